This design comes from an exercise in tuning for small area on the open sky130 flow, not from production work. Where RTL was checked, it was by simulation tests only, not by an equivalence proof against the original. Order is by start time. A run may have started before the one above it ended, and the first run may already hold edits. Some runs may be left out. An edit can pass the tests and still lose a function that they never use. The RTL of runs 1, 2, 8, 12 and 13 was laid out without a check of its function. No activity file was given, so power comes from the tool's default toggle rates.

`design/flow/design.v`:
```
module fifo_32x32 (
    input  logic        clk_i,
    input  logic        rst_n_i,
    input  logic        flush_i,
    output logic        full_o,
    output logic        empty_o,
    output logic [ 5:0] cnt_o,
    input  logic [31:0] dat_i,
    input  logic        push_i,
    output logic [31:0] dat_o,
    input  logic        pop_i
);
  fifo #(
      .DATA_WIDTH  (32),
      .BUFFER_DEPTH(32)
  ) u_fifo (
      .clk_i  (clk_i),
      .rst_n_i(rst_n_i),
      .flush_i(flush_i),
      .full_o (full_o),
      .empty_o(empty_o),
      .cnt_o  (cnt_o),
      .dat_i  (dat_i),
      .push_i (push_i),
      .dat_o  (dat_o),
      .pop_i  (pop_i)
  );
endmodule

module dff #(
    parameter int DATA_WIDTH = 1
) (
    input  logic                  clk_i,
    input  logic [DATA_WIDTH-1:0] dat_i,
    output logic [DATA_WIDTH-1:0] dat_o
);
  always_ff @(posedge clk_i) begin
    dat_o <= #0.0 dat_i;
  end
endmodule
module dffr #(
    parameter int DATA_WIDTH = 1
) (
    input  logic                  clk_i,
    input  logic                  rst_n_i,
    input  logic [DATA_WIDTH-1:0] dat_i,
    output logic [DATA_WIDTH-1:0] dat_o
);
  always_ff @(posedge clk_i, negedge rst_n_i) begin
    if (~rst_n_i) begin
      dat_o <= '0;
    end else begin
      dat_o <= #0.0 dat_i;
    end
  end
endmodule
module ndffr #(
    parameter int DATA_WIDTH = 1
) (
    input  logic                  clk_i,
    input  logic                  rst_n_i,
    input  logic [DATA_WIDTH-1:0] dat_i,
    output logic [DATA_WIDTH-1:0] dat_o
);
  always_ff @(negedge clk_i, negedge rst_n_i) begin
    if (~rst_n_i) begin
      dat_o <= '0;
    end else begin
      dat_o <= #0.0 dat_i;
    end
  end
endmodule
module dffrh #(
    parameter int DATA_WIDTH = 1
) (
    input  logic                  clk_i,
    input  logic                  rst_n_i,
    input  logic [DATA_WIDTH-1:0] dat_i,
    output logic [DATA_WIDTH-1:0] dat_o
);
  always_ff @(posedge clk_i, negedge rst_n_i) begin
    if (~rst_n_i) begin
      dat_o <= '1;
    end else begin
      dat_o <= #0.0 dat_i;
    end
  end
endmodule
module dffrc #(
    parameter int                    DATA_WIDTH = 1,
    parameter logic [DATA_WIDTH-1:0] RESET_VAL  = '0
) (
    input  logic                  clk_i,
    input  logic                  rst_n_i,
    input  logic [DATA_WIDTH-1:0] dat_i,
    output logic [DATA_WIDTH-1:0] dat_o
);
  always_ff @(posedge clk_i, negedge rst_n_i) begin
    if (~rst_n_i) begin
      dat_o <= RESET_VAL;
    end else begin
      dat_o <= #0.0 dat_i;
    end
  end
endmodule
module dffsr #(
    parameter int DATA_WIDTH = 1
) (
    input  logic                  clk_i,
    input  logic                  rst_n_i,
    input  logic [DATA_WIDTH-1:0] dat_i,
    output logic [DATA_WIDTH-1:0] dat_o
);
  always_ff @(posedge clk_i) begin
    if (~rst_n_i) begin
      dat_o <= '0;
    end else begin
      dat_o <= #0.0 dat_i;
    end
  end
endmodule
module dffl #(
    parameter int DATA_WIDTH = 1
) (
    input  logic                  clk_i,
    input  logic                  en_i,
    input  logic [DATA_WIDTH-1:0] dat_i,
    output logic [DATA_WIDTH-1:0] dat_o
);
  always_ff @(posedge clk_i) begin
    if (en_i) begin
      dat_o <= #0.0 dat_i;
    end
  end
endmodule
module dffer #(
    parameter int DATA_WIDTH = 1
) (
    input  logic                  clk_i,
    input  logic                  rst_n_i,
    input  logic                  en_i,
    input  logic [DATA_WIDTH-1:0] dat_i,
    output logic [DATA_WIDTH-1:0] dat_o
);
  always_ff @(posedge clk_i, negedge rst_n_i) begin
    if (~rst_n_i) begin
      dat_o <= '0;
    end else if (en_i) begin
      dat_o <= #0.0 dat_i;
    end
  end
endmodule
module dfferh #(
    parameter int DATA_WIDTH = 1
) (
    input  logic                  clk_i,
    input  logic                  rst_n_i,
    input  logic                  en_i,
    input  logic [DATA_WIDTH-1:0] dat_i,
    output logic [DATA_WIDTH-1:0] dat_o
);
  always_ff @(posedge clk_i, negedge rst_n_i) begin
    if (~rst_n_i) begin
      dat_o <= '1;
    end else if (en_i) begin
      dat_o <= #0.0 dat_i;
    end
  end
endmodule
module dfferc #(
    parameter int                    DATA_WIDTH = 1,
    parameter logic [DATA_WIDTH-1:0] RESET_VAL  = '0
) (
    input  logic                  clk_i,
    input  logic                  rst_n_i,
    input  logic                  en_i,
    input  logic [DATA_WIDTH-1:0] dat_i,
    output logic [DATA_WIDTH-1:0] dat_o
);
  always_ff @(posedge clk_i, negedge rst_n_i) begin
    if (~rst_n_i) begin
      dat_o <= RESET_VAL;
    end else if (en_i) begin
      dat_o <= #0.0 dat_i;
    end
  end
endmodule
module dffesr #(
    parameter int DATA_WIDTH = 1
) (
    input  logic                  clk_i,
    input  logic                  rst_n_i,
    input  logic                  en_i,
    input  logic [DATA_WIDTH-1:0] dat_i,
    output logic [DATA_WIDTH-1:0] dat_o
);
  always_ff @(posedge clk_i) begin
    if (~rst_n_i) begin
      dat_o <= '0;
    end else if (en_i) begin
      dat_o <= #0.0 dat_i;
    end
  end
endmodule
module fifo #(
    parameter int DATA_WIDTH       = 32,
    parameter int BUFFER_DEPTH     = 8,
    parameter int LOG_BUFFER_DEPTH = (BUFFER_DEPTH > 1) ? $clog2(BUFFER_DEPTH) : 1
) (
    input  logic                      clk_i,
    input  logic                      rst_n_i,
    input  logic                      flush_i,
    output logic                      full_o,
    output logic                      empty_o,
    output logic [LOG_BUFFER_DEPTH:0] cnt_o,
    input  logic [    DATA_WIDTH-1:0] dat_i,
    input  logic                      push_i,
    output logic [    DATA_WIDTH-1:0] dat_o,
    input  logic                      pop_i
);
  logic [LOG_BUFFER_DEPTH - 1:0] s_rd_ptr_d, s_rd_ptr_q, s_wr_ptr_d, s_wr_ptr_q;
  logic [LOG_BUFFER_DEPTH:0] s_cnt_d, s_cnt_q;
  logic [BUFFER_DEPTH - 1:0][DATA_WIDTH-1:0] s_mem_d, s_mem_q;
  logic push_hdshk, pop_hdshk;
  assign push_hdshk = push_i & ~full_o;
  assign pop_hdshk  = pop_i & ~empty_o;
  assign cnt_o      = s_cnt_q;
  assign empty_o    = s_cnt_q == 0;
  assign full_o     = s_cnt_q == BUFFER_DEPTH;
  assign dat_o      = s_mem_q[s_rd_ptr_q];
  always_comb begin
    s_rd_ptr_d = s_rd_ptr_q;
    if (flush_i) begin
      s_rd_ptr_d = '0;
    end else if (pop_hdshk) begin
      s_rd_ptr_d = s_rd_ptr_q + 1'b1;
    end
  end
  dffr #(LOG_BUFFER_DEPTH) u_rd_ptr_dffr (
      clk_i,
      rst_n_i,
      s_rd_ptr_d,
      s_rd_ptr_q
  );
  always_comb begin
    s_wr_ptr_d = s_wr_ptr_q;
    if (flush_i) begin
      s_wr_ptr_d = '0;
    end else if (push_hdshk) begin
      s_wr_ptr_d = s_wr_ptr_q + 1'b1;
    end
  end
  dffr #(LOG_BUFFER_DEPTH) u_wr_ptr_dffr (
      clk_i,
      rst_n_i,
      s_wr_ptr_d,
      s_wr_ptr_q
  );
  always_comb begin
    s_cnt_d = s_cnt_q;
    if (flush_i) begin
      s_cnt_d = '0;
    end else if (push_hdshk && ~pop_hdshk) begin
      s_cnt_d = s_cnt_q + 1'b1;
    end else if (~push_hdshk && pop_hdshk) begin
      s_cnt_d = s_cnt_q - 1'b1;
    end
  end
  dffr #(LOG_BUFFER_DEPTH + 1) u_cnt_dffr (
      clk_i,
      rst_n_i,
      s_cnt_d,
      s_cnt_q
  );
  always_comb begin
    s_mem_d = s_mem_q;
    if (push_hdshk) begin
      s_mem_d[s_wr_ptr_q] = dat_i;
    end
  end
  dffr #(BUFFER_DEPTH * DATA_WIDTH) u_mem_dffr (
      clk_i,
      rst_n_i,
      s_mem_d,
      s_mem_q
  );
endmodule
```
`design/flow/run.sh`:
```
#!/bin/bash
# synth_recipe.tcl (not shown) runs the flow's synth.tcl, then flattens the netlist and writes it again
# the make line also repeats each setting of config.mk as NAME=value (left out here)
make -C /OpenROAD-flow-scripts/flow DESIGN_CONFIG=/design/flow/config.mk WORK_HOME=/design/flow/orfs CLKGATE_MAP_FILE= SYNTH_SCRIPT=/design/flow/synth_recipe.tcl finish
```
`design/flow/config.mk`:
```
export PLATFORM = sky130hd
export DESIGN_NAME = fifo_32x32
export DESIGN_NICKNAME = fifo_32x32
export VERILOG_FILES = /design/flow/design.v
export SDC_FILE = /design/flow/constraint.sdc
export NUM_CORES = 8
export LEC_CHECK = 0
export CAP_MARGIN = 20
export CORE_MARGIN = 2
export CORE_UTILIZATION = 50
export PLACE_DENSITY = 0.6
export SLEW_MARGIN = 20
```
`design/flow/constraint.sdc`:
```
create_clock -name core_clock -period 5.0 [get_ports {clk_i}]
set_input_delay 1.0000 -clock core_clock [delete_from_list [all_inputs] [get_ports {clk_i}]]
set_output_delay 1.0000 -clock core_clock [all_outputs]
set_load 0.01 [all_outputs]
```
==> flow_summary.toml, run 1 <==
[timing]
setup_tns_ns = 0
whs_ns = 0.260
drv_slew = 0
finalCritPeriodShare_pct = 93.2
setup_violations = 0
rsz0062_at_grt = "false"
hold_viol = 0
worst_pin_slew_ns = 1.10
period_minus_slack_ns = 4.66
relSlewSlack_pct = 26.2
max_freq_mhz = 215
fin_worst_skew_ns = 0.0345

[clock_network]
clkTransAtPathRegs_ns = 0.06
cts-hold-fix-buffers = 0
cts_resized = 0
insertion_delay_ns = 0.70
htree_levels = 3
post_cts_buffers = 0
cts_made_buffers = 111
cts_sinks = 1040
clock_path_buffers = 3
cts_tree = "built"
cts-root-buf = "clkbuf_16"

[synthesis]
ys.flop_type = "dfrtp_1"
ys_types = 53
yosysSeqAreaShare_pct = 54.1
synth_area_leaders = "dfrtp_1 54%, mux2_2 19%, mux2i_1 6.7%"
synth_top_area_share_pct = 54.1
yosys_warnings = 4
synth_area_um2 = 48100
synth_edf_count = 0
ys_seq_elements = 1040
synth_area_leader_cell = "dfrtp_1"
synth_area_per_cell_um2 = 14.9
synthArstFlopShare_pct = 100
syn_inst = 3238

[critical_path]
cp.required_ns = 4.00
crit_path_end_kind = "output pin"
worst-path-max-fanout = 49
r2r_cells = 8
crit_arrival_ns = 3.66
r2r-start = "u_fifo.u_wr_ptr_dffr.dat_o[0]"
worstSetupPathType = "reg -> out"
worstSetupStartpointType = "flop"
rr_endpoint = "u_fifo.u_mem_dffr.dat_o[789]"
r2r_slack_ns = 1.13

[floorplanning]
start_util_pct = 50.6
io_pins = 77
die_h_um = 314
die_x_um = 314
fp-row-count = 113
core_um2 = 95200
die_area_um2 = 98700

[worst_hold_path]
hold_class = "in -> async"

[finish]
stdcell_count = 4573
fillerInstances = 7464
layout.nets = 3262
layout-area-overhead-vs-synth_pct = 11.9
drive_above_1_share_pct = 40.6

[run]
drv_cap = 0

[pwr]
p_leak_nw = 25.4
peakVddDrop_mv = 0.312
pwr_density_cell_nw_per_um2 = 424

[global_routing]
overflow = 0
grt_use_total_pct = 25.7
antenna_found_initial = 1
grt_max_degree = 120
grt_pass1_wl_um = 191000
grt_pass1_vias = 30200

[place]
port-buffer-count = 76
gp_congestion = 0.792
dp.cells = 4366
dpl.hpwl_um = 71300

[drt]
dr.pass1.iters = 5
first_iter_violations = 1762
final_antenna_net_count = 0
drt-total-wl_um = 125000
wl_per_cell_um = 27.3
drc = 0
via_per_inst = 6.11
num_vias = 27900

[outcome]
status = "no timing/DRC/antenna violations"
-- metal layers --
metal	up-vias	global-route usage [%]	routed length, um
met5	-	0	0
met4	0	7.30	2790
met3	184	4.62	6450
met2	621	40.4	58300
met1	15200	36.9	57500
li1	11900	-	-
-- state kept, by name, indices dropped and copies added (netlist names) --
name	count
u_fifo.u_mem_dffr.dat_o	1024
u_fifo.u_cnt_dffr.dat_o	6
u_fifo.u_wr_ptr_dffr.dat_o	5
u_fifo.u_rd_ptr_dffr.dat_o	5
-- kinds of logic after synthesis --
group / Yosys count / synth area share, %
multiplexers: 1478 / 37.0
XOR/XNOR: 14 / 0.255
buffers and inverters: 323 / 3.26
flip-flops: 1040 / 54.1
adder cells (fa/ha/maj): 9 / 0.250
AO/OA/AOI/OAI: 208 / 3.29
AND/OR/NAND/NOR: 166 / 1.85
-- Yosys cell counts, types with 8 or more instances --
library cell	count
dfrtp_1	1040
a31oi_1	32
nand3_1	9
nor3_1	35
and3_1	9
mux4_2	128
a22o_1	87
mux2_4	30
buf_2	67
buf_4	32
nor2_1	20
buf_1	24
a21oi_1	38
mux2i_1	324
clkbuf_1	176
nand2_1	51
buf_6	14
ha_1	8
nor2b_1	8
a22oi_1	9
xnor2_1	8
mux2_2	830
o221ai_1	32
mux2_1	166
-- layout make-up --
| type | instances | area [um2] | area share [%] |
|---|---|---|---|
| clock buffers | 160 | 3260 | 6.06 |
| diodes | 1 | 2.50 | 0.00465 |
| clock inverters | 44 | 465 | 0.865 |
| well taps | 1265 | 1580 | 2.94 |
| multi-input cells | 1875 | 20700 | 38.4 |
| inverters | 7 | 26.3 | 0.0488 |
| flip-flops and latches | 1040 | 26000 | 48.4 |
| repair buffers | 181 | 1790 | 3.33 |
-- cells in the final DEF, fill, tap and decap left out, types with 32 or more instances in the layout --
cell / instances
mux4_2: 128
a31oi_1: 32
mux2_1: 166
nor3_1: 34
buf_4: 80
clkdlybuf4s50_1: 60
clkbuf_16: 112
mux2_2: 830
a22o_1: 87
mux2i_1: 324
nand2_1: 40
o221ai_1: 32
dfrtp_1: 1037
a21oi_1: 38
-- through the flow --
stage / util (%) / cell area [um2] / worst slack, ns / power (mW)
2_1_floorplan: - / 48100 / 1.73 / 12.8
3_5_place_dp: 52.7 / 50100 / 1.11 / 14.7
4_1_cts: 56.6 / 53900 / 0.330 / 23.1
5_1_grt: 56.6 / 53800 / 0.230 / 23.8
3_3_place_gp: 52.7 / 50100 / 1.12 / 14.6
6_report: 56.6 / 53800 / 0.342 / 22.8
-- critical path, stage by stage (launching register included) --
cell,delay (ns)
dfrtp_4,0.84
buf_12,0.38
mux2i_1,0.33
a22oi_1,0.12
and3_1,0.21
a31oi_1,0.24
o221ai_1,0.23
clkdlybuf4s50_1,0.54
-- how the worst max path moves through the flow --
stage,startpoint,endpoint,slack (ns),depth (start not counted)
floorplan,u_fifo.u_cnt_dffr.dat_o[1],u_fifo.u_cnt_dffr.dat_o[5],1.73,12
global placement,u_fifo.u_rd_ptr_dffr.dat_o[1],dat_o[12],1.12,7
detailed placement,u_fifo.u_rd_ptr_dffr.dat_o[1],dat_o[26],1.11,8
CTS,u_fifo.u_rd_ptr_dffr.dat_o[1],dat_o[26],0.33,8
global route,u_fifo.u_rd_ptr_dffr.dat_o[1],dat_o[26],0.23,8
finish,u_fifo.u_rd_ptr_dffr.dat_o[1],dat_o[4],0.34,7
-- power breakdown --
part / leakage, nW / switching (mW) / internal, mW
clock network: 1.85 / 3.44 / 4.89
logic: 9.11 / 2.59 / 2.41
registers: 14.4 / 0.417 / 9.09
total: 25.4 / 6.45 / 16.4
==> inputs of run 2 (changes only) <==
--- a/design/flow/design.v
+++ b/design/flow/design.v
@@ -218,44 +218,17 @@
     output logic [    DATA_WIDTH-1:0] dat_o,
     input  logic                      pop_i
 );
-  logic [LOG_BUFFER_DEPTH - 1:0] s_rd_ptr_d, s_rd_ptr_q, s_wr_ptr_d, s_wr_ptr_q;
+  localparam int NGRP = (BUFFER_DEPTH + 2) / 3;   
+  localparam int NSEL = 3 * NGRP;
   logic [LOG_BUFFER_DEPTH:0] s_cnt_d, s_cnt_q;
-  logic [BUFFER_DEPTH - 1:0][DATA_WIDTH-1:0] s_mem_d, s_mem_q;
+  logic [BUFFER_DEPTH-1:0][DATA_WIDTH-1:0] s_mem_q;
+  logic [NSEL-1:0] s_sel;
   logic push_hdshk, pop_hdshk;
   assign push_hdshk = push_i & ~full_o;
   assign pop_hdshk  = pop_i & ~empty_o;
   assign cnt_o      = s_cnt_q;
   assign empty_o    = s_cnt_q == 0;
   assign full_o     = s_cnt_q == BUFFER_DEPTH;
-  assign dat_o      = s_mem_q[s_rd_ptr_q];
-  always_comb begin
-    s_rd_ptr_d = s_rd_ptr_q;
-    if (flush_i) begin
-      s_rd_ptr_d = '0;
-    end else if (pop_hdshk) begin
-      s_rd_ptr_d = s_rd_ptr_q + 1'b1;
-    end
-  end
-  dffr #(LOG_BUFFER_DEPTH) u_rd_ptr_dffr (
-      clk_i,
-      rst_n_i,
-      s_rd_ptr_d,
-      s_rd_ptr_q
-  );
-  always_comb begin
-    s_wr_ptr_d = s_wr_ptr_q;
-    if (flush_i) begin
-      s_wr_ptr_d = '0;
-    end else if (push_hdshk) begin
-      s_wr_ptr_d = s_wr_ptr_q + 1'b1;
-    end
-  end
-  dffr #(LOG_BUFFER_DEPTH) u_wr_ptr_dffr (
-      clk_i,
-      rst_n_i,
-      s_wr_ptr_d,
-      s_wr_ptr_q
-  );
   always_comb begin
     s_cnt_d = s_cnt_q;
     if (flush_i) begin
@@ -272,16 +245,51 @@
       s_cnt_d,
       s_cnt_q
   );
-  always_comb begin
-    s_mem_d = s_mem_q;
+  always_ff @(posedge clk_i) begin
     if (push_hdshk) begin
-      s_mem_d[s_wr_ptr_q] = dat_i;
-    end
-  end
-  dffr #(BUFFER_DEPTH * DATA_WIDTH) u_mem_dffr (
-      clk_i,
-      rst_n_i,
-      s_mem_d,
-      s_mem_q
-  );
-endmodule
+      s_mem_q[0] <= dat_i;
+      for (int i = 1; i < BUFFER_DEPTH; i++) s_mem_q[i] <= s_mem_q[i-1];
+    end
+  end
+  for (genvar i = 0; i < NSEL; i++) begin : g_sel
+    if (i < BUFFER_DEPTH) begin : g_used
+      assign s_sel[i] = s_cnt_q[LOG_BUFFER_DEPTH-1:0] == LOG_BUFFER_DEPTH'(i + 1);
+    end else begin : g_pad
+      assign s_sel[i] = 1'b0;
+    end
+  end
+  for (genvar b = 0; b < DATA_WIDTH; b++) begin : g_bit
+    logic [NSEL-1:0] s_col;
+    logic [NGRP-1:0] s_grp_n;
+    for (genvar i = 0; i < NSEL; i++) begin : g_col
+      if (i < BUFFER_DEPTH) begin : g_used
+        assign s_col[i] = s_mem_q[i][b];
+      end else begin : g_pad
+        assign s_col[i] = 1'b0;
+      end
+    end
+    for (genvar g = 0; g < NGRP; g++) begin : g_grp
+      fifo_aoi222 u_aoi (
+          .a1(s_sel[3*g]),
+          .a2(s_col[3*g]),
+          .b1(s_sel[3*g+1]),
+          .b2(s_col[3*g+1]),
+          .c1(s_sel[3*g+2]),
+          .c2(s_col[3*g+2]),
+          .y (s_grp_n[g])
+      );
+    end
+    assign dat_o[b] = ~&s_grp_n;
+  end
+endmodule
+module fifo_aoi222 (
+    input  logic a1,
+    input  logic a2,
+    input  logic b1,
+    input  logic b2,
+    input  logic c1,
+    input  logic c2,
+    output logic y
+);
+  assign y = ~((a1 & a2) | (b1 & b2) | (c1 & c2));
+endmodule
--- a/design/flow/config.mk
+++ b/design/flow/config.mk
@@ -10,3 +10,4 @@
 export CORE_UTILIZATION = 50
 export PLACE_DENSITY = 0.6
 export SLEW_MARGIN = 20
+export SYNTH_HIERARCHICAL = 1
==> flow_summary.toml, run 2 <==
[outcome]
status = "no timing/DRC/antenna violations"

[timing]
finalWorstSetupSlack_ns = 0.169
drv_slew = 0
finalCritPeriodShare_pct = 96.6
setup_tns_ns = 0
whs_ns = 0.441
hold_viol = 0
setup_violations = 0
max_freq_mhz = 207
period_minus_slack_ns = 4.83
fin_worst_skew_ns = 0.0245
rsz0062_at_grt = "false"
relSlewSlack_pct = 22.4
worst_pin_slew_ns = 1.16

[drt]
via_per_inst = 6.85
first_iter_violations = 4852
wl_per_cell_um = 30.6
num_vias = 20200
dr.pass1.iters = 8
final_antenna_net_count = 0
drt-total-wl_um = 90300
drc = 0

[floorplanning]
core_um2 = 71200
fp-row-count = 98
io_pins = 77
die_area_um2 = 73900
start_util_pct = 50.3
die_x_um = 272
die_h_um = 272

[global_routing]
grt_pass1_vias = 19200
overflow = 0
grt_use_total_pct = 23.9
antenna_found_initial = 1
grt_max_degree = 138
grt_pass1_wl_um = 130000

[pwr]
pwr-share-comb_pct = 15.7
p_total_mw = 23.3
pwr_density_cell_nw_per_um2 = 551
p_leak_nw = 13.8
p_clk_share_pct = 32.9
intPower_mw = 17.2
power_switching_mw = 6.16
seq_power_share_pct = 51.4
peakVddDrop_mv = 0.522
swShare_pct = 26.4

[clock_network]
htree_levels = 3
clock_path_buffers = 3
cts_tree = "built"
cts-root-buf = "clkbuf_16"
insertion_delay_ns = 0.66
clkTransAtPathRegs_ns = 0.07
post_cts_buffers = 0
cts-hold-fix-buffers = 0
cts_made_buffers = 101
cts_sinks = 1030

[critical_path]
r2r_cells = 7
crit_arrival_ns = 3.83
cp_cell_sequence = "inv_1 > nand2_1 > nor2_4 > buf_4 > a222oi_1 > nand4_1 > nor2_1 > nand4_1 > clkdlybuf4s50_1"
crit_cells = 9
slowest_stage = "a222oi_1"
crit_path_end_kind = "output pin"
crit_family = "buffers and inverters"
cp.required_ns = 4.00
worstSetupStartpointType = "flop"
crit_buf_inv = 3
worst-path-max-fanout = 32
worstSetupPathType = "reg -> out"
slowest_delay_ns = 0.61
path_common_cell = "nand4_1"

[synthesis]
synth_area_um2 = 35900
ys_types = 42
synth_edf_count = 1024
synth_top_area_share_pct = 85.7
synth_area_leader_cell = "edfxtp_1"
yosys_warnings = 8
ys_seq_elements = 1030
synthTopCellsByCount = "1024 x edfxtp_1, 352 x a222oi_1, 96 x nand4_1"
synth_area_leaders = "edfxtp_1 86%, a222oi_1 9.8%, nand4_1 1.7%"
syn_inst = 1621
yosysSeqAreaShare_pct = 86.2
synthArstFlopShare_pct = 0.583
synth.most_common_cell = "edfxtp_1"
ys.flop_type = "edfxtp_1"
synth_area_per_cell_um2 = 22.1

[finish]
drive_above_1_share_pct = 12.6
top_regs = "u_fifo.s_mem_q x1024, u_fifo.u_cnt_dffr.dat_o x6"
fillerInstances = 5090
top_register = "u_fifo.s_mem_q"
seq_area_um2 = 30900
largest_reg_flops = 1024
layout_commonest_cell = "edfxtp_1"
stdcell_count = 2949
diodes = 0
final_cell_mix = "1024 x edfxtp_1, 352 x a222oi_1, 104 x clkbuf_16"
multi_input_area_um2 = 5320
finish.utilization_pct = 59.4
layout.nets = 1963
stdcell_area_um2 = 42300
layout-area-overhead-vs-synth_pct = 18.0

[place]
gp_congestion = 0.781
dp.cells = 2766
dpl.hpwl_um = 47600
dpl_cell_area_um2 = 39000
port-buffer-count = 76
place_ws_ns = 0.682

[worst_hold_path]
worstHoldPathCells = 0
hold_class = "reg -> reg"

[run]
drv_cap = 0
[run 2: cell types whose count changed in the layout (fill, tap and decap cells not counted), sizes merged, moves of 56 or more]
cell / delta
a222oi: +352
buf: -56
mux4: -128
nand4: +91
mux2i: -320
dfrtp: -1034
conb: +64
edfxtp: +1024
mux2: -1022
a22o: -87
[run 2: final cells by class]
| class | instances | share of cell area, % |
|---|---|---|
| sequential | 1030 | 73.0 |
| multi-input combinational | 637 | 12.6 |
| clock buffer | 126 | 6.34 |
| tap | 950 | 2.81 |
| timing repair buffer | 141 | 3.63 |
| clock inverter | 57 | 1.50 |
| inverter | 8 | 0.133 |
[run 2: worst paths after layout]
path                                            startpoint                         end  slack, ns
max in group asynchronous                          rst_n_i  u_fifo.u_cnt_dffr.dat_o[0]       4.11
min in group asynchronous                          rst_n_i  u_fifo.u_cnt_dffr.dat_o[1]       0.62
worst max register to register  u_fifo.u_cnt_dffr.dat_o[1]         u_fifo.s_mem_q[139]       1.91
worst min-delay path                   u_fifo.s_mem_q[238]         u_fifo.s_mem_q[270]       0.44
worst min register to register         u_fifo.s_mem_q[238]         u_fifo.s_mem_q[270]       0.44
worst max-delay path            u_fifo.u_cnt_dffr.dat_o[4]                    dat_o[6]       0.17
[run 2: metal layers]
layer	global-route usage [%]	up-vias	share of wire, %
li1	-	8199	-
met1	38.2	10500	42
met2	33.5	1395	43
met3	5.48	114	14
met4	5.86	2	1.8
met5	0	-	0.0078
[run 2: power by group through the flow]
stage | Sequential, mW | Clock (mW) | Combinational (mW)
floorplan | 12.5 | 0 | 1.90
global placement | 12.0 | 0 | 3.63
detailed placement | 12.1 | 0 | 3.65
CTS | 12.0 | 7.81 | 3.67
global route | 12.1 | 8.13 | 3.90
finish | 12.0 | 7.67 | 3.67
[run 2: cell families (layout without fill, tap and decap cells)]
kind of cell               Yosys count  count (layout)  share of synthesized area (%)
and+or+nand+nor                    193             193                           2.85
adders and majority gates            7               7                          0.244
muxes                                8               8                          0.304
other                                1              64                         0.0105
buffers and inverters               17             332                          0.241
DFF                               1030            1030                           86.2
AOI/OAI and AO/OA                  365             365                           10.2
[run 2: what timing repair did]
| action | in CTS | in global routing |
|---|---|---|
| gates resized for setup | 1 | 1 |
| hold endpoints to repair | 0 | 0 |
| endpoints found under the setup margin | 1 | 19 |
==> inputs of run 3 (changes only) <==
--- a/design/flow/design.v
+++ b/design/flow/design.v
@@ -218,11 +218,12 @@
     output logic [    DATA_WIDTH-1:0] dat_o,
     input  logic                      pop_i
 );
-  localparam int NGRP = (BUFFER_DEPTH + 2) / 3;   
-  localparam int NSEL = 3 * NGRP;
+  localparam int NG3 = BUFFER_DEPTH / 3;   
+  localparam int NREM = BUFFER_DEPTH % 3;   
+  localparam int NGRP = NG3 + NREM;   
   logic [LOG_BUFFER_DEPTH:0] s_cnt_d, s_cnt_q;
   logic [BUFFER_DEPTH-1:0][DATA_WIDTH-1:0] s_mem_q;
-  logic [NSEL-1:0] s_sel;
+  logic [BUFFER_DEPTH-1:0] s_sel;
   logic push_hdshk, pop_hdshk;
   assign push_hdshk = push_i & ~full_o;
   assign pop_hdshk  = pop_i & ~empty_o;
@@ -251,35 +252,32 @@
       for (int i = 1; i < BUFFER_DEPTH; i++) s_mem_q[i] <= s_mem_q[i-1];
     end
   end
-  for (genvar i = 0; i < NSEL; i++) begin : g_sel
-    if (i < BUFFER_DEPTH) begin : g_used
-      assign s_sel[i] = s_cnt_q[LOG_BUFFER_DEPTH-1:0] == LOG_BUFFER_DEPTH'(i + 1);
-    end else begin : g_pad
-      assign s_sel[i] = 1'b0;
-    end
+  for (genvar i = 0; i < BUFFER_DEPTH; i++) begin : g_sel
+    assign s_sel[i] = s_cnt_q[LOG_BUFFER_DEPTH-1:0] == LOG_BUFFER_DEPTH'(i + 1);
   end
   for (genvar b = 0; b < DATA_WIDTH; b++) begin : g_bit
-    logic [NSEL-1:0] s_col;
     logic [NGRP-1:0] s_grp_n;
-    for (genvar i = 0; i < NSEL; i++) begin : g_col
-      if (i < BUFFER_DEPTH) begin : g_used
-        assign s_col[i] = s_mem_q[i][b];
-      end else begin : g_pad
-        assign s_col[i] = 1'b0;
-      end
-    end
-    for (genvar g = 0; g < NGRP; g++) begin : g_grp
+    for (genvar g = 0; g < NG3; g++) begin : g_grp
       fifo_aoi222 u_aoi (
           .a1(s_sel[3*g]),
-          .a2(s_col[3*g]),
+          .a2(s_mem_q[3*g][b]),
           .b1(s_sel[3*g+1]),
-          .b2(s_col[3*g+1]),
+          .b2(s_mem_q[3*g+1][b]),
           .c1(s_sel[3*g+2]),
-          .c2(s_col[3*g+2]),
+          .c2(s_mem_q[3*g+2][b]),
           .y (s_grp_n[g])
       );
     end
-    assign dat_o[b] = ~&s_grp_n;
+    for (genvar r = 0; r < NREM; r++) begin : g_rem
+      fifo_nand_n #(2) u_nand (
+          .a({s_sel[3*NG3+r], s_mem_q[3*NG3+r][b]}),
+          .y(s_grp_n[NG3+r])
+      );
+    end
+    fifo_or_n #(NGRP) u_or (
+        .a_n(s_grp_n),
+        .y  (dat_o[b])
+    );
   end
 endmodule
 module fifo_aoi222 (
@@ -293,3 +291,38 @@
 );
   assign y = ~((a1 & a2) | (b1 & b2) | (c1 & c2));
 endmodule
+module fifo_aoi22 (
+    input  logic a1,
+    input  logic a2,
+    input  logic b1,
+    input  logic b2,
+    output logic y
+);
+  assign y = ~((a1 & a2) | (b1 & b2));
+endmodule
+module fifo_or_n #(
+    parameter int N = 11
+) (
+    input  logic [N-1:0] a_n,
+    output logic         y
+);
+  localparam int NQ = (N + 3) / 4;
+  logic [NQ-1:0] s_part;
+  for (genvar q = 0; q < NQ; q++) begin : g_q
+    localparam int LO = 4 * q;
+    localparam int HI = (4 * q + 3 < N) ? 4 * q + 3 : N - 1;
+    fifo_nand_n #(HI - LO + 1) u_nand (
+        .a(a_n[HI:LO]),
+        .y(s_part[q])
+    );
+  end
+  assign y = |s_part;
+endmodule
+module fifo_nand_n #(
+    parameter int N = 4
+) (
+    input  logic [N-1:0] a,
+    output logic         y
+);
+  assign y = ~&a;
+endmodule
--- a/design/flow/config.mk
+++ b/design/flow/config.mk
@@ -8,6 +8,7 @@
 export CAP_MARGIN = 20
 export CORE_MARGIN = 2
 export CORE_UTILIZATION = 50
+export CTS_BUF_LIST = sky130_fd_sc_hd__clkbuf_4
 export PLACE_DENSITY = 0.6
 export SLEW_MARGIN = 20
 export SYNTH_HIERARCHICAL = 1
==> flow_summary.toml, run 3 <==
[outcome]
status = "no timing/DRC/antenna violations"

[global_routing]
grt_pass1_vias = 20100
grt_max_degree = 110
grt_pass1_wl_um = 123000
overflow = 0
grt.busiest_layer = "met2"
antenna_found_initial = 3
grt_use_total_pct = 22.1
grt.met2_usage_pct = 32.2
use_met3_pct = 7.03
grtUsageMet1_pct = 31.8

[clock_network]
cts_made_buffers = 274
cts_tree = "built"
clock_path_buffers = 4
clkTransAtPathRegs_ns = 0.07
htree_levels = 5
cts-hold-fix-buffers = 0
insertion_delay_ns = 1.07
cts_sinks = 1030
cts-root-buf = "clkbuf_4"

[floorplanning]
fp-row-count = 98
io_pins = 77
start_util_pct = 50.3
die_area_um2 = 73800
core_um2 = 71200
die_h_um = 272
die_x_um = 272

[critical_path]
worst-path-max-fanout = 16
crit_path_end_kind = "output pin"
rr_endpoint = "u_fifo.s_mem_q[433]"
crit_buf_inv = 3
crit_arrival_ns = 3.91
cp.required_ns = 4.00
r2r-start = "u_fifo.u_cnt_dffr.dat_o[0]"
slowest_delay_ns = 0.72
crit_family = "simple AND/OR/NAND/NOR gates"
r2r_slack_ns = 1.98
worstSetupStartpointType = "flop"
r2r_cells = 8
cp_cell_sequence = "inv_2 > ha_2 > nand2_4 > nor2_4 > clkbuf_16 > a222oi_1 > nand4_1 > or3_4 > clkdlybuf4s15_1"
slowest_stage = "a222oi_1"
worstSetupPathType = "reg -> out"

[place]
gp_congestion = 0.788
dpl.hpwl_um = 44700
port-buffer-count = 76

[finish]
final_cell_mix = "1024 x edfxtp_1, 385 x clkbuf_4, 320 x a222oi_1"
finish.utilization_pct = 58.7
fillerInstances = 5265
layout_commonest_cell = "edfxtp_1"
drive_above_1_share_pct = 24.0
layout.nets = 2104
top_register = "u_fifo.s_mem_q"
layout-area-overhead-vs-synth_pct = 16.9
largest_reg_flops = 1024
top_regs = "u_fifo.s_mem_q x1024, u_fifo.u_cnt_dffr.dat_o x6"

[drt]
wl_per_cell_um = 26.2
num_vias = 20400
dr.pass1.iters = 10
final_antenna_net_count = 0
drt-total-wl_um = 83000
drc = 0
first_iter_violations = 4170
via_per_inst = 6.45

[timing]
setup_violations = 0
max_freq_mhz = 204
finalCritPeriodShare_pct = 98.2
rsz0062_at_grt = "true"
fin_worst_skew_ns = 0.0583
worst_pin_slew_ns = 0.783
setup_tns_ns = 0
hold_viol = 0
relSlewSlack_pct = 47.8
drv_slew = 0
period_minus_slack_ns = 4.91

[synthesis]
synth_edf_count = 1024
ys.flop_type = "edfxtp_1"
synthArstFlopShare_pct = 0.583
synth_area_um2 = 35800
synth_area_leader_cell = "edfxtp_1"
synth_area_leaders = "edfxtp_1 86%, a222oi_1 8.9%, nand4_1 1.7%"
yosysSeqAreaShare_pct = 86.3
ys_seq_elements = 1030
ys_types = 36
synth_top_area_share_pct = 85.9
yosys_warnings = 8
synthTopCellsByCount = "1024 x edfxtp_1, 320 x a222oi_1, 96 x nand4_1"
synth_area_per_cell_um2 = 21.6
syn_inst = 1659
synth.most_common_cell = "edfxtp_1"

[pwr]
peakVddDrop_mv = 0.335
p_leak_nw = 14.1
pwr_density_cell_nw_per_um2 = 531
p_total_mw = 22.2

[worst_hold_path]
hold_class = "in -> async"

[run]
drv_cap = 0
-- run 3: worst max-delay path by stage --
stage | from | end | slack (ns) | depth (start not counted)
after global placement | u_fifo.u_cnt_dffr.dat_o[2] | dat_o[20] | 0.56 | 8
final | u_fifo.u_cnt_dffr.dat_o[1] | dat_o[25] | 0.09 | 9
after CTS | u_fifo.u_cnt_dffr.dat_o[0] | dat_o[20] | -0.01 | 9
after floorplan | u_fifo.u_cnt_dffr.dat_o[1] | u_fifo.s_mem_q[0] | -3.65 | 7
after global routing | u_fifo.u_cnt_dffr.dat_o[0] | dat_o[30] | -0.02 | 9
after detailed placement | u_fifo.u_cnt_dffr.dat_o[2] | dat_o[20] | 0.54 | 8
-- run 3: logic make-up (layout without fill, tap and decap cells) --
logic type,count (synthesis),count (layout),synth area share (%)
muxes,4,4,0.122
and+or+nand+nor,267,267,3.88
buffers and inverters,17,570,0.210
other,0,1,0
AOI/OAI and AO/OA,335,335,9.28
DFF,1030,1030,86.3
adders and majority gates,6,6,0.210
-- run 3: metrics by stage --
stage               hold slack (ns)  instance area [um2]  instances  setup WS (ns)
floorplan                     0.425                35900       1659          -3.65
global placement              0.429                38300       2725          0.561
detailed placement            0.431                38300       2725          0.540
CTS                           0.101                41700       3158        -0.0111
global route                  0.175                41900       3163        -0.0236
finish                        0.219                41900       3163         0.0900
-- run 3: power breakdown --
group | total, mW | switching (mW) | internal [mW]
sequential | 11.4 | 0.546 | 10.8
combinational | 4.07 | 2.43 | 1.63
clock | 6.77 | 3.22 | 3.55
-- run 3: area by class of cell --
class | instances | area [um2] | share of cell area (%)
Sequential cell | 1030 | 30900 | 73.8
Clock buffer | 385 | 2890 | 6.91
Antenna cell | 1 | 2.50 | 0.00598
Inverter | 8 | 60.1 | 0.144
Clock inverter | 42 | 185 | 0.442
Multi-Input combinational cell | 612 | 5100 | 12.2
Tap cell | 950 | 1190 | 2.84
Timing Repair Buffer | 135 | 1520 | 3.63
-- run 3: repair_timing --
| action | in CTS | in global routing |
|---|---|---|
| endpoints found under the setup margin | 32 | 24 |
| pin swaps | 72 | 39 |
| resized for setup | 73 | 25 |
| setup buffers | 6 | 3 |
| cloned | 0 | 1 |
-- run 3: per-layer routing --
metal / vias up / wire length, um / share of wire (%)
li1: 8617 / - / -
met1: 10400 / 34700 / 42
met2: 1243 / 37800 / 46
met3: 116 / 8950 / 11
met4: 0 / 1520 / 1.8
met5: - / 0 / 0
-- run 3: worst reg2reg max path: cells and delay by family (launching register included) --
kind	cells	cell delay, ns
buffers and inverters	4	1.06
and+or+nand+nor	3	0.95
DFF	1	0.45
adders and majority gates	1	0.20
==> inputs of run 4 (changes only) <==
--- a/design/flow/config.mk
+++ b/design/flow/config.mk
@@ -8,7 +8,9 @@
 export CAP_MARGIN = 20
 export CORE_MARGIN = 2
 export CORE_UTILIZATION = 50
-export CTS_BUF_LIST = sky130_fd_sc_hd__clkbuf_4
+export CTS_BUF_LIST = sky130_fd_sc_hd__clkbuf_2 sky130_fd_sc_hd__clkbuf_4 sky130_fd_sc_hd__clkbuf_8
+export CTS_CLUSTER_DIAMETER = 40
+export CTS_CLUSTER_SIZE = 16
 export PLACE_DENSITY = 0.6
 export SLEW_MARGIN = 20
 export SYNTH_HIERARCHICAL = 1
==> flow_summary.toml, run 4 <==
[global_routing]
grt_pass1_wl_um = 119000
grt_max_degree = 110
antenna_found_initial = 9
grt_pass1_vias = 18800
overflow = 0
grt_use_total_pct = 21.4

[critical_path]
slowest_stage = "a222oi_1"
r2r-start = "u_fifo.u_cnt_dffr.dat_o[1]"
slowest_delay_ns = 0.73
crit_arrival_ns = 3.95
cp.required_ns = 4.00
crit_path_end_kind = "output pin"
worstSetupStartpointType = "flop"
crit_family = "simple AND/OR/NAND/NOR gates"
cp_cell_sequence = "ha_1 > nand2_2 > nor2_2 > buf_6 > a222oi_1 > nand4_1 > or3_4 > clkdlybuf4s50_1"
worstSetupPathType = "reg -> out"
crit_buf_inv = 2
worst-path-max-fanout = 32
crit_start = "u_fifo.u_cnt_dffr.dat_o[1]"

[synthesis]
synth_area_leader_cell = "edfxtp_1"
synthArstFlopShare_pct = 0.583
synth_top_area_share_pct = 85.9
synth_area_um2 = 35800
syn_inst = 1659
ys_seq_elements = 1030
synth_edf_count = 1024
synth_area_leaders = "edfxtp_1 86%, a222oi_1 8.9%, nand4_1 1.7%"
synthTopCellsByCount = "1024 x edfxtp_1, 320 x a222oi_1, 96 x nand4_1"
yosys_warnings = 8
ys.flop_type = "edfxtp_1"
synth_area_per_cell_um2 = 21.6
synth.most_common_cell = "edfxtp_1"
ys_types = 36
yosysSeqAreaShare_pct = 86.3

[floorplanning]
die_area_um2 = 73800
start_util_pct = 50.3
fp-row-count = 98
die_h_um = 272
io_pins = 77
core_um2 = 71200
die_x_um = 272

[worst_hold_path]
hold_class = "reg -> reg"
min-delay-start = "u_fifo.s_mem_q[661]"

[run]
drv_cap = 0

[timing]
setup_tns_ns = 0
max_freq_mhz = 202
hold_viol = 0
finalCritPeriodShare_pct = 99.0
period_minus_slack_ns = 4.95
worst_pin_slew_ns = 0.778
drv_slew = 0
setup_violations = 0
relSlewSlack_pct = 48.2
fin_worst_skew_ns = 0.0367

[drt]
highest_layer = "met4"
met3_length_um = 8110
first_iter_violations = 4393
drt-total-wl_um = 80900
num_vias = 19400
wl_per_cell_um = 27.4
drc = 0
final_antenna_net_count = 0
via_per_inst = 6.56
wl_met1_um = 34100
dr.pass1.iters = 8
routed-wl-met2_um = 37100

[finish]
final_cell_mix = "1024 x edfxtp_1, 320 x a222oi_1, 123 x clkbuf_8"
fillerInstances = 5156
largest_reg_flops = 1024
drive_above_1_share_pct = 15.8
stdcell_count = 2955
layout-area-overhead-vs-synth_pct = 15.5
top_regs = "u_fifo.s_mem_q x1024, u_fifo.u_cnt_dffr.dat_o x6"
top_register = "u_fifo.s_mem_q"
finish.utilization_pct = 58.0
multi_input_area_um2 = 4960
seq_area_um2 = 30900
layout.nets = 1941
layout_commonest_cell = "edfxtp_1"

[clock_network]
cts_tree = "built"
clock_path_buffers = 3
cts_sinks = 1030
cts-root-buf = "clkbuf_8"
cts_made_buffers = 120
htree_levels = 3
clkTransAtPathRegs_ns = 0.08
insertion_delay_ns = 0.75

[place]
port-buffer-count = 76
dp.cells = 2725
gp_congestion = 0.788
dpl.hpwl_um = 44700

[outcome]
status = "no timing/DRC/antenna violations"

[pwr]
peakVddDrop_mv = 0.264
p_leak_nw = 13.5
pwr_density_cell_nw_per_um2 = 533
[run 4: worst register-to-register path, delay by kind of cell, from the launching register on]
family                   cells  cell delay (ns)
buffers and inverters        4             1.02
adder cells (fa/ha/maj)      1             0.19
AND/OR/NAND/NOR              3             1.11
flip-flops                   1             0.45
[run 4: stage by stage]
step / hold WS [ns] / area, um2 / total power, mW / setup WS [ns]
3_5_place_dp: 0.431 / 38300 / 15.3 / 0.540
4_1_cts: 0.410 / 41300 / 22.2 / 0.00811
6_report: 0.421 / 41400 / 22.0 / 0.0490
5_1_grt: 0.423 / 41300 / 22.9 / -0.00736
2_1_floorplan: 0.425 / 35900 / 13.3 / -3.65
3_3_place_gp: 0.429 / 38300 / 15.2 / 0.561
[run 4: area by class of cell]
cell class,count,area share (%)
sequential,1030,74.7
multi-input combinational,612,12.0
clock buffer,129,4.20
timing repair buffer,126,3.18
clock inverter,97,2.89
tap,950,2.87
inverter,8,0.0908
antenna,3,0.0182
[run 4: routing by layer]
| layer | global-route usage [%] | vias up |
|---|---|---|
| met2 | 31.8 | 1019 |
| met1 | 31.9 | 10100 |
| met5 | 0 | - |
| met4 | 6.45 | 0 |
| li1 | - | 8175 |
| met3 | 4.92 | 105 |
[run 4: repair_timing]
action	in CTS	in global routing
pin swaps	6	5
gates cloned	0	0
setup endpoints to repair	26	16
hold buffers	0	0
resized for setup	6	13
buffers inserted	0	1
[run 4: cells by family (layout without fill, tap and decap cells)]
logic type                 count (synthesis)  count (layout)  synth area share (%)
AOI/OAI and AO/OA                        335             335                  9.28
adders and majority gates                  6               6                 0.210
buffers and inverters                     17             360                 0.210
DFF                                     1030            1030                  86.3
muxes                                      4               4                 0.122
other                                      0               3                     0
and+or+nand+nor                          267             267                  3.88
[run 4: power breakdown]
| part | internal [mW] | switching, mW |
|---|---|---|
| logic | 1.44 | 2.37 |
| registers | 10.8 | 0.551 |
| clock network | 3.50 | 3.35 |
| total | 15.8 | 6.27 |
[run 4: path summary, 6_finish.rpt]
check	to	slack, ns	cells after the start
min in group asynchronous	u_fifo.u_cnt_dffr.dat_o[5]	0.53	1
hold / removal	u_fifo.s_mem_q[693]	0.42	0
max in group asynchronous	u_fifo.u_cnt_dffr.dat_o[4]	4.20	1
hold reg to reg	u_fifo.s_mem_q[693]	0.42	0
setup reg to reg	u_fifo.s_mem_q[421]	1.85	8
setup / recovery	dat_o[25]	0.05	8
==> inputs of run 5 (changes only) <==
==> design/flow/flow/run.sh (new file) <==
#!/bin/bash
# Standard ORFS layout with a lighter clock tree (no dummy loads, one
# mid-size clock buffer) and the smallest buffer on the ports.
set -euo pipefail
bash standard.sh \
  "CTS_ARGS=-sink_clustering_enable -repair_clock_nets -dont_use_dummy_load -buf_list sky130_fd_sc_hd__clkbuf_8 -sink_clustering_size 16 -sink_clustering_max_diameter 50" \
  "BUFFER_PORTS_ARGS=-buffer_cell sky130_fd_sc_hd__buf_1" \
  finish > standard.log 2>&1
==> design/flow/standard.sh (new file) <==
#!/bin/bash
# synth_recipe.tcl (not shown) runs the flow's synth.tcl, then flattens the netlist and writes it again
# the make line also repeats each setting of config.mk as NAME=value (left out here)
make -C /OpenROAD-flow-scripts/flow DESIGN_CONFIG=/design/flow/config.mk WORK_HOME=/design/flow/orfs CLKGATE_MAP_FILE= SYNTH_SCRIPT=/design/flow/synth_recipe.tcl "${@:-finish}"
==> design/flow/config.mk (replaced) <==
export PLATFORM = sky130hd
export DESIGN_NAME = fifo_32x32
export DESIGN_NICKNAME = fifo_32x32
export VERILOG_FILES = /design/flow/design.v
export SDC_FILE = /design/flow/constraint.sdc
export NUM_CORES = 8
export LEC_CHECK = 0
export CAP_MARGIN = 20
export CORE_MARGIN = 2
export CORE_UTILIZATION = 80
export PLACE_DENSITY = 0.9
export SLEW_MARGIN = 20
export SYNTH_HIERARCHICAL = 1
removed: design/flow/run.sh
==> flow_summary.toml, run 5 <==
[clock_network]
cts-hold-fix-buffers = 0
clkTransAtPathRegs_ns = 0.10
cts_tree = "built"
cts_sinks = 1030
cts-root-buf = "clkbuf_8"
cts_made_buffers = 75
htree_levels = 3
post_cts_buffers = 0
insertion_delay_ns = 0.71
cts_resized = 0
clock_path_buffers = 3

[floorplanning]
die_area_um2 = 46500
start_util_pct = 81.0
fp-row-count = 77
core_um2 = 44200
die_h_um = 216
die_x_um = 216
io_pins = 77

[global_routing]
grt_pass1_wl_um = 126000
overflow = 0
grt_max_degree = 123
grt_use_total_pct = 37.1
antenna_found_initial = 12
grt_pass1_vias = 20100

[synthesis]
synthArstFlopShare_pct = 0.583
synth_area_leaders = "edfxtp_1 86%, a222oi_1 8.9%, nand4_1 1.7%"
ys.flop_type = "edfxtp_1"
synth_area_um2 = 35800
yosysSeqAreaShare_pct = 86.3
synth_top_area_share_pct = 85.9
synth_area_leader_cell = "edfxtp_1"
ys_types = 36
synth_area_per_cell_um2 = 21.6
synth_edf_count = 1024
synth.most_common_cell = "edfxtp_1"
syn_inst = 1659
yosys_warnings = 8
synthTopCellsByCount = "1024 x edfxtp_1, 320 x a222oi_1, 96 x nand4_1"
ys_seq_elements = 1030

[finish]
top_register = "u_fifo.s_mem_q"
stdcell_area_um2 = 38400
layout.nets = 1896
drive_above_1_share_pct = 8.97
layout_commonest_cell = "edfxtp_1"
finish.utilization_pct = 86.8
final_cell_mix = "1024 x edfxtp_1, 320 x a222oi_1, 96 x nand4_1"
largest_reg_flops = 1024
top_regs = "u_fifo.s_mem_q x1024, u_fifo.u_cnt_dffr.dat_o x6"
layout-area-overhead-vs-synth_pct = 7.26

[timing]
finalCritPeriodShare_pct = 102
finalWorstSetupSlack_ns = -0.0826
whs_ns = 0.170
hold_viol = 0
period_minus_slack_ns = 5.08
worst_pin_slew_ns = 1.14
relSlewSlack_pct = 24.1
setup_tns_ns = -0.0826
fin_worst_skew_ns = 0.0684
drv_slew = 0
setup_violations = 1
rsz0062_at_grt = "false"
max_freq_mhz = 197

[critical_path]
cp_cell_sequence = "inv_1 > nand2_1 > nor2_4 > a222oi_1 > nand4_1 > or3_1 > buf_1"
slowest_delay_ns = 0.73
worstSetupStartpointType = "flop"
slowest_stage = "a222oi_1"
worst-path-max-fanout = 32
crit_buf_inv = 2
crit_arrival_ns = 4.08
crit_path_end_kind = "output pin"
crit_family = "simple AND/OR/NAND/NOR gates"
worstSetupPathType = "reg -> out"
cp.required_ns = 4.00

[place]
port-buffer-count = 76
dpl_cell_area_um2 = 37400
place_ws_ns = 1.16
gp_congestion = 0.868
dpl.hpwl_um = 46600

[drt]
dr.pass1.iters = 13
via_per_inst = 8.55
first_iter_violations = 5460
wl_per_cell_um = 35.1
drc = 0
final_antenna_net_count = 0
num_vias = 20900
drt-total-wl_um = 86000

[run]
drv_cap = 0

[pwr]
p_leak_nw = 12.4
peakVddDrop_mv = 0.421
pwr_density_cell_nw_per_um2 = 487

[outcome]
status = "finished with violations"
violatedChecks = "setup timing"

[worst_hold_path]
hold_class = "in -> async"
[run 5: cell types whose count changed in the layout (fill, tap and decap cells not counted), moves of 16 or more]
cell	delta
buf_1	+76
bufinv_16	-19
clkbuf_8	-48
clkdlybuf4s50_1	-75
clkinv_4	-18
inv_6	-16
[run 5: where the power goes]
| group | switching (mW) | internal [mW] |
|---|---|---|
| logic | 2.43 | 0.927 |
| clock network | 2.48 | 1.35 |
| registers | 0.683 | 10.8 |
[run 5: per-layer routing]
layer / GRT usage (%) / vias up / share of wire [%]
met5: 0 / - / 0.066
met1: 51.0 / 10100 / 32
met3: 9.50 / 410 / 16
li1: - / 7967 / -
met2: 57.5 / 2430 / 47
met4: 17.5 / 8 / 5.0
[run 5: area by class of cell]
| type | instances | area, um2 |
|---|---|---|
| tap | 592 | 741 |
| antenna | 5 | 12.5 |
| clock buffer | 75 | 1030 |
| sequential | 1030 | 30900 |
| inverter | 8 | 37.5 |
| multi-input combinational | 612 | 4930 |
| fill | 1546 | 5820 |
| timing repair buffer | 126 | 748 |
[run 5: through the flow]
stage / std cells / total power, mW
global placement: 2368 / 14.4
finish: 2448 / 18.7
floorplan: 1659 / 13.3
global route: 2443 / 19.1
CTS: 2443 / 18.5
detailed placement: 2368 / 14.7
[run 5: final timing paths]
check	startpoint	end	slack (ns)	cells after the start
worst max register to register	u_fifo.u_cnt_dffr.dat_o[1]	u_fifo.s_mem_q[126]	1.58	7
worst max-delay path	u_fifo.u_cnt_dffr.dat_o[2]	dat_o[7]	-0.08	7
max in group asynchronous	rst_n_i	u_fifo.u_cnt_dffr.dat_o[0]	4.47	1
worst min register to register	u_fifo.s_mem_q[427]	u_fifo.s_mem_q[459]	0.42	0
min in group core_clock	u_fifo.s_mem_q[427]	u_fifo.s_mem_q[459]	0.42	0
worst min-delay path	rst_n_i	u_fifo.u_cnt_dffr.dat_o[3]	0.17	1
[run 5: worst register-to-register path, stage by stage, from the launching register on]
cell and delay, ns:
dfrtp_2 0.45, inv_2 0.09, ha_4 0.20, or4b_1 0.41, inv_8 0.22, nand2_4 0.16, and2_4 0.82, buf_4 0.72
[run 5: logic make-up after synthesis]
| group | Yosys count | synth area share (%) |
|---|---|---|
| AND/OR/NAND/NOR | 267 | 3.88 |
| flip-flops | 1030 | 86.3 |
| multiplexers | 4 | 0.122 |
| AO/OA/AOI/OAI | 335 | 9.28 |
| adder cells (fa/ha/maj) | 6 | 0.210 |
| buffers and inverters | 17 | 0.210 |
==> inputs of run 6 (changes only) <==
--- a/design/flow/config.mk
+++ b/design/flow/config.mk
@@ -7,7 +7,7 @@
 export LEC_CHECK = 0
 export CAP_MARGIN = 20
 export CORE_MARGIN = 2
-export CORE_UTILIZATION = 80
-export PLACE_DENSITY = 0.9
+export CORE_UTILIZATION = 70
+export PLACE_DENSITY = 0.8
 export SLEW_MARGIN = 20
 export SYNTH_HIERARCHICAL = 1
==> flow_summary.toml, run 6 <==
[synthesis]
synthSimpleGateAreaFrac_pct = 3.88
ys.flop_type = "edfxtp_1"
synth_area_leaders = "edfxtp_1 86%, a222oi_1 8.9%, nand4_1 1.7%"
synth_mux_area_share_pct = 0.122
synth_edf_count = 1024
yosysSeqAreaShare_pct = 86.3
yosys.area_share.xor_xnor_pct = 0
synth_area_um2 = 35800
synth_top_family_by_area = "compound AO/OA/AOI/OAI gates"
ys_types = 36
yosys_warnings = 8
ys_seq_elements = 1030
synth_top_area_share_pct = 85.9
syn_inst = 1659
synth_area_leader_cell = "edfxtp_1"
synthTopCellsByCount = "1024 x edfxtp_1, 320 x a222oi_1, 96 x nand4_1"
synth_fa_ha_area_share_pct = 0.210
synthArstFlopShare_pct = 0.583
synth.most_common_cell = "edfxtp_1"
synth_area_per_cell_um2 = 21.6
synth_compound_area_share_pct = 9.28

[critical_path]
crit_arrival_ns = 3.66
r2r_cells = 8
worstSetupPathType = "reg -> out"
rr_endpoint = "u_fifo.s_mem_q[851]"
r2r_slack_ns = 1.69
worstSetupStartpointType = "flop"
crit_path_end_kind = "output pin"
r2r-start = "u_fifo.u_cnt_dffr.dat_o[1]"
worst-path-max-fanout = 32
cp.required_ns = 4.00

[floorplanning]
die_x_um = 230
die_area_um2 = 53000
die_h_um = 230
start_util_pct = 71.2
io_pins = 77
core_um2 = 50300
fp-row-count = 82

[global_routing]
antenna_found_initial = 6
grt_max_degree = 131
overflow = 0
grt_use_total_pct = 27.8
grt_pass1_vias = 18600
grt_pass1_wl_um = 111000

[finish]
top_register = "u_fifo.s_mem_q"
layout.nets = 1897
fillerInstances = 2660
diodes = 0
seq_area_um2 = 30900
largest_reg_flops = 1024
drive_above_1_share_pct = 8.96
layout-area-overhead-vs-synth_pct = 7.73
stdcell_area_um2 = 38600
layout_commonest_cell = "edfxtp_1"
multi_input_area_um2 = 4920
final_cell_mix = "1024 x edfxtp_1, 320 x a222oi_1, 96 x nand4_1"
stdcell_count = 2524
top_regs = "u_fifo.s_mem_q x1024, u_fifo.u_cnt_dffr.dat_o x6"

[timing]
period_minus_slack_ns = 4.66
finalCritPeriodShare_pct = 93.1
finalWorstSetupSlack_ns = 0.343
fin_worst_skew_ns = 0.0585
max_freq_mhz = 215
worst_pin_slew_ns = 0.861
hold_viol = 0
rsz0062_at_grt = "false"
setup_tns_ns = 0
setup_violations = 0
relSlewSlack_pct = 42.6
drv_slew = 0

[drt]
wl_per_cell_um = 29.3
final_antenna_net_count = 0
drc = 0
dr.pass1.iters = 10
drt-total-wl_um = 74000
via_per_inst = 7.65
num_vias = 19300
first_iter_violations = 4414

[clock_network]
cts-hold-fix-buffers = 0
insertion_delay_ns = 0.67
cts_tree = "built"
cts_made_buffers = 80
post_cts_buffers = 0
cts_resized = 0
clkTransAtPathRegs_ns = 0.10
cts_sinks = 1030
cts-root-buf = "clkbuf_8"
clock_path_buffers = 3
htree_levels = 3

[place]
dpl.hpwl_um = 42000
place_ws_ns = 1.14
gp_congestion = 0.841
dp.cells = 2444
dpl_cell_area_um2 = 37500
port-buffer-count = 76

[pwr]
p_leak_nw = 12.4
pwr_density_cell_nw_per_um2 = 479
peakVddDrop_mv = 0.325
p_total_mw = 18.5

[outcome]
status = "no timing/DRC/antenna violations"

[worst_hold_path]
hold_class = "in -> async"

[run]
drv_cap = 0
run 6: changes by cell type in the layout (fill, tap and decap cells not counted):
cell | before | now
nor2_2 | 28 | 29
buf_12 | 7 | 11
buf_4 | 43 | 35
diode_2 | 5 | 0
ha_1 | 4 | 5
nor2_4 | 1 | 0
ha_2 | 1 | 0
clkbuf_8 | 75 | 80
run 6: per-layer routing:
layer  track usage, %  share of wire (%)
met1             42.9                 39
met4             9.78                2.3
met5                0              0.045
met2             40.7                 46
met3             5.70                 13
run 6: metrics by stage:
step | utilization [%] | hold slack [ns]
finish | 76.7 | 0.209
global route | 76.7 | 0.189
CTS | 76.7 | 0.161
detailed placement | 74.5 | 0.432
global placement | 74.5 | 0.428
floorplan | - | 0.425
run 6: worst max-delay path, stage by stage (launching register included):
cell      delay (ns)
dfrtp_2         0.46
inv_2           0.08
ha_1            0.21
nand2_1         0.20
nor2_2          0.07
buf_4           0.28
a222oi_1        0.60
nand4_1         0.41
or3_1           0.51
buf_1           0.16
run 6: layout make-up:
class / count / area share [%]
Clock buffer: 80 / 2.85
Inverter: 8 / 0.0973
Multi-Input combinational cell: 612 / 12.8
Sequential cell: 1030 / 80.1
Tap cell: 672 / 2.18
Timing Repair Buffer: 122 / 1.99
run 6: cells by family after synthesis:
kind of cell | after synthesis
muxes | 4
and+or+nand+nor | 267
adders and majority gates | 6
AOI/OAI and AO/OA | 335
buffers and inverters | 17
DFF | 1030
run 6: how the worst max path moves through the flow:
stage	start	endpoint	slack, ns	cells past startpoint
detailed placement	u_fifo.u_cnt_dffr.dat_o[4]	dat_o[5]	1.14	8
CTS	u_fifo.u_cnt_dffr.dat_o[1]	dat_o[5]	0.39	9
global placement	u_fifo.u_cnt_dffr.dat_o[4]	dat_o[5]	1.21	8
floorplan	u_fifo.u_cnt_dffr.dat_o[1]	u_fifo.s_mem_q[0]	-3.65	7
global route	u_fifo.u_cnt_dffr.dat_o[1]	dat_o[5]	0.15	9
finish	u_fifo.u_cnt_dffr.dat_o[1]	dat_o[5]	0.34	9
run 6: where the power goes:
group / internal [mW] / switching, mW
Combinational: 0.925 / 2.27
Sequential: 10.8 / 0.570
Clock: 1.44 / 2.43
Total: 13.2 / 5.27
==> inputs of run 7 (changes only) <==
--- a/design/flow/design.v
+++ b/design/flow/design.v
@@ -230,16 +230,17 @@
   assign cnt_o      = s_cnt_q;
   assign empty_o    = s_cnt_q == 0;
   assign full_o     = s_cnt_q == BUFFER_DEPTH;
-  always_comb begin
-    s_cnt_d = s_cnt_q;
-    if (flush_i) begin
-      s_cnt_d = '0;
-    end else if (push_hdshk && ~pop_hdshk) begin
-      s_cnt_d = s_cnt_q + 1'b1;
-    end else if (~push_hdshk && pop_hdshk) begin
-      s_cnt_d = s_cnt_q - 1'b1;
-    end
+  logic s_inc, s_dec;
+  logic [LOG_BUFFER_DEPTH:0] s_all1, s_all0;
+  assign s_inc = push_hdshk & ~pop_hdshk;
+  assign s_dec = pop_hdshk & ~push_hdshk;
+  assign s_all1[0] = s_inc;
+  assign s_all0[0] = s_dec;
+  for (genvar i = 1; i <= LOG_BUFFER_DEPTH; i++) begin : g_cnt
+    assign s_all1[i] = s_all1[i-1] & s_cnt_q[i-1];
+    assign s_all0[i] = s_all0[i-1] & ~s_cnt_q[i-1];
   end
+  assign s_cnt_d = flush_i ? '0 : s_cnt_q ^ (s_all1 | s_all0);
   dffr #(LOG_BUFFER_DEPTH + 1) u_cnt_dffr (
       clk_i,
       rst_n_i,
@@ -252,8 +253,19 @@
       for (int i = 1; i < BUFFER_DEPTH; i++) s_mem_q[i] <= s_mem_q[i-1];
     end
   end
+  localparam int LLO = LOG_BUFFER_DEPTH / 2;
+  localparam int LHI = LOG_BUFFER_DEPTH - LLO;
+  logic [(1<<LLO)-1:0] s_nlo;
+  logic [(1<<LHI)-1:0] s_nhi;
+  for (genvar j = 0; j < (1 << LLO); j++) begin : g_lo
+    assign s_nlo[j] = ~(s_cnt_q[LLO-1:0] == LLO'(j));
+  end
+  for (genvar j = 0; j < (1 << LHI); j++) begin : g_hi
+    assign s_nhi[j] = ~(s_cnt_q[LOG_BUFFER_DEPTH-1:LLO] == LHI'(j));
+  end
   for (genvar i = 0; i < BUFFER_DEPTH; i++) begin : g_sel
-    assign s_sel[i] = s_cnt_q[LOG_BUFFER_DEPTH-1:0] == LOG_BUFFER_DEPTH'(i + 1);
+    localparam int K = (i + 1) % (1 << LOG_BUFFER_DEPTH);
+    assign s_sel[i] = ~(s_nlo[K%(1<<LLO)] | s_nhi[K>>LLO]);
   end
   for (genvar b = 0; b < DATA_WIDTH; b++) begin : g_bit
     logic [NGRP-1:0] s_grp_n;
==> design/flow/flow/run.sh (replaced) <==
#!/bin/bash
# Standard ORFS layout. Synthesis runs unchanged; the later steps use a
# lighter clock tree (no dummy loads, clkbuf_8 only), the smallest buffer on
# the ports, and no buffers above buf_4 for repairs.
set -euo pipefail
bash standard.sh synth > standard_synth.log 2>&1
DU="sky130_fd_sc_hd__probe_p_8 sky130_fd_sc_hd__probec_p_8 sky130_fd_sc_hd__lpflow_bleeder_1 sky130_fd_sc_hd__lpflow_clkbufkapwr_1 sky130_fd_sc_hd__lpflow_clkbufkapwr_16 sky130_fd_sc_hd__lpflow_clkbufkapwr_2 sky130_fd_sc_hd__lpflow_clkbufkapwr_4 sky130_fd_sc_hd__lpflow_clkbufkapwr_8 sky130_fd_sc_hd__lpflow_clkinvkapwr_1 sky130_fd_sc_hd__lpflow_clkinvkapwr_16 sky130_fd_sc_hd__lpflow_clkinvkapwr_2 sky130_fd_sc_hd__lpflow_clkinvkapwr_4 sky130_fd_sc_hd__lpflow_clkinvkapwr_8 sky130_fd_sc_hd__lpflow_decapkapwr_12 sky130_fd_sc_hd__lpflow_decapkapwr_3 sky130_fd_sc_hd__lpflow_decapkapwr_4 sky130_fd_sc_hd__lpflow_decapkapwr_6 sky130_fd_sc_hd__lpflow_decapkapwr_8 sky130_fd_sc_hd__lpflow_inputiso0n_1 sky130_fd_sc_hd__lpflow_inputiso0p_1 sky130_fd_sc_hd__lpflow_inputiso1n_1 sky130_fd_sc_hd__lpflow_inputiso1p_1 sky130_fd_sc_hd__lpflow_inputisolatch_1 sky130_fd_sc_hd__lpflow_isobufsrc_1 sky130_fd_sc_hd__lpflow_isobufsrc_16 sky130_fd_sc_hd__lpflow_isobufsrc_2 sky130_fd_sc_hd__lpflow_isobufsrc_4 sky130_fd_sc_hd__lpflow_isobufsrc_8 sky130_fd_sc_hd__lpflow_isobufsrckapwr_16 sky130_fd_sc_hd__lpflow_lsbuf_lh_hl_isowell_tap_1 sky130_fd_sc_hd__lpflow_lsbuf_lh_hl_isowell_tap_2 sky130_fd_sc_hd__lpflow_lsbuf_lh_hl_isowell_tap_4 sky130_fd_sc_hd__lpflow_lsbuf_lh_isowell_4 sky130_fd_sc_hd__lpflow_lsbuf_lh_isowell_tap_1 sky130_fd_sc_hd__lpflow_lsbuf_lh_isowell_tap_2 sky130_fd_sc_hd__lpflow_lsbuf_lh_isowell_tap_4 sky130_fd_sc_hd__fill_1 sky130_fd_sc_hd__fill_2 sky130_fd_sc_hd__fill_4 sky130_fd_sc_hd__fill_8  sky130_fd_sc_hd__buf_6 sky130_fd_sc_hd__buf_8 sky130_fd_sc_hd__buf_12 sky130_fd_sc_hd__buf_16 sky130_fd_sc_hd__bufbuf_8 sky130_fd_sc_hd__bufbuf_16"
bash standard.sh \
  "DONT_USE_CELLS=$DU" \
  "CTS_ARGS=-sink_clustering_enable -repair_clock_nets -dont_use_dummy_load -buf_list sky130_fd_sc_hd__clkbuf_8 -sink_clustering_size 18 -sink_clustering_max_diameter 60" \
  "BUFFER_PORTS_ARGS=-buffer_cell sky130_fd_sc_hd__buf_1" \
  finish > standard.log 2>&1
==> flow_summary.toml, run 7 <==
[global_routing]
overflow = 0
grt_use_total_pct = 28.5
grt_max_degree = 73
grt_pass1_wl_um = 113000
antenna_found_initial = 9
grt_pass1_vias = 18700

[synthesis]
syn_inst = 1629
synth.most_common_cell = "edfxtp_1"
ys_seq_elements = 1030
ys_types = 34
yosysSeqAreaShare_pct = 86.7
synth_top_area_share_pct = 86.3
ys.flop_type = "edfxtp_1"
synthArstFlopShare_pct = 0.583
synth_area_leader_cell = "edfxtp_1"
synth_area_per_cell_um2 = 21.9
synthTopCellsByCount = "1024 x edfxtp_1, 320 x a222oi_1, 96 x nand4_1"
yosys_warnings = 8
synth_edf_count = 1024
synth_area_um2 = 35600
synth_area_leaders = "edfxtp_1 86%, a222oi_1 9.0%, nand4_1 1.7%"

[critical_path]
worstSetupPathType = "reg -> out"
slowest_delay_ns = 0.54
slowest_stage = "dfrtp_1"
crit_arrival_ns = 3.82
cp_cell_sequence = "nand2b_1 > nor2_2 > buf_2 > a222oi_1 > nand4_1 > or3_1 > buf_1"
worstSetupStartpointType = "flop"
crit_path_end_kind = "output pin"
worst-path-max-fanout = 10
cp.required_ns = 4.00

[pwr]
p_total_mw = 19.0
pwr_density_cell_nw_per_um2 = 498
peakVddDrop_mv = 0.382
power_switching_mw = 5.48
seq_power_share_pct = 64.4
p_clk_share_pct = 19.0
swShare_pct = 28.8
p_leak_nw = 12.3
pwr-share-comb_pct = 16.6
intPower_mw = 13.5

[finish]
layout_commonest_cell = "edfxtp_1"
drive_above_1_share_pct = 9.29
top_register = "u_fifo.s_mem_q"
fillerInstances = 2632
layout.nets = 1882
final_cell_mix = "1024 x edfxtp_1, 320 x a222oi_1, 96 x nand4_1"
largest_reg_flops = 1024
layout-area-overhead-vs-synth_pct = 7.17
top_regs = "u_fifo.s_mem_q x1024, u_fifo.u_cnt_dffr.dat_o x6"

[drt]
dr.pass1.iters = 14
final_antenna_net_count = 0
first_iter_violations = 4420
wl_per_cell_um = 29.9
num_vias = 19200
drt-total-wl_um = 75000
drc = 0
via_per_inst = 7.62

[timing]
hold_viol = 0
finalCritPeriodShare_pct = 96.3
rsz0062_at_grt = "false"
period_minus_slack_ns = 4.82
setup_violations = 0
relSlewSlack_pct = 24.8
setup_tns_ns = 0
fin_worst_skew_ns = 0.0927
drv_slew = 0
worst_pin_slew_ns = 1.12
max_freq_mhz = 208

[clock_network]
cts_made_buffers = 68
htree_levels = 3
clkTransAtPathRegs_ns = 0.10
insertion_delay_ns = 0.67
cts_tree = "built"
clock_path_buffers = 3
cts_sinks = 1030
cts-root-buf = "clkbuf_8"
post_cts_buffers = 0

[floorplanning]
die_x_um = 230
die_h_um = 230
die_area_um2 = 52700
fp-row-count = 82
start_util_pct = 71.0
core_um2 = 50200
io_pins = 77

[run]
drv_cap = 0

[place]
port-buffer-count = 76
dpl.hpwl_um = 48000
gp_congestion = 0.826

[outcome]
status = "no timing/DRC/antenna violations"

[worst_hold_path]
hold_class = "in -> async"
run 7: cell count changes after synthesis, sizes merged, moves of 4 or more:
cell,change
nor2,+4
nand2,-11
ha,-4
inv,-6
run 7: worst max-delay path, delay by kind of cell, from the launching register on:
family	cells	cell delay, ns
flops	1	0.54
simple gates	4	1.66
buf+inv	2	0.43
compound gates	1	0.52
run 7: routing by layer:
metal	GRT usage, %	vias to the layer above	part of all wire (%)
met5	0	-	0.040
met4	8.30	4	2.7
li1	-	7892	-
met1	43.6	9648	38
met2	42.9	1480	46
met3	5.67	143	13
run 7: worst paths after layout:
check | startpoint | to | slack, ns | cells past startpoint
hold / removal | rst_n_i | u_fifo.u_cnt_dffr.dat_o[1] | 0.24 | 1
max in group asynchronous | rst_n_i | u_fifo.u_cnt_dffr.dat_o[4] | 4.46 | 1
min in group core_clock | u_fifo.s_mem_q[950] | u_fifo.s_mem_q[982] | 0.37 | 0
hold reg to reg | u_fifo.s_mem_q[950] | u_fifo.s_mem_q[982] | 0.37 | 0
setup reg to reg | u_fifo.u_cnt_dffr.dat_o[0] | u_fifo.s_mem_q[131] | 1.59 | 5
setup / recovery | u_fifo.u_cnt_dffr.dat_o[0] | dat_o[5] | 0.18 | 7
run 7: what timing repair did:
item,in CTS,in global routing
resized for setup,0,1
endpoints found under the setup margin,0,2
hold buffers,0,0
run 7: metrics by stage:
stage / instances / worst slack [ns] / utilization (%) / instance area (um2) / hold WS (ns)
5_1_grt: 2514 / 0.0108 / 76.1 / 38200 / 0.206
3_3_place_gp: 2445 / 1.01 / 74.3 / 37300 / 0.427
3_5_place_dp: 2445 / 0.815 / 74.3 / 37300 / 0.433
6_report: 2514 / 0.184 / 76.1 / 38200 / 0.244
4_1_cts: 2513 / 0.0599 / 76.1 / 38200 / 0.195
2_1_floorplan: 1629 / -13.07 / - / 35700 / 0.425
run 7: layout make-up:
cell class | instances | area, um2 | area share, %
Sequential cell | 1030 | 30900 | 80.9
Multi-Input combinational cell | 589 | 4790 | 12.5
Clock buffer | 68 | 936 | 2.45
Tap cell | 672 | 841 | 2.20
Timing Repair Buffer | 152 | 727 | 1.90
Inverter | 2 | 7.51 | 0.0197
Antenna cell | 1 | 2.50 | 0.00655
run 7: kinds of logic after synthesis:
group	after synthesis	synth area share (%)
DFF	1030	86.7
AOI/OAI and AO/OA	326	9.10
and+or+nand+nor	254	3.79
buffers and inverters	10	0.137
muxes	5	0.161
xor gates and xnor gates	2	0.0492
adders and majority gates	2	0.0702
run 7: power by group through the flow:
stage	clock, mW	combinational (mW)	sequential (mW)
6_report	3.60	3.16	12.3
5_1_grt	3.94	3.33	12.4
3_3_place_gp	0	3.02	12.3
3_5_place_dp	0	3.11	12.4
4_1_cts	3.66	3.12	12.2
2_1_floorplan	0	1.69	12.6
==> inputs of run 8 (changes only) <==
--- a/design/flow/design.v
+++ b/design/flow/design.v
@@ -224,7 +224,7 @@
   logic [LOG_BUFFER_DEPTH:0] s_cnt_d, s_cnt_q;
   logic [BUFFER_DEPTH-1:0][DATA_WIDTH-1:0] s_mem_q;
   logic [BUFFER_DEPTH-1:0] s_sel;
-  logic push_hdshk, pop_hdshk;
+  logic push_hdshk, pop_hdshk, s_mem_en;
   assign push_hdshk = push_i & ~full_o;
   assign pop_hdshk  = pop_i & ~empty_o;
   assign cnt_o      = s_cnt_q;
@@ -247,8 +247,18 @@
       s_cnt_d,
       s_cnt_q
   );
+  logic s_push_n;
+  fifo_inv u_push_n (
+      .a(push_i),
+      .y(s_push_n)
+  );
+  fifo_nor2 u_mem_en (
+      .a(s_push_n),
+      .b(full_o),
+      .y(s_mem_en)
+  );
   always_ff @(posedge clk_i) begin
-    if (push_hdshk) begin
+    if (s_mem_en) begin
       s_mem_q[0] <= dat_i;
       for (int i = 1; i < BUFFER_DEPTH; i++) s_mem_q[i] <= s_mem_q[i-1];
     end
@@ -265,7 +275,11 @@
   end
   for (genvar i = 0; i < BUFFER_DEPTH; i++) begin : g_sel
     localparam int K = (i + 1) % (1 << LOG_BUFFER_DEPTH);
-    assign s_sel[i] = ~(s_nlo[K%(1<<LLO)] | s_nhi[K>>LLO]);
+    fifo_nor2 u_sel (
+        .a(s_nlo[K%(1<<LLO)]),
+        .b(s_nhi[K>>LLO]),
+        .y(s_sel[i])
+    );
   end
   for (genvar b = 0; b < DATA_WIDTH; b++) begin : g_bit
     logic [NGRP-1:0] s_grp_n;
@@ -338,3 +352,16 @@
 );
   assign y = ~&a;
 endmodule
+module fifo_inv (
+    input  logic a,
+    output logic y
+);
+  assign y = ~a;
+endmodule
+module fifo_nor2 (
+    input  logic a,
+    input  logic b,
+    output logic y
+);
+  assign y = ~(a | b);
+endmodule
==> flow_summary.toml, run 8 <==
[outcome]
status = "no timing/DRC/antenna violations"

[worst_hold_path]
hold_class = "in -> async"

[critical_path]
worstSetupPathType = "reg -> out"
r2r_cells = 6
crit_start = "u_fifo.u_cnt_dffr.dat_o[0]"
worst-path-max-fanout = 14
worstSetupStartpointType = "flop"
crit_arrival_ns = 3.87
r2r-start = "u_fifo.u_cnt_dffr.dat_o[2]"
crit_path_end_kind = "output pin"
cp.required_ns = 4.00

[finish]
largest_reg_flops = 1024
fillerInstances = 2580
top_regs = "u_fifo.s_mem_q x1024, u_fifo.u_cnt_dffr.dat_o x6"
layout.nets = 1910
stdcell_count = 2545
top_register = "u_fifo.s_mem_q"
layout_commonest_cell = "edfxtp_1"
drive_above_1_share_pct = 9.90
final_cell_mix = "1024 x edfxtp_1, 320 x a222oi_1, 98 x buf_1"
finish.utilization_pct = 76.5
layout-area-overhead-vs-synth_pct = 7.62

[floorplanning]
start_util_pct = 71.0
io_pins = 77
die_x_um = 230
core_um2 = 50200
fp-row-count = 82
die_area_um2 = 52700
die_h_um = 230

[global_routing]
grtUsageMet1_pct = 41.4
use_met3_pct = 7.79
grt_use_total_pct = 27.3
overflow = 0
grt_pass1_wl_um = 109000
grt_max_degree = 61
grt_pass1_vias = 18100
grt.busiest_layer = "met1"
antenna_found_initial = 8
grt.met2_usage_pct = 39.9

[clock_network]
cts_resized = 0
cts_tree = "built"
htree_levels = 3
clock_path_buffers = 3
cts-root-buf = "clkbuf_8"
cts_made_buffers = 68
cts-hold-fix-buffers = 0
cts_sinks = 1030
post_cts_buffers = 0
clkTransAtPathRegs_ns = 0.08
insertion_delay_ns = 0.69

[drt]
final_antenna_net_count = 0
num_vias = 19100
first_iter_violations = 4199
dr.pass1.iters = 10
drt-total-wl_um = 72400
via_per_inst = 7.51
wl_per_cell_um = 28.4
drc = 0

[timing]
finalWorstSetupSlack_ns = 0.134
hold_viol = 0
finalCritPeriodShare_pct = 97.3
setup_tns_ns = 0
period_minus_slack_ns = 4.87
rsz0062_at_grt = "false"
relSlewSlack_pct = 22.9
worst_pin_slew_ns = 1.16
drv_slew = 0
max_freq_mhz = 205
fin_worst_skew_ns = 0.0540
setup_violations = 0

[synthesis]
synth_compound_area_share_pct = 9.09
synth_area_um2 = 35600
synth_mux_area_share_pct = 0.151
ys_seq_elements = 1030
synth_area_per_cell_um2 = 21.9
synth_edf_count = 1024
synth_top_area_share_pct = 86.3
synthTopCellsByCount = "1024 x edfxtp_1, 320 x a222oi_1, 96 x nand4_1"
yosys_warnings = 8
synth_area_leader_cell = "edfxtp_1"
synthSimpleGateAreaFrac_pct = 3.79
ys.flop_type = "edfxtp_1"
ys_types = 30
yosysSeqAreaShare_pct = 86.7
yosys.area_share.xor_xnor_pct = 0.0491
synth.most_common_cell = "edfxtp_1"
synth_area_leaders = "edfxtp_1 86%, a222oi_1 9.0%, nand4_1 1.7%"
synth_top_family_by_area = "compound AO/OA/AOI/OAI gates"
synthArstFlopShare_pct = 0.583
syn_inst = 1631
synth_fa_ha_area_share_pct = 0.0702

[pwr]
p_clk_share_pct = 18.9
seq_power_share_pct = 65.0
swShare_pct = 28.3
power_switching_mw = 5.34
peakVddDrop_mv = 0.285
pwr-share-comb_pct = 16.1
p_total_mw = 18.9
intPower_mw = 13.5
pwr_density_cell_nw_per_um2 = 492
p_leak_nw = 12.4

[run]
drv_cap = 0

[place]
gp_congestion = 0.872
place_ws_ns = 0.836
dp.cells = 2472
port-buffer-count = 76
dpl.hpwl_um = 47600
==> run 8: worst paths after layout <==
check                                                  end  slack [ns]
max in group asynchronous       u_fifo.u_cnt_dffr.dat_o[4]        4.55
worst max-delay path                              dat_o[2]        0.13
worst min-delay path            u_fifo.u_cnt_dffr.dat_o[1]        0.20
worst max register to register         u_fifo.s_mem_q[740]        2.01
worst min register to register         u_fifo.s_mem_q[575]        0.41
min in group core_clock                u_fifo.s_mem_q[575]        0.41
==> run 8: per-layer routing <==
layer,wire (um),up-vias,part of all wire [%]
met5,31,-,0.043
met4,1780,6,2.5
met1,28500,9556,39
li1,-,7955,-
met2,32500,1453,45
met3,9530,134,13
==> run 8: worst max-delay path, cell delays in order (launching register included) <==
cell and delay [ns]:
dfrtp_1 0.56, nand2b_1 0.56, nor2_2 0.30, buf_4 0.28, a222oi_1 0.52, nand4_1 0.35
or3_1 0.46, buf_1 0.15
==> run 8: cell type report <==
| class | instances | area (um2) | share of cell area [%] |
|---|---|---|---|
| tap | 672 | 841 | 2.19 |
| clock buffer | 68 | 936 | 2.44 |
| sequential | 1030 | 30900 | 80.6 |
| antenna | 4 | 10.0 | 0.0261 |
| inverter | 4 | 27.5 | 0.0718 |
| multi-input combinational | 591 | 4800 | 12.5 |
| timing repair buffer | 176 | 848 | 2.21 |
==> run 8: Yosys stat by module (local to each module, per instance), excerpt <==
| module | cell area (um2) | flops+latches | cells | copies in the design |
|---|---|---|---|---|
| fifo_aoi222 | 10.0 | 0 | 1 | 320 |
| fifo_inv | 3.75 | 0 | 1 | 1 |
| fifo_nor2 | 3.75 | 0 | 1 | 33 |
==> run 8: kinds of logic (layout without fill, tap and decap cells) <==
| kind of cell | count (synthesis) | count (layout) |
|---|---|---|
| AOI/OAI and AO/OA | 325 | 325 |
| xor gates and xnor gates | 2 | 2 |
| adders and majority gates | 2 | 2 |
| buffers and inverters | 10 | 248 |
| DFF | 1030 | 1030 |
| muxes | 5 | 5 |
| other | 0 | 4 |
| and+or+nand+nor | 257 | 257 |
==> run 8: power by group through the flow <==
stage	clock network [mW]	logic (mW)	registers, mW
floorplan	0	1.63	12.7
global placement	0	2.88	12.3
detailed placement	0	2.97	12.4
CTS	3.65	2.98	12.2
global route	3.90	3.22	12.4
finish	3.58	3.03	12.3
==> run 8: stage by stage <==
| step | hold WS [ns] | instance area, um2 |
|---|---|---|
| final | 0.199 | 38400 |
| after global routing | 0.199 | 38300 |
| after CTS | 0.170 | 38300 |
| after detailed placement | 0.432 | 37400 |
| after global placement | 0.427 | 37400 |
| after floorplan | 0.425 | 35700 |
==> inputs of run 9 (changes only) <==
--- a/design/flow/design.v
+++ b/design/flow/design.v
@@ -223,7 +223,8 @@
   localparam int NGRP = NG3 + NREM;   
   logic [LOG_BUFFER_DEPTH:0] s_cnt_d, s_cnt_q;
   logic [BUFFER_DEPTH-1:0][DATA_WIDTH-1:0] s_mem_q;
-  logic [BUFFER_DEPTH-1:0] s_sel;
+  localparam int NHALF = 2;   
+  logic [NHALF-1:0][BUFFER_DEPTH-1:0] s_sel;
   logic push_hdshk, pop_hdshk, s_mem_en;
   assign push_hdshk = push_i & ~full_o;
   assign pop_hdshk  = pop_i & ~empty_o;
@@ -275,28 +276,31 @@
   end
   for (genvar i = 0; i < BUFFER_DEPTH; i++) begin : g_sel
     localparam int K = (i + 1) % (1 << LOG_BUFFER_DEPTH);
-    fifo_nor2 u_sel (
-        .a(s_nlo[K%(1<<LLO)]),
-        .b(s_nhi[K>>LLO]),
-        .y(s_sel[i])
-    );
+    for (genvar h = 0; h < NHALF; h++) begin : g_half
+      fifo_nor2 u_sel (
+          .a(s_nlo[K%(1<<LLO)]),
+          .b(s_nhi[K>>LLO]),
+          .y(s_sel[h][i])
+      );
+    end
   end
   for (genvar b = 0; b < DATA_WIDTH; b++) begin : g_bit
+    localparam int H = b * NHALF / DATA_WIDTH;
     logic [NGRP-1:0] s_grp_n;
     for (genvar g = 0; g < NG3; g++) begin : g_grp
       fifo_aoi222 u_aoi (
-          .a1(s_sel[3*g]),
+          .a1(s_sel[H][3*g]),
           .a2(s_mem_q[3*g][b]),
-          .b1(s_sel[3*g+1]),
+          .b1(s_sel[H][3*g+1]),
           .b2(s_mem_q[3*g+1][b]),
-          .c1(s_sel[3*g+2]),
+          .c1(s_sel[H][3*g+2]),
           .c2(s_mem_q[3*g+2][b]),
           .y (s_grp_n[g])
       );
     end
     for (genvar r = 0; r < NREM; r++) begin : g_rem
       fifo_nand_n #(2) u_nand (
-          .a({s_sel[3*NG3+r], s_mem_q[3*NG3+r][b]}),
+          .a({s_sel[H][3*NG3+r], s_mem_q[3*NG3+r][b]}),
           .y(s_grp_n[NG3+r])
       );
     end
==> flow_summary.toml, run 9 <==
[finish]
largest_reg_flops = 1024
top_register = "u_fifo.s_mem_q"
fillerInstances = 2685
layout-area-overhead-vs-synth_pct = 6.85
layout_commonest_cell = "edfxtp_1"
multi_input_area_um2 = 4900
layout.nets = 1905
drive_above_1_share_pct = 8.10
seq_area_um2 = 30900
top_regs = "u_fifo.s_mem_q x1024, u_fifo.u_cnt_dffr.dat_o x6"
final_cell_mix = "1024 x edfxtp_1, 320 x a222oi_1, 100 x buf_1"

[synthesis]
synth_area_um2 = 35800
ys_seq_elements = 1030
yosysSeqAreaShare_pct = 86.4
synth_mux_area_share_pct = 0.150
synth.most_common_cell = "edfxtp_1"
synth_edf_count = 1024
ys.flop_type = "edfxtp_1"
synth_area_per_cell_um2 = 21.5
synth_fa_ha_area_share_pct = 0.0700
synth_area_leader_cell = "edfxtp_1"
yosys_warnings = 8
synth_compound_area_share_pct = 9.06
synth_top_family_by_area = "compound AO/OA/AOI/OAI gates"
synthArstFlopShare_pct = 0.583
yosys.area_share.xor_xnor_pct = 0.0490
synthTopCellsByCount = "1024 x edfxtp_1, 320 x a222oi_1, 96 x nand4_1"
synth_area_leaders = "edfxtp_1 86%, a222oi_1 9.0%, nand4_1 1.7%"
synth_top_area_share_pct = 86.0
synthSimpleGateAreaFrac_pct = 4.11
syn_inst = 1663
ys_types = 30

[timing]
period_minus_slack_ns = 4.89
rsz0062_at_grt = "false"
drv_slew = 0
hold_viol = 0
fin_worst_skew_ns = 0.0309
max_freq_mhz = 205
finalWorstSetupSlack_ns = 0.113
finalCritPeriodShare_pct = 97.7
worst_pin_slew_ns = 1.16
setup_violations = 0
relSlewSlack_pct = 22.6
setup_tns_ns = 0

[drt]
num_vias = 19000
via_per_inst = 7.47
final_antenna_net_count = 0
drc = 0
dr.pass1.iters = 12
wl_per_cell_um = 26.8
drt-total-wl_um = 68000
first_iter_violations = 4339

[clock_network]
cts_tree = "built"
insertion_delay_ns = 0.66
clkTransAtPathRegs_ns = 0.10
post_cts_buffers = 0
cts-root-buf = "clkbuf_8"
cts_made_buffers = 67
clock_path_buffers = 3
cts-hold-fix-buffers = 0
cts_sinks = 1030
cts_resized = 0
htree_levels = 3

[critical_path]
worst-path-max-fanout = 16
crit_start = "u_fifo.u_cnt_dffr.dat_o[0]"
cp.required_ns = 4.00
path_common_cell = "nor2_1"
crit_arrival_ns = 3.89
crit_path_end_kind = "output pin"
cp_cell_sequence = "nor2_1 > clkinvlp_4 > nor2_1 > a222oi_1 > nand4_1 > or3_1 > buf_1"
crit_buf_inv = 2
crit_family = "simple AND/OR/NAND/NOR gates"
worstSetupStartpointType = "flop"
worstSetupPathType = "reg -> out"
slowest_delay_ns = 1.05
r2r-start = "u_fifo.u_cnt_dffr.dat_o[0]"
slowest_stage = "nor2_1"

[global_routing]
antenna_found_initial = 4
grt_pass1_vias = 17700
overflow = 0
grt_pass1_wl_um = 103000
grt_use_total_pct = 25.5
grt_max_degree = 65

[place]
gp_congestion = 0.824
port-buffer-count = 76
place_ws_ns = 0.749
dpl.hpwl_um = 45600

[outcome]
status = "no timing/DRC/antenna violations"

[floorplanning]
die_x_um = 230
core_um2 = 50300
io_pins = 77
start_util_pct = 71.1
die_area_um2 = 52900
die_h_um = 230
fp-row-count = 82

[run]
drv_cap = 0

[pwr]
pwr_density_cell_nw_per_um2 = 492
peakVddDrop_mv = 0.296
p_leak_nw = 12.2

[worst_hold_path]
hold_class = "in -> async"
==> run 9: final cells by class <==
type	count	area share, %
clock buffers	67	2.41
multi-input cells	623	12.8
diodes	2	0.0131
flip-flops and latches	1030	80.9
repair buffers	140	1.60
inverters	4	0.0819
well taps	672	2.20
==> run 9: per-layer routing <==
layer | track usage, % | routed length [um] | up-vias
li1 | - | - | 7984
met1 | 41.5 | 28200 | 9551
met2 | 35.8 | 29900 | 1338
met3 | 5.48 | 8530 | 92
met4 | 7.38 | 1360 | 0
met5 | 0 | 0 | -
==> run 9: logic make-up after synthesis <==
| family | after synthesis |
|---|---|
| fa+ha+maj | 2 |
| flops | 1030 |
| simple gates | 289 |
| mux | 5 |
| xor+xnor | 2 |
| buf+inv | 10 |
| compound gates | 325 |
==> run 9: final timing paths <==
| check | end | slack (ns) | cells past startpoint |
|---|---|---|---|
| setup / recovery | dat_o[4] | 0.11 | 7 |
| min in group core_clock | u_fifo.s_mem_q[891] | 0.45 | 0 |
| hold / removal | u_fifo.u_cnt_dffr.dat_o[5] | 0.21 | 1 |
| max in group asynchronous | u_fifo.u_cnt_dffr.dat_o[2] | 4.49 | 1 |
| hold reg to reg | u_fifo.s_mem_q[891] | 0.45 | 0 |
| setup reg to reg | u_fifo.s_mem_q[603] | 1.95 | 6 |
==> run 9: Yosys stat by module, one instance, submodules excluded, a selection <==
module       copies in the design  cell area (um2)  cells inside
fifo_nor2                      65             3.75             1
fifo_aoi222                   320             10.0             1
fifo_inv                        1             3.75             1
==> run 9: where the power goes <==
part | internal [mW] | switching, mW
clock network | 1.21 | 2.29
logic | 0.817 | 2.22
registers | 11.5 | 0.801
==> run 9: per-stage QoR <==
step | area [um2] | util (%) | total power [mW] | hold WS (ns) | std cells
3_5_place_dp | 37200 | 73.9 | 15.4 | 0.433 | 2466
4_1_cts | 38100 | 75.8 | 18.8 | 0.169 | 2533
3_3_place_gp | 37200 | 73.9 | 15.1 | 0.426 | 2466
2_1_floorplan | 35800 | - | 14.3 | 0.425 | 1663
6_report | 38200 | 76.0 | 18.8 | 0.213 | 2538
5_1_grt | 38200 | 76.0 | 19.5 | 0.202 | 2537
==> inputs of run 10 (changes only) <==
--- a/design/flow/flow/run.sh
+++ b/design/flow/flow/run.sh
@@ -7,6 +7,6 @@
 DU="sky130_fd_sc_hd__probe_p_8 sky130_fd_sc_hd__probec_p_8 sky130_fd_sc_hd__lpflow_bleeder_1 sky130_fd_sc_hd__lpflow_clkbufkapwr_1 sky130_fd_sc_hd__lpflow_clkbufkapwr_16 sky130_fd_sc_hd__lpflow_clkbufkapwr_2 sky130_fd_sc_hd__lpflow_clkbufkapwr_4 sky130_fd_sc_hd__lpflow_clkbufkapwr_8 sky130_fd_sc_hd__lpflow_clkinvkapwr_1 sky130_fd_sc_hd__lpflow_clkinvkapwr_16 sky130_fd_sc_hd__lpflow_clkinvkapwr_2 sky130_fd_sc_hd__lpflow_clkinvkapwr_4 sky130_fd_sc_hd__lpflow_clkinvkapwr_8 sky130_fd_sc_hd__lpflow_decapkapwr_12 sky130_fd_sc_hd__lpflow_decapkapwr_3 sky130_fd_sc_hd__lpflow_decapkapwr_4 sky130_fd_sc_hd__lpflow_decapkapwr_6 sky130_fd_sc_hd__lpflow_decapkapwr_8 sky130_fd_sc_hd__lpflow_inputiso0n_1 sky130_fd_sc_hd__lpflow_inputiso0p_1 sky130_fd_sc_hd__lpflow_inputiso1n_1 sky130_fd_sc_hd__lpflow_inputiso1p_1 sky130_fd_sc_hd__lpflow_inputisolatch_1 sky130_fd_sc_hd__lpflow_isobufsrc_1 sky130_fd_sc_hd__lpflow_isobufsrc_16 sky130_fd_sc_hd__lpflow_isobufsrc_2 sky130_fd_sc_hd__lpflow_isobufsrc_4 sky130_fd_sc_hd__lpflow_isobufsrc_8 sky130_fd_sc_hd__lpflow_isobufsrckapwr_16 sky130_fd_sc_hd__lpflow_lsbuf_lh_hl_isowell_tap_1 sky130_fd_sc_hd__lpflow_lsbuf_lh_hl_isowell_tap_2 sky130_fd_sc_hd__lpflow_lsbuf_lh_hl_isowell_tap_4 sky130_fd_sc_hd__lpflow_lsbuf_lh_isowell_4 sky130_fd_sc_hd__lpflow_lsbuf_lh_isowell_tap_1 sky130_fd_sc_hd__lpflow_lsbuf_lh_isowell_tap_2 sky130_fd_sc_hd__lpflow_lsbuf_lh_isowell_tap_4 sky130_fd_sc_hd__fill_1 sky130_fd_sc_hd__fill_2 sky130_fd_sc_hd__fill_4 sky130_fd_sc_hd__fill_8  sky130_fd_sc_hd__buf_6 sky130_fd_sc_hd__buf_8 sky130_fd_sc_hd__buf_12 sky130_fd_sc_hd__buf_16 sky130_fd_sc_hd__bufbuf_8 sky130_fd_sc_hd__bufbuf_16"
 bash standard.sh \
   "DONT_USE_CELLS=$DU" \
-  "CTS_ARGS=-sink_clustering_enable -repair_clock_nets -dont_use_dummy_load -buf_list sky130_fd_sc_hd__clkbuf_8 -sink_clustering_size 18 -sink_clustering_max_diameter 60" \
+  "CTS_ARGS=-sink_clustering_enable -repair_clock_nets -dont_use_dummy_load -buf_list sky130_fd_sc_hd__clkbuf_8 -sink_clustering_size 20 -sink_clustering_max_diameter 60" \
   "BUFFER_PORTS_ARGS=-buffer_cell sky130_fd_sc_hd__buf_1" \
   finish > standard.log 2>&1
==> flow_summary.toml, run 10 <==
[timing]
finalWorstSetupSlack_ns = 0.140
finalCritPeriodShare_pct = 97.2
relSlewSlack_pct = 22.2
worst_pin_slew_ns = 1.16
period_minus_slack_ns = 4.86
fin_worst_skew_ns = 0.0339
setup_violations = 0
hold_viol = 0
max_freq_mhz = 206
rsz0062_at_grt = "true"
drv_slew = 0
setup_tns_ns = 0

[global_routing]
overflow = 0
grt_max_degree = 65
antenna_found_initial = 4
grt_use_total_pct = 25.6
grt_pass1_wl_um = 104000
grt_pass1_vias = 17600

[critical_path]
worstSetupPathType = "reg -> out"
crit_path_end_kind = "output pin"
crit_arrival_ns = 3.86
r2r_cells = 6
worst-path-max-fanout = 16
cp.required_ns = 4.00
worstSetupStartpointType = "flop"

[synthesis]
synth_area_per_cell_um2 = 21.5
yosys.area_share.xor_xnor_pct = 0.0490
ys_seq_elements = 1030
synth_fa_ha_area_share_pct = 0.0700
synthTopCellsByCount = "1024 x edfxtp_1, 320 x a222oi_1, 96 x nand4_1"
syn_inst = 1663
ys.flop_type = "edfxtp_1"
synth_area_leaders = "edfxtp_1 86%, a222oi_1 9.0%, nand4_1 1.7%"
synth_top_family_by_area = "compound AO/OA/AOI/OAI gates"
yosys_warnings = 8
synthArstFlopShare_pct = 0.583
synth_area_leader_cell = "edfxtp_1"
synth_edf_count = 1024
synthSimpleGateAreaFrac_pct = 4.11
synth_mux_area_share_pct = 0.150
ys_types = 30
synth_area_um2 = 35800
synth_compound_area_share_pct = 9.06
synth_top_area_share_pct = 86.0
synth.most_common_cell = "edfxtp_1"
yosysSeqAreaShare_pct = 86.4

[pwr]
peakVddDrop_mv = 0.363
seq_power_share_pct = 65.9
p_leak_nw = 12.1
pwr_density_cell_nw_per_um2 = 489
p_clk_share_pct = 17.8
power_switching_mw = 5.30
intPower_mw = 13.3
swShare_pct = 28.5
pwr-share-comb_pct = 16.3

[finish]
drive_above_1_share_pct = 7.82
stdcell_count = 2528
layout_commonest_cell = "edfxtp_1"
fillerInstances = 2705
finish.utilization_pct = 75.8
top_register = "u_fifo.s_mem_q"
top_regs = "u_fifo.s_mem_q x1024, u_fifo.u_cnt_dffr.dat_o x6"
layout.nets = 1896
multi_input_area_um2 = 4900
seq_area_um2 = 30900
final_cell_mix = "1024 x edfxtp_1, 320 x a222oi_1, 100 x buf_1"
largest_reg_flops = 1024
layout-area-overhead-vs-synth_pct = 6.51

[run]
drv_cap = 0

[outcome]
status = "no timing/DRC/antenna violations"

[place]
dp.cells = 2466
place_ws_ns = 0.749
port-buffer-count = 76
gp_congestion = 0.824
dpl.hpwl_um = 45600

[clock_network]
cts_tree = "built"
htree_levels = 2
clkTransAtPathRegs_ns = 0.09
cts_made_buffers = 58
clock_path_buffers = 3
cts_sinks = 1030
cts-root-buf = "clkbuf_8"
insertion_delay_ns = 0.72

[drt]
final_antenna_net_count = 0
drt-total-wl_um = 68400
wl_per_cell_um = 27.1
via_per_inst = 7.51
num_vias = 19000
dr.pass1.iters = 10
drc = 0
first_iter_violations = 4227

[floorplanning]
die_h_um = 230
core_um2 = 50300
start_util_pct = 71.1
die_x_um = 230
fp-row-count = 82
die_area_um2 = 52900
io_pins = 77

[worst_hold_path]
hold_class = "in -> async"
-- run 10: changes by cell type in the layout (fill, tap and decap cells not counted), sizes merged --
cell and change:
clkbuf -9, diode -1
-- run 10: final cells by class --
class                           count  area share, %
Clock buffer                       58           2.10
Sequential cell                  1030           81.1
Tap cell                          672           2.21
Inverter                            4         0.0821
Timing Repair Buffer              140           1.61
Antenna cell                        1        0.00657
Multi-Input combinational cell    623           12.9
-- run 10: critical path, cell delays in order (launching register included) --
cell      delay (ns)
dfrtp_1         0.57
nand2b_2        0.53
nor2_1          0.38
a222oi_1        0.59
nand4_1         0.42
or3_1           0.50
buf_1           0.15
-- run 10: timing repair --
item / 4_1_cts / 5_1_grt
setup buffers: 0 / 0
hold buffers: 0 / 0
setup endpoints to repair: 5 / 31
gates resized for setup: 3 / 14
gates cloned: 0 / 0
pin swaps: 0 / 1
-- run 10: final timing paths --
kind	startpoint	end	slack, ns
min in group core_clock	dat_i[25]	u_fifo.s_mem_q[25]	0.44
min reg2reg	u_fifo.s_mem_q[240]	u_fifo.s_mem_q[272]	0.44
max	u_fifo.u_cnt_dffr.dat_o[1]	dat_o[16]	0.14
max reg2reg	u_fifo.u_cnt_dffr.dat_o[0]	u_fifo.s_mem_q[974]	1.95
max in group asynchronous	rst_n_i	u_fifo.u_cnt_dffr.dat_o[4]	4.52
min	rst_n_i	u_fifo.u_cnt_dffr.dat_o[1]	0.17
-- run 10: through the flow --
step                      hold slack, ns  instance area, um2  power [mW]
after global placement             0.426               37200        15.1
final                              0.170               38100        18.6
after detailed placement           0.433               37200        15.4
after global routing               0.149               38100        19.3
after CTS                          0.122               38000        18.6
after floorplan                    0.425               35800        14.3
-- run 10: logic make-up (layout without fill, tap and decap cells) --
family	count (synthesis)	after routing
AOI/OAI and AO/OA	325	325
xor gates and xnor gates	2	2
adders and majority gates	2	2
buffers and inverters	10	202
DFF	1030	1030
muxes	5	5
other	0	1
and+or+nand+nor	289	289
-- run 10: power by group through the flow --
stage | registers, mW | clock network, mW | logic, mW
5_1_grt | 12.4 | 3.68 | 3.23
3_3_place_gp | 12.2 | 0 | 2.84
2_1_floorplan | 12.7 | 0 | 1.67
4_1_cts | 12.2 | 3.40 | 2.95
3_5_place_dp | 12.4 | 0 | 2.94
6_report | 12.3 | 3.32 | 3.03
-- run 10: metal layers --
| metal | GRT usage (%) | wire length (um) | vias to the layer above |
|---|---|---|---|
| li1 | - | - | 7953 |
| met1 | 41.6 | 28200 | 9622 |
| met2 | 36.0 | 30200 | 1315 |
| met3 | 5.94 | 8630 | 90 |
| met4 | 6.71 | 1330 | 0 |
| met5 | 0 | 0 | - |
-- run 10: modules after synthesis, one instance, submodules excluded, a selection --
| module | times used | cells |
|---|---|---|
| fifo_inv | 1 | 1 |
| fifo_aoi222 | 320 | 1 |
| fifo_nor2 | 65 | 1 |
==> inputs of run 11 (changes only) <==
--- a/design/flow/config.mk
+++ b/design/flow/config.mk
@@ -8,6 +8,6 @@
 export CAP_MARGIN = 20
 export CORE_MARGIN = 2
 export CORE_UTILIZATION = 70
-export PLACE_DENSITY = 0.8
+export PLACE_DENSITY = 0.75
 export SLEW_MARGIN = 20
 export SYNTH_HIERARCHICAL = 1
==> flow_summary.toml, run 11 <==
[outcome]
status = "no timing/DRC/antenna violations"

[synthesis]
synth_area_per_cell_um2 = 21.5
synth_edf_count = 1024
synth_top_area_share_pct = 86.0
synth_area_leader_cell = "edfxtp_1"
synth_mux_area_share_pct = 0.150
yosysSeqAreaShare_pct = 86.4
synth_area_leaders = "edfxtp_1 86%, a222oi_1 9.0%, nand4_1 1.7%"
yosys.area_share.xor_xnor_pct = 0.0490
ys.flop_type = "edfxtp_1"
synth_compound_area_share_pct = 9.06
synthTopCellsByCount = "1024 x edfxtp_1, 320 x a222oi_1, 96 x nand4_1"
synthSimpleGateAreaFrac_pct = 4.11
ys_seq_elements = 1030
synth_area_um2 = 35800
synth_top_family_by_area = "compound AO/OA/AOI/OAI gates"
ys_types = 30
synthArstFlopShare_pct = 0.583
yosys_warnings = 8
synth_fa_ha_area_share_pct = 0.0700
synth.most_common_cell = "edfxtp_1"
syn_inst = 1663

[drt]
drt-total-wl_um = 68000
dr.pass1.iters = 9
first_iter_violations = 4178
drc = 0
final_antenna_net_count = 0
via_per_inst = 7.41
wl_per_cell_um = 26.7
num_vias = 18800

[critical_path]
worstSetupPathType = "reg -> out"
worst-path-max-fanout = 16
worstSetupStartpointType = "flop"
crit_start = "u_fifo.u_cnt_dffr.dat_o[2]"
rr_endpoint = "u_fifo.s_mem_q[1022]"
r2r_slack_ns = 1.94
r2r_cells = 6
crit_path_end_kind = "output pin"
crit_arrival_ns = 3.88
cp.required_ns = 4.00
r2r-start = "u_fifo.u_cnt_dffr.dat_o[2]"
critical_path.endpoint = "dat_o[31]"

[place]
dpl.hpwl_um = 45700
place_ws_ns = 0.783
gp_congestion = 0.816
dp.cells = 2484
port-buffer-count = 76

[pwr]
p_total_mw = 18.7
pwr-share-comb_pct = 16.9
swShare_pct = 28.7
pwr_density_cell_nw_per_um2 = 489
intPower_mw = 13.3
seq_power_share_pct = 65.3
p_leak_nw = 12.2
power_switching_mw = 5.37
peakVddDrop_mv = 0.320
p_clk_share_pct = 17.8

[clock_network]
clock_path_buffers = 3
htree_levels = 2
insertion_delay_ns = 0.72
post_cts_buffers = 0
cts_made_buffers = 58
cts-root-buf = "clkbuf_8"
cts_tree = "built"
clkTransAtPathRegs_ns = 0.11
cts_sinks = 1030
cts-hold-fix-buffers = 0
cts_resized = 1

[floorplanning]
start_util_pct = 71.1
die_area_um2 = 52900
die_h_um = 230
die_x_um = 230
core_um2 = 50300
io_pins = 77
fp-row-count = 82

[finish]
drive_above_1_share_pct = 8.81
stdcell_count = 2544
diodes = 0
top_register = "u_fifo.s_mem_q"
top_regs = "u_fifo.s_mem_q x1024, u_fifo.u_cnt_dffr.dat_o x6"
layout_commonest_cell = "edfxtp_1"
layout-area-overhead-vs-synth_pct = 7.03
fillerInstances = 2773
final_cell_mix = "1024 x edfxtp_1, 320 x a222oi_1, 106 x buf_1"
largest_reg_flops = 1024
layout.nets = 1913

[timing]
rsz0062_at_grt = "true"
setup_violations = 0
relSlewSlack_pct = 24.8
finalCritPeriodShare_pct = 97.7
period_minus_slack_ns = 4.88
finalWorstSetupSlack_ns = 0.117
max_freq_mhz = 205
fin_worst_skew_ns = 0.0514
hold_viol = 0
whs_ns = 0.149
setup_tns_ns = 0
drv_slew = 0
worst_pin_slew_ns = 1.12

[global_routing]
grt_pass1_vias = 17500
grt_max_degree = 59
overflow = 0
antenna_found_initial = 7
grt_use_total_pct = 25.7
grt_pass1_wl_um = 104000

[run]
drv_cap = 0

[worst_hold_path]
hold_class = "in -> async"
==> run 11: power groups by stage <==
stage / clock network [mW] / registers, mW / logic (mW)
6_report: 3.34 / 12.2 / 3.16
2_1_floorplan: 0 / 12.7 / 1.67
3_3_place_gp: 0 / 12.2 / 2.96
4_1_cts: 3.42 / 12.2 / 3.03
3_5_place_dp: 0 / 12.4 / 3.02
5_1_grt: 3.71 / 12.4 / 3.37
==> run 11: cell type report <==
class | count | area [um2] | share of cell area [%]
Sequential cell | 1030 | 30900 | 80.7
Inverter | 4 | 35.0 | 0.0915
Clock buffer | 58 | 798 | 2.09
Timing Repair Buffer | 157 | 726 | 1.90
Tap cell | 672 | 841 | 2.20
Multi-Input combinational cell | 623 | 4980 | 13.0
==> run 11: cells by family (layout without fill, tap and decap cells) <==
family                     count (synthesis)  in the layout
and+or+nand+nor                          289            289
DFF                                     1030           1030
xor gates and xnor gates                   2              2
adders and majority gates                  2              2
buffers and inverters                     10            219
muxes                                      5              5
AOI/OAI and AO/OA                        325            325
==> run 11: layer usage <==
metal | vias to the layer above | global-route usage [%] | part of all wire, %
met5 | - | 0 | 0.019
met4 | 2 | 5.79 | 1.9
met3 | 98 | 6.05 | 12
met2 | 1235 | 35.2 | 43
met1 | 9509 | 43.0 | 43
li1 | 7999 | - | -
==> run 11: worst min path at each step <==
| stage | startpoint | endpoint |
|---|---|---|
| floorplan | u_fifo.s_mem_q[96] | u_fifo.s_mem_q[128] |
| global placement | u_fifo.s_mem_q[677] | u_fifo.s_mem_q[709] |
| detailed placement | u_fifo.s_mem_q[97] | u_fifo.s_mem_q[129] |
| CTS | rst_n_i | u_fifo.u_cnt_dffr.dat_o[5] |
| global route | rst_n_i | u_fifo.u_cnt_dffr.dat_o[2] |
| finish | rst_n_i | u_fifo.u_cnt_dffr.dat_o[2] |
==> run 11: stage by stage <==
stage,cell area (um2),util [%]
6_report,38300,76.1
5_1_grt,38300,76.1
4_1_cts,38100,75.8
3_5_place_dp,37300,74.2
3_3_place_gp,37300,74.2
2_1_floorplan,35800,-
==> run 11: critical path, stage by stage, from the launching register on <==
cell and delay [ns]:
dfrtp_1 0.66, or3b_2 0.63, nor2_1 0.88, a222oi_1 0.28, nand4_1 0.35, or3_1 0.19
buf_1 0.16
==> run 11: modules after synthesis, one instance, submodules excluded, excerpt <==
module	cells	copies in the design	area [um2]	flops+latches
fifo_nor2	1	65	3.75	0
fifo_inv	1	1	3.75	0
fifo_aoi222	1	320	10.0	0
==> inputs of run 12 (changes only) <==
--- a/design/flow/design.v
+++ b/design/flow/design.v
@@ -230,7 +230,7 @@
   assign pop_hdshk  = pop_i & ~empty_o;
   assign cnt_o      = s_cnt_q;
   assign empty_o    = s_cnt_q == 0;
-  assign full_o     = s_cnt_q == BUFFER_DEPTH;
+  assign full_o     = s_cnt_q[LOG_BUFFER_DEPTH];
   logic s_inc, s_dec;
   logic [LOG_BUFFER_DEPTH:0] s_all1, s_all0;
   assign s_inc = push_hdshk & ~pop_hdshk;
--- a/design/flow/config.mk
+++ b/design/flow/config.mk
@@ -8,6 +8,6 @@
 export CAP_MARGIN = 20
 export CORE_MARGIN = 2
 export CORE_UTILIZATION = 70
-export PLACE_DENSITY = 0.75
+export PLACE_DENSITY = 0.8
 export SLEW_MARGIN = 20
 export SYNTH_HIERARCHICAL = 1
==> flow_summary.toml, run 12 <==
[outcome]
status = "no timing/DRC/antenna violations"

[drt]
drc = 0
final_antenna_net_count = 0
drt-total-wl_um = 69600
first_iter_violations = 3936
via_per_inst = 7.46
wl_per_cell_um = 27.2
num_vias = 19100
dr.pass1.iters = 10

[synthesis]
synth_top_area_share_pct = 86.0
syn_inst = 1660
ys_seq_elements = 1030
synthArstFlopShare_pct = 0.583
synth.most_common_cell = "edfxtp_1"
synth_edf_count = 1024
synth_area_leader_cell = "edfxtp_1"
synth_area_um2 = 35700
ys.flop_type = "edfxtp_1"
synth_area_leaders = "edfxtp_1 86%, a222oi_1 9.0%, nand4_1 1.7%"
yosys_warnings = 8
ys_types = 32
synth_area_per_cell_um2 = 21.5
synthTopCellsByCount = "1024 x edfxtp_1, 320 x a222oi_1, 96 x nand4_1"
yosysSeqAreaShare_pct = 86.4

[global_routing]
overflow = 0
antenna_found_initial = 6
grt_pass1_vias = 17900
grt_max_degree = 54
grt_pass1_wl_um = 105000
grt_use_total_pct = 26.0

[finish]
layout-area-overhead-vs-synth_pct = 6.84
top_register = "u_fifo.s_mem_q"
layout_commonest_cell = "edfxtp_1"
largest_reg_flops = 1024
drive_above_1_share_pct = 7.34
final_cell_mix = "1024 x edfxtp_1, 320 x a222oi_1, 119 x buf_1"
layout.nets = 1921
fillerInstances = 2735
top_regs = "u_fifo.s_mem_q x1024, u_fifo.u_cnt_dffr.dat_o x6"

[timing]
hold_viol = 0
finalCritPeriodShare_pct = 97.6
worst_pin_slew_ns = 1.13
rsz0062_at_grt = "false"
period_minus_slack_ns = 4.88
whs_ns = 0.218
fin_worst_skew_ns = 0.0517
setup_violations = 0
finalWorstSetupSlack_ns = 0.122
relSlewSlack_pct = 24.3
setup_tns_ns = 0
drv_slew = 0
max_freq_mhz = 205

[clock_network]
cts_sinks = 1030
clock_path_buffers = 3
htree_levels = 2
insertion_delay_ns = 0.70
cts_tree = "built"
cts-root-buf = "clkbuf_8"
cts_made_buffers = 59
clkTransAtPathRegs_ns = 0.11

[pwr]
p_total_mw = 19.9
p_leak_nw = 12.2
peakVddDrop_mv = 0.401
pwr_density_cell_nw_per_um2 = 522

[place]
port-buffer-count = 76
place_ws_ns = 0.765
gp_congestion = 0.839
dpl.hpwl_um = 47100

[critical_path]
rr_endpoint = "u_fifo.u_cnt_dffr.dat_o[4]"
cp_cell_sequence = "nand2_1 > nor2_1 > a222oi_1 > nand4_1 > or3_1 > buf_1"
critical_path.endpoint = "dat_o[18]"
worst-path-max-fanout = 16
worstSetupStartpointType = "flop"
crit_arrival_ns = 3.88
crit_path_end_kind = "output pin"
slowest_delay_ns = 0.61
slowest_stage = "nand2_1"
r2r_slack_ns = 1.90
r2r_cells = 7
r2r-start = "u_fifo.u_cnt_dffr.dat_o[0]"
crit_start = "u_fifo.u_cnt_dffr.dat_o[0]"
worstSetupPathType = "reg -> out"
cp.required_ns = 4.00

[floorplanning]
fp-row-count = 82
die_area_um2 = 52900
start_util_pct = 71.1
io_pins = 77
die_x_um = 230
die_h_um = 230
core_um2 = 50300

[run]
drv_cap = 0

[worst_hold_path]
hold_class = "in -> async"
==> run 12: changes by cell type in the layout (fill, tap and decap cells not counted), moves of 3 or more <==
| cell | change |
|---|---|
| nor2_1 | +20 |
| nor2_2 | -14 |
| buf_1 | +13 |
| nor2_4 | -8 |
| buf_2 | +4 |
| buf_4 | -4 |
| diode_2 | +3 |
==> run 12: timing repair <==
item / CTS / global route
setup buffers: 0 / 0
hold buffers: 0 / 0
gates resized for setup: 1 / 1
endpoints found under the hold margin: 0 / 0
setup endpoints to repair: 3 / 1
==> run 12: cell type report <==
cell class,instances,area [um2],area share (%)
multi-input combinational,620,4860,12.7
timing repair buffer,167,744,1.95
sequential,1030,30900,80.9
clock buffer,59,812,2.13
inverter,4,27.5,0.0721
tap,672,841,2.20
antenna,3,7.51,0.0197
==> run 12: worst max-delay path, delay by kind of cell, from the launching register on <==
| family | cells | cell delay (ns) |
|---|---|---|
| buffers and inverters | 1 | 0.16 |
| AO/OA/AOI/OAI | 1 | 0.57 |
| AND/OR/NAND/NOR | 4 | 1.92 |
| flip-flops | 1 | 0.51 |
==> run 12: Yosys stat by module (local to each module, per instance), excerpt <==
module	cells	copies in the design	flip-flops and latches	area [um2]
fifo_aoi222	1	320	0	10.0
fifo_inv	1	1	0	3.75
fifo_nor2	1	65	0	3.75
==> run 12: power by group <==
part / internal, mW / leakage, nW / switching (mW)
clock: 1.06 / 0.424 / 2.30
sequential: 12.0 / 10.1 / 0.978
combinational: 0.936 / 1.68 / 2.63
==> run 12: cell families after synthesis <==
| kind of cell | share of synthesized area, % |
|---|---|
| compound gates | 9.04 |
| xor+xnor | 0.0490 |
| fa+ha+maj | 0.0700 |
| buf+inv | 0.140 |
| flops | 86.4 |
| mux | 0.161 |
| simple gates | 4.10 |
==> run 12: per-stage QoR <==
| step | util [%] | std cells | instance area, um2 |
|---|---|---|---|
| final | 76.0 | 2555 | 38200 |
| after global routing | 76.0 | 2553 | 38200 |
| after CTS | 75.8 | 2550 | 38100 |
| after detailed placement | 74.2 | 2491 | 37300 |
| after global placement | 74.2 | 2491 | 37300 |
| after floorplan | - | 1660 | 35800 |
==> run 12: worst min-delay path by stage <==
stage                        start                          to  slack (ns)
4_1_cts                    rst_n_i  u_fifo.u_cnt_dffr.dat_o[4]        0.15
3_3_place_gp   u_fifo.s_mem_q[602]         u_fifo.s_mem_q[634]        0.43
3_5_place_dp   u_fifo.s_mem_q[439]         u_fifo.s_mem_q[471]        0.43
2_1_floorplan   u_fifo.s_mem_q[96]         u_fifo.s_mem_q[128]        0.43
6_report                   rst_n_i  u_fifo.u_cnt_dffr.dat_o[0]        0.22
5_1_grt                    rst_n_i  u_fifo.u_cnt_dffr.dat_o[0]        0.20
==> run 12: per-layer routing <==
metal  track usage, %  up-vias  part of all wire (%)
li1                 -     8009                     -
met1             40.7     9614                    40
met2             36.8     1330                    44
met3             7.22      116                    13
met4             7.80        0                   2.5
met5                0        -                     0
==> inputs of run 13 (changes only) <==
--- a/design/flow/flow/run.sh
+++ b/design/flow/flow/run.sh
@@ -7,6 +7,6 @@
 DU="sky130_fd_sc_hd__probe_p_8 sky130_fd_sc_hd__probec_p_8 sky130_fd_sc_hd__lpflow_bleeder_1 sky130_fd_sc_hd__lpflow_clkbufkapwr_1 sky130_fd_sc_hd__lpflow_clkbufkapwr_16 sky130_fd_sc_hd__lpflow_clkbufkapwr_2 sky130_fd_sc_hd__lpflow_clkbufkapwr_4 sky130_fd_sc_hd__lpflow_clkbufkapwr_8 sky130_fd_sc_hd__lpflow_clkinvkapwr_1 sky130_fd_sc_hd__lpflow_clkinvkapwr_16 sky130_fd_sc_hd__lpflow_clkinvkapwr_2 sky130_fd_sc_hd__lpflow_clkinvkapwr_4 sky130_fd_sc_hd__lpflow_clkinvkapwr_8 sky130_fd_sc_hd__lpflow_decapkapwr_12 sky130_fd_sc_hd__lpflow_decapkapwr_3 sky130_fd_sc_hd__lpflow_decapkapwr_4 sky130_fd_sc_hd__lpflow_decapkapwr_6 sky130_fd_sc_hd__lpflow_decapkapwr_8 sky130_fd_sc_hd__lpflow_inputiso0n_1 sky130_fd_sc_hd__lpflow_inputiso0p_1 sky130_fd_sc_hd__lpflow_inputiso1n_1 sky130_fd_sc_hd__lpflow_inputiso1p_1 sky130_fd_sc_hd__lpflow_inputisolatch_1 sky130_fd_sc_hd__lpflow_isobufsrc_1 sky130_fd_sc_hd__lpflow_isobufsrc_16 sky130_fd_sc_hd__lpflow_isobufsrc_2 sky130_fd_sc_hd__lpflow_isobufsrc_4 sky130_fd_sc_hd__lpflow_isobufsrc_8 sky130_fd_sc_hd__lpflow_isobufsrckapwr_16 sky130_fd_sc_hd__lpflow_lsbuf_lh_hl_isowell_tap_1 sky130_fd_sc_hd__lpflow_lsbuf_lh_hl_isowell_tap_2 sky130_fd_sc_hd__lpflow_lsbuf_lh_hl_isowell_tap_4 sky130_fd_sc_hd__lpflow_lsbuf_lh_isowell_4 sky130_fd_sc_hd__lpflow_lsbuf_lh_isowell_tap_1 sky130_fd_sc_hd__lpflow_lsbuf_lh_isowell_tap_2 sky130_fd_sc_hd__lpflow_lsbuf_lh_isowell_tap_4 sky130_fd_sc_hd__fill_1 sky130_fd_sc_hd__fill_2 sky130_fd_sc_hd__fill_4 sky130_fd_sc_hd__fill_8  sky130_fd_sc_hd__buf_6 sky130_fd_sc_hd__buf_8 sky130_fd_sc_hd__buf_12 sky130_fd_sc_hd__buf_16 sky130_fd_sc_hd__bufbuf_8 sky130_fd_sc_hd__bufbuf_16"
 bash standard.sh \
   "DONT_USE_CELLS=$DU" \
-  "CTS_ARGS=-sink_clustering_enable -repair_clock_nets -dont_use_dummy_load -buf_list sky130_fd_sc_hd__clkbuf_8 -sink_clustering_size 20 -sink_clustering_max_diameter 60" \
+  "CTS_ARGS=-sink_clustering_enable -repair_clock_nets -dont_use_dummy_load -buf_list sky130_fd_sc_hd__clkbuf_8 -sink_clustering_size 20 -sink_clustering_max_diameter 45" \
   "BUFFER_PORTS_ARGS=-buffer_cell sky130_fd_sc_hd__buf_1" \
   finish > standard.log 2>&1
==> flow_summary.toml, run 13 <==
[timing]
relSlewSlack_pct = 24.5
max_freq_mhz = 206
drv_slew = 0
hold_viol = 0
fin_worst_skew_ns = 0.0611
worst_pin_slew_ns = 1.13
rsz0062_at_grt = "false"
finalCritPeriodShare_pct = 97.0
period_minus_slack_ns = 4.85
setup_tns_ns = 0
setup_violations = 0

[place]
port-buffer-count = 76
dpl_cell_area_um2 = 37300
gp_congestion = 0.839
dpl.hpwl_um = 47100

[global_routing]
grt_pass1_vias = 18100
grt_pass1_wl_um = 106000
grt_max_degree = 54
antenna_found_initial = 7
overflow = 0
grt_use_total_pct = 26.3

[clock_network]
clkTransAtPathRegs_ns = 0.11
cts-hold-fix-buffers = 0
insertion_delay_ns = 0.71
htree_levels = 3
cts_made_buffers = 86
cts_tree = "built"
clock_path_buffers = 3
cts-root-buf = "clkbuf_8"
cts_sinks = 1030

[synthesis]
yosysSeqAreaShare_pct = 86.4
synth_edf_count = 1024
synth_area_leader_cell = "edfxtp_1"
synth_top_area_share_pct = 86.0
synth_fa_ha_area_share_pct = 0.0700
synthArstFlopShare_pct = 0.583
synth_top_family_by_area = "compound AO/OA/AOI/OAI gates"
yosys_warnings = 8
ys.flop_type = "edfxtp_1"
synth.most_common_cell = "edfxtp_1"
ys_types = 32
yosys.area_share.xor_xnor_pct = 0.0490
synth_area_per_cell_um2 = 21.5
ys_seq_elements = 1030
synth_mux_area_share_pct = 0.161
synth_area_um2 = 35700
synthSimpleGateAreaFrac_pct = 4.10
synthTopCellsByCount = "1024 x edfxtp_1, 320 x a222oi_1, 96 x nand4_1"
synth_area_leaders = "edfxtp_1 86%, a222oi_1 9.0%, nand4_1 1.7%"
synth_compound_area_share_pct = 9.04
syn_inst = 1660

[floorplanning]
io_pins = 77
core_um2 = 50300
start_util_pct = 71.1
fp-row-count = 82
die_x_um = 230
die_h_um = 230
die_area_um2 = 52900

[critical_path]
worstSetupStartpointType = "flop"
slowest_delay_ns = 0.60
crit_path_end_kind = "output pin"
cp.required_ns = 4.00
worstSetupPathType = "reg -> out"
crit_arrival_ns = 3.85
slowest_stage = "nand2_1"
worst-path-max-fanout = 16
cp_cell_sequence = "nand2_1 > nor2_1 > a222oi_1 > nand4_1 > or3_1 > buf_1"

[drt]
drc = 0
wl_per_cell_um = 27.2
first_iter_violations = 4033
final_antenna_net_count = 0
dr.pass1.iters = 11
via_per_inst = 7.43
drt-total-wl_um = 70100
num_vias = 19200

[finish]
final_cell_mix = "1024 x edfxtp_1, 320 x a222oi_1, 119 x buf_1"
layout-area-overhead-vs-synth_pct = 7.87
drive_above_1_share_pct = 8.65
layout_commonest_cell = "edfxtp_1"
stdcell_area_um2 = 38600
largest_reg_flops = 1024
top_register = "u_fifo.s_mem_q"
fillerInstances = 2690
top_regs = "u_fifo.s_mem_q x1024, u_fifo.u_cnt_dffr.dat_o x6"
layout.nets = 1948

[pwr]
p_leak_nw = 12.4
intPower_mw = 14.5
swShare_pct = 29.3
power_switching_mw = 6.01
pwr_density_cell_nw_per_um2 = 532
pwr-share-comb_pct = 17.3
peakVddDrop_mv = 0.315
p_clk_share_pct = 19.2
seq_power_share_pct = 63.5

[run]
drv_cap = 0

[outcome]
status = "no timing/DRC/antenna violations"

[worst_hold_path]
hold_class = "in -> async"
run 13: worst paths after layout:
check,start,to,slack [ns],cells past startpoint
max,u_fifo.u_cnt_dffr.dat_o[0],dat_o[18],0.15,6
min,rst_n_i,u_fifo.u_cnt_dffr.dat_o[1],0.23,1
max reg2reg,u_fifo.u_cnt_dffr.dat_o[0],u_fifo.u_cnt_dffr.dat_o[4],1.85,7
min reg2reg,u_fifo.s_mem_q[538],u_fifo.s_mem_q[570],0.39,0
max in group asynchronous,rst_n_i,u_fifo.u_cnt_dffr.dat_o[3],4.39,1
min in group core_clock,u_fifo.s_mem_q[538],u_fifo.s_mem_q[570],0.39,0
run 13: layout make-up:
cell class,count,area (um2),share of cell area (%)
Antenna cell,2,5.00,0.0130
Clock buffer,86,1180,3.07
Inverter,4,27.5,0.0714
Multi-Input combinational cell,620,4860,12.6
Sequential cell,1030,30900,80.1
Tap cell,672,841,2.18
Timing Repair Buffer,167,744,1.93
run 13: modules after synthesis, one instance, submodules excluded, a selection:
module,area (um2),copies in the design,cells inside
fifo_inv,3.75,1,1
fifo_aoi222,10.0,320,1
fifo_nor2,3.75,65,1
run 13: metal layers:
| layer | vias up | global-route usage [%] | share of wire (%) |
|---|---|---|---|
| li1 | 8071 | - | - |
| met1 | 9602 | 41.0 | 40 |
| met2 | 1412 | 37.4 | 44 |
| met3 | 103 | 7.78 | 14 |
| met4 | 0 | 7.34 | 2.1 |
| met5 | - | 0 | 0 |
run 13: per-stage QoR:
| stage | utilization (%) | std cells | hold WS [ns] | setup slack (ns) | power (mW) |
|---|---|---|---|---|---|
| 3_5_place_dp | 74.2 | 2491 | 0.432 | 0.765 | 16.6 |
| 5_1_grt | 76.7 | 2580 | 0.205 | 0.00208 | 21.3 |
| 3_3_place_gp | 74.2 | 2491 | 0.426 | 0.958 | 16.3 |
| 2_1_floorplan | - | 1660 | 0.425 | -11.55 | 15.4 |
| 6_report | 76.7 | 2581 | 0.227 | 0.151 | 20.5 |
| 4_1_cts | 76.6 | 2577 | 0.185 | 0.214 | 20.5 |
run 13: critical path, delay by kind of cell, from the launching register on:
family,cells,cell delay (ns)
and+or+nand+nor,4,1.90
AOI/OAI and AO/OA,1,0.57
DFF,1,0.51
buffers and inverters,1,0.16
run 13: kinds of logic after synthesis:
kind of cell / count (synthesis)
compound gates: 323
xor+xnor: 2
fa+ha+maj: 2
buf+inv: 10
flops: 1030
mux: 5
simple gates: 288
run 13: what timing repair did:
| action | 4_1_cts | 5_1_grt |
|---|---|---|
| resized for setup | 1 | 1 |
| endpoints found under the setup margin | 3 | 1 |
| endpoints found under the hold margin | 0 | 0 |
| buffers inserted | 0 | 0 |
run 13: power groups by stage:
stage               logic, mW  clock network, mW  registers (mW)
finish                   3.55               3.95            13.0
global route             3.75               4.32            13.2
CTS                      3.46               4.03            13.0
detailed placement       3.45                  0            13.2
global placement         3.33                  0            12.9
floorplan                1.89                  0            13.5
==> inputs of run 14 (changes only) <==
--- a/design/flow/design.v
+++ b/design/flow/design.v
@@ -230,7 +230,7 @@
   assign pop_hdshk  = pop_i & ~empty_o;
   assign cnt_o      = s_cnt_q;
   assign empty_o    = s_cnt_q == 0;
-  assign full_o     = s_cnt_q[LOG_BUFFER_DEPTH];
+  assign full_o     = s_cnt_q == BUFFER_DEPTH;
   logic s_inc, s_dec;
   logic [LOG_BUFFER_DEPTH:0] s_all1, s_all0;
   assign s_inc = push_hdshk & ~pop_hdshk;
--- a/design/flow/flow/run.sh
+++ b/design/flow/flow/run.sh
@@ -7,6 +7,6 @@
 DU="sky130_fd_sc_hd__probe_p_8 sky130_fd_sc_hd__probec_p_8 sky130_fd_sc_hd__lpflow_bleeder_1 sky130_fd_sc_hd__lpflow_clkbufkapwr_1 sky130_fd_sc_hd__lpflow_clkbufkapwr_16 sky130_fd_sc_hd__lpflow_clkbufkapwr_2 sky130_fd_sc_hd__lpflow_clkbufkapwr_4 sky130_fd_sc_hd__lpflow_clkbufkapwr_8 sky130_fd_sc_hd__lpflow_clkinvkapwr_1 sky130_fd_sc_hd__lpflow_clkinvkapwr_16 sky130_fd_sc_hd__lpflow_clkinvkapwr_2 sky130_fd_sc_hd__lpflow_clkinvkapwr_4 sky130_fd_sc_hd__lpflow_clkinvkapwr_8 sky130_fd_sc_hd__lpflow_decapkapwr_12 sky130_fd_sc_hd__lpflow_decapkapwr_3 sky130_fd_sc_hd__lpflow_decapkapwr_4 sky130_fd_sc_hd__lpflow_decapkapwr_6 sky130_fd_sc_hd__lpflow_decapkapwr_8 sky130_fd_sc_hd__lpflow_inputiso0n_1 sky130_fd_sc_hd__lpflow_inputiso0p_1 sky130_fd_sc_hd__lpflow_inputiso1n_1 sky130_fd_sc_hd__lpflow_inputiso1p_1 sky130_fd_sc_hd__lpflow_inputisolatch_1 sky130_fd_sc_hd__lpflow_isobufsrc_1 sky130_fd_sc_hd__lpflow_isobufsrc_16 sky130_fd_sc_hd__lpflow_isobufsrc_2 sky130_fd_sc_hd__lpflow_isobufsrc_4 sky130_fd_sc_hd__lpflow_isobufsrc_8 sky130_fd_sc_hd__lpflow_isobufsrckapwr_16 sky130_fd_sc_hd__lpflow_lsbuf_lh_hl_isowell_tap_1 sky130_fd_sc_hd__lpflow_lsbuf_lh_hl_isowell_tap_2 sky130_fd_sc_hd__lpflow_lsbuf_lh_hl_isowell_tap_4 sky130_fd_sc_hd__lpflow_lsbuf_lh_isowell_4 sky130_fd_sc_hd__lpflow_lsbuf_lh_isowell_tap_1 sky130_fd_sc_hd__lpflow_lsbuf_lh_isowell_tap_2 sky130_fd_sc_hd__lpflow_lsbuf_lh_isowell_tap_4 sky130_fd_sc_hd__fill_1 sky130_fd_sc_hd__fill_2 sky130_fd_sc_hd__fill_4 sky130_fd_sc_hd__fill_8  sky130_fd_sc_hd__buf_6 sky130_fd_sc_hd__buf_8 sky130_fd_sc_hd__buf_12 sky130_fd_sc_hd__buf_16 sky130_fd_sc_hd__bufbuf_8 sky130_fd_sc_hd__bufbuf_16"
 bash standard.sh \
   "DONT_USE_CELLS=$DU" \
-  "CTS_ARGS=-sink_clustering_enable -repair_clock_nets -dont_use_dummy_load -buf_list sky130_fd_sc_hd__clkbuf_8 -sink_clustering_size 20 -sink_clustering_max_diameter 45" \
+  "CTS_ARGS=-sink_clustering_enable -repair_clock_nets -dont_use_dummy_load -buf_list sky130_fd_sc_hd__clkbuf_8 -sink_clustering_size 20 -sink_clustering_max_diameter 60" \
   "BUFFER_PORTS_ARGS=-buffer_cell sky130_fd_sc_hd__buf_1" \
   finish > standard.log 2>&1
--- a/design/flow/config.mk
+++ b/design/flow/config.mk
@@ -8,6 +8,7 @@
 export CAP_MARGIN = 20
 export CORE_MARGIN = 2
 export CORE_UTILIZATION = 70
+export GPL_ROUTABILITY_DRIVEN = 0
 export PLACE_DENSITY = 0.8
 export SLEW_MARGIN = 20
 export SYNTH_HIERARCHICAL = 1
==> flow_summary.toml, run 14 <==
[finish]
finish.utilization_pct = 75.9
layout.nets = 1893
top_register = "u_fifo.s_mem_q"
drive_above_1_share_pct = 8.42
layout_commonest_cell = "edfxtp_1"
final_cell_mix = "1024 x edfxtp_1, 320 x a222oi_1, 96 x nand4_1, 96 x buf_1, 68 x nand2_1"
top_regs = "u_fifo.s_mem_q x1024, u_fifo.u_cnt_dffr.dat_o x6"
stdcell_area_um2 = 38200
layout-area-overhead-vs-synth_pct = 6.69
largest_reg_flops = 1024

[global_routing]
antenna_found_initial = 11
overflow = 0
grt_use_total_pct = 25.2
grt_max_degree = 80
grt_pass1_wl_um = 102000
grt_pass1_vias = 17500

[synthesis]
ys.flop_type = "edfxtp_1"
synth_area_um2 = 35800
synth_area_leader_cell = "edfxtp_1"
synthTopCellsByCount = "1024 x edfxtp_1, 320 x a222oi_1, 96 x nand4_1"
ys_seq_elements = 1030
yosys_warnings = 8
synth_edf_count = 1024
synth_top_area_share_pct = 86.0
synth_area_per_cell_um2 = 21.5
yosysSeqAreaShare_pct = 86.4
syn_inst = 1663
synthArstFlopShare_pct = 0.583
ys_types = 30
synth_area_leaders = "edfxtp_1 86%, a222oi_1 9.0%, nand4_1 1.7%"
synth.most_common_cell = "edfxtp_1"

[place]
place_ws_ns = 0.759
dpl.hpwl_um = 45200
dpl_cell_area_um2 = 37200
port-buffer-count = 76

[timing]
setup_violations = 0
period_minus_slack_ns = 4.89
max_freq_mhz = 204
finalWorstSetupSlack_ns = 0.109
whs_ns = 0.148
worst_pin_slew_ns = 1.14
finalCritPeriodShare_pct = 97.8
drv_slew = 0
fin_worst_skew_ns = 0.0445
hold_viol = 0
relSlewSlack_pct = 24.0
rsz0062_at_grt = "true"

[clock_network]
htree_levels = 2
cts_tree = "built"
cts_sinks = 1030
insertion_delay_ns = 0.72
clock_path_buffers = 3
clkTransAtPathRegs_ns = 0.12
cts_made_buffers = 58
cts-root-buf = "clkbuf_8"

[floorplanning]
io_pins = 77
core_um2 = 50300
die_x_um = 230
fp-row-count = 82
die_area_um2 = 52900
die_h_um = 230
start_util_pct = 71.1

[pwr]
p_total_mw = 18.7
pwr_density_cell_nw_per_um2 = 490
peakVddDrop_mv = 0.290
p_leak_nw = 12.1

[outcome]
status = "no timing/DRC/antenna violations"

[drt]
wl_per_cell_um = 26.8
dr.pass1.iters = 12
final_antenna_net_count = 0
first_iter_violations = 4346
drc = 0
drt-total-wl_um = 67800
via_per_inst = 7.50
num_vias = 19000

[critical_path]
r2r-start = "u_fifo.u_cnt_dffr.dat_o[0]"
crit_arrival_ns = 3.89
crit_start = "u_fifo.u_cnt_dffr.dat_o[0]"
crit_path_end_kind = "output pin"
worstSetupStartpointType = "flop"
worst-path-max-fanout = 16
cp.required_ns = 4.00
worstSetupPathType = "reg -> out"

[run]
drv_cap = 0

[worst_hold_path]
hold_class = "in -> async"
==> run 14: changes by cell type after synthesis, sizes merged, moves of 2 or more <==
| cell | delta |
|---|---|
| a2bb2oi | +2 |
| buf | +2 |
| clkbuf | -2 |
| nor2 | +2 |
| or3 | -2 |
==> run 14: layout make-up <==
class	count	area, um2
clock buffers	58	798
inverters	4	35.0
well taps	672	841
multi-input cells	623	4970
repair buffers	137	601
fillers	2659	12100
diodes	3	7.51
flip-flops and latches	1030	30900
==> run 14: critical path, stage by stage (launching register included) <==
cell and delay [ns]:
dfrtp_1 0.56, nor2_1 0.33, clkinvlp_4 0.59, nor2_2 0.76, a222oi_1 0.21, nand4_1 0.29, or3_1 0.23, buf_1 0.19
==> run 14: where the power goes <==
part           total (mW)  switching [mW]  internal, mW
clock                3.33            2.29          1.04
combinational        3.12            2.29         0.830
sequential           12.3           0.800          11.5
total                18.7            5.38          13.3
==> run 14: Yosys stat by module (local to each module, per instance), excerpt <==
| module | cells inside | times used | cell area, um2 | flops+latches |
|---|---|---|---|---|
| fifo_inv | 1 | 1 | 3.75 | 0 |
| fifo_nor2 | 1 | 65 | 3.75 | 0 |
| fifo_aoi222 | 1 | 320 | 10.0 | 0 |
==> run 14: cells by family after synthesis <==
kind of cell               Yosys count  share of synthesized area, %
muxes                                5                         0.150
DFF                               1030                          86.4
AOI/OAI and AO/OA                  325                          9.06
and+or+nand+nor                    289                          4.11
buffers and inverters               10                         0.154
adders and majority gates            2                        0.0700
xor gates and xnor gates             2                        0.0490
==> run 14: path summary, 6_finish.rpt <==
| path | endpoint | slack (ns) | depth (start not counted) |
|---|---|---|---|
| setup / recovery | dat_o[22] | 0.11 | 7 |
| hold / removal | u_fifo.u_cnt_dffr.dat_o[2] | 0.15 | 1 |
| setup reg to reg | u_fifo.s_mem_q[987] | 1.91 | 6 |
| hold reg to reg | u_fifo.s_mem_q[86] | 0.43 | 0 |
| max in group asynchronous | u_fifo.u_cnt_dffr.dat_o[5] | 4.56 | 1 |
| min in group core_clock | u_fifo.s_mem_q[86] | 0.43 | 0 |
==> run 14: what timing repair did <==
| item | 4_1_cts | 5_1_grt |
|---|---|---|
| gates resized for setup | 4 | 25 |
| buffers inserted | 0 | 0 |
| endpoints found under the setup margin | 9 | 32 |
| hold buffers | 0 | 0 |
==> run 14: per-layer routing <==
metal  up-vias  part of all wire (%)  track usage (%)
met1      9525                    41             40.9
met4         2                   2.2             7.08
met3       102                    12             5.52
li1       7964                     -                -
met2      1357                    44             35.6
met5         -                 0.019                0
==> run 14: through the flow <==
| step | TNS (ns) | std cells |
|---|---|---|
| after global placement | 0 | 2463 |
| final | 0 | 2527 |
| after floorplan | - | 1663 |
| after global routing | -0.161 | 2525 |
| after detailed placement | 0 | 2463 |
| after CTS | -0.0400 | 2521 |
==> inputs of run 15 (changes only) <==
--- a/design/flow/config.mk
+++ b/design/flow/config.mk
@@ -7,8 +7,7 @@
 export LEC_CHECK = 0
 export CAP_MARGIN = 20
 export CORE_MARGIN = 2
-export CORE_UTILIZATION = 70
-export GPL_ROUTABILITY_DRIVEN = 0
+export CORE_UTILIZATION = 65
 export PLACE_DENSITY = 0.8
 export SLEW_MARGIN = 20
 export SYNTH_HIERARCHICAL = 1
==> flow_summary.toml, run 15 <==
[clock_network]
cts-root-buf = "clkbuf_8"
cts_resized = 6
post_cts_buffers = 0
htree_levels = 2
cts_sinks = 1030
insertion_delay_ns = 0.70
cts_made_buffers = 59
cts_tree = "built"
clkTransAtPathRegs_ns = 0.11
cts-hold-fix-buffers = 0
clock_path_buffers = 3

[timing]
worst_pin_slew_ns = 1.17
rsz0062_at_grt = "true"
relSlewSlack_pct = 21.5
max_freq_mhz = 204
finalCritPeriodShare_pct = 98.1
drv_slew = 0
fin_worst_skew_ns = 0.0421
whs_ns = 0.175
setup_tns_ns = 0
period_minus_slack_ns = 4.90
finalWorstSetupSlack_ns = 0.0966
hold_viol = 0
setup_violations = 0

[critical_path]
crit_family = "simple AND/OR/NAND/NOR gates"
worstSetupPathType = "reg -> out"
slowest_delay_ns = 0.67
cp.required_ns = 4.00
crit_arrival_ns = 3.90
crit_path_end_kind = "output pin"
worstSetupStartpointType = "flop"
worst-path-max-fanout = 16
r2r-start = "u_fifo.u_cnt_dffr.dat_o[0]"
cp_cell_sequence = "nor3_2 > inv_1 > nor2_2 > a222oi_1 > nand4_1 > or3_1 > buf_1"
crit_buf_inv = 2
slowest_stage = "a222oi_1"
crit_start = "u_fifo.u_cnt_dffr.dat_o[2]"

[synthesis]
synth_mux_area_share_pct = 0.150
synth_area_um2 = 35800
synth_top_area_share_pct = 86.0
synthSimpleGateAreaFrac_pct = 4.11
synthTopCellsByCount = "1024 x edfxtp_1, 320 x a222oi_1, 96 x nand4_1"
yosys.area_share.xor_xnor_pct = 0.0490
synth_fa_ha_area_share_pct = 0.0700
synth_compound_area_share_pct = 9.06
synth_area_per_cell_um2 = 21.5
synth_edf_count = 1024
ys_types = 30
synth_area_leaders = "edfxtp_1 86%, a222oi_1 9.0%, nand4_1 1.7%"
synth_area_leader_cell = "edfxtp_1"
syn_inst = 1663
synth.most_common_cell = "edfxtp_1"
yosysSeqAreaShare_pct = 86.4
ys.flop_type = "edfxtp_1"
ys_seq_elements = 1030
synth_top_family_by_area = "compound AO/OA/AOI/OAI gates"
synthArstFlopShare_pct = 0.583
yosys_warnings = 8

[drt]
wl_met1_um = 28500
met3_length_um = 8110
highest_layer = "met4"
routed-wl-met2_um = 30800
drt-total-wl_um = 68800
via_per_inst = 7.40
num_vias = 19000
dr.pass1.iters = 9
drc = 0
wl_per_cell_um = 26.8
first_iter_violations = 4201
final_antenna_net_count = 0

[finish]
finish.utilization_pct = 70.6
largest_reg_flops = 1024
multi_input_area_um2 = 4920
top_register = "u_fifo.s_mem_q"
drive_above_1_share_pct = 8.50
final_cell_mix = "1024 x edfxtp_1, 320 x a222oi_1, 107 x buf_1"
layout_commonest_cell = "edfxtp_1"
layout.nets = 1912
seq_area_um2 = 30900
fillerInstances = 3058
top_regs = "u_fifo.s_mem_q x1024, u_fifo.u_cnt_dffr.dat_o x6"
layout-area-overhead-vs-synth_pct = 6.93

[outcome]
status = "no timing/DRC/antenna violations"

[global_routing]
antenna_found_initial = 3
grt_pass1_wl_um = 104000
overflow = 0
grt_pass1_vias = 17900
grt_use_total_pct = 23.8
grt_max_degree = 68

[floorplanning]
die_area_um2 = 56900
start_util_pct = 66.1
fp-row-count = 85
io_pins = 77
die_h_um = 239
die_x_um = 239
core_um2 = 54100

[pwr]
p_leak_nw = 12.2
peakVddDrop_mv = 0.285
pwr_density_cell_nw_per_um2 = 489
p_total_mw = 18.7

[place]
port-buffer-count = 76
place_ws_ns = 0.623
dpl.hpwl_um = 46200
gp_congestion = 0.859

[run]
drv_cap = 0

[worst_hold_path]
hold_class = "in -> async"
[run 15: worst register-to-register path, delay by kind of cell (launching register included)]
| family | cells | cell delay (ns) |
|---|---|---|
| buffers and inverters | 3 | 0.92 |
| flip-flops | 1 | 0.60 |
| AND/OR/NAND/NOR | 3 | 1.12 |
[run 15: per-stage QoR]
stage                     std cells  instance area (um2)
final                          2568                38200
after global routing           2568                38200
after CTS                      2562                38100
after detailed placement       2503                37300
after global placement         2503                37300
after floorplan                1663                35800
[run 15: layout make-up]
| class | instances | area share, % |
|---|---|---|
| Inverter | 4 | 0.0818 |
| Sequential cell | 1030 | 80.8 |
| Tap cell | 696 | 2.28 |
| Clock buffer | 59 | 2.12 |
| Timing Repair Buffer | 155 | 1.84 |
| Antenna cell | 1 | 0.00654 |
| Multi-Input combinational cell | 623 | 12.9 |
[run 15: modules after synthesis (local to each module, per instance), a selection]
module	cells	copies in the design	flops+latches	cell area [um2]
fifo_nor2	1	65	0	3.75
fifo_inv	1	1	0	3.75
fifo_aoi222	1	320	0	10.0
[run 15: layer usage]
metal | GRT usage [%] | vias up
li1 | - | 7998
met1 | 37.9 | 9615
met2 | 35.0 | 1294
met3 | 4.42 | 98
met4 | 6.16 | 0
met5 | 0 | -
[run 15: report_power, final]
group	leakage, nW	internal [mW]	total (mW)	switching (mW)
sequential	10.1	11.5	12.3	0.805
clock	0.424	1.06	3.35	2.29
combinational	1.67	0.834	3.09	2.26
[run 15: path summary, 6_finish.rpt]
check | end | slack [ns] | depth (start not counted)
min reg2reg | u_fifo.s_mem_q[80] | 0.44 | 0
max | dat_o[31] | 0.1 | 7
min | u_fifo.u_cnt_dffr.dat_o[3] | 0.18 | 1
max reg2reg | u_fifo.s_mem_q[976] | 1.99 | 6
min in group core_clock | u_fifo.s_mem_q[80] | 0.44 | 0
max in group asynchronous | u_fifo.u_cnt_dffr.dat_o[4] | 4.53 | 1
[run 15: kinds of logic (layout without fill, tap and decap cells)]
family,Yosys count,in the layout
muxes,5,5
adders and majority gates,2,2
xor gates and xnor gates,2,2
buffers and inverters,10,218
AOI/OAI and AO/OA,325,325
and+or+nand+nor,289,289
DFF,1030,1030
other,0,1

[afterwards: timing with drivers on the ports]
The results above use ideal ports. As a check the final layouts listed here were re-extracted and re-timed, cells and wires unchanged. Step 1 assumes that a clkbuf_16 drives the clock port and a buf_2 every other input. Step 2 moves the port delays by t, midway between the first and last clock arrival at a register: inputs arrive t later, outputs are due t later. That takes back most of the time a late clock gives input paths. a / b / c = no drivers / after step 1 / after step 2; a / b = the first two.
| run | shift t [ns] | slack for setup (ns) | worst register clock-pin slew, ns |
|---|---|---|---|
| run 1 | 0.750 | 0.342 / 0.277 / 1.027 | 0.06 / 0.06 |
| run 2 | 0.712 | 0.169 / 0.102 / 0.814 | 0.07 / 0.07 |
| run 3 | 1.101 | 0.090 / 0.031 / 1.132 | 0.07 / 0.07 |
| run 4 | 0.790 | 0.049 / -0.010 / 0.780 | 0.09 / 0.09 |
| run 5 | 0.735 | -0.083 / -0.135 / 0.600 | 0.11 / 0.11 |
| run 6 | 0.701 | 0.343 / 0.286 / 0.987 | 0.10 / 0.10 |
| run 7 | 0.685 | 0.184 / 0.128 / 0.813 | 0.11 / 0.11 |
| run 8 | 0.721 | 0.134 / 0.073 / 0.794 | 0.11 / 0.11 |
| run 9 | 0.696 | 0.113 / 0.064 / 0.760 | 0.11 / 0.11 |
| run 10 | 0.747 | 0.140 / 0.092 / 0.839 | 0.12 / 0.12 |
| run 11 | 0.747 | 0.117 / 0.064 / 0.811 | 0.12 / 0.12 |
| run 12 | 0.732 | 0.122 / 0.073 / 0.805 | 0.12 / 0.12 |
| run 13 | 0.734 | 0.151 / 0.096 / 0.831 | 0.12 / 0.12 |
| run 14 | 0.750 | 0.109 / 0.057 / 0.808 | 0.12 / 0.12 |
| run 15 | 0.740 | 0.097 / 0.041 / 0.781 | 0.12 / 0.12 |
